Context: an optimization exercise on an open-source flow, tuned for small area, a short achievable clock period and few clock cycles per item. The choices shown serve that exercise and are no tape-out recipe. At most, simulation tests tie the RTL to the original design; equivalence was not proved. The runs stand in the order in which they began. Some may have run side by side, so a run need not build on the results above it, and the first need not be the original design. The series may have gaps, and a smaller design here may also do less where the tests do not look. For runs 1 to 3, 5 to 10, 12, 13, 18, 22, 25 to 27 and 30 to 32, only the layout was checked, not whether the RTL still works.

**design/flow/design.v**
```verilog
module grn #(parameter SIZE = 69) (
	input logic rst, 
	input logic clk,
	input logic start_in,
	input logic done_in,
	input logic [SIZE-1:0] conf_in,
	output logic [SIZE-1:0] conf_out,
	output logic [31:0] length_out,
	output logic [31:0] transient_out,
	output logic done_out
);
typedef enum{
	STATE_RST,
   STATE_RUN,
   STATE_FINISH,
   STATE_IDLE,
	STATE_INIT
	}
	t_state;
	t_state state_V1, state_V2;
	typedef enum logic [2:0]{
	STATE_RESET,
   STATE_TRANSIENT,
   STATE_LENGTH,
   STATE_DONE,
	STATE_BUBBLE,
	STATE_CONFIG}
	c_state;
c_state state_control;
reg [SIZE-1:0] V1;
reg [SIZE-1:0] V2;
reg [SIZE:0] atractor;
reg [31:0] count;
reg [31:0] transient;
reg [31:0] length_value;
reg stop_1;
reg stop_2;
always @ (posedge clk)
  begin : FSM_1
  if (rst == 1'b1) begin
	 state_V1 <= STATE_RST;
  end
  else begin
    case(state_V1)
      STATE_RST	:	begin
								state_V1 <= STATE_INIT;
							end
		STATE_INIT	: 	begin
								if(start_in == 1'b1) begin
									V1 <= conf_in;
									count <= 32'h00000000;
									state_V1 <= STATE_RUN;
								end
							end
		STATE_RUN 	: 	begin
								if (stop_1 == 1'b0) begin
									V1[0] <= V1[40];
									V1[1] <= V1[40] & ~ V1[32];
									V1[2] <= V1[35] & ~ (V1[36] | V1[6]);
									V1[3] <= ((V1[50] | V1[33]) & V1[36]) & ~ V1[2];
									V1[4] <= ~ (V1[20] & 0);
									V1[5] <= (V1[48] | V1[31]) & ~ (V1[33] | V1[36]);
									V1[6] <= (V1[7] | V1[8]) & ~ V1[21];
									V1[7] <= V1[17] & ~ (V1[10] | V1[32]);
									V1[8] <= V1[13] & ~ (V1[21] | V1[32]);
									V1[9] <= V1[46] & ~ V1[47];
									V1[10] <= V1[31];
									V1[11] <= V1[42] & V1[52];
									V1[12] <= (V1[4] | V1[48] | V1[26]) & ~ V1[20];
									V1[13] <= V1[30];
									V1[14] <= V1[34];
									V1[15] <= V1[28];
									V1[16] <= V1[64];
									V1[17] <= V1[52] | V1[16];
									V1[18] <= V1[15];
									V1[19] <= V1[59];
									V1[20] <= ~ (V1[14] | V1[2]);
									V1[21] <= (V1[31] | V1[48]) & ~ V1[43];
									V1[22] <= ~ V1[23];
									V1[23] <= (V1[2] | (V1[42] & V1[52]));
									V1[24] <= V1[19] & ~ V1[49];
									V1[25] <= V1[1] | V1[29];
									V1[26] <= ((V1[4] | V1[15]) & V1[25]) & ~ V1[20];
									V1[27] <= (V1[33] & V1[2]) & ~ (V1[20] | V1[0]);
									V1[28] <= V1[38] | V1[40];
									V1[29] <= V1[9] | V1[51] | V1[52];
									V1[30] <= (V1[3] | V1[50] | V1[9]) & ~ V1[5];
									V1[31] <= ~ V1[22];
									V1[32] <= (V1[33] | V1[44]) & ~ (V1[20] | V1[6]);
									V1[33] <= (V1[37] | V1[25] | V1[0]) & ~ V1[27];
									V1[34] <= V1[11];
									V1[35] <= (V1[14] | V1[39]) & ~ V1[37];
									V1[36] <= V1[9] & ~ V1[2];
									V1[37] <= V1[33] & ~ (V1[31] | V1[26]);
									V1[38] <= V1[9] | V1[39];
									V1[39] <= V1[14] | V1[19];
									V1[40] <= V1[52] & ~ V1[41];
									V1[41] <= V1[31] | V1[48];
									V1[42] <= V1[47];
									V1[43] <= V1[30];
									V1[44] <= V1[51] & ~ V1[26];
									V1[45] <= V1[44] | V1[31];
									V1[46] <= V1[33] | V1[17];
									V1[47] <= V1[15] | V1[52];
									V1[48] <= V1[24];
									V1[49] <= V1[48];
									V1[50] <= V1[7] & ~ V1[5];
									V1[51] <= V1[57] & ~ V1[45];
									V1[52] <= V1[54];
									V1[53] <= (V1[62] | V1[65]) & ~ V1[59];
									V1[54] <= V1[58];
									V1[55] <= V1[60] & ~ (V1[63] | V1[57]);
									V1[56] <= (V1[61] | V1[63]) & ~ (V1[62] | V1[57] | V1[60]);
									V1[57] <= V1[53];
									V1[58] <= (V1[63] | V1[66]) & ~ V1[62];
									V1[59] <= V1[58] | V1[65] | V1[31];
									V1[60] <= V1[65] | V1[55];
									V1[61] <= V1[65] | V1[58];
									V1[62] <= V1[53] | V1[55];
									V1[63] <= V1[56] | V1[64];
									V1[64] <= V1[63] & ~ V1[57];
									V1[65] <= (V1[66] | V1[54]) & ~ V1[62];
									V1[66] <= V1[31];
									V1[67] <= (V1[18] & V1[12]) & ~ (V1[32] | V1[6]);
									V1[68] <= V1[6];			
									count <= count + 1;
									state_V1 <= STATE_RUN;
								end
								else begin
									state_V1 <= STATE_INIT;
								end
								end
		STATE_IDLE	:	begin
								state_V1 <= STATE_IDLE;
							end
		default : 		begin
								state_V1 <= STATE_IDLE;
							end
    endcase
  end
 end 
always @ (posedge clk)
  begin : FSM2
  if (rst == 1'b1) begin
	 state_V2 <= STATE_RST;
  end
  else begin
    case(state_V2)
		STATE_RST	:	begin
								state_V2 <= STATE_INIT;
							end
      STATE_INIT	:	begin
								if(start_in == 1'b1) begin
									conf_out <= conf_in;
									V2 <= conf_in;
									state_V2 <= STATE_RUN;
								end
							end
		STATE_RUN 	: 	begin
								if (stop_2 == 1'b0) begin
									V2[0] <= (V2[52] & ~ V2[41]);
									V2[1] <= (V2[52] & ~ V2[41]) & ~ ((V2[33] | V2[44]) & ~ (V2[20] | V2[6]));
									V2[2] <= ((V2[14] | V2[39]) & ~ V2[37]) & ~ ((V2[9] & ~ V2[2]) | ((V2[7] | V2[8]) & ~ V2[21]));
									V2[3] <= (((V2[7] & ~ V2[5]) | ((V2[37] | V2[25] | V2[0]) & ~ V2[27])) & (V2[9] & ~ V2[2])) & ~ (V2[35] & ~ (V2[36] | V2[6]));
									V2[4] <= ~ ((~ (V2[14] | V2[2])) & 0);
									V2[5] <= ((V2[24]) | (~ V2[22])) & ~ (((V2[37] | V2[25] | V2[0]) & ~ V2[27]) | (V2[9] & ~ V2[2]));
									V2[6] <= ((V2[17] & ~ (V2[10] | V2[32])) | (V2[13] & ~ (V2[21] | V2[32]))) & ~ ((V2[31] | V2[48]) & ~ V2[43]);
									V2[7] <= (V2[52] | V2[16]) & ~ ((V2[31]) | ((V2[33] | V2[44]) & ~ (V2[20] | V2[6])));
									V2[8] <= (V2[30]) & ~ (((V2[31] | V2[48]) & ~ V2[43]) | ((V2[33] | V2[44]) & ~ (V2[20] | V2[6])));
									V2[9] <= (V2[33] | V2[17]) & ~ (V2[15] | V2[52]);
									V2[10] <= (~ V2[22]);
									V2[11] <= (V2[47]) & (V2[54]);
									V2[12] <= ((~ (V2[20] & 0)) | (V2[24]) | (((V2[4] | V2[15]) & V2[25]) & ~ V2[20])) & ~ (~ (V2[14] | V2[2]));
									V2[13] <= ((V2[3] | V2[50] | V2[9]) & ~ V2[5]);
									V2[14] <= (V2[11]);
									V2[15] <= (V2[38] | V2[40]);
									V2[16] <= (V2[63] & ~ V2[57]);
									V2[17] <= (V2[54]) | (V2[64]);
									V2[18] <= (V2[28]);
									V2[19] <= (V2[58] | V2[65] | V2[31]);
									V2[20] <= ~ ((V2[34]) | (V2[35] & ~ (V2[36] | V2[6])));
									V2[21] <= ((~ V2[22]) | (V2[24])) & ~ (V2[30]);
									V2[22] <= ~ ((V2[2] | (V2[42] & V2[52])));
									V2[23] <= ((V2[35] & ~ (V2[36] | V2[6])) | ((V2[47]) & (V2[54])));
									V2[24] <= (V2[59]) & ~ (V2[48]);
									V2[25] <= (V2[40] & ~ V2[32]) | (V2[9] | V2[51] | V2[52]);
									V2[26] <= (((~ (V2[20] & 0)) | (V2[28])) & (V2[1] | V2[29])) & ~ (~ (V2[14] | V2[2]));
									V2[27] <= (((V2[37] | V2[25] | V2[0]) & ~ V2[27]) & (V2[35] & ~ (V2[36] | V2[6]))) & ~ ((~ (V2[14] | V2[2])) | (V2[40]) );
									V2[28] <= (V2[9] | V2[39]) | (V2[52] & ~ V2[41]);
									V2[29] <= (V2[46] & ~ V2[47]) | (V2[57] & ~ V2[45]) | (V2[54]);
									V2[30] <= ((((V2[50] | V2[33]) & V2[36]) & ~ V2[2]) | (V2[7] & ~ V2[5]) | (V2[46] & ~ V2[47])) & ~ ((V2[48] | V2[31]) & ~ (V2[33] | V2[36]));
									V2[31] <= ~ (~V2[23]);
									V2[32] <= (((V2[37] | V2[25] | V2[0]) & ~ V2[27]) | (V2[51] & ~ V2[26])) & ~ ((~ (V2[14] | V2[2])) | ((V2[7] | V2[8]) & ~ V2[21]));
									V2[33] <= ((V2[33] & ~ (V2[31] | V2[26])) | (V2[1] | V2[29]) | (V2[40]) ) & ~ ((V2[33] & V2[2]) & ~ (V2[20] | V2[0]));
									V2[34] <= (V2[42] & V2[52]);
									V2[35] <= ((V2[34]) | (V2[14] | V2[19])) & ~ (V2[33] & ~ (V2[31] | V2[26]));
									V2[36] <= (V2[46] & ~ V2[47]) & ~ (V2[35] & ~ (V2[36] | V2[6]));
									V2[37] <= ((V2[37] | V2[25] | V2[0]) & ~ V2[27]) & ~ ((~ V2[22]) | (((V2[4] | V2[15]) & V2[25]) & ~ V2[20]));
									V2[38] <= (V2[46] & ~ V2[47]) | (V2[14] | V2[19]);
									V2[39] <= (V2[34]) | (V2[59]);
									V2[40] <= (V2[54]) & ~ (V2[31] | V2[48]);
									V2[41] <= (~ V2[22]) | (V2[24]);
									V2[42] <= (V2[15] | V2[52]);
									V2[43] <= ((V2[3] | V2[50] | V2[9]) & ~ V2[5]);
									V2[44] <= (V2[57] & ~ V2[45]) & ~ (((V2[4] | V2[15]) & V2[25]) & ~ V2[20]);
									V2[45] <= (V2[51] & ~ V2[26]) | (~ V2[22]);
									V2[46] <= ((V2[37] | V2[25] | V2[0]) & ~ V2[27]) | (V2[52] | V2[16]);
									V2[47] <= (V2[28]) | (V2[54]);
									V2[48] <= (V2[19] & ~ V2[49]);
									V2[49] <= (V2[24]);
									V2[50] <= (V2[17] & ~ (V2[10] | V2[32])) & ~ ((V2[48] | V2[31]) & ~ (V2[33] | V2[36]));
									V2[51] <= (V2[53]) & ~ (V2[44] | V2[31]);
									V2[52] <= (V2[58]);
									V2[53] <= ((V2[53] | V2[55]) | ((V2[66] | V2[54]) & ~ V2[62])) & ~ (V2[58] | V2[65] | V2[31]);
									V2[54] <= ((V2[63] | V2[66]) & ~ V2[62]);
									V2[55] <= (V2[65] | V2[55]) & ~ ((V2[56] | V2[64]) | (V2[53]));
									V2[56] <= ((V2[65] | V2[58]) | (V2[56] | V2[64])) & ~ ((V2[53] | V2[55]) | (V2[53]) | (V2[65] | V2[55]));
									V2[57] <= ((V2[62] | V2[65]) & ~ V2[59]);
									V2[58] <= ((V2[56] | V2[64]) | (V2[31])) & ~ (V2[53] | V2[55]);
									V2[59] <= ((V2[63] | V2[66]) & ~ V2[62]) | ((V2[66] | V2[54]) & ~ V2[62]) | (~ V2[22]);
									V2[60] <= ((V2[66] | V2[54]) & ~ V2[62]) | (V2[60] & ~ (V2[63] | V2[57]));
									V2[61] <= ((V2[66] | V2[54]) & ~ V2[62]) | ((V2[63] | V2[66]) & ~ V2[62]);
									V2[62] <= ((V2[62] | V2[65]) & ~ V2[59]) | (V2[60] & ~ (V2[63] | V2[57]));
									V2[63] <= ((V2[61] | V2[63]) & ~ (V2[62] | V2[57] | V2[60])) | (V2[63] & ~ V2[57]);
									V2[64] <= (V2[56] | V2[64]) & ~ (V2[53]);
									V2[65] <= ((V2[31]) | (V2[58])) & ~ (V2[53] | V2[55]);
									V2[66] <= (~ V2[22]);
									V2[67] <= ((V2[15]) & ((V2[4] | V2[48] | V2[26]) & ~ V2[20])) & ~ (((V2[33] | V2[44]) & ~ (V2[20] | V2[6])) | ((V2[7] | V2[8]) & ~ V2[21]));
									V2[68] <= ((V2[7] | V2[8]) & ~ V2[21]);
									state_V2 <= STATE_RUN;
								end
								else begin
									state_V2 <= STATE_INIT;
								end
								end
		STATE_IDLE	:	begin
								state_V2 <= STATE_IDLE;
							end
		default : 		begin
								state_V2 <= STATE_IDLE;
							end
    endcase
  end 
 end
always @ (posedge clk)
  begin : FSM_C
  if (rst == 1'b1) begin
	 done_out <= 1'b0;
	 state_control <= STATE_RESET;
	 stop_1 <= 1'b0;
	 stop_2 <= 1'b0;
  end
  else begin
    case(state_control)
      STATE_RESET 		:	begin
										state_control <= STATE_CONFIG;
									end
		STATE_CONFIG		: 	begin
										if(start_in == 1'b1) begin
											state_control <= STATE_BUBBLE;
										end
									end
		STATE_BUBBLE		: 	begin
										state_control <= STATE_TRANSIENT;
									end
		STATE_TRANSIENT 	: 	begin
										if (V1 == V2) begin
											atractor <= V2;
											transient <= count;
											transient_out<= count;
											state_control <= STATE_LENGTH;
											stop_2<=1;
										end
										else begin
											state_control <= STATE_TRANSIENT;
										end
									end
		STATE_LENGTH		:	begin
										if (V1 == atractor) begin
											done_out <= 1'b1;
											stop_1<=1;
											length_out <= count - transient;
											state_control <= STATE_DONE;
										end
										else begin
											state_control <= STATE_LENGTH;
										end
									end
		STATE_DONE			: 	begin
										stop_1<=0;
										stop_2<=0;
										if (start_in == 1'b1) begin
											done_out <= 1'b0;
											state_control <= STATE_BUBBLE;
										end
										if (done_in == 1'b1) begin
											done_out <= 1'b0;
											state_control <= STATE_DONE;
										end
									end
		default 				: 	begin
										state_control <= STATE_DONE;	
									end
    endcase
	end
  end 
  endmodule 
module grn_farm #(
	parameter BLOCKS_NUMBER = 8,
	parameter VECTOR_SIZE   = 69
) (
	input  logic                   clk,
	input  logic                   rst,
	input  logic                   in_valid,
	input  logic [VECTOR_SIZE-1:0] in_conf,
	output logic                   in_ready,
	output logic                   out_valid,
	output logic [VECTOR_SIZE-1:0] out_conf,
	output logic [31:0]            out_transient,
	output logic [31:0]            out_length
);
typedef enum logic [1:0] {
			STATE_RUN,
			STATE_HANDLE,
			STATE_DONE} t_state;
t_state state;
wire done_in[BLOCKS_NUMBER];
wire [31:0] length_wire[BLOCKS_NUMBER];
wire [31:0] transient_wire[BLOCKS_NUMBER];
wire [VECTOR_SIZE-1:0] conf_out[BLOCKS_NUMBER];
reg [VECTOR_SIZE-1:0] conf_init[BLOCKS_NUMBER];
reg done_out[BLOCKS_NUMBER];
reg start_block[BLOCKS_NUMBER];
reg [BLOCKS_NUMBER-1:0] busy;
reg [31:0] block_ID;
genvar i;
generate
	for (i = 0; i < BLOCKS_NUMBER; i = i + 1) begin : gen_grn
	grn #(.SIZE(VECTOR_SIZE)) block (
		.clk(clk),
		.rst(rst),
		.start_in(start_block[i]),
		.done_in(done_out[i]),
		.conf_in(conf_init[i]),
		.conf_out(conf_out[i]),
		.length_out(length_wire[i]),
		.transient_out(transient_wire[i]),
		.done_out(done_in[i])
	);
	end
endgenerate
logic any_done;
logic [31:0] done_ID;
logic any_free;
logic [31:0] free_ID;
always_comb begin
	any_done = 1'b0;
	done_ID  = 32'd0;
	any_free = 1'b0;
	free_ID  = 32'd0;
	for (int x = 0; x < BLOCKS_NUMBER; x = x + 1) begin
		if (busy[x] && done_in[x]) begin
			any_done = 1'b1;
			done_ID  = x;
		end
		if (!busy[x]) begin
			any_free = 1'b1;
			free_ID  = x;
		end
	end
end
assign in_ready = (state == STATE_RUN) && !any_done && any_free;
always @ (posedge clk)
	begin : FSM
	if (rst == 1'b1) begin
		state     <= STATE_RUN;
		busy      <= '0;
		out_valid <= 1'b0;
		block_ID  <= 32'd0;
		for (int x = 0; x < BLOCKS_NUMBER; x = x + 1) begin
			start_block[x] <= 1'b0;
			done_out[x]    <= 1'b0;
		end
	end
	else begin
		for (int x = 0; x < BLOCKS_NUMBER; x = x + 1) begin
			start_block[x] <= 1'b0;
		end
		case (state)
		STATE_RUN    : begin
						out_valid <= 1'b0;
						if (any_done) begin
							block_ID <= done_ID;
							state    <= STATE_HANDLE;
						end
						else if (in_valid && any_free) begin
							conf_init[free_ID]   <= in_conf;
							start_block[free_ID] <= 1'b1;
							busy[free_ID]        <= 1'b1;
						end
					end
		STATE_HANDLE : begin
						out_conf      <= conf_out[block_ID];
						out_transient <= transient_wire[block_ID];
						out_length    <= length_wire[block_ID];
						out_valid     <= 1'b1;
						done_out[block_ID] <= 1'b1;
						busy[block_ID]     <= 1'b0;
						state <= STATE_DONE;
					end
		STATE_DONE   : begin
						out_valid <= 1'b0;
						done_out[block_ID] <= 1'b0;
						state <= STATE_RUN;
					end
		default      : begin
						state <= STATE_RUN;
					end
		endcase
	end
	end
endmodule
```
**design/flow/run.sh**
```bash
#!/bin/bash
# synth_recipe.tcl (not shown) runs the flow's synth.tcl, then flattens the netlist and writes it again
# the make line also repeats each setting of config.mk as NAME=value (left out here)
make -C /OpenROAD-flow-scripts/flow DESIGN_CONFIG=/design/flow/config.mk WORK_HOME=/design/flow/orfs CLKGATE_MAP_FILE= SYNTH_SCRIPT=/design/flow/synth_recipe.tcl finish
```
**design/flow/config.mk**
```make
export PLATFORM = sky130hd
export DESIGN_NAME = grn_farm
export DESIGN_NICKNAME = grn_farm
export VERILOG_FILES = /design/flow/design.v
export SDC_FILE = /design/flow/constraint.sdc
export NUM_CORES = 4
export LEC_CHECK = 0
export CAP_MARGIN = 20
export CORE_MARGIN = 2
export CORE_UTILIZATION = 45
export PLACE_DENSITY = 0.6
export SLEW_MARGIN = 20
```
**design/flow/constraint.sdc**
```tcl
create_clock -name core_clock -period 5.0 [get_ports {clk}]
set_input_delay 1.0000 -clock core_clock [delete_from_list [all_inputs] [get_ports {clk}]]
set_output_delay 1.0000 -clock core_clock [all_outputs]
set_load 0.01 [all_outputs]
```
==> results.txt, run 1 <==
* Post-synth ARST share at 0%
* Nets at approximately 14000
* Post-detailed-route via-to-cell ratio at a little over 6
* Vias at about 120k
* Dpl hpwl at ~480 mm
* Worst Hold Endpoint: gen_grn[4].block.atractor[68]
* CP required at about 5.7 ns
* CP startpoint kind: flip-flop
* Detailed Route WL at ~650 mm
* DR WL/cell at 34.1 µm
* Global-route usage over all layers at between 30% and 40%
* Fillers at roughly 32000
* Crit path max fanout at 56
* Clock sinks at between 3000 and 4000
* Min-Delay Startpoint: gen_grn[4].block.V2[68]
* Worst-path clk slew at approximately 0.060 ns
* F_max at between 200 and 250 MHz
* Final period utilization at a little over nine tenths
* CTS Root Cell: clkbuf_16
* Worst Setup SP: block_ID[0]
* Chip Width at 618 µm
* First-pass GRT wire length at slightly below 900 mm
* Post-CTS Hold Buffers at 0
* Slew headroom at between 10% and 20%
* Hold Crit Class: reg2reg
* Top-count cell post-synth: edfxtp_1
* Top cells by area, synth: edfxtp_1 (65%), xnor2_1 (4.1%), xor2_1 (3.8%), nand2_1 (3.6%), nor2_1 (2.7%)
* RR Endpoint: out_transient[2]
* Synth Register Bits at 3787
* Unrepaired setup endpoints after global routing: false
* PortBufs at 206
* Skew-Pair Late Insertion Delay at between 1 and 1.5 ns
* Largest net degree at the start of global routing at roughly 110
* Synth Instances at approximately 13000
* Post-CTS Setup Inserts at 0
* Slew Viols, Final at 0
* Clock tree buffer depth at 4
* Final setup fails at 0
* Reg2reg path depth at 8
* Die Area at 382000 µm²
* Initial Utilization at 45.2%
* Synth cell count leaders: edfxtp_1 (3669), nand2_1 (1631), nor2_1 (1231)
* TritonCTS Buffers at 409
* Number of global-route vias before repair at ~110k
* Floorplan core area at 375000 µm²
* Initial DRC Count at between 15000 and 20000
* Cts repair resizes at 0
* Setup Crit Path Kind: reg2reg
* Worst-Margin Slew at ~1.3 ns
* Synth top area share at 65.0%
* Tmin final at 4.69 ns
* Mapped Nets at around 14000
* Die extent in y at 618 µm
* Maxcap violations at 0
* Outcome: complete, no violations
* Post-synth cell types at approximately 90
* Critical Path Sink Type: flip-flop
* Cell row count at between 200 and 250
* H-tree levels at 5
* Critical Path AT at roughly 5.4 ns
* Final Skew at 0.0878 ns
* Setup WS post-layout at just over 0.3 ns
* Boundary Pins at 207
* Syn-to-layout area delta at 13.9%
* TritonRoute pass-1 iters at 13
* Top_reg_cell synth: edfxtp_1
* R2R Setup Slk at 0.31 ns
* Routability cong. at 1.06
* Place WS at 0.328 ns
* Grt ovf at 0
* Hold Vio Cnt, Final at 0
* Finished Core Util at 51.5%
* Synthesized area at 170000 µm²
* Largest area contributor in the netlist: edfxtp_1
* DRC Markers at 0
* Share of layout cells above drive strength 1 at 7.52%
* Initial antenna violation count at 39
* Final ANT Viol Nets at 0
* Post-synthesis sequential area ratio at between 60% and 70%
* Hold Path Depth at 0
* Post-synth EDFFs at around 3700
* Reg2Reg Launch Point: block_ID[0]
* CTS tree: built
* Syn avg cell area at around 13 µm²
* Synth warnings at 2
[state kept, by name (all words and copies together), names as in the netlist, 32 cells and up]
signal                       flops
conf_init                      552
gen_grn.block.V1               552
gen_grn.block.V2               552
gen_grn.block.atractor         552
gen_grn.block.conf_out         552
gen_grn.block.count            256
gen_grn.block.length_out       256
gen_grn.block.transient        224
out_conf                        69
gen_grn.block.transient_out     32
out_length                      32
out_transient                   32
[stage by stage]
stage                     TNS (ns)  hold WS [ns]  std cells  cell area, µm²
after floorplan            -523.09         0.424      13352          170000
after global routing             0         0.457      19117          193000
after global placement           0         0.449      18352          180000
final                            0         0.458      19184          193000
after CTS                        0         0.451      19108          193000
after detailed placement         0         0.456      18363          180000
[critical path, cell delays in order, from the launching register on]
cell and delay [ns]:
dfxtp_1 0.46, inv_1 0.31, ha_4 0.59, buf_4 0.61, buf_4 0.75, a222oi_1 0.41
mux2i_1 0.65, a21oi_1 0.16, a21oi_1 0.42
[layout make-up]
| class | instances | area [µm²] | area share [%] |
|---|---|---|---|
| Timing Repair Buffer | 538 | 5150 | 2.67 |
| Multi-Input combinational cell | 8594 | 54100 | 28.0 |
| Inverter | 454 | 1710 | 0.888 |
| Clock inverter | 243 | 2310 | 1.20 |
| Sequential cell | 3787 | 113000 | 58.3 |
| Tap cell | 4994 | 6250 | 3.24 |
| Clock buffer | 502 | 10900 | 5.62 |
| Antenna cell | 72 | 180 | 0.0933 |
[worst max path at each step]
stage,end,depth (start not counted)
4_1_cts,out_transient[2],8
3_5_place_dp,out_transient[2],8
5_1_grt,out_transient[2],8
6_report,out_transient[2],8
2_1_floorplan,gen_grn[0].block.V2[0],4
3_3_place_gp,out_transient[2],8
[cells by family after synthesis]
family	Yosys count	share of synthesized area (%)
AND/OR/NAND/NOR	4403	11.8
XOR/XNOR	1536	7.93
AO/OA/AOI/OAI	2298	9.23
buffers and inverters	971	2.15
multiplexers	85	0.503
adder cells (fa/ha/maj)	272	2.04
flip-flops	3787	66.4
[placed cells by master, fill, tap and decap left out, types with 102 or more instances in the layout]
cell type | netlist | routed
dfxtp_1 | 118 | 118
a222oi_1 | 218 | 218
xor2_1 | 740 | 740
nor4_1 | 193 | 179
nand3_1 | 183 | 183
o41ai_1 | 102 | 102
clkbuf_16 | 0 | 416
inv_1 | 453 | 452
nor3_1 | 360 | 340
ha_1 | 264 | 260
nor2_1 | 1231 | 1213
a21oi_1 | 535 | 535
xnor2_1 | 796 | 795
clkdlybuf4s50_1 | 0 | 199
a22oi_1 | 103 | 103
o21ai_0 | 484 | 484
buf_4 | 0 | 272
edfxtp_1 | 3669 | 3669
nand4_1 | 235 | 235
a21o_1 | 140 | 140
nand2b_1 | 162 | 162
o31ai_1 | 191 | 190
nand2_1 | 1631 | 1616
[routing by layer]
| metal | share of wire (%) | routed length, µm | global-route usage (%) |
|---|---|---|---|
| met5 | 0.0057 | 37 | 0 |
| met2 | 44 | 285000 | 49.8 |
| met4 | 8.3 | 54200 | 23.4 |
| met3 | 11 | 70500 | 6.35 |
| met1 | 37 | 244000 | 44.4 |
Power of run 1 is not shown: the default activity estimate is doubtful for this run.
==> run 2, diff against run 1 <==
==> design/flow/design.v (replaced) <==
module grn_step (input logic [68:0] v, output logic [68:0] y);
assign y[0] = v[40];
assign y[1] = v[40] & ~ v[32];
assign y[2] = v[35] & ~ (v[36] | v[6]);
assign y[3] = ((v[50] | v[33]) & v[36]) & ~ v[2];
assign y[4] = ~ (v[20] & 0);
assign y[5] = (v[48] | v[31]) & ~ (v[33] | v[36]);
assign y[6] = (v[7] | v[8]) & ~ v[21];
assign y[7] = v[17] & ~ (v[10] | v[32]);
assign y[8] = v[13] & ~ (v[21] | v[32]);
assign y[9] = v[46] & ~ v[47];
assign y[10] = v[31];
assign y[11] = v[42] & v[52];
assign y[12] = (v[4] | v[48] | v[26]) & ~ v[20];
assign y[13] = v[30];
assign y[14] = v[34];
assign y[15] = v[28];
assign y[16] = v[64];
assign y[17] = v[52] | v[16];
assign y[18] = v[15];
assign y[19] = v[59];
assign y[20] = ~ (v[14] | v[2]);
assign y[21] = (v[31] | v[48]) & ~ v[43];
assign y[22] = ~ v[23];
assign y[23] = (v[2] | (v[42] & v[52]));
assign y[24] = v[19] & ~ v[49];
assign y[25] = v[1] | v[29];
assign y[26] = ((v[4] | v[15]) & v[25]) & ~ v[20];
assign y[27] = (v[33] & v[2]) & ~ (v[20] | v[0]);
assign y[28] = v[38] | v[40];
assign y[29] = v[9] | v[51] | v[52];
assign y[30] = (v[3] | v[50] | v[9]) & ~ v[5];
assign y[31] = ~ v[22];
assign y[32] = (v[33] | v[44]) & ~ (v[20] | v[6]);
assign y[33] = (v[37] | v[25] | v[0]) & ~ v[27];
assign y[34] = v[11];
assign y[35] = (v[14] | v[39]) & ~ v[37];
assign y[36] = v[9] & ~ v[2];
assign y[37] = v[33] & ~ (v[31] | v[26]);
assign y[38] = v[9] | v[39];
assign y[39] = v[14] | v[19];
assign y[40] = v[52] & ~ v[41];
assign y[41] = v[31] | v[48];
assign y[42] = v[47];
assign y[43] = v[30];
assign y[44] = v[51] & ~ v[26];
assign y[45] = v[44] | v[31];
assign y[46] = v[33] | v[17];
assign y[47] = v[15] | v[52];
assign y[48] = v[24];
assign y[49] = v[48];
assign y[50] = v[7] & ~ v[5];
assign y[51] = v[57] & ~ v[45];
assign y[52] = v[54];
assign y[53] = (v[62] | v[65]) & ~ v[59];
assign y[54] = v[58];
assign y[55] = v[60] & ~ (v[63] | v[57]);
assign y[56] = (v[61] | v[63]) & ~ (v[62] | v[57] | v[60]);
assign y[57] = v[53];
assign y[58] = (v[63] | v[66]) & ~ v[62];
assign y[59] = v[58] | v[65] | v[31];
assign y[60] = v[65] | v[55];
assign y[61] = v[65] | v[58];
assign y[62] = v[53] | v[55];
assign y[63] = v[56] | v[64];
assign y[64] = v[63] & ~ v[57];
assign y[65] = (v[66] | v[54]) & ~ v[62];
assign y[66] = v[31];
assign y[67] = (v[18] & v[12]) & ~ (v[32] | v[6]);
assign y[68] = v[6];
endmodule
module grn_farm #(
	parameter VECTOR_SIZE = 69,
	parameter LS          = 3           
) (
	input  logic                   clk,
	input  logic                   rst,
	input  logic                   in_valid,
	input  logic [VECTOR_SIZE-1:0] in_conf,
	output logic                   in_ready,
	output logic                   out_valid,
	output logic [VECTOR_SIZE-1:0] out_conf,
	output logic [31:0]            out_transient,
	output logic [31:0]            out_length
);
localparam int S  = 1 << LS;
localparam int CW = 32 - LS;
localparam logic [1:0] P_EMPTY = 2'd0;
localparam logic [1:0] P_ONE   = 2'd1;     
localparam logic [1:0] P_TWO   = 2'd2;     
localparam logic [1:0] P_DONE  = 2'd3;
logic [1:0]             ph [S];
logic [VECTOR_SIZE-1:0] A  [S];
logic [VECTOR_SIZE-1:0] B  [S];
logic [VECTOR_SIZE-1:0] C  [S];
logic [CW-1:0]          c1 [S];
logic [CW-1:0]          c2 [S];
logic [LS-1:0]          s1 [S];
logic [LS-1:0]          dd [S];     
logic                   bw [S];     
logic                   fresh;      
logic [1:0]             ph_n [S];
logic [VECTOR_SIZE-1:0] A_n  [S];
logic [VECTOR_SIZE-1:0] B_h  [S];
logic [VECTOR_SIZE-1:0] B_n  [S];
logic [LS-1:0]          s1_n [S];
logic [LS-1:0]          dd_n [S];
logic                   bw_n [S];
genvar s;
generate
	for (s = 0; s < S; s = s + 1) begin : gen_stage
		logic meet;
		grn_step step_a  (.v(A[s]),   .y(A_n[s]));
		grn_step step_b1 (.v(B[s]),   .y(B_h[s]));
		grn_step step_b2 (.v(B_h[s]), .y(B_n[s]));
		if (s == 0) begin : g_first
			assign meet = (A[s] == B[s]) && !fresh;
		end else begin : g_rest
			assign meet = (A[s] == B[s]);
		end
		always_comb begin
			ph_n[s] = ph[s];
			s1_n[s] = s1[s];
			dd_n[s] = dd[s];
			bw_n[s] = bw[s];
			if (meet && ph[s] == P_ONE) begin
				ph_n[s] = P_TWO;
				s1_n[s] = LS'(s);
			end
			if (meet && ph[s] == P_TWO) begin
				ph_n[s] = P_DONE;
				dd_n[s] = LS'(s) - s1[s];
				bw_n[s] = LS'(s) < s1[s];
			end
		end
		if (s < S - 1) begin : g_pass
			always_ff @(posedge clk) begin
				if (rst) ph[s+1] <= P_EMPTY;
				else     ph[s+1] <= ph_n[s];
				A[s+1]  <= A_n[s];
				B[s+1]  <= B_n[s];
				C[s+1]  <= C[s];
				c1[s+1] <= c1[s];
				c2[s+1] <= c2[s];
				s1[s+1] <= s1_n[s];
				dd[s+1] <= dd_n[s];
				bw[s+1] <= bw_n[s];
			end
		end
	end
endgenerate
logic free;
assign free     = (ph[S-1] == P_EMPTY) || (ph[S-1] == P_DONE);
assign in_ready = free;
always_ff @(posedge clk) begin
	if (rst) begin
		ph[0]     <= P_EMPTY;
		out_valid <= 1'b0;
	end else begin
		ph[0]     <= free ? (in_valid ? P_ONE : P_EMPTY) : ph_n[S-1];
		out_valid <= (ph[S-1] == P_DONE);
	end
	fresh <= free;
	if (free) begin
		A[0]  <= in_conf;
		B[0]  <= in_conf;
		C[0]  <= in_conf;
		c1[0] <= '0;
		c2[0] <= '0;
	end else begin
		A[0]  <= A_n[S-1];
		B[0]  <= B_n[S-1];
		C[0]  <= C[S-1];
		c1[0] <= c1[S-1] + CW'(ph_n[S-1] == P_ONE);
		c2[0] <= c2[S-1] + CW'(ph_n[S-1] == P_TWO);
	end
	s1[0] <= s1_n[S-1];
	dd[0] <= dd_n[S-1];
	bw[0] <= bw_n[S-1];
	out_conf      <= C[S-1];
	out_transient <= {c1[S-1], s1[S-1]};
	out_length    <= {c2[S-1] - CW'(bw[S-1]), dd[S-1]};
end
endmodule
==> results.txt, run 2 <==
* Top cells by area, synth: dfxtp_1 (72%), xnor2_1 (4.2%), xor2_1 (3.5%), nor2_1 (2.8%), or2_2 (1.4%)
* Post-synthesis sequential area ratio at around 72%
* Synth Register Bits at about 2300
* H-tree levels at 4
* PortBufs at approximately 210
* Synth cell count leaders: dfxtp_1 (2284), nor2_1 (480), xnor2_1 (306)
* Tmin final at ~4.3 ns
* Setup Crit Path Kind: reg2reg
* Final period utilization at between 80% and 90%
* Die extent in y at approximately 380 µm
* Synth top area share at just over 70%
* Critical Path AT at approximately 5.0 ns
* Cts repair resizes at 0
* Synthesized area at 63700 µm²
* Largest net degree at the start of global routing at around 110
* Routability cong. at about 0.96
* Cell row count at 138
* CP required at 5.69 ns
* Initial DRC Count at between 3000 and 4000
* Critical Path Sink Type: flip-flop
* CTS Root Cell: clkbuf_16
* Initial Utilization at ~45%
* Global-route usage over all layers at a little under 30%
* CP startpoint kind: flip-flop
* Max reg flops at between 500 and 600
* Register with the most flip-flops: C
* DR WL/cell at 28.0 µm
* Number of global-route vias before repair at between 30000 and 40000
* Largest regs: C: 552 flops, B: 531 flops, A: 530 flops
* Post-detailed-route via-to-cell ratio at a little over 5
* First-pass GRT wire length at ~300 mm
* Hold Vio Cnt, Final at 0
* TritonCTS Buffers at 213
* Setup tns final at 0 ns
* Chip Width at 380 µm
* Outcome: complete, no violations
* Syn avg cell area at about 12 µm²
* CTS tree: built
* Unrepaired setup endpoints after global routing: false
* Final ANT Viol Nets at 0
* DRC Markers at 0
* Crit path max fanout at 5
* Boundary Pins at roughly 210
* Top_reg_cell synth: dfxtp_1
* Post-route insts no fill at just under 8000
* Slew Viols, Final at 0
* Dpl hpwl at approximately 170 mm
* Worst-Margin Slew at ~1.2 ns
* Final Skew at 0.0475 ns
* Post-synth cell types at 69
* TritonRoute pass-1 iters at 6
* Share of layout cells above drive strength 1 at about a tenth
* Worst-path clk slew at roughly 0.060 ns
* Die Area at about 140000 µm²
* Top-count cell post-synth: dfxtp_1
* F_max at between 200 and 250 MHz
* Initial antenna violation count at 20
* Hold_ws at 0.297 ns
* Slew headroom at 18.6%
* Most frequent cells in the layout: dfxtp_1 (2284), nor2_1 (480), xnor2_1 (306)
* Nets at about 5700
* Post-synth ARST share at 0%
* Post-CTS Hold Buffers at 0
* Hold Crit Class: reg2reg
* Clock sinks at around 2300
* Final setup fails at 0
* Synth Instances at 5264
* Post-CTS Setup Inserts at 0
* Placed cells at ~7300
* Mapped Nets at about 5400
* Maxcap violations at 0
* Largest area contributor in the netlist: dfxtp_1
* Syn-to-layout area delta at 19.0%
* Floorplan core area at 141000 µm²
* Skew-Pair Late Insertion Delay at approximately 0.85 ns
* Most common cell after layout, fill and taps aside: dfxtp_1
* Grt ovf at 0
* Clock tree buffer depth at 3
* Vias at roughly 40000
* Synth warnings at 30
* Detailed Route WL at around 220 mm
* Post-synth EDFFs at 0
==> run 2: final cells by class <==
type,instances,area [µm²]
antenna,4,10.0
clock buffer,307,6300
clock inverter,92,1430
fill,12144,65300
inverter,235,882
multi-input combinational,2677,16900
sequential,2284,45700
tap,1890,2360
timing repair buffer,227,2230
==> run 2: per-stage QoR <==
step                utilization (%)  cell area [µm²]  setup WS (ns)
CTS                            53.7            75800          0.702
finish                         53.7            75800          0.672
global route                   53.7            75800          0.237
floorplan                         -            63700           1.62
global placement               48.2            68100          0.691
detailed placement             48.3            68100          0.697
==> run 2: layer usage <==
layer,share of wire (%),wire length [µm],GRT usage [%],up-vias
met3,7.2,15600,5.90,453
met5,0.039,85,0,-
li1,-,-,-,18052
met4,4.4,9600,12.3,12
met2,45,98300,47.0,1731
met1,43,92600,38.9,19330
==> run 2: worst paths after layout <==
path,from,endpoint,slack [ns],cells after the start
worst max register to register,A[7][55],c2[0][28],0.67,15
worst min-delay path,C[6][9],C[7][9],0.30,0
worst max-delay path,A[7][55],c2[0][28],0.67,15
worst min register to register,C[6][9],C[7][9],0.30,0
==> run 2: logic make-up after synthesis <==
kind of cell | count (synthesis) | synth area share, %
muxes | 55 | 0.941
DFF | 2284 | 71.8
AOI/OAI and AO/OA | 395 | 3.81
buffers and inverters | 303 | 1.79
xor gates and xnor gates | 561 | 7.71
and+or+nand+nor | 1651 | 13.7
adders and majority gates | 15 | 0.295
==> run 2: critical path, cell delays in order, from the launching register on <==
cell      delay (ns)
dfxtp_1         0.35
xnor2_1         0.26
o221ai_1        0.18
nor4_1          0.62
nand4_1         0.41
or4_1           0.57
o31ai_1         0.08
ha_1            0.31
ha_1            0.23
and4_1          0.20
nor2b_1         0.24
buf_4           0.18
and3_1          0.23
nand4_1         0.13
xor2_1          0.15
nor2_1          0.05
Power of run 2 is not shown: the default activity estimate is doubtful for this run.
==> run 3, diff against run 2 <==
--- a/design/flow/design.v
+++ b/design/flow/design.v
@@ -73,3 +73,4 @@
 	parameter VECTOR_SIZE = 69,
-	parameter LS          = 3           
+	parameter LS          = 3,          
+	parameter LK          = 0           
 ) (
@@ -86,3 +87,5 @@
 localparam int S  = 1 << LS;
-localparam int CW = 32 - LS;
+localparam int K  = 1 << LK;
+localparam int LU = LS + LK;
+localparam int CW = 32 - LU;
 localparam logic [1:0] P_EMPTY = 2'd0;
@@ -97,4 +100,4 @@
 logic [CW-1:0]          c2 [S];
-logic [LS-1:0]          s1 [S];
-logic [LS-1:0]          dd [S];     
+logic [LU-1:0]          u1 [S];
+logic [LU-1:0]          dd [S];     
 logic                   bw [S];     
@@ -103,33 +106,45 @@
 logic [VECTOR_SIZE-1:0] A_n  [S];
-logic [VECTOR_SIZE-1:0] B_h  [S];
 logic [VECTOR_SIZE-1:0] B_n  [S];
-logic [LS-1:0]          s1_n [S];
-logic [LS-1:0]          dd_n [S];
+logic [LU-1:0]          u1_n [S];
+logic [LU-1:0]          dd_n [S];
 logic                   bw_n [S];
-genvar s;
+genvar s, q;
 generate
 	for (s = 0; s < S; s = s + 1) begin : gen_stage
-		logic meet;
-		grn_step step_a  (.v(A[s]),   .y(A_n[s]));
-		grn_step step_b1 (.v(B[s]),   .y(B_h[s]));
-		grn_step step_b2 (.v(B_h[s]), .y(B_n[s]));
-		if (s == 0) begin : g_first
-			assign meet = (A[s] == B[s]) && !fresh;
-		end else begin : g_rest
-			assign meet = (A[s] == B[s]);
+		logic [VECTOR_SIZE-1:0] a  [K+1];
+		logic [VECTOR_SIZE-1:0] b  [K+1];
+		logic [VECTOR_SIZE-1:0] bh [K];
+		logic [K-1:0]           meet;
+		assign a[0] = A[s];
+		assign b[0] = B[s];
+		for (q = 0; q < K; q = q + 1) begin : gen_sub
+			grn_step step_a  (.v(a[q]),  .y(a[q+1]));
+			grn_step step_b1 (.v(b[q]),  .y(bh[q]));
+			grn_step step_b2 (.v(bh[q]), .y(b[q+1]));
+			if (s == 0 && q == 0) begin : g_first
+				assign meet[q] = (a[q] == b[q]) && !fresh;
+			end else begin : g_rest
+				assign meet[q] = (a[q] == b[q]);
+			end
 		end
+		assign A_n[s] = a[K];
+		assign B_n[s] = b[K];
 		always_comb begin
-			ph_n[s] = ph[s];
-			s1_n[s] = s1[s];
+			logic [1:0] p;
+			p       = ph[s];
+			u1_n[s] = u1[s];
 			dd_n[s] = dd[s];
 			bw_n[s] = bw[s];
-			if (meet && ph[s] == P_ONE) begin
-				ph_n[s] = P_TWO;
-				s1_n[s] = LS'(s);
+			for (int k = 0; k < K; k = k + 1) begin
+				if (meet[k] && p == P_TWO) begin
+					p       = P_DONE;
+					dd_n[s] = LU'(K*s + k) - u1_n[s];
+					bw_n[s] = LU'(K*s + k) < u1_n[s];
+				end
+				if (meet[k] && p == P_ONE) begin
+					p       = P_TWO;
+					u1_n[s] = LU'(K*s + k);
+				end
 			end
-			if (meet && ph[s] == P_TWO) begin
-				ph_n[s] = P_DONE;
-				dd_n[s] = LS'(s) - s1[s];
-				bw_n[s] = LS'(s) < s1[s];
-			end
+			ph_n[s] = p;
 		end
@@ -142,5 +157,10 @@
 				C[s+1]  <= C[s];
-				c1[s+1] <= c1[s];
-				c2[s+1] <= c2[s];
-				s1[s+1] <= s1_n[s];
+				if (s == 0) begin
+					c1[s+1] <= c1[s] + CW'(ph[s] == P_ONE && !fresh);
+					c2[s+1] <= c2[s] + CW'(ph[s] == P_TWO);
+				end else begin
+					c1[s+1] <= c1[s];
+					c2[s+1] <= c2[s];
+				end
+				u1[s+1] <= u1_n[s];
 				dd[s+1] <= dd_n[s];
@@ -173,6 +193,6 @@
 		C[0]  <= C[S-1];
-		c1[0] <= c1[S-1] + CW'(ph_n[S-1] == P_ONE);
-		c2[0] <= c2[S-1] + CW'(ph_n[S-1] == P_TWO);
+		c1[0] <= c1[S-1];
+		c2[0] <= c2[S-1];
 	end
-	s1[0] <= s1_n[S-1];
+	u1[0] <= u1_n[S-1];
 	dd[0] <= dd_n[S-1];
@@ -180,3 +200,3 @@
 	out_conf      <= C[S-1];
-	out_transient <= {c1[S-1], s1[S-1]};
+	out_transient <= {c1[S-1], u1[S-1]};
 	out_length    <= {c2[S-1] - CW'(bw[S-1]), dd[S-1]};
--- a/design/flow/config.mk
+++ b/design/flow/config.mk
@@ -11,2 +11,3 @@
 export PLACE_DENSITY = 0.6
+export SETUP_SLACK_MARGIN = 2.6
 export SLEW_MARGIN = 20
==> results.txt, run 3 <==
* Outcome: complete, no violations
* Crit path max fanout at 2
* Critical Path Sink Type: output pin
* Final Skew at slightly below 0.08 ns
* Place WS at about 2.1 ns
* Dpl hpwl at approximately 170 mm
* Chip Width at between 300 and 400 µm
* Critical path's top delay family: flip-flops
* DR WL/cell at around 28 µm
* Post-synth EDFFs at 0
* TritonCTS Buffers at 212
* Final period utilization at a little over half
* Post-synth ARST share at 0%
* Highest-delay cell along the critical path: dfxtp_2
* Die extent in y at between 300 and 400 µm
* Critical path buffers and inverters at 2
* Synth Register Bits at between 2000 and 2500
* Max reg flops at between 500 and 600
* Synth cell count leaders: dfxtp_1 (2284), nor2_1 (447), xnor2_1 (340)
* Initial antenna violation count at 20
* Mapped Nets at around 5300
* Slew headroom at between 20% and 30%
* Routability cong. at roughly 0.99
* H-tree levels at 4
* Detailed Route WL at roughly 210 mm
* Initial Utilization at between 40 and 50%
* Post-detailed-route via-to-cell ratio at around 5
* Synthesized area at 63600 µm²
* Vias at between 30000 and 40000
* Clock tree buffer depth at 3
* Floorplan core area at 140000 µm²
* CTS tree: built
* CP startpoint kind: flip-flop
* Initial DRC Count at 3591
* Global-route usage over all layers at 28.9%
* Worst-Margin Slew at 1.13 ns
* Hold Crit Class: reg2reg
* Multiplexer area fraction after synthesis at less than 1%
* Grt ovf at 0
* Post-synthesis sequential area ratio at 71.9%
* Synth Instances at approximately 5200
* Final ANT Viol Nets at 0
* Syn avg cell area at 12.2 µm²
* Number of global-route vias before repair at 38987
* Largest net degree at the start of global routing at 79
* F_max at around 370 MHz
* Slew Viols, Final at 0
* Synth Area in Adders at less than 1%
* Synth top area share at a little under three quarters
* Syn-to-layout area delta at 19.0%
* Largest family of logic cells by synthesized area: simple AND/OR/NAND/NOR gates
* CTS Root Cell: clkbuf_16
* Largest regs: C: 552 flops, B: 531 flops, A: 530 flops
* Setup Crit Path Kind: reg2out
* Synth warnings at 71
* Setup tns final at 0 ns
* First-pass GRT wire length at 295 mm
* Top-count cell post-synth: dfxtp_1
* Nets at 5716
* Most frequent cells in the layout: dfxtp_1 (2220), nor2_1 (441), xnor2_1 (332)
* DRC Markers at 0
* Cells along the critical path: inv_2 -> ha_4 -> buf_6
* Boundary Pins at roughly 210
* Unrepaired setup endpoints after global routing: true
* Top_reg_cell synth: dfxtp_1
* Share of layout cells above drive strength 1 at approximately 15%
* Final setup fails at 0
* Tmin final at ~2.7 ns
* Setup WS post-layout at 2.32 ns
* Skew-Pair Late Insertion Delay at approximately 0.86 ns
* PortBufs at between 200 and 250
* Critical Path AT at between 1.5 and 2 ns
* Worst-path clk slew at ~0.070 ns
* Max incr delay on CP at approximately 0.35 ns
* CP required at 4.00 ns
* Post-synthesis compound-gate area fraction at 3.68%
* Top cells by area, synth: dfxtp_1 (72%), xnor2_1 (4.7%), xor2_1 (3.3%), nor2_1 (2.6%), nor2b_1 (1.8%)
* Clock sinks at between 2000 and 2500
* Post-synth cell types at 66
* Xor and xnor area share after synthesis at 8.00%
* Most common cell after layout, fill and taps aside: dfxtp_1
* Hold Vio Cnt, Final at 0
* Cell row count at roughly 140
* Post-CTS Hold Buffers at 0
* Synth Area in Simple Gates at a little over an eighth
* TritonRoute pass-1 iters at 6
* Largest area contributor in the netlist: dfxtp_1
* Register with the most flip-flops: C
* Die Area at about 140000 µm²
* Maxcap violations at 0
## run 3: cell types whose count changed in the layout (fill, tap and decap cells not counted), moves of 19 or more
cell             before   now
clkdlybuf4s50_1     206    71
buf_2                 0   120
dfxtp_1            2284  2220
dfxtp_2               0    61
nor2b_1             138   178
nor2_1              480   441
nand2b_1             83    54
xnor2_1             306   332
clkbuf_8             60    39
mux2_2               15    34
## run 3: kinds of logic after synthesis
family                   after synthesis
flip-flops                          2284
AND/OR/NAND/NOR                     1618
XOR/XNOR                             581
AO/OA/AOI/OAI                        383
buffers and inverters                296
multiplexers                          52
adder cells (fa/ha/maj)               15
## run 3: path summary, 6_finish.rpt
check	startpoint	to	slack (ns)	depth (start not counted)
max	ph[7][0]	in_ready	2.32	3
min	C[5][66]	C[6][66]	0.29	0
max reg2reg	ph[7][0]	A[0][28]	2.54	6
min reg2reg	C[5][66]	C[6][66]	0.29	0
## run 3: routing by layer
layer / vias to the layer above / GRT usage [%] / routed length, µm
met3: 436 / 5.79 / 15600
met1: 19136 / 38.8 / 92500
met5: - / 0 / 31
li1: 17936 / - / -
met4: 6 / 11.3 / 8990
met2: 1629 / 45.9 / 96300
## run 3: cell type report
type | instances | area, µm²
inverters | 238 | 897
multi-input cells | 2649 | 17100
well taps | 1876 | 2350
diodes | 3 | 7.51
clock buffers | 284 | 5970
flip-flops and latches | 2284 | 45800
clock inverters | 108 | 1790
fillers | 12085 | 64100
repair buffers | 244 | 1800
## run 3: through the flow
stage	cells	area [µm²]	hold slack (ns)	util [%]
2_1_floorplan	5229	63600	0.310	-
4_1_cts	7676	75600	0.272	54.0
5_1_grt	7683	75700	0.276	54.2
6_report	7686	75800	0.292	54.2
3_5_place_dp	7264	67900	0.312	48.6
3_3_place_gp	7264	67900	0.310	48.6
## run 3: repair_timing
action / in CTS / in global routing
buffers inserted: 19 / 7
gates cloned: 1 / 0
gates resized for setup: 614 / 61
setup endpoints to repair: 317 / 60
pin swaps: 12 / 7
## run 3: worst register-to-register path, delay by kind of cell (launching register included)
family	cells	cell delay, ns
DFF	1	0.35
and+or+nand+nor	2	1.06
buffers and inverters	3	0.58
adders and majority gates	1	0.28
Power of run 3 is not shown: the default activity estimate is doubtful for this run.
==> run 4, diff against run 3 <==
--- a/design/flow/design.v
+++ b/design/flow/design.v
@@ -73,4 +73,4 @@
 	parameter VECTOR_SIZE = 69,
-	parameter LS          = 3,          
-	parameter LK          = 0           
+	parameter LS          = 2,          
+	parameter LK          = 1           
 ) (
--- a/design/flow/config.mk
+++ b/design/flow/config.mk
@@ -11,3 +11,3 @@
 export PLACE_DENSITY = 0.6
-export SETUP_SLACK_MARGIN = 2.6
+export SETUP_SLACK_MARGIN = 2.0
 export SLEW_MARGIN = 20
==> results.txt, run 4 <==
* Chip Width at around 320 µm
* Synth Area in Adders at less than 1%
* Hold Crit Class: reg2reg
* Largest net degree at the start of global routing at 142
* Worst-path clk slew at roughly 0.06 ns
* Syn-to-layout area delta at 20.9%
* Setup Crit Path Kind: reg2reg
* F_max at 322 MHz
* Synthesized area at about 44000 µm²
* TritonRoute pass-1 iters at 7
* Clock tree buffer depth at 3
* Syn avg cell area at between 9 and 10 µm²
* Nets at ~4800
* Final setup fails at 0
* Largest regs: C: 276 flops, B: 267 flops, A: 266 flops
* Post-synth cell types at between 100 and 150
* Critical Path Sink Type: flip-flop
* Final period utilization at 62.2%
* Critical Path AT at 3.64 ns
* Dpl hpwl at 153 mm
* Initial DRC Count at about 5000
* Outcome: complete, no violations
* First-pass GRT wire length at between 200 and 300 mm
* Initial Utilization at a little under half
* Routability cong. at approximately 1.2
* Cells along the critical path: inv_1 -> ha_4 -> buf_4 -> clkinv_1 -> buf_4 -> nand2_1 -> o31ai_1
* Vias at 36669
* Slew Viols, Final at 0
* Mapped Nets at around 4500
* CP startpoint kind: flip-flop
* Cell row count at approximately 110
* Placed cell area at ~48000 µm²
* Most common cell after layout, fill and taps aside: dfxtp_1
* Xor and xnor area share after synthesis at 10.5%
* TritonCTS Buffers at 118
* Synth Instances at 4436
* Largest family of logic cells by synthesized area: simple AND/OR/NAND/NOR gates
* Boundary Pins at between 200 and 250
* Post-CTS Hold Buffers at 0
* Fillers at ~8600
* Post-synthesis sequential area ratio at 55.2%
* Top cells by area, synth: dfxtp_1 (55%), xor2_1 (5.4%), xnor2_1 (5.2%), nor2_1 (3.5%), nand2_1 (2.4%)
* Synth top area share at between 50% and 60%
* DR WL/cell at 31.9 µm
* Highest-delay cell along the critical path: o31ai_1
* Tmin final at roughly 3.1 ns
* PortBufs at 206
* Top_reg_cell synth: dfxtp_1
* CP dominant cell by count: buf_4
* Detailed Route WL at about 190 mm
* Max reg flops at around 280
* Final Cell Area at 53100 µm²
* Top-count cell post-synth: dfxtp_1
* Most frequent cells in the layout: dfxtp_1 (1108), nor2_1 (394), nand2_1 (285)
* Floorplan core area at between 90000 and 100000 µm²
* Critical path buffers and inverters at 4
* Reg2reg path depth at 7
* Largest area contributor in the netlist: dfxtp_1
* Slew headroom at a little over a fifth
* Register with the most flip-flops: C
* Die Area at between 100000 and 150000 µm²
* CP required at roughly 5.5 ns
* Crit path max fanout at 43
* Final Skew at 0.0491 ns
* Synth warnings at 51
* Die extent in y at approximately 320 µm
* Final ANT Viol Nets at 0
* Synth Register Bits at approximately 1200
* Critical path's top delay family: buffers and inverters
* Share of layout cells above drive strength 1 at roughly 14%
* Synth cell count leaders: dfxtp_1 (1212), nor2_1 (409), nand2_1 (285)
* Setup tns final at 0 ns
* CTS Root Cell: clkbuf_16
* Number of global-route vias before repair at approximately 35000
* Skew-Pair Late Insertion Delay at about 0.74 ns
* Post-synth EDFFs at 0
* Initial antenna violation count at 16
* Global-route usage over all layers at a little under two fifths
* Unrepaired setup endpoints after global routing: true
* Hold Path Depth at 0
* Maxcap violations at 0
* Grt ovf at 0
* H-tree levels at 3
* Post-synthesis compound-gate area fraction at a little under a tenth
* Post-detailed-route via-to-cell ratio at 6.01
* WP depth at 7
* Hold Vio Cnt, Final at 0
* DRC Markers at 0
* Multiplexer area fraction after synthesis at around 1.1%
* Clock sinks at between 1000 and 1500
* Post-synth ARST share at 0%
* Max incr delay on CP at around 0.94 ns
* CTS tree: built
* Synth Area in Simple Gates at around a fifth
* Worst-Margin Slew at about 1.2 ns
## run 4: cell types whose count changed after synthesis, moves of 29 or more
cell / delta
or2_2: -94
nor2b_1: -30
nand2_1: +105
o21bai_1: +34
dfxtp_1: -1072
xnor2_1: -81
a21oi_1: +31
clkbuf_1: +61
nor2_1: -38
inv_1: -72
xor2_1: +29
nand3_1: +70
## run 4: kinds of logic after synthesis
logic type | Yosys count
AOI/OAI and AO/OA | 601
muxes | 45
DFF | 1212
xor gates and xnor gates | 529
and+or+nand+nor | 1741
adders and majority gates | 15
buffers and inverters | 293
## run 4: per-stage QoR
stage               hold WS, ns  worst slack (ns)  std cells  util [%]
CTS                       0.307              1.87       6082      54.1
finish                    0.306              1.89       6102      54.9
floorplan                 0.310              2.12       4436         -
global route              0.315              1.88       6097      54.9
global placement          0.310              1.12       5841      49.2
detailed placement        0.312              1.23       5841      49.2
## run 4: worst paths after layout
check	startpoint	to	slack, ns
min reg2reg	C[1][37]	C[2][37]	0.31
max reg2reg	ph[3][0]	B[0][5]	1.89
max	ph[3][0]	B[0][5]	1.89
min	C[1][37]	C[2][37]	0.31
## run 4: final cells by class
cell class	instances	area [µm²]	area share, %
Clock buffer	151	3290	6.19
Multi-Input combinational cell	2931	19600	36.8
Timing Repair Buffer	290	2740	5.15
Sequential cell	1212	24400	46.0
Tap cell	1276	1600	3.01
Antenna cell	5	12.5	0.0236
Inverter	166	623	1.17
Clock inverter	71	878	1.65
## run 4: what timing repair did
item	4_1_cts	5_1_grt
setup buffers	19	15
cloned	0	0
endpoints found under the setup margin	40	40
pin swaps	17	20
resized for setup	135	176
## run 4: worst register-to-register path, stage by stage (launching register included)
cell,delay [ns]
dfxtp_4,0.40
inv_1,0.09
ha_4,0.26
buf_4,0.24
clkinv_1,0.11
buf_4,0.51
nand2_1,0.39
o31ai_1,0.94
## run 4: routing by layer
| metal | GRT usage [%] | wire, µm |
|---|---|---|
| met4 | 20.1 | 12900 |
| met2 | 58.3 | 83400 |
| met3 | 11.6 | 22000 |
| met1 | 48.0 | 76100 |
| met5 | 0 | 42 |
Testbench counts for the RTL of run 4, summed over its fixed seeds: cycles 6,145, items 1,280.
Power of run 4 is not shown: the default activity estimate is doubtful for this run.
==> run 5, diff against run 4 <==
--- a/design/flow/design.v
+++ b/design/flow/design.v
@@ -172,3 +172,2 @@
 logic free;
-assign free     = (ph[S-1] == P_EMPTY) || (ph[S-1] == P_DONE);
 assign in_ready = free;
@@ -176,2 +175,3 @@
 	if (rst) begin
+		free      <= 1'b1;
 		ph[0]     <= P_EMPTY;
@@ -179,2 +179,3 @@
 	end else begin
+		free      <= (ph_n[S-2] == P_EMPTY) || (ph_n[S-2] == P_DONE);
 		ph[0]     <= free ? (in_valid ? P_ONE : P_EMPTY) : ph_n[S-1];
--- a/design/flow/config.mk
+++ b/design/flow/config.mk
@@ -11,3 +11,3 @@
 export PLACE_DENSITY = 0.6
-export SETUP_SLACK_MARGIN = 2.0
+export SETUP_SLACK_MARGIN = 2.5
 export SLEW_MARGIN = 20
==> results.txt, run 5 <==
* Outcome: complete, no violations
* Max incr delay on CP at around 0.58 ns
* Syn avg cell area at about 10 µm²
* Grt ovf at 0
* CP required at between 5 and 6 ns
* Final ANT Viol Nets at 0
* TritonRoute pass-1 iters at 6
* Most frequent cells in the layout: dfxtp_1 (957), nor2_1 (356), xnor2_1 (257)
* Number of global-route vias before repair at around 34000
* Reg2reg path depth at 9
* Post-synth ARST share at 0%
* Most common cell after layout, fill and taps aside: dfxtp_1
* Initial antenna violation count at 11
* Top_reg_cell synth: dfxtp_1
* Worst-Margin Slew at roughly 1.1 ns
* Routability cong. at 1.08
* Nets at between 4000 and 5000
* Reg2Reg Launch Point: B[3][48]
* First-pass GRT wire length at approximately 260 mm
* Slew Viols, Final at 0
* Synth warnings at 51
* Chip Width at 314 µm
* Clock sinks at ~1200
* Critical path's top delay family: simple AND/OR/NAND/NOR gates
* Max reg flops at roughly 280
* Initial Utilization at a little under half
* H-tree levels at 3
* Place WS at a little over 0.9 ns
* CTS Root Cell: clkbuf_16
* Critical path buffers and inverters at 1
* DRC Markers at 0
* Initial DRC Count at 4504
* Setup Crit Path Kind: reg2reg
* Unrepaired setup endpoints after global routing: true
* R2R Setup Slk at 2.03 ns
* Synth top area share at ~56%
* Tmin final at approximately 3.0 ns
* Setup tns final at 0 ns
* Cell row count at 113
* Synthesized area at 43200 µm²
* Setup WS post-layout at about 2.0 ns
* Top-count cell post-synth: dfxtp_1
* RR Endpoint: dd[0][1]
* Largest regs: C: 276 flops, B: 267 flops, A: 266 flops
* Detailed Route WL at roughly 190 mm
* CP dominant cell by count: nand4_1
* CP startpoint kind: flip-flop
* Global-route usage over all layers at a little under two fifths
* Boundary Pins at roughly 210
* Share of layout cells above drive strength 1 at about 24%
* Post-synthesis sequential area ratio at ~56%
* Syn-to-layout area delta at 28.8%
* Final Skew at ~0.057 ns
* Synth cell count leaders: dfxtp_1 (1213), nor2_1 (396), xnor2_1 (278)
* Critical Path Sink Type: flip-flop
* Clock tree buffer depth at 3
* Top cells by area, synth: dfxtp_1 (56%), xnor2_1 (5.6%), xor2_1 (5.2%), nor2_1 (3.4%), nor2b_1 (2.5%)
* Final period utilization at ~59%
* WP depth at 9
* Highest-delay cell along the critical path: or4_4
* Register with the most flip-flops: C
* PortBufs at 206
* DR WL/cell at 31.1 µm
* Cells along the critical path: nand2b_2 -> xnor2_1 -> nand4_1 -> nor4_2 -> nand4_1 -> buf_4 -> or4_4 -> o21bai_4 -> mux2_2
* Dpl hpwl at between 100 and 150 mm
* Post-synth EDFFs at 0
* Critical Path AT at about 3.6 ns
* Die Area at roughly 100000 µm²
* Worst-path clk slew at approximately 0.060 ns
* Hold Crit Class: reg2reg
* Vias at 35973
* TritonCTS Buffers at about 120
* F_max at about 340 MHz
* CP endpoint: dd[0][1]
* Synth Instances at about 4300
* Hold Vio Cnt, Final at 0
* Worst Setup SP: B[3][48]
* Largest area contributor in the netlist: dfxtp_1
* CTS tree: built
* Post-detailed-route via-to-cell ratio at about 6
* Maxcap violations at 0
* Post-CTS Hold Buffers at 0
* Final setup fails at 0
* Slew headroom at about 29%
* Synth Register Bits at approximately 1200
* Mapped Nets at between 4000 and 5000
* Die extent in y at roughly 310 µm
* Crit path max fanout at 4
* Largest net degree at the start of global routing at roughly 110
* Post-synth cell types at 92
* Skew-Pair Late Insertion Delay at around 0.75 ns
* Floorplan core area at roughly 95000 µm²
[run 5: how the worst min path moves through the flow]
| stage | to | start | cells past startpoint |
|---|---|---|---|
| 6_report | C[1][51] | C[0][51] | 0 |
| 5_1_grt | C[1][55] | C[0][55] | 0 |
| 4_1_cts | C[1][51] | C[0][51] | 0 |
| 3_5_place_dp | C[1][0] | C[0][0] | 0 |
| 3_3_place_gp | c1[3][12] | c1[2][12] | 0 |
| 2_1_floorplan | C[1][0] | C[0][0] | 0 |
[run 5: logic make-up (layout without fill, tap and decap cells)]
group / after synthesis / in the layout / share of synthesized area (%)
multiplexers: 45 / 45 / 1.13
AND/OR/NAND/NOR: 1629 / 1629 / 19.9
AO/OA/AOI/OAI: 588 / 588 / 8.97
XOR/XNOR: 534 / 534 / 10.8
other: 0 / 4 / 0
adder cells (fa/ha/maj): 12 / 12 / 0.347
buffers and inverters: 301 / 834 / 2.65
flip-flops: 1213 / 1213 / 56.1
[run 5: worst register-to-register path, cell delays in order (launching register included)]
cell and delay (ns):
dfxtp_2 0.48, nand2b_2 0.35, xnor2_1 0.17, nand4_1 0.16, nor4_2 0.33, nand4_1 0.12
buf_4 0.17, or4_4 0.58, o21bai_4 0.22, mux2_2 0.28
[run 5: metrics by stage]
step                      hold slack (ns)  util, %  area [µm²]  cells
after global routing                0.317     58.5       55700   6120
after CTS                           0.317     56.5       53800   6034
after detailed placement            0.312     49.6       47200   5724
after floorplan                     0.310        -       43700   4322
final                               0.297     58.5       55700   6124
after global placement              0.310     49.6       47200   5723
[run 5: what timing repair did]
| action | CTS | global route |
|---|---|---|
| pin swaps | 83 | 97 |
| endpoints found under the setup margin | 212 | 60 |
| buffers inserted | 94 | 86 |
| resized for setup | 667 | 338 |
[run 5: layout make-up]
type                    count  area [µm²]
well taps                1265        1580
flip-flops and latches   1213       24800
repair buffers            444        3950
multi-input cells        2808       20500
diodes                      4        10.0
clock inverters            60         916
inverters                 174         661
fillers                  8228       39500
clock buffers             156        3260
[run 5: metal layers]
| layer | vias up | share of wire (%) | global-route usage, % |
|---|---|---|---|
| met3 | 695 | 11 | 9.69 |
| met5 | - | 0.051 | 0 |
| met1 | 17312 | 39 | 48.0 |
| met4 | 10 | 6.9 | 20.9 |
| li1 | 15646 | - | - |
| met2 | 2310 | 43 | 57.9 |
Power of run 5 is not shown: the default activity estimate is doubtful for this run.
==> run 6, diff against run 5 <==
--- a/design/flow/config.mk
+++ b/design/flow/config.mk
@@ -7,2 +7,3 @@
 export LEC_CHECK = 0
+export ABC_CLOCK_PERIOD_IN_PS = 1500
 export CAP_MARGIN = 20
@@ -10,2 +11,4 @@
 export CORE_UTILIZATION = 45
+export CTS_CLUSTER_DIAMETER = 80
+export CTS_CLUSTER_SIZE = 25
 export PLACE_DENSITY = 0.6
==> results.txt, run 6 <==
* Setup tns final at 0 ns
* Post-synth cell types at 92
* Register area at approximately 25000 µm²
* Synth top area share at approximately 56%
* Largest net degree at the start of global routing at 112
* Synth Register Bits at 1213
* CTS Root Cell: clkbuf_16
* Synth cell count leaders: dfxtp_1 (1213), nor2_1 (396), xnor2_1 (278)
* Detailed Route WL at 189 mm
* Routability cong. at between 1 and 1.5
* Number of global-route vias before repair at between 30000 and 40000
* Most common cell after layout, fill and taps aside: dfxtp_1
* CTS tree: built
* Post-CTS Hold Buffers at 0
* Syn-to-layout area delta at 22.4%
* Largest area contributor in the netlist: dfxtp_1
* Largest regs: C: 276 flops, B: 267 flops, A: 266 flops
* Critical Path AT at 3.60 ns
* Reg2reg path depth at 9
* Post-synthesis sequential area ratio at around 56%
* Top_reg_cell synth: dfxtp_1
* Clock sinks at ~1200
* Worst-path clk slew at 0.10 ns
* CP required at between 5 and 6 ns
* Initial Utilization at between 40% and 50%
* Setup Crit Path Kind: reg2reg
* TritonRoute pass-1 iters at 8
* Hold Vio Cnt, Final at 0
* Skew-Pair Late Insertion Delay at 0.74 ns
* Chip Width at approximately 310 µm
* Maxcap violations at 0
* Hold Crit Class: reg2reg
* Top-count cell post-synth: dfxtp_1
* TritonCTS Buffers at a little over 60
* Dpl hpwl at approximately 150 mm
* CP endpoint: dd[0][1]
* Unrepaired setup endpoints after global routing: true
* Final Skew at roughly 0.056 ns
* Synth Instances at between 4000 and 5000
* Final ANT Viol Nets at 0
* Register with the most flip-flops: C
* Share of layout cells above drive strength 1 at between 20% and 30%
* Vias at roughly 36000
* Worst Setup SP: B[3][48]
* Floorplan core area at between 90000 and 100000 µm²
* Syn avg cell area at around 10 µm²
* H-tree levels at 2
* R2R Setup Slk at approximately 2 ns
* Mapped Nets at 4406
* Nets at between 4000 and 5000
* Slew headroom at a little under a quarter
* Initial DRC Count at about 4600
* Die extent in y at ~310 µm
* Fillers at 8486
* Critical Path Sink Type: flip-flop
* F_max at ~330 MHz
* Synth warnings at between 50 and 60
* Final setup fails at 0
* Outcome: complete, no violations
* Die Area at 98600 µm²
* Worst-Margin Slew at 1.13 ns
* Post-synth ARST share at 0%
* Area of the multi-input gates at between 20000 and 25000 µm²
* PortBufs at a little over 200
* Synthesized area at 43200 µm²
* Cell row count at roughly 110
* Top cells by area, synth: dfxtp_1 (56%), xnor2_1 (5.6%), xor2_1 (5.2%), nor2_1 (3.4%), nor2b_1 (2.5%)
* First-pass GRT wire length at 259 mm
* Grt ovf at 0
* RR Endpoint: dd[0][1]
* Max reg flops at between 200 and 300
* Post-detailed-route via-to-cell ratio at 5.95
* Global-route usage over all layers at a little under two fifths
* Reg2Reg Launch Point: B[3][48]
* CP startpoint kind: flip-flop
* Boundary Pins at 207
* Post-synth EDFFs at 0
* DRC Markers at 0
* Tmin final at about 3 ns
* Clock tree buffer depth at 3
* Crit path max fanout at 4
* DR WL/cell at between 30 and 40 µm
* Initial antenna violation count at 13
* Final period utilization at between 60 and 70%
* Slew Viols, Final at 0
* Most frequent cells in the layout: dfxtp_1 (972), nor2_1 (365), xnor2_1 (259)
==> run 6: cell types whose count changed in the layout (fill, tap and decap cells not counted), moves of 8 or more <==
cell and delta:
buf_4 -13, dfxtp_4 +16, clkbuf_8 -20, nor2_2 -8, dfxtp_1 +15, nor2b_2 +8, clkinv_2 -17, nor2_1 +9
clkinv_4 -8, nor4_2 +11, clkbuf_1 -18, clkbuf_16 -53, bufinv_16 -18, dfxtp_2 -31
==> run 6: worst min-delay path by stage <==
stage / start / to / depth (start not counted)
floorplan: C[0][0] / C[1][0] / 0
global placement: c1[2][12] / c1[3][12] / 0
detailed placement: C[0][0] / C[1][0] / 0
CTS: C[1][21] / C[2][21] / 0
global route: C[1][21] / C[2][21] / 0
finish: C[1][21] / C[2][21] / 0
==> run 6: layout make-up <==
cell class / count / area share (%)
Sequential cell: 1213 / 46.9
Multi-Input combinational cell: 2808 / 38.1
Timing Repair Buffer: 428 / 7.22
Clock buffer: 65 / 3.01
Tap cell: 1265 / 2.99
Inverter: 174 / 1.24
Clock inverter: 13 / 0.496
Antenna cell: 6 / 0.0284
==> run 6: metrics by stage <==
step / worst slack, ns / hold WS [ns] / cells / util [%] / instance area [µm²]
floorplan: 2.36 / 0.310 / 4322 / - / 43700
global placement: 0.797 / 0.310 / 5723 / 49.6 / 47200
detailed placement: 0.905 / 0.312 / 5724 / 49.6 / 47200
CTS: 2.07 / 0.317 / 5922 / 54.4 / 51800
global route: 2.02 / 0.312 / 5966 / 55.6 / 52900
finish: 2.00 / 0.318 / 5972 / 55.6 / 52900
==> run 6: repair_timing <==
action                                  CTS  global route
endpoints found under the setup margin  213            56
resized for setup                       720           215
endpoints found under the hold margin     0             0
gates cloned                              0             0
pin swaps                                87            48
setup buffers                           120            44
==> run 6: cells by family after synthesis <==
family          share of synthesized area, %
xor+xnor                                10.8
fa+ha+maj                              0.347
flops                                   56.1
simple gates                            19.9
compound gates                          8.97
mux                                     1.13
buf+inv                                 2.65
==> run 6: per-layer routing <==
metal | vias up | track usage [%] | share of wire, %
li1 | 15419 | - | -
met1 | 17182 | 48.3 | 40
met2 | 2254 | 57.6 | 43
met3 | 643 | 9.08 | 9.9
met4 | 8 | 19.7 | 6.8
met5 | - | 0 | 0.025
==> run 6: worst max-delay path: stages (launching register included) <==
cell	delay, ns
dfxtp_2	0.49
nand2b_2	0.33
xnor2_1	0.17
nand4_1	0.17
nor4_2	0.33
nand4_1	0.13
buf_4	0.18
or4_4	0.59
o21bai_4	0.23
mux2_2	0.28
Power of run 6 is not shown: the default activity estimate is doubtful for this run.
==> run 7, diff against run 6 <==
--- a/design/flow/config.mk
+++ b/design/flow/config.mk
@@ -7,3 +7,3 @@
 export LEC_CHECK = 0
-export ABC_CLOCK_PERIOD_IN_PS = 1500
+export ABC_CLOCK_PERIOD_IN_PS = 2500
 export CAP_MARGIN = 20
@@ -11,4 +11,2 @@
 export CORE_UTILIZATION = 45
-export CTS_CLUSTER_DIAMETER = 80
-export CTS_CLUSTER_SIZE = 25
 export PLACE_DENSITY = 0.6
==> results.txt, run 7 <==
* Largest area contributor in the netlist: dfxtp_1
* Critical Path Sink Type: flip-flop
* Dpl hpwl at about 150 mm
* Syn-to-layout area delta at 28.8%
* Unrepaired setup endpoints after global routing: true
* Chip Width at 314 µm
* Post-synth ARST share at 0%
* Largest regs: C: 276 flops, B: 267 flops, A: 266 flops
* Floorplan core area at approximately 95000 µm²
* Outcome: complete, no violations
* Mapped Nets at approximately 4400
* DRC Markers at 0
* Die Area at 98600 µm²
* Die extent in y at 314 µm
* Initial DRC Count at 4504
* F_max at between 300 and 400 MHz
* Most frequent cells in the layout: dfxtp_1 (957), nor2_1 (356), xnor2_1 (257)
* Setup Crit Path Kind: reg2reg
* CTS Root Cell: clkbuf_16
* Synth top area share at a little under three fifths
* Global-route usage over all layers at a little under two fifths
* CP startpoint kind: flip-flop
* Number of global-route vias before repair at between 30000 and 40000
* Register with the most flip-flops: C
* Clock tree buffer depth at 3
* Synthesized area at 43200 µm²
* Max reg flops at around 280
* PortBufs at 206
* Post-CTS Hold Buffers at 0
* Fillers at approximately 8200
* Routability cong. at between 1 and 1.5
* Post-synth EDFFs at 0
* Initial antenna violation count at 11
* Boundary Pins at between 200 and 250
* Worst-Margin Slew at 1.06 ns
* Final period utilization at between 50% and 60%
* Hold Vio Cnt, Final at 0
* Synth cell count leaders: dfxtp_1 (1213), nor2_1 (396), xnor2_1 (278)
* Largest net degree at the start of global routing at 112
* CTS tree: built
* Cell row count at 113
* Final setup fails at 0
* Synth Instances at 4322
* Skew-Pair Late Insertion Delay at roughly 0.75 ns
* Slew headroom at 28.7%
* TritonCTS Buffers at ~120
* TritonRoute pass-1 iters at 6
* Post-synth cell types at 92
* Crit path max fanout at 4
* Synth warnings at between 50 and 60
* CP required at 5.60 ns
* First-pass GRT wire length at approximately 260 mm
* Post-detailed-route via-to-cell ratio at 5.87
* Initial Utilization at a little under half
* Detailed Route WL at about 190 mm
* H-tree levels at 3
* Worst-path clk slew at around 0.06 ns
* Syn avg cell area at 10.0 µm²
* Slew Viols, Final at 0
* Synth Register Bits at approximately 1200
* Tmin final at between 2 and 3 ns
* Clock sinks at between 1000 and 1500
* Vias at approximately 36000
* Finished Core Util at 58.5%
* DR WL/cell at approximately 31 µm
* Final ANT Viol Nets at 0
* Setup tns final at 0 ns
* Hold_ws at between 0.2 and 0.3 ns
* Share of layout cells above drive strength 1 at roughly a quarter
* Grt ovf at 0
* Top-count cell post-synth: dfxtp_1
* Post-synthesis sequential area ratio at ~56%
* Top_reg_cell synth: dfxtp_1
* Most common cell after layout, fill and taps aside: dfxtp_1
* Critical Path AT at 3.57 ns
* Final Skew at between 0.05 and 0.06 ns
* Maxcap violations at 0
* Hold Crit Class: reg2reg
* Top cells by area, synth: dfxtp_1 (56%), xnor2_1 (5.6%), xor2_1 (5.2%), nor2_1 (3.4%), nor2b_1 (2.5%)
* Nets at 4841
==> run 7: worst max-delay path, cell delays in order, from the launching register on <==
cell      delay, ns
dfxtp_2        0.48
nand2b_2       0.34
xnor2_1        0.17
nand4_1        0.16
nor4_2         0.33
nand4_1        0.12
buf_4          0.17
or4_4          0.58
o21bai_4       0.21
mux2_2         0.28
==> run 7: kinds of logic after synthesis <==
family | share of synthesized area [%]
buf+inv | 2.65
simple gates | 19.9
mux | 1.13
flops | 56.1
xor+xnor | 10.8
fa+ha+maj | 0.347
compound gates | 8.97
==> run 7: what timing repair did <==
item                                   in CTS  in global routing
resized for setup                         667                338
setup buffers                              94                 86
setup endpoints to repair                 212                 60
endpoints found under the hold margin       0                  0
pin swaps                                  83                 97
==> run 7: path summary, 6_finish.rpt <==
check                              start  endpoint  slack [ns]  cells past startpoint
worst max-delay path            B[3][48]  dd[0][1]        2.03                      9
worst min-delay path            C[0][51]  C[1][51]        0.30                      0
worst max register to register  B[3][48]  dd[0][1]        2.03                      9
worst min register to register  C[0][51]  C[1][51]        0.30                      0
==> run 7: metrics by stage <==
stage	cells	area, µm²	worst slack, ns
3_3_place_gp	5723	47200	0.797
5_1_grt	6120	55700	2.02
3_5_place_dp	5724	47200	0.905
6_report	6124	55700	2.03
4_1_cts	6034	53800	1.96
2_1_floorplan	4322	43700	2.36
==> run 7: area by class of cell <==
type | instances | area (µm²) | share of cell area [%]
Sequential cell | 1213 | 24800 | 44.5
Multi-Input combinational cell | 2808 | 20500 | 36.8
Timing Repair Buffer | 444 | 3950 | 7.09
Clock buffer | 156 | 3260 | 5.86
Tap cell | 1265 | 1580 | 2.84
Clock inverter | 60 | 916 | 1.64
Inverter | 174 | 661 | 1.19
Antenna cell | 4 | 10.0 | 0.0180
==> run 7: routing by layer <==
layer	vias to the layer above	GRT usage (%)	part of all wire, %
met3	695	9.69	11
met2	2310	57.9	43
met1	17312	48.0	39
met5	-	0	0.051
met4	10	20.9	6.9
li1	15646	-	-
Power of run 7 is not shown: the default activity estimate is doubtful for this run.
==> run 8, diff against run 7 <==
--- a/design/flow/design.v
+++ b/design/flow/design.v
@@ -98,2 +98,3 @@
 logic [VECTOR_SIZE-1:0] C  [S];
+logic [K-1:0]           E  [S];     
 logic [CW-1:0]          c1 [S];
@@ -107,2 +108,3 @@
 logic [VECTOR_SIZE-1:0] B_n  [S];
+logic [K-1:0]           E_n  [S];
 logic [LU-1:0]          u1_n [S];
@@ -113,2 +115,3 @@
 	for (s = 0; s < S; s = s + 1) begin : gen_stage
+		localparam int SP = (s + S - 1) % S;    
 		logic [VECTOR_SIZE-1:0] a  [K+1];
@@ -116,3 +119,2 @@
 		logic [VECTOR_SIZE-1:0] bh [K];
-		logic [K-1:0]           meet;
 		assign a[0] = A[s];
@@ -124,5 +126,5 @@
 			if (s == 0 && q == 0) begin : g_first
-				assign meet[q] = (a[q] == b[q]) && !fresh;
+				assign E_n[s][q] = (a[q] == b[q]) && !fresh;
 			end else begin : g_rest
-				assign meet[q] = (a[q] == b[q]);
+				assign E_n[s][q] = (a[q] == b[q]);
 			end
@@ -138,10 +140,10 @@
 			for (int k = 0; k < K; k = k + 1) begin
-				if (meet[k] && p == P_TWO) begin
+				if (E[s][k] && p == P_TWO) begin
 					p       = P_DONE;
-					dd_n[s] = LU'(K*s + k) - u1_n[s];
-					bw_n[s] = LU'(K*s + k) < u1_n[s];
+					dd_n[s] = LU'(K*SP + k) - u1_n[s];
+					bw_n[s] = LU'(K*SP + k) < u1_n[s];
 				end
-				if (meet[k] && p == P_ONE) begin
+				if (E[s][k] && p == P_ONE) begin
 					p       = P_TWO;
-					u1_n[s] = LU'(K*s + k);
+					u1_n[s] = LU'(K*SP + k);
 				end
@@ -157,5 +159,6 @@
 				C[s+1]  <= C[s];
+				E[s+1]  <= E_n[s];
 				if (s == 0) begin
-					c1[s+1] <= c1[s] + CW'(ph[s] == P_ONE && !fresh);
-					c2[s+1] <= c2[s] + CW'(ph[s] == P_TWO);
+					c1[s+1] <= c1[s] + CW'(ph_n[s] == P_ONE && !fresh);
+					c2[s+1] <= c2[s] + CW'(ph_n[s] == P_TWO);
 				end else begin
@@ -171,2 +174,13 @@
 endgenerate
+function automatic logic [1:0] next_phase(input logic [1:0] p, input logic [K-1:0] e);
+	logic [1:0] r;
+	r = p;
+	for (int k = 0; k < K; k = k + 1) begin
+		if (e[k] && r == P_TWO)      r = P_DONE;
+		else if (e[k] && r == P_ONE) r = P_TWO;
+	end
+	next_phase = r;
+endfunction
+logic [1:0] ph_ahead;
+assign ph_ahead = next_phase(ph_n[S-2], E_n[S-2]);
 logic free;
@@ -179,5 +193,5 @@
 	end else begin
-		free      <= (ph_n[S-2] == P_EMPTY) || (ph_n[S-2] == P_DONE);
+		free      <= (ph_ahead == P_EMPTY) || (ph_ahead == P_DONE);
 		ph[0]     <= free ? (in_valid ? P_ONE : P_EMPTY) : ph_n[S-1];
-		out_valid <= (ph[S-1] == P_DONE);
+		out_valid <= (ph_n[S-1] == P_DONE);
 	end
@@ -188,2 +202,3 @@
 		C[0]  <= in_conf;
+		E[0]  <= '0;
 		c1[0] <= '0;
@@ -194,2 +209,3 @@
 		C[0]  <= C[S-1];
+		E[0]  <= E_n[S-1];
 		c1[0] <= c1[S-1];
@@ -201,4 +217,4 @@
 	out_conf      <= C[S-1];
-	out_transient <= {c1[S-1], u1[S-1]};
-	out_length    <= {c2[S-1] - CW'(bw[S-1]), dd[S-1]};
+	out_transient <= {c1[S-1], u1_n[S-1]};
+	out_length    <= {c2[S-1] - CW'(bw_n[S-1]), dd_n[S-1]};
 end
--- a/design/flow/config.mk
+++ b/design/flow/config.mk
@@ -7,3 +7,2 @@
 export LEC_CHECK = 0
-export ABC_CLOCK_PERIOD_IN_PS = 2500
 export CAP_MARGIN = 20
@@ -11,2 +10,4 @@
 export CORE_UTILIZATION = 45
+export CTS_CLUSTER_DIAMETER = 80
+export CTS_CLUSTER_SIZE = 25
 export PLACE_DENSITY = 0.6
==> results.txt, run 8 <==
* Largest regs: C: 276 flops, B: 267 flops, A: 266 flops
* Final ANT Viol Nets at 0
* Floorplan core area at 93000 µm²
* Vias at roughly 33000
* Grt ovf at 0
* CP required at between 5 and 6 ns
* Die extent in y at 310 µm
* Post-synthesis sequential area ratio at 57.7%
* Critical path buffers and inverters at 14
* Synth top area share at 57.7%
* Top_reg_cell synth: dfxtp_1
* Post-detailed-route via-to-cell ratio at between 5 and 6
* Die Area at roughly 96000 µm²
* Unrepaired setup endpoints after global routing: true
* CTS Root Cell: clkbuf_16
* Setup Crit Path Kind: reg2reg
* Initial antenna violation count at 7
* Initial DRC Count at roughly 4200
* Synth Register Bits at about 1200
* Post-synth EDFFs at 0
* Final period utilization at a little over half
* Nets at 4583
* Critical path's top delay family: buffers and inverters
* Hold Path Depth at 0
* Post-synth cell types at 91
* Slew headroom at roughly a quarter
* Maxcap violations at 0
* Register with the most flip-flops: C
* DR WL/cell at 31.0 µm
* Reg2reg path depth at 20
* WP depth at 20
* Syn-to-layout area delta at 16.4%
* Number of global-route vias before repair at approximately 32000
* PortBufs at a little over 200
* Top cells by area, synth: dfxtp_1 (58%), xnor2_1 (6.4%), xor2_1 (4.2%), nor2_1 (3.7%), nand2_1 (2.6%)
* RR Endpoint: out_length[2]
* Tmin final at 2.67 ns
* Clock tree buffer depth at 3
* Max incr delay on CP at around 0.37 ns
* DRC Markers at 0
* Boundary Pins at ~210
* Global-route usage over all layers at between 30% and 40%
* Syn avg cell area at ~10 µm²
* Synth Instances at 4238
* Routability cong. at 1.06
* Post-synth ARST share at 0%
* Detailed Route WL at 179 mm
* Largest area contributor in the netlist: dfxtp_1
* CP dominant cell by count: buf_4
* Worst Setup SP: ph[3][0]
* Most frequent cells in the layout: dfxtp_1 (1139), nor2_1 (397), xnor2_1 (304)
* Post-CTS Hold Buffers at 0
* Dpl hpwl at between 100 and 150 mm
* Critical Path Sink Type: flip-flop
* Final setup fails at 0
* Chip Width at 310 µm
* Synth warnings at 55
* Synthesized area at 42200 µm²
* Final Skew at ~0.048 ns
* Top-count cell post-synth: dfxtp_1
* R2R Setup Slk at ~2.3 ns
* Hold Crit Class: reg2reg
* CP startpoint kind: flip-flop
* Outcome: complete, no violations
* Worst-path clk slew at ~0.10 ns
* TritonCTS Buffers at 61
* Fillers at about 8600
* Highest-delay cell along the critical path: dfxtp_4
* H-tree levels at 2
* Clock sinks at 1215
* Share of layout cells above drive strength 1 at 11.8%
* Hold Vio Cnt, Final at 0
* Setup tns final at 0 ns
* CP endpoint: out_length[2]
* CTS tree: built
* Cells along the critical path: nor2b_4 -> nand2_2 -> o21ai_2 -> nand2_2 -> buf_6 -> buf_4 -> buf_4 -> buf_4 -> buf_4 -> buf_4 -> buf_4 -> buf_4 -> buf_4 -> buf_4 -> buf_4 -> buf_4 -> buf_4 -> buf_4 -> nand2_1 -> o21ai_1
* F_max at 374 MHz
* Worst-Margin Slew at 1.13 ns
* TritonRoute pass-1 iters at 6
* Synth cell count leaders: dfxtp_1 (1215), nor2_1 (417), xnor2_1 (310)
* Cell row count at roughly 110
* Reg2Reg Launch Point: ph[3][0]
* First-pass GRT wire length at between 200 and 250 mm
* Slew Viols, Final at 0
* Most common cell after layout, fill and taps aside: dfxtp_1
* Initial Utilization at about 45%
* Critical Path AT at 3.28 ns
* Mapped Nets at between 4000 and 5000
* Crit path max fanout at 5
* Skew-Pair Late Insertion Delay at approximately 0.74 ns
* Largest net degree at the start of global routing at between 100 and 150
* Max reg flops at roughly 280
-- run 8: kinds of logic (layout without fill, tap and decap cells) --
family	count (synthesis)	count (layout)	share of synthesized area, %
XOR/XNOR	513	513	10.7
AO/OA/AOI/OAI	603	603	9.02
buffers and inverters	308	588	2.83
other	0	7	0
adder cells (fa/ha/maj)	13	13	0.380
AND/OR/NAND/NOR	1561	1561	18.8
multiplexers	25	25	0.653
flip-flops	1215	1215	57.7
-- run 8: final cells by class --
class	instances	area, µm²	area share, %
timing repair buffer	313	2790	5.68
clock inverter	19	288	0.586
clock buffer	63	1540	3.14
inverter	193	724	1.48
antenna	7	17.5	0.0357
tap	1254	1570	3.20
sequential	1215	24400	49.8
multi-input combinational	2715	17700	36.1
-- run 8: metrics by stage --
stage	setup slack [ns]	utilization [%]	std cells	instance area, µm²	hold WS (ns)
6_report	2.33	52.8	5779	49100	0.322
5_1_grt	2.19	52.7	5772	49100	0.332
4_1_cts	2.32	51.8	5737	48200	0.326
3_5_place_dp	1.83	49.1	5611	45700	0.312
3_3_place_gp	1.86	49.1	5611	45700	0.310
2_1_floorplan	2.51	-	4238	42200	0.310
-- run 8: worst min path at each step --
| stage | from | endpoint |
|---|---|---|
| 6_report | C[0][31] | C[1][31] |
| 5_1_grt | C[2][32] | C[3][32] |
| 4_1_cts | C[2][28] | C[3][28] |
| 3_5_place_dp | C[0][44] | C[1][44] |
| 3_3_place_gp | C[0][0] | C[1][0] |
| 2_1_floorplan | C[0][0] | C[1][0] |
-- run 8: timing repair --
item | in CTS | in global routing
endpoints found under the setup margin | 187 | 43
hold endpoints to repair | 0 | 0
pin swaps | 30 | 41
setup buffers | 44 | 35
gates resized for setup | 291 | 158
-- run 8: layer usage --
metal / GRT usage (%) / share of wire [%]
met1: 47.4 / 41
met2: 56.3 / 44
met3: 7.55 / 9.0
met4: 21.0 / 6.7
met5: 0 / 0.016
-- run 8: worst reg2reg max path: stages, from the launching register on --
cell	delay, ns
dfxtp_4	0.37
nor2b_4	0.18
nand2_2	0.08
o21ai_2	0.07
nand2_2	0.09
buf_6	0.13
buf_4	0.12
buf_4	0.12
buf_4	0.12
buf_4	0.12
buf_4	0.12
buf_4	0.12
buf_4	0.12
buf_4	0.12
buf_4	0.12
buf_4	0.12
buf_4	0.12
buf_4	0.13
buf_4	0.12
nand2_1	0.04
o21ai_1	0.05
Power of run 8 is not shown: the default activity estimate is doubtful for this run.
==> run 9, diff against run 8 <==
--- a/design/flow/design.v
+++ b/design/flow/design.v
@@ -112,2 +112,6 @@
 logic                   bw_n [S];
+logic [CW-1:0] c1_inc, c2_inc, c2_dec;
+assign c1_inc = c1[0] + 1'b1;
+assign c2_inc = c2[0] + 1'b1;
+assign c2_dec = c2[S-1] - 1'b1;
 genvar s, q;
@@ -161,4 +165,4 @@
 				if (s == 0) begin
-					c1[s+1] <= c1[s] + CW'(ph_n[s] == P_ONE && !fresh);
-					c2[s+1] <= c2[s] + CW'(ph_n[s] == P_TWO);
+					c1[s+1] <= (ph_n[s] == P_ONE && !fresh) ? c1_inc : c1[s];
+					c2[s+1] <= (ph_n[s] == P_TWO) ? c2_inc : c2[s];
 				end else begin
@@ -218,3 +222,3 @@
 	out_transient <= {c1[S-1], u1_n[S-1]};
-	out_length    <= {c2[S-1] - CW'(bw_n[S-1]), dd_n[S-1]};
+	out_length    <= {bw_n[S-1] ? c2_dec : c2[S-1], dd_n[S-1]};
 end
==> results.txt, run 9 <==
* Placed cells at ~5600
* CP startpoint kind: flip-flop
* DR WL/cell at approximately 31 µm
* F_max at 375 MHz
* Register with the most flip-flops: C
* Detailed Route WL at 177 mm
* First-pass GRT wire length at roughly 240 mm
* Critical Path AT at between 3 and 4 ns
* Worst-Margin Slew at 1.25 ns
* Most common cell after layout, fill and taps aside: dfxtp_1
* Syn avg cell area at 9.93 µm²
* Post-route insts no fill at 5752
* Synth Instances at 4262
* Clock tree buffer depth at 3
* Grt ovf at 0
* Synth top area share at a little under three fifths
* Unrepaired setup endpoints after global routing: true
* Synthesized area at between 40000 and 50000 µm²
* Largest regs: C: 276 flops, B: 267 flops, A: 266 flops
* Post-synthesis sequential area ratio at a little under three fifths
* Dpl hpwl at around 140 mm
* TritonCTS Buffers at 60
* Critical path buffers and inverters at 1
* Outcome: complete, no violations
* Syn-to-layout area delta at 14.6%
* Initial antenna violation count at 10
* Top-count cell post-synth: dfxtp_1
* DRC Markers at 0
* Mapped Nets at ~4300
* Worst-path clk slew at 0.11 ns
* Max incr delay on CP at ~0.61 ns
* Vias at around 33000
* Share of layout cells above drive strength 1 at 10.0%
* Critical path's top delay family: simple AND/OR/NAND/NOR gates
* Synth cell count leaders: dfxtp_1 (1215), nor2_1 (424), nand2_1 (296)
* Largest area contributor in the netlist: dfxtp_1
* Initial DRC Count at a little over 4000
* Critical Path Sink Type: flip-flop
* Skew-Pair Late Insertion Delay at ~0.73 ns
* H-tree levels at 2
* Final period utilization at 53.4%
* Area of the multi-input gates at between 15000 and 20000 µm²
* Most frequent cells in the layout: dfxtp_1 (1115), nor2_1 (407), nand2_1 (294)
* Nets at between 4000 and 5000
* Hold Vio Cnt, Final at 0
* Setup Crit Path Kind: reg2reg
* Routability cong. at slightly above 1
* CP required at approximately 5.7 ns
* Chip Width at approximately 310 µm
* Crit path max fanout at 8
* Cells along the critical path: xor2_1 -> nor3_1 -> nand4_1 -> nor3_4 -> buf_6 -> nor4_1 -> o31ai_2 -> a21o_1
* Post-synth cell types at 78
* Synth warnings at 55
* Number of global-route vias before repair at 31636
* Die extent in y at between 300 and 400 µm
* Floorplan core area at ~93000 µm²
* Clock sinks at 1215
* Top cells by area, synth: dfxtp_1 (57%), xnor2_1 (6.1%), xor2_1 (4.9%), nor2_1 (3.8%), nand2_1 (2.6%)
* Boundary Pins at around 210
* Die Area at between 90000 and 100000 µm²
* Maxcap violations at 0
* Post-CTS Hold Buffers at 0
* Cell row count at around 110
* Final setup fails at 0
* Setup tns final at 0 ns
* TritonRoute pass-1 iters at 7
* Post-synth ARST share at 0%
* PortBufs at roughly 200
* Slew Viols, Final at 0
* Post-synth EDFFs at 0
* Hold Crit Class: reg2reg
* Global-route usage over all layers at a little over a third
* Tmin final at 2.67 ns
* CTS tree: built
* Fillers at 8667
* Finished Core Util at a little over half
* Register area at around 25000 µm²
* CTS Root Cell: clkbuf_16
* Largest net degree at the start of global routing at between 100 and 150
* Hold_ws at 0.327 ns
* Highest-delay cell along the critical path: dfxtp_1
* Top_reg_cell synth: dfxtp_1
* Final ANT Viol Nets at 0
* Post-detailed-route via-to-cell ratio at 5.78
* Slew headroom at between 10% and 20%
* Final Skew at 0.0409 ns
* Synth Register Bits at approximately 1200
* Max reg flops at approximately 280
* Initial Utilization at between 40% and 50%
==> run 9: metal layers <==
metal,vias to the layer above,global-route usage (%),share of wire [%]
met2,1868,53.9,43
met1,16116,47.0,41
met5,-,0,0.038
met4,10,18.3,6.3
met3,486,8.56,9.5
li1,14739,-,-
==> run 9: stage by stage <==
stage | worst slack, ns | instance area (µm²)
after floorplan | 2.58 | 42300
after global placement | 1.42 | 45800
after detailed placement | 1.47 | 45800
after CTS | 2.26 | 47800
after global routing | 2.31 | 48500
final | 2.33 | 48500
==> run 9: cells by family after synthesis <==
kind of cell | after synthesis | synth area share (%)
AO/OA/AOI/OAI | 587 | 8.67
XOR/XNOR | 533 | 11.0
adder cells (fa/ha/maj) | 9 | 0.266
buffers and inverters | 314 | 2.84
flip-flops | 1215 | 57.5
multiplexers | 26 | 0.671
AND/OR/NAND/NOR | 1578 | 19.0
==> run 9: repair_timing <==
action,4_1_cts,5_1_grt
setup buffers,11,22
resized for setup,241,162
endpoints found under the setup margin,184,34
pin swaps,10,18
==> run 9: area by class of cell <==
cell class,instances,area share [%]
repair buffers,278,5.10
multi-input cells,2733,36.0
inverters,187,1.45
flip-flops and latches,1215,50.6
clock inverters,14,0.472
diodes,4,0.0206
well taps,1254,3.24
clock buffers,67,3.17
==> run 9: worst paths after layout <==
path | start | end | slack, ns | cells after the start
worst max-delay path | A[2][2] | free | 2.33 | 8
worst min-delay path | C[2][4] | C[3][4] | 0.33 | 0
worst max register to register | A[2][2] | free | 2.33 | 8
worst min register to register | C[2][4] | C[3][4] | 0.33 | 0
Power of run 9 is not shown: the default activity estimate is doubtful for this run.
==> run 10, diff against run 9 <==
--- a/design/flow/config.mk
+++ b/design/flow/config.mk
@@ -9,7 +9,7 @@
 export CORE_MARGIN = 2
-export CORE_UTILIZATION = 45
+export CORE_UTILIZATION = 55
 export CTS_CLUSTER_DIAMETER = 80
 export CTS_CLUSTER_SIZE = 25
-export PLACE_DENSITY = 0.6
-export SETUP_SLACK_MARGIN = 2.5
+export PLACE_DENSITY = 0.65
+export SETUP_SLACK_MARGIN = 3.0
 export SLEW_MARGIN = 20
==> results.txt, run 10 <==
* Floorplan core area at 76100 µm²
* Initial DRC Count at about 5600
* Min-Delay Startpoint: c2[2][9]
* Critical Path AT at ~3.4 ns
* Slew headroom at 23.3%
* Unrepaired setup endpoints after global routing: true
* Global-route usage over all layers at a little under half
* Largest area contributor in the netlist: dfxtp_1
* Worst Setup SP: c2[3][9]
* Register with the most flip-flops: C
* First-pass GRT wire length at between 200 and 300 mm
* Post-detailed-route via-to-cell ratio at roughly 6.5
* Cells along the critical path: or3_4 -> or2_4 -> nor4_4 -> nor4b_4 -> nor3b_4 -> nand2_4 -> nor4_4 -> xor2_1
* CTS Root Cell: clkbuf_16
* Crit path max fanout at 2
* Hold Vio Cnt, Final at 0
* CP required at roughly 5.6 ns
* Syn-to-layout area delta at 21.4%
* Post-synth cell types at between 70 and 80
* Worst-Margin Slew at 1.15 ns
* Dpl hpwl at between 100 and 150 mm
* Final Skew at approximately 0.028 ns
* Tmin final at 2.82 ns
* CP dominant cell by count: nor4_4
* Skew-Pair Late Insertion Delay at 0.73 ns
* Chip Width at roughly 280 µm
* Post-synth ARST share at 0%
* Worst-path clk slew at between 0.1 and 0.15 ns
* CP startpoint kind: flip-flop
* Highest-delay cell along the critical path: or3_4
* Synth warnings at 55
* TritonRoute pass-1 iters at 9
* Share of layout cells above drive strength 1 at between 20% and 30%
* Largest regs: C: 276 flops, B: 267 flops, A: 266 flops
* Synth top area share at roughly 57%
* Max incr delay on CP at roughly 0.38 ns
* Synth cell count leaders: dfxtp_1 (1215), nor2_1 (424), nand2_1 (296)
* Number of global-route vias before repair at ~35000
* Synth Instances at 4262
* Maxcap violations at 0
* Setup tns final at 0 ns
* Cell row count at just over 100
* Die Area at roughly 80000 µm²
* Most common cell after layout, fill and taps aside: dfxtp_1
* Hold Crit Class: reg2reg
* Routability cong. at 1.11
* Synth Register Bits at 1215
* Grt ovf at 0
* Largest net degree at the start of global routing at 110
* Nets at 4666
* PortBufs at between 200 and 250
* Initial antenna violation count at 10
* Reg2Reg Launch Point: c2[3][9]
* Final setup fails at 0
* Clock sinks at 1215
* Finished Core Util at 67.5%
* F_max at roughly 350 MHz
* Max reg flops at around 280
* Top_reg_cell synth: dfxtp_1
* Top cells by area, synth: dfxtp_1 (57%), xnor2_1 (6.1%), xor2_1 (4.9%), nor2_1 (3.8%), nand2_1 (2.6%)
* Initial Utilization at 55.6%
* Syn avg cell area at around 9.9 µm²
* Vias at 36686
* Detailed Route WL at approximately 190 mm
* Post-synth EDFFs at 0
* Outcome: complete, no violations
* Post-synthesis sequential area ratio at a little under three fifths
* TritonCTS Buffers at between 50 and 60
* Boundary Pins at between 200 and 250
* Die extent in y at approximately 280 µm
* Critical Path Sink Type: flip-flop
* Most frequent cells in the layout: dfxtp_1 (979), nor2_1 (369), nand2_1 (280)
* Hold_ws at about 0.32 ns
* Setup Crit Path Kind: reg2reg
* Final period utilization at a little under three fifths
* Synthesized area at 42300 µm²
* Clock tree buffer depth at 3
* DR WL/cell at between 30 and 40 µm
* Mapped Nets at about 4300
* CTS tree: built
* Slew Viols, Final at 0
* H-tree levels at 2
* DRC Markers at 0
* Top-count cell post-synth: dfxtp_1
* Final ANT Viol Nets at 0
run 10: cell counts after synthesis:
Identical to the previous run, type by type.
run 10: layout make-up:
type	count	area [µm²]
sequential	1215	24800
fill	5588	24700
multi-input combinational	2733	19200
timing repair buffer	389	3590
clock buffer	62	1510
tap	1030	1290
inverter	187	714
clock inverter	15	240
antenna	5	12.5
run 10: path summary, 6_finish.rpt:
path,endpoint,slack [ns],cells past startpoint
min reg2reg,c2[3][9],0.32,0
max,out_length[26],2.18,8
max reg2reg,out_length[26],2.18,8
min,c2[3][9],0.32,0
run 10: logic make-up after synthesis:
| logic type | Yosys count | share of synthesized area, % |
|---|---|---|
| and+or+nand+nor | 1578 | 19.0 |
| adders and majority gates | 9 | 0.266 |
| xor gates and xnor gates | 533 | 11.0 |
| AOI/OAI and AO/OA | 587 | 8.67 |
| DFF | 1215 | 57.5 |
| muxes | 26 | 0.671 |
| buffers and inverters | 314 | 2.84 |
run 10: critical path, delay by kind of cell (launching register included):
kind | cells | cell delay, ns
and+or+nand+nor | 7 | 1.92
xor gates and xnor gates | 1 | 0.38
DFF | 1 | 0.37
run 10: repair_timing:
action / CTS / global route
pin swaps: 74 / 82
endpoints found under the setup margin: 452 / 251
gates cloned: 2 / 1
gates resized for setup: 1130 / 337
hold buffers: 0 / 0
setup buffers: 102 / 50
run 10: metal layers:
metal / share of wire [%] / routed length, µm / global-route usage [%]
met4: 8.8 / 16900 / 28.9
met2: 42 / 80900 / 68.4
met1: 36 / 69300 / 55.7
met3: 13 / 24300 / 13.9
met5: 0.058 / 112 / 0
run 10: through the flow:
step	std cells	instance area [µm²]	setup WS, ns
3_3_place_gp	5399	45500	1.55
5_1_grt	5631	51300	2.19
6_report	5636	51300	2.18
3_5_place_dp	5399	45600	1.63
4_1_cts	5580	49600	2.46
2_1_floorplan	4262	42500	2.78
Power of run 10 is not shown: the default activity estimate is doubtful for this run.
==> run 11, diff against run 10 <==
--- a/design/flow/design.v
+++ b/design/flow/design.v
@@ -74,3 +74,4 @@
 	parameter LS          = 2,          
-	parameter LK          = 1           
+	parameter LK          = 1,          
+	parameter G           = 6           
 ) (
@@ -90,2 +91,3 @@
 localparam int CW = 32 - LU;
+localparam int EW = 1 + (K - 1) * G;    
 localparam logic [1:0] P_EMPTY = 2'd0;
@@ -98,3 +100,3 @@
 logic [VECTOR_SIZE-1:0] C  [S];
-logic [K-1:0]           E  [S];     
+logic [EW-1:0]          E  [S];     
 logic [CW-1:0]          c1 [S];
@@ -108,3 +110,3 @@
 logic [VECTOR_SIZE-1:0] B_n  [S];
-logic [K-1:0]           E_n  [S];
+logic [EW-1:0]          E_n  [S];
 logic [LU-1:0]          u1_n [S];
@@ -129,6 +131,15 @@
 			grn_step step_b2 (.v(bh[q]), .y(b[q+1]));
-			if (s == 0 && q == 0) begin : g_first
-				assign E_n[s][q] = (a[q] == b[q]) && !fresh;
-			end else begin : g_rest
-				assign E_n[s][q] = (a[q] == b[q]);
+			if (q == 0) begin : g_first
+				if (s == 0) begin : g_s0
+					assign E_n[s][0] = (a[0] == b[0]) && !fresh;
+				end else begin : g_sn
+					assign E_n[s][0] = (a[0] == b[0]);
+				end
+			end else begin : g_late
+				genvar g;
+				for (g = 0; g < G; g = g + 1) begin : gen_grp
+					localparam int LO = g * VECTOR_SIZE / G;
+					localparam int HI = (g + 1) * VECTOR_SIZE / G - 1;
+					assign E_n[s][1 + (q - 1) * G + g] = (a[q][HI:LO] == b[q][HI:LO]);
+				end
 			end
@@ -137,2 +148,7 @@
 		assign B_n[s] = b[K];
+		logic [K-1:0] meet;
+		assign meet[0] = E[s][0];
+		for (q = 1; q < K; q = q + 1) begin : gen_meet
+			assign meet[q] = &E[s][1 + (q - 1) * G +: G];
+		end
 		always_comb begin
@@ -144,3 +160,3 @@
 			for (int k = 0; k < K; k = k + 1) begin
-				if (E[s][k] && p == P_TWO) begin
+				if (meet[k] && p == P_TWO) begin
 					p       = P_DONE;
@@ -149,3 +165,3 @@
 				end
-				if (E[s][k] && p == P_ONE) begin
+				if (meet[k] && p == P_ONE) begin
 					p       = P_TWO;
@@ -178,13 +194,8 @@
 endgenerate
-function automatic logic [1:0] next_phase(input logic [1:0] p, input logic [K-1:0] e);
-	logic [1:0] r;
-	r = p;
-	for (int k = 0; k < K; k = k + 1) begin
-		if (e[k] && r == P_TWO)      r = P_DONE;
-		else if (e[k] && r == P_ONE) r = P_TWO;
-	end
-	next_phase = r;
-endfunction
 logic [1:0] ph_ahead;
-assign ph_ahead = next_phase(ph_n[S-2], E_n[S-2]);
+always_comb begin
+	ph_ahead = ph_n[S-2];
+	if (E_n[S-2][0] && ph_ahead == P_TWO)      ph_ahead = P_DONE;
+	else if (E_n[S-2][0] && ph_ahead == P_ONE) ph_ahead = P_TWO;
+end
 logic free;
@@ -199,3 +210,3 @@
 		ph[0]     <= free ? (in_valid ? P_ONE : P_EMPTY) : ph_n[S-1];
-		out_valid <= (ph_n[S-1] == P_DONE);
+		out_valid <= free && (ph_n[S-1] == P_DONE);
 	end
--- a/design/flow/config.mk
+++ b/design/flow/config.mk
@@ -9,7 +9,7 @@
 export CORE_MARGIN = 2
-export CORE_UTILIZATION = 55
+export CORE_UTILIZATION = 35
 export CTS_CLUSTER_DIAMETER = 80
 export CTS_CLUSTER_SIZE = 25
-export PLACE_DENSITY = 0.65
-export SETUP_SLACK_MARGIN = 3.0
+export PLACE_DENSITY = 0.55
+export SETUP_SLACK_MARGIN = 2.6
 export SLEW_MARGIN = 20
==> results.txt, run 11 <==
* Synth Register Bits at roughly 1200
* Final period utilization at 51.1%
* DRC Markers at 0
* Largest area contributor in the netlist: dfxtp_1
* Area of the multi-input gates at around 18000 µm²
* Hold Crit Class: reg2reg
* Synth top area share at between 50% and 60%
* Clock tree buffer depth at 3
* Setup WS post-layout at approximately 2.4 ns
* Register area at around 25000 µm²
* Final Skew at approximately 0.034 ns
* Register with the most flip-flops: C
* Setup tns final at 0 ns
* Synth cell count leaders: dfxtp_1 (1235), nor2_1 (372), xnor2_1 (295)
* Crit path max fanout at 54
* Largest regs: C: 276 flops, B: 267 flops, A: 266 flops
* Dpl hpwl at between 100 and 150 mm
* Most common cell after layout, fill and taps aside: dfxtp_1
* Die extent in y at about 360 µm
* CP required at 5.49 ns
* Cell row count at between 100 and 150
* Unrepaired setup endpoints after global routing: true
* Worst-Margin Slew at between 1 and 1.5 ns
* CTS tree: built
* Top_reg_cell synth: dfxtp_1
* Maxcap violations at 0
* Grt ovf at 0
* First-pass GRT wire length at 252 mm
* Reg2reg path depth at 6
* Initial antenna violation count at 8
* Min-Delay Startpoint: c1[2][22]
* Mapped Nets at roughly 4400
* Largest net degree at the start of global routing at roughly 180
* Top-count cell post-synth: dfxtp_1
* Skew-Pair Late Insertion Delay at slightly below 0.7 ns
* Outcome: complete, no violations
* PortBufs at slightly above 200
* Synthesized area at approximately 43000 µm²
* Synth warnings at between 50 and 60
* Initial DRC Count at around 3600
* DR WL/cell at 29.9 µm
* Met1 WL at 79.2 mm
* Tmin final at between 2 and 3 ns
* Vias at 33288
* Critical Path AT at 3.05 ns
* Post-synth cell types at 89
* Reg2Reg Launch Point: free
* Routability cong. at 0.998
* Post-synth EDFFs at 0
* Fillers at between 10000 and 15000
* Nets at approximately 4600
* Met2 Routed Length at roughly 82 mm
* Max reg flops at 276
* Top Metal Used: met5
* Floorplan core area at roughly 120000 µm²
* CTS Root Cell: clkbuf_16
* Syn-to-layout area delta at 14.2%
* Chip Width at approximately 360 µm
* TritonRoute pass-1 iters at 6
* Syn avg cell area at 10.1 µm²
* Worst Hold Endpoint: c1[3][22]
* R2R Setup Slk at about 2.4 ns
* Post-CTS Hold Buffers at 0
* Die Area at between 100000 and 150000 µm²
* Hold Vio Cnt, Final at 0
* Initial Utilization at a little over a third
* RR Endpoint: B[0][37]
* Post-synthesis sequential area ratio at 57.0%
* Place WS at about 2.3 ns
* Most frequent cells in the layout: dfxtp_1 (1221), nor2_1 (369), xnor2_1 (295)
* Worst-path clk slew at roughly 0.090 ns
* F_max at about 390 MHz
* CP startpoint kind: flip-flop
* Final setup fails at 0
* Synth Instances at about 4300
* Detailed Route WL at about 180 mm
* Slew headroom at 19.6%
* Final ANT Viol Nets at 0
* H-tree levels at 3
* Number of global-route vias before repair at 32129
* Boundary Pins at between 200 and 250
* Critical Path Sink Type: flip-flop
* Worst Setup SP: free
* Hold Path Depth at 0
* Setup Crit Path Kind: reg2reg
* Global-route usage over all layers at 28.3%
* Top cells by area, synth: dfxtp_1 (57%), xnor2_1 (6.0%), xor2_1 (5.4%), nor2_1 (3.2%), nor2b_1 (2.4%)
* Post-detailed-route via-to-cell ratio at 5.41
* TritonCTS Buffers at roughly 70
* Post-synth ARST share at 0%
* Share of layout cells above drive strength 1 at 6.63%
* Clock sinks at between 1000 and 1500
* DR WL met3 at 13.7 mm
* Slew Viols, Final at 0
## run 11: through the flow
step | util [%] | cells | hold slack [ns] | area, µm²
finish | 40.2 | 6150 | 0.320 | 49600
global route | 40.2 | 6149 | 0.316 | 49600
CTS | 40.1 | 6145 | 0.316 | 49400
detailed placement | 38.3 | 6037 | 0.312 | 47200
global placement | 38.2 | 6036 | 0.310 | 47200
floorplan | - | 4317 | 0.310 | 43400
## run 11: cells by family (layout without fill, tap and decap cells)
group	after synthesis	count (layout)	synth area share [%]
xor gates and xnor gates	564	564	11.4
DFF	1235	1235	57.0
and+or+nand+nor	1568	1568	18.8
muxes	30	30	0.761
adders and majority gates	9	9	0.259
other	0	2	0
buffers and inverters	305	499	2.69
AOI/OAI and AO/OA	606	606	9.20
## run 11: cell type report
type                       count  share of cell area, %
sequential                  1235                   49.9
multi-input combinational   2777                   35.9
timing repair buffer         243                   4.47
tap                         1637                   4.13
clock buffer                  74                   3.62
inverter                     156                   1.18
clock inverter                26                  0.765
antenna                        2                 0.0101
## run 11: repair_timing
item / 4_1_cts / 5_1_grt
setup endpoints to repair: 164 / 56
setup buffers: 8 / 3
pin swaps: 3 / 3
cloned: 0 / 0
resized for setup: 170 / 44
## run 11: worst max path at each step
| stage | slack (ns) | endpoint |
|---|---|---|
| floorplan | 2.86 | E[2][3] |
| global placement | 1.88 | B[0][26] |
| detailed placement | 2.28 | B[0][26] |
| CTS | 2.51 | B[3][2] |
| global route | 2.45 | B[0][37] |
| finish | 2.45 | B[0][37] |
## run 11: worst max-delay path, cell delays in order (launching register included)
cell     delay [ns]
dfxtp_4        0.39
buf_4          0.24
buf_4          0.33
nor3_1         0.30
buf_4          0.23
o21ai_0        0.12
o21ai_0        0.71
## run 11: per-layer routing
| layer | vias up | GRT usage, % |
|---|---|---|
| met5 | - | 0 |
| met4 | 8 | 11.9 |
| met3 | 414 | 5.74 |
| met2 | 1620 | 44.7 |
| met1 | 16322 | 37.5 |
| li1 | 14924 | - |
Testbench counts for the RTL of run 11, summed over its fixed seeds: cycles 6,150, items 1,280.
Power of run 11 is not shown: the default activity estimate is doubtful for this run.
==> run 12, diff against run 11 <==
--- a/design/flow/design.v
+++ b/design/flow/design.v
@@ -117,3 +117,3 @@
 assign c2_inc = c2[0] + 1'b1;
-assign c2_dec = c2[S-1] - 1'b1;
+assign c2_dec = c2[S-2] - 1'b1;
 genvar s, q;
@@ -125,2 +125,3 @@
 		logic [VECTOR_SIZE-1:0] bh [K];
+		logic                   eq0;
 		assign a[0] = A[s];
@@ -133,6 +134,7 @@
 				if (s == 0) begin : g_s0
-					assign E_n[s][0] = (a[0] == b[0]) && !fresh;
+					assign eq0 = (a[0] == b[0]) && !fresh;
 				end else begin : g_sn
-					assign E_n[s][0] = (a[0] == b[0]);
-				end
+					assign eq0 = (a[0] == b[0]);
+				end
+				assign E_n[s][0] = (s == S - 2) ? 1'b0 : eq0;
 			end else begin : g_late
@@ -170,2 +172,13 @@
 			end
+			if (s == S - 2) begin
+				if (eq0 && p == P_TWO) begin
+					p       = P_DONE;
+					dd_n[s] = LU'(K*s) - u1_n[s];
+					bw_n[s] = LU'(K*s) < u1_n[s];
+				end
+				if (eq0 && p == P_ONE) begin
+					p       = P_TWO;
+					u1_n[s] = LU'(K*s);
+				end
+			end
 			ph_n[s] = p;
@@ -183,2 +196,5 @@
 					c2[s+1] <= (ph_n[s] == P_TWO) ? c2_inc : c2[s];
+				end else if (s == S - 2) begin
+					c1[s+1] <= c1[s];
+					c2[s+1] <= (ph_n[s] == P_DONE && bw_n[s]) ? c2_dec : c2[s];
 				end else begin
@@ -194,10 +210,7 @@
 endgenerate
-logic [1:0] ph_ahead;
-always_comb begin
-	ph_ahead = ph_n[S-2];
-	if (E_n[S-2][0] && ph_ahead == P_TWO)      ph_ahead = P_DONE;
-	else if (E_n[S-2][0] && ph_ahead == P_ONE) ph_ahead = P_TWO;
-end
 logic free;
-assign in_ready = free;
+assign in_ready      = free;
+assign out_conf      = C[S-1];
+assign out_transient = {c1[S-1], u1[S-1]};
+assign out_length    = {c2[S-1], dd[S-1]};
 always_ff @(posedge clk) begin
@@ -208,5 +221,5 @@
 	end else begin
-		free      <= (ph_ahead == P_EMPTY) || (ph_ahead == P_DONE);
+		free      <= (ph_n[S-2] == P_EMPTY) || (ph_n[S-2] == P_DONE);
 		ph[0]     <= free ? (in_valid ? P_ONE : P_EMPTY) : ph_n[S-1];
-		out_valid <= free && (ph_n[S-1] == P_DONE);
+		out_valid <= (ph_n[S-2] == P_DONE);
 	end
@@ -231,5 +244,2 @@
 	bw[0] <= bw_n[S-1];
-	out_conf      <= C[S-1];
-	out_transient <= {c1[S-1], u1_n[S-1]};
-	out_length    <= {bw_n[S-1] ? c2_dec : c2[S-1], dd_n[S-1]};
 end
--- a/design/flow/config.mk
+++ b/design/flow/config.mk
@@ -9,6 +9,6 @@
 export CORE_MARGIN = 2
-export CORE_UTILIZATION = 35
+export CORE_UTILIZATION = 45
 export CTS_CLUSTER_DIAMETER = 80
 export CTS_CLUSTER_SIZE = 25
-export PLACE_DENSITY = 0.55
+export PLACE_DENSITY = 0.6
 export SETUP_SLACK_MARGIN = 2.6
==> results.txt, run 12 <==
* Grt ovf at 0
* Nets at around 4500
* DR WL/cell at around 33 µm
* Post-synth EDFFs at 0
* Largest area contributor in the netlist: dfxtp_1
* PortBufs at between 200 and 250
* Reg2reg path depth at 15
* Slew headroom at 15.4%
* Outcome: complete, no violations
* Cell row count at 110
* Share of layout cells above drive strength 1 at a little over a tenth
* Max reg flops at 276
* Clock tree buffer depth at 3
* Most frequent cells in the layout: dfxtp_1 (1034), nor2_1 (402), xnor2_1 (286)
* Synth warnings at 55
* CTS tree: built
* Slew Viols, Final at 0
* Top-count cell post-synth: dfxtp_1
* Final setup fails at 0
* Largest regs: C: 276 flops, B: 267 flops, A: 266 flops
* Largest net degree at the start of global routing at ~150
* TritonRoute pass-1 iters at 7
* Unrepaired setup endpoints after global routing: true
* Initial Utilization at a little under half
* Top_reg_cell synth: dfxtp_1
* Final Skew at 0.0446 ns
* Final period utilization at ~60%
* Crit path max fanout at 7
* Die extent in y at around 300 µm
* Post-detailed-route via-to-cell ratio at 5.97
* Setup tns final at 0 ns
* Top cells by area, synth: dfxtp_1 (55%), xnor2_1 (6.5%), xor2_1 (5.4%), nor2_1 (3.8%), nand2_1 (2.5%)
* Global-route usage over all layers at 38.4%
* CP startpoint kind: flip-flop
* Die Area at between 90000 and 100000 µm²
* Synth Instances at between 4000 and 5000
* Synthesized area at 40500 µm²
* Setup Crit Path Kind: reg2reg
* CP required at 5.57 ns
* Floorplan core area at approximately 90000 µm²
* Tmin final at a little over 3 ns
* Final ANT Viol Nets at 0
* Finished Core Util at ~52%
* Routability cong. at roughly 1.1
* Hold Vio Cnt, Final at 0
* Register with the most flip-flops: C
* Worst-Margin Slew at roughly 1.3 ns
* Syn avg cell area at a little under 10 µm²
* Most common cell after layout, fill and taps aside: dfxtp_1
* Critical Path AT at ~3.6 ns
* Reg2Reg Launch Point: A[2][54]
* Detailed Route WL at between 150 and 200 mm
* Synth top area share at around 55%
* Vias at between 30000 and 40000
* Synth cell count leaders: dfxtp_1 (1107), nor2_1 (415), xnor2_1 (299)
* Post-synthesis sequential area ratio at ~55%
* Dpl hpwl at between 100 and 150 mm
* Chip Width at ~300 µm
* Synth Register Bits at between 1000 and 1500
* Initial antenna violation count at 18
* Hold Path Depth at 0
* Post-CTS Hold Buffers at 0
* F_max at 331 MHz
* TritonCTS Buffers at 57
* Post-synth cell types at 86
* Maxcap violations at 0
* Critical Path Sink Type: flip-flop
* Number of global-route vias before repair at approximately 32000
* DRC Markers at 0
* Initial DRC Count at around 4700
* Boundary Pins at a little over 200
* Skew-Pair Late Insertion Delay at a little under 0.7 ns
* R2R Setup Slk at a little under 2 ns
* Hold Crit Class: reg2reg
* RR Endpoint: c2[3][6]
* CP endpoint: c2[3][6]
* Worst Setup SP: A[2][54]
* Fillers at between 8000 and 9000
* Syn-to-layout area delta at 15.8%
* First-pass GRT wire length at 250 mm
* Post-synth ARST share at 0%
* Clock sinks at 1107
* H-tree levels at 2
* Worst-path clk slew at approximately 0.10 ns
* Mapped Nets at ~4200
* CTS Root Cell: clkbuf_16
-- run 12: cell types whose count changed in the layout (fill, tap and decap cells not counted), sizes merged, moves of 12 or more --
cell	delta
dfxtp	-128
buf	+43
nor2	+43
inv	+25
nand3	-19
xor2	-19
o21bai	-18
a2111oi	+15
or2	+14
clkbuf	-12
nor2b	-12
o21ba	-12
-- run 12: kinds of logic after synthesis --
logic type      count (synthesis)  synth area share [%]
compound gates                576                  9.38
xor+xnor                      549                  11.9
mux                            39                  1.04
simple gates                 1565                  19.7
buf+inv                       311                  2.98
fa+ha+maj                      10                 0.309
flops                        1107                  54.7
-- run 12: stage by stage --
| step | area (µm²) | cells | setup slack [ns] | hold slack (ns) |
|---|---|---|---|---|
| after floorplan | 40800 | 4157 | 2.52 | 0.310 |
| after global placement | 44200 | 5461 | 1.44 | 0.310 |
| after detailed placement | 44200 | 5461 | 1.41 | 0.312 |
| after CTS | 46500 | 5566 | 2.08 | 0.326 |
| after global routing | 46900 | 5578 | 1.94 | 0.332 |
| final | 46900 | 5586 | 1.98 | 0.325 |
-- run 12: how the worst min path moves through the flow --
| stage | start | endpoint | slack [ns] |
|---|---|---|---|
| 2_1_floorplan | C[0][0] | C[1][0] | 0.31 |
| 3_3_place_gp | C[1][62] | C[2][62] | 0.31 |
| 3_5_place_dp | C[0][15] | C[1][15] | 0.31 |
| 4_1_cts | c2[1][3] | c2[2][3] | 0.33 |
| 5_1_grt | C[2][2] | C[3][2] | 0.33 |
| 6_report | c2[1][3] | c2[2][3] | 0.33 |
-- run 12: cell type report --
cell class | instances | area, µm² | share of cell area, %
antenna | 8 | 20.0 | 0.0427
timing repair buffer | 284 | 2670 | 5.69
tap | 1176 | 1470 | 3.14
clock buffer | 61 | 1450 | 3.09
sequential | 1107 | 22300 | 47.5
inverter | 188 | 706 | 1.50
multi-input combinational | 2743 | 18100 | 38.5
clock inverter | 19 | 268 | 0.571
-- run 12: metal layers --
layer / routed length (µm) / vias to the layer above / global-route usage, %
met5: 57 / - / 0
met4: 11500 / 8 / 21.0
met3: 19700 / 522 / 9.51
met2: 77000 / 2213 / 57.3
met1: 74600 / 16122 / 51.1
li1: - / 14511 / -
-- run 12: what timing repair did --
action                     CTS  global route
resized for setup          283            91
setup buffers               20            12
setup endpoints to repair  254            84
pin swaps                   45            24
gates cloned                 5             0
-- run 12: critical path, cell delays in order, from the launching register on --
cell and delay [ns]:
dfxtp_2 0.33, buf_6 0.12, xnor2_4 0.16, nand4_1 0.26, nor4_4 0.33, nand3_2 0.22, nor2_4 0.24, mux2i_4 0.27
nor3_2 0.05, ha_2 0.20, buf_12 0.14, buf_6 0.11, nand2b_4 0.14, buf_4 0.14, a211oi_2 0.03, xor2_1 0.15
Power of run 12 is not shown: the default activity estimate is doubtful for this run.
==> run 13, diff against run 12 <==
--- a/design/flow/design.v
+++ b/design/flow/design.v
@@ -117,3 +117,3 @@
 assign c2_inc = c2[0] + 1'b1;
-assign c2_dec = c2[S-2] - 1'b1;
+always_ff @(posedge clk) c2_dec <= c2[S-3] - 1'b1;
 genvar s, q;
==> results.txt, run 13 <==
* Outcome: complete, no violations
* Synth Register Bits at ~1100
* Reg2Reg Launch Point: A[2][6]
* Top-count cell post-synth: dfxtp_1
* Largest net degree at the start of global routing at 164
* Hold Crit Class: reg2reg
* Tmin final at approximately 3.2 ns
* PortBufs at between 200 and 250
* Crit path max fanout at 7
* H-tree levels at 2
* Register with the most flip-flops: C
* Critical Path AT at about 3.7 ns
* Hold Path Depth at 0
* Max reg flops at between 200 and 300
* DR WL/cell at 31.3 µm
* Post-CTS Hold Buffers at 0
* Syn avg cell area at slightly below 10 µm²
* Dpl hpwl at around 140 mm
* Post-detailed-route via-to-cell ratio at around 5.8
* Final Skew at around 0.057 ns
* Vias at 32600
* Share of layout cells above drive strength 1 at between 9 and 10%
* CTS Root Cell: clkbuf_16
* Initial DRC Count at between 4000 and 5000
* Clock sinks at about 1100
* Reg2reg path depth at 13
* Cells along the critical path: xor2_1 -> nor4_1 -> nand4_1 -> nor2_2 -> and3_4 -> a21oi_2 -> nor3_2 -> ha_2 -> nand4_1 -> mux2i_4 -> buf_12 -> clkbuf_16 -> mux2_2
* Top_reg_cell synth: dfxtp_1
* Slew Viols, Final at 0
* TritonRoute pass-1 iters at 6
* Synth warnings at 55
* TritonCTS Buffers at 58
* Worst-Margin Slew at about 1.3 ns
* CTS tree: built
* Chip Width at 305 µm
* Grt ovf at 0
* Max incr delay on CP at roughly 0.5 ns
* Worst Hold Endpoint: c1[2][17]
* Clock tree buffer depth at 3
* Largest area contributor in the netlist: dfxtp_1
* Hold Vio Cnt, Final at 0
* Critical Path Sink Type: flip-flop
* F_max at between 300 and 400 MHz
* Setup Crit Path Kind: reg2reg
* Detailed Route WL at between 150 and 200 mm
* Initial Utilization at a little under half
* Top cells by area, synth: dfxtp_1 (56%), xnor2_1 (6.3%), xor2_1 (5.4%), nor2_1 (3.9%), nor2b_1 (2.5%)
* Final period utilization at between 60% and 70%
* Most frequent cells in the layout: dfxtp_1 (1079), nor2_1 (413), xnor2_1 (294)
* Mapped Nets at about 4200
* Number of global-route vias before repair at 31305
* R2R Setup Slk at about 1.8 ns
* First-pass GRT wire length at around 240 mm
* Global-route usage over all layers at 36.4%
* Cell row count at 110
* Largest regs: C: 276 flops, B: 267 flops, A: 266 flops
* CP dominant cell by count: nand4_1
* Syn-to-layout area delta at 14.8%
* Setup tns final at 0 ns
* Placed cells at 5477
* Die Area at roughly 93000 µm²
* Highest-delay cell along the critical path: dfxtp_1
* Synth top area share at 55.7%
* Synth cell count leaders: dfxtp_1 (1136), nor2_1 (425), xnor2_1 (295)
* Final setup fails at 0
* Initial antenna violation count at 17
* Final ANT Viol Nets at 0
* Post-synthesis sequential area ratio at 55.7%
* Min-Delay Startpoint: c1[1][17]
* RR Endpoint: c2[3][4]
* Die extent in y at 305 µm
* Boundary Pins at just over 200
* Skew-Pair Late Insertion Delay at 0.70 ns
* Nets at approximately 4500
* Worst-path clk slew at 0.09 ns
* Synth Instances at around 4200
* Post-synth cell types at 74
* CP required at about 5.6 ns
* Most common cell after layout, fill and taps aside: dfxtp_1
* Maxcap violations at 0
* Post-route insts no fill at approximately 5600
* DRC Markers at 0
* Floorplan core area at roughly 90000 µm²
* Slew headroom at about a tenth
* Synthesized area at ~40000 µm²
* Post-synth ARST share at 0%
* Post-synth EDFFs at 0
* CP startpoint kind: flip-flop
* Unrepaired setup endpoints after global routing: true
* Routability cong. at approximately 1.1
run 13: cell types whose count changed after synthesis, sizes merged, moves of 7 or more:
cell,previous run,this run
a22o,2,9
nor3,173,184
dfxtp,1107,1136
a211oi,27,16
or3,29,20
a2111oi,26,11
nor2,415,425
clkbuf,109,97
a22oi,12,4
inv,188,169
a21oi,114,125
mux2,26,54
nor4,104,112
run 13: per-stage QoR:
| step | setup slack (ns) | util [%] | instance area, µm² | hold slack (ns) |
|---|---|---|---|---|
| floorplan | 2.21 | - | 40900 | 0.310 |
| global placement | 1.31 | 49.3 | 44300 | 0.310 |
| detailed placement | 1.26 | 49.3 | 44400 | 0.312 |
| CTS | 1.78 | 51.7 | 46500 | 0.326 |
| global route | 1.70 | 52.1 | 46900 | 0.333 |
| finish | 1.82 | 52.1 | 46900 | 0.310 |
run 13: how the worst max path moves through the flow:
stage / end / depth (start not counted) / startpoint / slack (ns)
detailed placement: c2[3][1] / 11 / A[2][58] / 1.26
CTS: c2[3][22] / 13 / B[2][34] / 1.78
finish: c2[3][4] / 13 / A[2][6] / 1.82
floorplan: c2[3][18] / 14 / B[2][15] / 2.21
global route: c2[3][20] / 13 / A[2][36] / 1.70
global placement: c2[3][16] / 12 / B[2][40] / 1.31
run 13: repair_timing:
| item | 4_1_cts | 5_1_grt |
|---|---|---|
| pin swaps | 13 | 12 |
| gates resized for setup | 246 | 84 |
| endpoints found under the hold margin | 0 | 0 |
| endpoints found under the setup margin | 239 | 85 |
| setup buffers | 10 | 3 |
| gates cloned | 2 | 1 |
run 13: worst max-delay path: cells and delay by family (launching register included):
kind	cells	cell delay (ns)
and+or+nand+nor	6	1.28
muxes	2	0.51
DFF	1	0.50
buffers and inverters	2	0.35
adders and majority gates	1	0.20
xor gates and xnor gates	1	0.12
AOI/OAI and AO/OA	1	0.05
run 13: final cells by class:
type                    instances  area (µm²)
fillers                      8515       43100
flip-flops and latches       1136       22800
multi-input cells            2748       17700
repair buffers                264        2440
clock buffers                  59        1480
well taps                    1176        1470
inverters                     169         634
clock inverters                20         322
diodes                          6        15.0
run 13: logic make-up (layout without fill, tap and decap cells):
logic type	Yosys count	count (layout)	share of synthesized area (%)
simple gates	1577	1577	19.5
flops	1136	1136	55.7
compound gates	549	549	8.40
xor+xnor	547	547	11.7
buf+inv	279	512	2.59
mux	65	65	1.76
fa+ha+maj	10	10	0.306
other cells	0	6	0
run 13: metal layers:
metal | global-route usage, % | routed length [µm] | up-vias
li1 | - | - | 14464
met1 | 47.5 | 70400 | 15607
met2 | 57.1 | 76400 | 2004
met3 | 7.91 | 17300 | 515
met4 | 18.2 | 10200 | 10
met5 | 0 | 101 | -
Power of run 13 is not shown: the default activity estimate is doubtful for this run.
==> run 14, diff against run 13 <==
--- a/design/flow/design.v
+++ b/design/flow/design.v
@@ -117,3 +117,3 @@
 assign c2_inc = c2[0] + 1'b1;
-always_ff @(posedge clk) c2_dec <= c2[S-3] - 1'b1;
+assign c2_dec = c2[S-1] - 1'b1;
 genvar s, q;
@@ -125,3 +125,2 @@
 		logic [VECTOR_SIZE-1:0] bh [K];
-		logic                   eq0;
 		assign a[0] = A[s];
@@ -134,7 +133,6 @@
 				if (s == 0) begin : g_s0
-					assign eq0 = (a[0] == b[0]) && !fresh;
+					assign E_n[s][0] = (a[0] == b[0]) && !fresh;
 				end else begin : g_sn
-					assign eq0 = (a[0] == b[0]);
-				end
-				assign E_n[s][0] = (s == S - 2) ? 1'b0 : eq0;
+					assign E_n[s][0] = (a[0] == b[0]);
+				end
 			end else begin : g_late
@@ -172,13 +170,2 @@
 			end
-			if (s == S - 2) begin
-				if (eq0 && p == P_TWO) begin
-					p       = P_DONE;
-					dd_n[s] = LU'(K*s) - u1_n[s];
-					bw_n[s] = LU'(K*s) < u1_n[s];
-				end
-				if (eq0 && p == P_ONE) begin
-					p       = P_TWO;
-					u1_n[s] = LU'(K*s);
-				end
-			end
 			ph_n[s] = p;
@@ -196,5 +183,2 @@
 					c2[s+1] <= (ph_n[s] == P_TWO) ? c2_inc : c2[s];
-				end else if (s == S - 2) begin
-					c1[s+1] <= c1[s];
-					c2[s+1] <= (ph_n[s] == P_DONE && bw_n[s]) ? c2_dec : c2[s];
 				end else begin
@@ -210,7 +194,10 @@
 endgenerate
+logic [1:0] ph_ahead;
+always_comb begin
+	ph_ahead = ph_n[S-2];
+	if (E_n[S-2][0] && ph_ahead == P_TWO)      ph_ahead = P_DONE;
+	else if (E_n[S-2][0] && ph_ahead == P_ONE) ph_ahead = P_TWO;
+end
 logic free;
-assign in_ready      = free;
-assign out_conf      = C[S-1];
-assign out_transient = {c1[S-1], u1[S-1]};
-assign out_length    = {c2[S-1], dd[S-1]};
+assign in_ready = free;
 always_ff @(posedge clk) begin
@@ -221,5 +208,5 @@
 	end else begin
-		free      <= (ph_n[S-2] == P_EMPTY) || (ph_n[S-2] == P_DONE);
+		free      <= (ph_ahead == P_EMPTY) || (ph_ahead == P_DONE);
 		ph[0]     <= free ? (in_valid ? P_ONE : P_EMPTY) : ph_n[S-1];
-		out_valid <= (ph_n[S-2] == P_DONE);
+		out_valid <= free && (ph_n[S-1] == P_DONE);
 	end
@@ -244,2 +231,5 @@
 	bw[0] <= bw_n[S-1];
+	out_conf      <= C[S-1];
+	out_transient <= {c1[S-1], u1_n[S-1]};
+	out_length    <= {bw_n[S-1] ? c2_dec : c2[S-1], dd_n[S-1]};
 end
==> results.txt, run 14 <==
* Max reg flops at between 200 and 300
* Synth top area share at a little under three fifths
* Synth Instances at 4317
* Final ANT Viol Nets at 0
* Largest area contributor in the netlist: dfxtp_1
* Floorplan core area at approximately 95000 µm²
* Detailed Route WL at ~180 mm
* Hold Crit Class: reg2reg
* Critical Path AT at between 2 and 3 ns
* Synth cell count leaders: dfxtp_1 (1235), nor2_1 (372), xnor2_1 (295)
* Most frequent cells in the layout: dfxtp_1 (1223), nor2_1 (371), xnor2_1 (295)
* CP required at 5.52 ns
* Initial antenna violation count at 11
* Largest family of logic cells by synthesized area: simple AND/OR/NAND/NOR gates
* Vias at between 30000 and 40000
* TritonRoute pass-1 iters at 6
* Post-synth EDFFs at 0
* Post-synth cell types at just under 90
* Largest net degree at the start of global routing at 161
* Number of global-route vias before repair at about 32000
* Critical Path Sink Type: flip-flop
* Synth Area in Adders at less than 1%
* Hold_ws at 0.321 ns
* DR WL/cell at 30.9 µm
* TritonCTS Buffers at 66
* Top_reg_cell synth: dfxtp_1
* Synth warnings at 55
* PortBufs at 206
* Setup tns final at 0 ns
* Final Skew at roughly 0.03 ns
* Mapped Nets at approximately 4400
* Top-count cell post-synth: dfxtp_1
* Global-route usage over all layers at 35.5%
* Synthesized area at 43400 µm²
* Worst-Margin Slew at about 1.3 ns
* Dpl hpwl at between 100 and 150 mm
* Post-synthesis sequential area ratio at 57.0%
* Synth Area in Simple Gates at between 10% and 20%
* Tmin final at 2.46 ns
* CP endpoint: B[3][2]
* Die Area at just under 100000 µm²
* Skew-Pair Late Insertion Delay at just under 0.7 ns
* Cell row count at roughly 110
* First-pass GRT wire length at 247 mm
* Synth Register Bits at ~1200
* Worst Setup SP: B[2][33]
* Post-detailed-route via-to-cell ratio at slightly below 6
* Routability cong. at 1.03
* CTS Root Cell: clkbuf_16
* Top cells by area, synth: dfxtp_1 (57%), xnor2_1 (6.0%), xor2_1 (5.4%), nor2_1 (3.2%), nor2b_1 (2.4%)
* Unrepaired setup endpoints after global routing: true
* Most common cell after layout, fill and taps aside: dfxtp_1
* Clock sinks at between 1000 and 1500
* Final period utilization at between 40% and 50%
* Multiplexer area fraction after synthesis at less than 1%
* H-tree levels at 3
* Die extent in y at 315 µm
* Crit path max fanout at 8
* Initial DRC Count at approximately 4500
* Worst-path clk slew at approximately 0.10 ns
* Nets at around 4600
* DRC Markers at 0
* Initial Utilization at approximately 46%
* Syn-to-layout area delta at 12.7%
* CP startpoint kind: flip-flop
* RR Endpoint: B[3][2]
* Maxcap violations at 0
* F_max at between 400 and 500 MHz
* Grt ovf at 0
* Share of layout cells above drive strength 1 at ~6.2%
* Reg2Reg Launch Point: B[2][33]
* Final setup fails at 0
* Chip Width at 315 µm
* Boundary Pins at 207
* Reg2reg path depth at 5
* Slew headroom at roughly 14%
* Clock tree buffer depth at 3
* R2R Setup Slk at around 2.5 ns
* Outcome: complete, no violations
* Xor and xnor area share after synthesis at between 10% and 20%
* Slew Viols, Final at 0
* Syn avg cell area at about 10 µm²
* CTS tree: built
* Register with the most flip-flops: C
* Post-synthesis compound-gate area fraction at 9.20%
* Hold Vio Cnt, Final at 0
* Largest regs: C: 276 flops, B: 267 flops, A: 266 flops
* Setup Crit Path Kind: reg2reg
* Post-synth ARST share at 0%
[run 14: cell count changes in the layout (fill, tap and decap cells not counted), moves of 16 or more]
| cell | before | now |
|---|---|---|
| a211oi_1 | 15 | 33 |
| nor2_1 | 413 | 371 |
| dfxtp_2 | 53 | 11 |
| o21bai_1 | 21 | 44 |
| nand3_1 | 67 | 86 |
| xor2_1 | 251 | 269 |
| mux2_4 | 16 | 0 |
| dfxtp_1 | 1079 | 1223 |
| or2_2 | 54 | 38 |
| nor4_1 | 84 | 102 |
[run 14: what timing repair did]
action	in CTS	in global routing
pin swaps	1	3
buffers inserted	6	5
hold endpoints to repair	0	0
gates resized for setup	151	37
setup endpoints to repair	163	50
hold buffers	0	0
[run 14: per-stage QoR]
| stage | setup WS, ns | area [µm²] | utilization, % | std cells |
|---|---|---|---|---|
| global route | 2.58 | 48900 | 51.3 | 5772 |
| detailed placement | 2.42 | 46800 | 49.1 | 5671 |
| finish | 2.54 | 48900 | 51.3 | 5775 |
| CTS | 2.35 | 48700 | 51.1 | 5767 |
| floorplan | 2.86 | 43400 | - | 4317 |
| global placement | 2.26 | 46700 | 49.1 | 5671 |
[run 14: area by class of cell]
| cell class | count | area [µm²] |
|---|---|---|
| antenna | 3 | 7.51 |
| clock buffer | 72 | 1780 |
| clock inverter | 18 | 248 |
| fill | 8985 | 46400 |
| inverter | 156 | 586 |
| multi-input combinational | 2777 | 17700 |
| sequential | 1235 | 24700 |
| tap | 1265 | 1580 |
| timing repair buffer | 249 | 2250 |
[run 14: kinds of logic after synthesis]
| kind of cell | Yosys count |
|---|---|
| simple gates | 1568 |
| flops | 1235 |
| compound gates | 606 |
| xor+xnor | 564 |
| buf+inv | 305 |
| mux | 30 |
| fa+ha+maj | 9 |
[run 14: worst min-delay path by stage]
stage / slack [ns] / endpoint / cells past startpoint / start
4_1_cts: 0.32 / C[2][19] / 0 / C[1][19]
5_1_grt: 0.34 / C[3][10] / 0 / C[2][10]
6_report: 0.32 / C[2][30] / 0 / C[1][30]
3_5_place_dp: 0.31 / C[2][20] / 0 / C[1][20]
2_1_floorplan: 0.31 / C[1][0] / 0 / C[0][0]
3_3_place_gp: 0.31 / C[2][63] / 0 / C[1][63]
[run 14: layer usage]
layer	track usage [%]	vias to the layer above	part of all wire, %
met2	55.1	1987	44
li1	-	14935	-
met4	18.6	2	6.2
met3	6.40	483	8.5
met1	47.2	16267	41
met5	0	-	0.0062
[run 14: critical path: stages, from the launching register on]
cell and delay (ns):
dfxtp_1 0.58, o21bai_1 0.27, o221ai_1 0.47, nor2_1 0.09
o2bb2a_1 0.41, nor4_1 0.49
Testbench counts for the RTL of run 14, summed over its fixed seeds: cycles 6,150, items 1,280.
Power of run 14 is not shown: the default activity estimate is doubtful for this run.
==> run 15, diff against run 14 <==
--- a/design/flow/config.mk
+++ b/design/flow/config.mk
@@ -9,6 +9,6 @@
 export CORE_MARGIN = 2
-export CORE_UTILIZATION = 45
+export CORE_UTILIZATION = 60
 export CTS_CLUSTER_DIAMETER = 80
 export CTS_CLUSTER_SIZE = 25
-export PLACE_DENSITY = 0.6
+export PLACE_DENSITY = 0.7
 export SETUP_SLACK_MARGIN = 2.6
==> results.txt, run 15 <==
* Outcome: complete, no violations
* Largest area contributor in the netlist: dfxtp_1
* Unrepaired setup endpoints after global routing: true
* Post-synth cell types at 89
* Post-route insts no fill at approximately 5400
* Synth warnings at 55
* Post-synth ARST share at 0%
* Vias at 34835
* Final period utilization at about half
* TritonRoute pass-1 iters at 6
* CTS Root Cell: clkbuf_16
* Initial Utilization at between 60% and 70%
* Boundary Pins at ~210
* Most common cell after layout, fill and taps aside: dfxtp_1
* First-pass GRT wire length at roughly 230 mm
* Post-synthesis sequential area ratio at between 50% and 60%
* Chip Width at between 200 and 300 µm
* Nets at between 4000 and 5000
* CTS tree: built
* Setup Crit Path Kind: reg2reg
* Max reg flops at roughly 280
* Post-CTS Hold Buffers at 0
* Largest net degree at the start of global routing at approximately 170
* CP startpoint kind: flip-flop
* Cells along the critical path: xnor2_1 -> nand4_1 -> nor4_1 -> nand3_1 -> o311ai_0
* Max incr delay on CP at 0.91 ns
* Largest regs: C: 276 flops, B: 267 flops, A: 266 flops
* Die extent in y at 273 µm
* Post-detailed-route via-to-cell ratio at approximately 6.4
* Synthesized area at between 40000 and 50000 µm²
* Final setup fails at 0
* Global-route usage over all layers at a little over two fifths
* H-tree levels at 2
* Syn avg cell area at approximately 10 µm²
* Worst-path clk slew at 0.10 ns
* Area of the multi-input gates at between 15000 and 20000 µm²
* Synth Register Bits at around 1200
* Setup tns final at 0 ns
* Final Skew at between 0.03 and 0.04 ns
* Number of global-route vias before repair at about 34000
* Mapped Nets at about 4400
* Grt ovf at 0
* Clock tree buffer depth at 3
* DR WL/cell at between 30 and 40 µm
* Top cells by area, synth: dfxtp_1 (57%), xnor2_1 (6.0%), xor2_1 (5.4%), nor2_1 (3.2%), nor2b_1 (2.4%)
* Critical Path Sink Type: flip-flop
* Register area at around 25000 µm²
* Synth top area share at 57.0%
* F_max at about 410 MHz
* DRC Markers at 0
* Synth cell count leaders: dfxtp_1 (1235), nor2_1 (372), xnor2_1 (295)
* Top_reg_cell synth: dfxtp_1
* Tmin final at 2.42 ns
* Fillers at about 5500
* Share of layout cells above drive strength 1 at about 5.3%
* Synth Instances at 4317
* Hold_ws at 0.320 ns
* Slew headroom at approximately 16%
* Initial DRC Count at between 5000 and 6000
* Cell row count at between 90 and 100
* Final ANT Viol Nets at 0
* Critical Path AT at between 2 and 3 ns
* Syn-to-layout area delta at 10.7%
* Dpl hpwl at 128 mm
* Crit path max fanout at 10
* PortBufs at 206
* Top-count cell post-synth: dfxtp_1
* Worst Setup SP: B[2][23]
* Floorplan core area at 71600 µm²
* Placed cells at around 5300
* Maxcap violations at 0
* Die Area at between 70000 and 80000 µm²
* CP required at about 5.6 ns
* Most frequent cells in the layout: dfxtp_1 (1227), nor2_1 (372), xnor2_1 (295)
* Worst-Margin Slew at roughly 1.3 ns
* Register with the most flip-flops: C
* Skew-Pair Late Insertion Delay at between 0.6 and 0.7 ns
* Slew Viols, Final at 0
* Reg2Reg Launch Point: B[2][23]
* Clock sinks at 1235
* Hold Vio Cnt, Final at 0
* Routability cong. at 1.11
* Highest-delay cell along the critical path: dfxtp_1
* Post-synth EDFFs at 0
* Initial antenna violation count at 8
* Hold Crit Class: reg2reg
* Min-Delay Startpoint: c1[2][24]
* TritonCTS Buffers at 59
* Detailed Route WL at about 170 mm
==> run 15: cell counts after synthesis <==
Identical to the previous run, type by type.
==> run 15: final timing paths <==
path               end  slack (ns)  cells after the start
max               free        2.58                      5
min          c1[3][24]        0.32                      0
max reg2reg       free        2.58                      5
min reg2reg  c1[3][24]        0.32                      0
==> run 15: what timing repair did <==
item / 4_1_cts / 5_1_grt
pin swaps: 2 / 2
gates resized for setup: 149 / 25
setup buffers: 6 / 2
endpoints found under the setup margin: 160 / 50
==> run 15: metrics by stage <==
step                setup slack [ns]  instance area [µm²]  utilization (%)
floorplan                       2.86                43400                -
global placement                2.40                46300             64.6
detailed placement              2.39                46300             64.6
CTS                             2.39                47900             66.9
global route                    2.50                48100             67.1
finish                          2.58                48100             67.1
==> run 15: kinds of logic after synthesis <==
kind of cell	count (synthesis)	share of synthesized area, %
XOR/XNOR	564	11.4
multiplexers	30	0.761
adder cells (fa/ha/maj)	9	0.259
AO/OA/AOI/OAI	606	9.20
buffers and inverters	305	2.69
AND/OR/NAND/NOR	1568	18.8
flip-flops	1235	57.0
==> run 15: layout make-up <==
cell class	instances	area share, %
sequential	1235	51.5
multi-input combinational	2777	36.8
timing repair buffer	237	4.54
clock buffer	63	3.19
tap	950	2.47
inverter	156	1.22
clock inverter	10	0.281
antenna	6	0.0312
==> run 15: worst max-delay path: cells and delay by family, from the launching register on <==
kind | cells | cell delay, ns
AO/OA/AOI/OAI | 1 | 0.42
flip-flops | 1 | 0.91
XOR/XNOR | 1 | 0.22
AND/OR/NAND/NOR | 3 | 0.73
==> run 15: metal layers <==
layer  share of wire [%]  vias to the layer above  GRT usage (%)  routed length (µm)
met5               0.014                        -              0                  23
met4                 7.6                        4           27.1               12700
met3                  12                      673           12.9               20700
met2                  43                     2655           66.6               72000
met1                  37                    16618           54.2               61500
li1                    -                    14885              -                   -
Power of run 15 is not shown: the default activity estimate is doubtful for this run.
==> run 16, diff against run 15 <==
--- a/design/flow/config.mk
+++ b/design/flow/config.mk
@@ -7,8 +7,9 @@
 export LEC_CHECK = 0
+export ABC_AREA = 1
 export CAP_MARGIN = 20
 export CORE_MARGIN = 2
-export CORE_UTILIZATION = 60
+export CORE_UTILIZATION = 45
 export CTS_CLUSTER_DIAMETER = 80
 export CTS_CLUSTER_SIZE = 25
-export PLACE_DENSITY = 0.7
+export PLACE_DENSITY = 0.6
 export SETUP_SLACK_MARGIN = 2.6
==> results.txt, run 16 <==
* DR WL met3 at slightly below 20 mm
* TritonRoute pass-1 iters at 8
* Synth top area share at between 50% and 60%
* Setup Crit Path Kind: reg2reg
* Reg2reg path depth at 6
* Final ANT Viol Nets at 0
* Number of global-route vias before repair at around 37000
* # diodes at 0
* Unrepaired setup endpoints after global routing: false
* Crit path max fanout at 4
* Post-synth cell types at 55
* CP startpoint kind: flip-flop
* H-tree levels at 2
* Cell row count at approximately 120
* Initial Utilization at between 40% and 50%
* Global-route usage over all layers at 37.2%
* Post-CTS Hold Buffers at 0
* CP required at about 5.6 ns
* Slew Viols, Final at 0
* Detailed Route WL at ~190 mm
* TritonCTS Buffers at 61
* Worst-Margin Slew at between 1 and 1.5 ns
* Post-synthesis sequential area ratio at between 50% and 60%
* Met1 WL at 81.1 mm
* Min-Delay Startpoint: C[1][45]
* Hold Crit Class: reg2reg
* Max reg flops at ~280
* Routability cong. at about 1.1
* Post-synth ARST share at 0%
* Top cells by area, synth: dfxtp_1 (56%), nand2_1 (10%), inv_1 (6.6%), nor2_1 (5.7%), xor2_1 (3.9%)
* Synth warnings at 55
* Synthesized area at roughly 45000 µm²
* Synth Register Bits at approximately 1200
* Synth Instances at between 5000 and 6000
* Post-synth EDFFs at 0
* Final Skew at between 0.07 and 0.08 ns
* Finished Core Util at 50.8%
* Clock sinks at about 1200
* Slew headroom at 12.3%
* Post-detailed-route via-to-cell ratio at between 5 and 6
* Top-count cell post-synth: dfxtp_1
* Register with the most flip-flops: C
* Setup tns final at 0 ns
* Die extent in y at 319 µm
* Vias at a little under 40000
* Grt ovf at 0
* PortBufs at 206
* Syn avg cell area at 8.17 µm²
* Dpl hpwl at roughly 160 mm
* Most frequent cells in the layout: dfxtp_1 (1231), nand2_1 (1196), inv_1 (778)
* Syn-to-layout area delta at 12.1%
* Critical Path AT at between 2 and 3 ns
* Maxcap violations at 0
* Top_reg_cell synth: dfxtp_1
* Initial DRC Count at 5241
* Outcome: complete, no violations
* Tmin final at between 2 and 2.5 ns
* First-pass GRT wire length at between 200 and 300 mm
* Largest net degree at the start of global routing at 128
* Synth cell count leaders: dfxtp_1 (1235), nand2_1 (1196), inv_1 (779)
* Final setup fails at 0
* Clock tree buffer depth at 3
* Largest regs: C: 276 flops, B: 267 flops, A: 266 flops
* Chip Width at 319 µm
* CTS tree: built
* Top Metal Used: met5
* Die Area at 101000 µm²
* Largest area contributor in the netlist: dfxtp_1
* DRC Markers at 0
* Reg2Reg Launch Point: B[0][7]
* DR WL/cell at between 20 and 30 µm
* Final period utilization at a little under half
* Initial antenna violation count at 9
* Hold Vio Cnt, Final at 0
* Fillers at just under 10000
* Floorplan core area at approximately 100000 µm²
* Worst-path clk slew at 0.11 ns
* F_max at about 420 MHz
* Worst Setup SP: B[0][7]
* Critical Path Sink Type: flip-flop
* CTS Root Cell: clkbuf_16
* Nets at around 5800
* Met2 Routed Length at about 80 mm
* Mapped Nets at 5534
* Skew-Pair Late Insertion Delay at 0.75 ns
* Hold Path Depth at 0
* Most common cell after layout, fill and taps aside: dfxtp_1
* Boundary Pins at 207
* Share of layout cells above drive strength 1 at 3.08%
## run 16: critical path: stages, from the launching register on
cell and delay [ns]:
dfxtp_1 0.41, o21ai_0 0.70, nand3_1 0.44, inv_1 0.22, nand4_1 0.11, o21ai_0 0.21
inv_1 0.10
## run 16: metrics by stage
| stage | instance area (µm²) | hold slack [ns] | worst slack (ns) | std cells |
|---|---|---|---|---|
| 6_report | 49900 | 0.288 | 2.61 | 6993 |
| 5_1_grt | 49900 | 0.298 | 2.60 | 6993 |
| 3_5_place_dp | 48100 | 0.312 | 2.46 | 6910 |
| 2_1_floorplan | 44500 | 0.310 | 3.35 | 5453 |
| 3_3_place_gp | 48100 | 0.310 | 2.27 | 6909 |
| 4_1_cts | 49900 | 0.311 | 2.35 | 6993 |
## run 16: final cells by class
cell class	instances	area, µm²	share of cell area (%)
inverter	783	2950	5.90
clock inverter	17	309	0.619
timing repair buffer	227	2130	4.27
tap	1287	1610	3.23
multi-input combinational	3381	16600	33.3
sequential	1235	24700	49.6
clock buffer	63	1540	3.09
## run 16: logic make-up after synthesis
group | synth area share, %
AOI/OAI and AO/OA | 7.68
xor gates and xnor gates | 6.12
adders and majority gates | 0.253
buffers and inverters | 7.17
DFF | 55.5
and+or+nand+nor | 23.3
## run 16: per-layer routing
layer | global-route usage [%] | vias to the layer above
met1 | 50.1 | 18265
li1 | - | 17641
met3 | 8.08 | 577
met2 | 54.6 | 2410
met4 | 22.3 | 10
met5 | 0 | -
## run 16: worst paths after layout
check	to	slack [ns]
setup reg to reg	B[1][33]	2.61
setup / recovery	B[1][33]	2.61
hold reg to reg	C[2][45]	0.29
hold / removal	C[2][45]	0.29
## run 16: repair_timing
item | in CTS | in global routing
pin swaps | 0 | 0
endpoints found under the setup margin | 143 | 30
resized for setup | 153 | 12
setup buffers | 3 | 0
gates cloned | 0 | 0
Power of run 16 is not shown: the default activity estimate is doubtful for this run.
==> run 17, diff against run 16 <==
--- a/design/flow/config.mk
+++ b/design/flow/config.mk
@@ -7,3 +7,2 @@
 export LEC_CHECK = 0
-export ABC_AREA = 1
 export CAP_MARGIN = 20
@@ -14,3 +13,3 @@
 export PLACE_DENSITY = 0.6
-export SETUP_SLACK_MARGIN = 2.6
+export SETUP_SLACK_MARGIN = 3.2
 export SLEW_MARGIN = 20
==> results.txt, run 17 <==
* Final Skew at approximately 0.037 ns
* Final setup fails at 0
* Crit path max fanout at 2
* Place WS at ~2.4 ns
* Initial DRC Count at between 4000 and 5000
* Post-synthesis sequential area ratio at 57.0%
* Cells along the critical path: buf_6
* Setup WS post-layout at about 2.8 ns
* Post-synth ARST share at 0%
* Fillers at 8452
* Worst-Margin Slew at around 1.1 ns
* Tmin final at between 2 and 2.5 ns
* Nets at 4731
* Critical path buffers and inverters at 1
* Dpl hpwl at between 100 and 150 mm
* CTS tree: built
* Vias at about 35000
* Chip Width at roughly 310 µm
* Reg2reg path depth at 6
* Critical path's top delay family: flip-flops
* Initial Utilization at between 40% and 50%
* Highest-delay cell along the critical path: dfxtp_4
* Grt ovf at 0
* CTS Root Cell: clkbuf_16
* Critical Path AT at ~1.2 ns
* Maxcap violations at 0
* Largest regs: C: 276 flops, B: 267 flops, A: 266 flops
* WP depth at 1
* DR WL/cell at ~31 µm
* Max incr delay on CP at roughly 0.41 ns
* Top cells by area, synth: dfxtp_1 (57%), xnor2_1 (6.0%), xor2_1 (5.4%), nor2_1 (3.2%), nor2b_1 (2.4%)
* Synth top area share at a little under three fifths
* CP required at around 4.0 ns
* Syn avg cell area at ~10 µm²
* Final ANT Viol Nets at 0
* Cell row count at between 100 and 150
* Routability cong. at 1.05
* Largest net degree at the start of global routing at 75
* Clock sinks at around 1200
* PortBufs at a little over 200
* Largest area contributor in the netlist: dfxtp_1
* Max reg flops at ~280
* Clock tree buffer depth at 3
* Hold Crit Class: reg2reg
* TritonRoute pass-1 iters at 8
* Critical Path Sink Type: output pin
* Share of layout cells above drive strength 1 at ~27%
* Die extent in y at between 300 and 400 µm
* Most common cell after layout, fill and taps aside: dfxtp_1
* DRC Markers at 0
* H-tree levels at 3
* Synthesized area at 43400 µm²
* Outcome: complete, no violations
* Syn-to-layout area delta at 24.1%
* Post-detailed-route via-to-cell ratio at between 5 and 6
* Post-synth cell types at between 80 and 90
* F_max at 457 MHz
* Detailed Route WL at 186 mm
* CP startpoint kind: flip-flop
* Hold Path Depth at 0
* Mapped Nets at 4398
* Synth warnings at 55
* Setup Crit Path Kind: reg2out
* Top_reg_cell synth: dfxtp_1
* Number of global-route vias before repair at approximately 33000
* Floorplan core area at roughly 95000 µm²
* Synth Instances at about 4300
* Synth Register Bits at roughly 1200
* Global-route usage over all layers at 36.5%
* Setup tns final at 0 ns
* Boundary Pins at a little over 200
* Slew headroom at approximately 25%
* R2R Setup Slk at around 2.9 ns
* Skew-Pair Late Insertion Delay at approximately 0.7 ns
* Slew Viols, Final at 0
* Unrepaired setup endpoints after global routing: true
* Post-synth EDFFs at 0
* Initial antenna violation count at 3
* Synth cell count leaders: dfxtp_1 (1235), nor2_1 (372), xnor2_1 (295)
* Die Area at ~99000 µm²
* Final period utilization at a little over two fifths
* Hold Vio Cnt, Final at 0
* Worst-path clk slew at 0.10 ns
* Most frequent cells in the layout: dfxtp_1 (909), nor2_1 (334), xnor2_1 (278)
* Top-count cell post-synth: dfxtp_1
* TritonCTS Buffers at 66
* First-pass GRT wire length at 255 mm
* Register with the most flip-flops: C
run 17: cell type report:
type	count	area (µm²)	share of cell area, %
flip-flops and latches	1235	25300	47.0
multi-input cells	2782	20500	38.0
repair buffers	409	3830	7.11
clock buffers	78	1850	3.43
well taps	1265	1580	2.94
inverters	156	592	1.10
clock inverters	14	219	0.406
diodes	2	5.00	0.00929
run 17: cell families after synthesis:
| kind of cell | Yosys count | synth area share [%] |
|---|---|---|
| flip-flops | 1235 | 57.0 |
| buffers and inverters | 305 | 2.69 |
| XOR/XNOR | 564 | 11.4 |
| AO/OA/AOI/OAI | 606 | 9.20 |
| AND/OR/NAND/NOR | 1568 | 18.8 |
| adder cells (fa/ha/maj) | 9 | 0.259 |
| multiplexers | 30 | 0.761 |
run 17: what timing repair did:
item	4_1_cts	5_1_grt
setup buffers	96	80
resized for setup	1306	339
hold buffers	0	0
hold endpoints to repair	0	0
endpoints found under the setup margin	590	379
gates cloned	9	1
pin swaps	92	122
run 17: worst paths after layout:
path / end / startpoint
worst max register to register: out_length[28] / c2[3][15]
worst max-delay path: in_ready / free
worst min register to register: C[3][42] / C[2][42]
worst min-delay path: C[3][42] / C[2][42]
run 17: metal layers:
metal  vias to the layer above  track usage [%]  part of all wire [%]
met4                         2             21.4                   7.4
met1                     16930             47.1                    39
met3                       638             8.53                   9.9
met5                         -                0                0.0070
li1                      15265                -                     -
met2                      2264             55.9                    43
run 17: through the flow:
step | utilization, % | cells | hold slack, ns | instance area, µm²
finish | 56.5 | 5941 | 0.317 | 53900
global route | 56.5 | 5939 | 0.317 | 53900
CTS | 54.5 | 5858 | 0.319 | 52000
detailed placement | 49.2 | 5661 | 0.312 | 46900
global placement | 49.2 | 5661 | 0.310 | 46900
floorplan | - | 4317 | 0.310 | 43700
Power of run 17 is not shown: the default activity estimate is doubtful for this run.
==> run 18, diff against run 17 <==
--- a/design/flow/design.v
+++ b/design/flow/design.v
@@ -71,2 +71,73 @@
 endmodule
+module grn_step2 (input logic [68:0] v, output logic [68:0] y);
+assign y[0] = (v[52] & ~ v[41]);
+assign y[1] = (v[52] & ~ v[41]) & ~ ((v[33] | v[44]) & ~ (v[20] | v[6]));
+assign y[2] = ((v[14] | v[39]) & ~ v[37]) & ~ ((v[9] & ~ v[2]) | ((v[7] | v[8]) & ~ v[21]));
+assign y[3] = (((v[7] & ~ v[5]) | ((v[37] | v[25] | v[0]) & ~ v[27])) & (v[9] & ~ v[2])) & ~ (v[35] & ~ (v[36] | v[6]));
+assign y[4] = ~ ((~ (v[14] | v[2])) & 0);
+assign y[5] = ((v[24]) | (~ v[22])) & ~ (((v[37] | v[25] | v[0]) & ~ v[27]) | (v[9] & ~ v[2]));
+assign y[6] = ((v[17] & ~ (v[10] | v[32])) | (v[13] & ~ (v[21] | v[32]))) & ~ ((v[31] | v[48]) & ~ v[43]);
+assign y[7] = (v[52] | v[16]) & ~ ((v[31]) | ((v[33] | v[44]) & ~ (v[20] | v[6])));
+assign y[8] = (v[30]) & ~ (((v[31] | v[48]) & ~ v[43]) | ((v[33] | v[44]) & ~ (v[20] | v[6])));
+assign y[9] = (v[33] | v[17]) & ~ (v[15] | v[52]);
+assign y[10] = (~ v[22]);
+assign y[11] = (v[47]) & (v[54]);
+assign y[12] = ((~ (v[20] & 0)) | (v[24]) | (((v[4] | v[15]) & v[25]) & ~ v[20])) & ~ (~ (v[14] | v[2]));
+assign y[13] = ((v[3] | v[50] | v[9]) & ~ v[5]);
+assign y[14] = (v[11]);
+assign y[15] = (v[38] | v[40]);
+assign y[16] = (v[63] & ~ v[57]);
+assign y[17] = (v[54]) | (v[64]);
+assign y[18] = (v[28]);
+assign y[19] = (v[58] | v[65] | v[31]);
+assign y[20] = ~ ((v[34]) | (v[35] & ~ (v[36] | v[6])));
+assign y[21] = ((~ v[22]) | (v[24])) & ~ (v[30]);
+assign y[22] = ~ ((v[2] | (v[42] & v[52])));
+assign y[23] = ((v[35] & ~ (v[36] | v[6])) | ((v[47]) & (v[54])));
+assign y[24] = (v[59]) & ~ (v[48]);
+assign y[25] = (v[40] & ~ v[32]) | (v[9] | v[51] | v[52]);
+assign y[26] = (((~ (v[20] & 0)) | (v[28])) & (v[1] | v[29])) & ~ (~ (v[14] | v[2]));
+assign y[27] = (((v[37] | v[25] | v[0]) & ~ v[27]) & (v[35] & ~ (v[36] | v[6]))) & ~ ((~ (v[14] | v[2])) | (v[40]) );
+assign y[28] = (v[9] | v[39]) | (v[52] & ~ v[41]);
+assign y[29] = (v[46] & ~ v[47]) | (v[57] & ~ v[45]) | (v[54]);
+assign y[30] = ((((v[50] | v[33]) & v[36]) & ~ v[2]) | (v[7] & ~ v[5]) | (v[46] & ~ v[47])) & ~ ((v[48] | v[31]) & ~ (v[33] | v[36]));
+assign y[31] = ~ (~v[23]);
+assign y[32] = (((v[37] | v[25] | v[0]) & ~ v[27]) | (v[51] & ~ v[26])) & ~ ((~ (v[14] | v[2])) | ((v[7] | v[8]) & ~ v[21]));
+assign y[33] = ((v[33] & ~ (v[31] | v[26])) | (v[1] | v[29]) | (v[40]) ) & ~ ((v[33] & v[2]) & ~ (v[20] | v[0]));
+assign y[34] = (v[42] & v[52]);
+assign y[35] = ((v[34]) | (v[14] | v[19])) & ~ (v[33] & ~ (v[31] | v[26]));
+assign y[36] = (v[46] & ~ v[47]) & ~ (v[35] & ~ (v[36] | v[6]));
+assign y[37] = ((v[37] | v[25] | v[0]) & ~ v[27]) & ~ ((~ v[22]) | (((v[4] | v[15]) & v[25]) & ~ v[20]));
+assign y[38] = (v[46] & ~ v[47]) | (v[14] | v[19]);
+assign y[39] = (v[34]) | (v[59]);
+assign y[40] = (v[54]) & ~ (v[31] | v[48]);
+assign y[41] = (~ v[22]) | (v[24]);
+assign y[42] = (v[15] | v[52]);
+assign y[43] = ((v[3] | v[50] | v[9]) & ~ v[5]);
+assign y[44] = (v[57] & ~ v[45]) & ~ (((v[4] | v[15]) & v[25]) & ~ v[20]);
+assign y[45] = (v[51] & ~ v[26]) | (~ v[22]);
+assign y[46] = ((v[37] | v[25] | v[0]) & ~ v[27]) | (v[52] | v[16]);
+assign y[47] = (v[28]) | (v[54]);
+assign y[48] = (v[19] & ~ v[49]);
+assign y[49] = (v[24]);
+assign y[50] = (v[17] & ~ (v[10] | v[32])) & ~ ((v[48] | v[31]) & ~ (v[33] | v[36]));
+assign y[51] = (v[53]) & ~ (v[44] | v[31]);
+assign y[52] = (v[58]);
+assign y[53] = ((v[53] | v[55]) | ((v[66] | v[54]) & ~ v[62])) & ~ (v[58] | v[65] | v[31]);
+assign y[54] = ((v[63] | v[66]) & ~ v[62]);
+assign y[55] = (v[65] | v[55]) & ~ ((v[56] | v[64]) | (v[53]));
+assign y[56] = ((v[65] | v[58]) | (v[56] | v[64])) & ~ ((v[53] | v[55]) | (v[53]) | (v[65] | v[55]));
+assign y[57] = ((v[62] | v[65]) & ~ v[59]);
+assign y[58] = ((v[56] | v[64]) | (v[31])) & ~ (v[53] | v[55]);
+assign y[59] = ((v[63] | v[66]) & ~ v[62]) | ((v[66] | v[54]) & ~ v[62]) | (~ v[22]);
+assign y[60] = ((v[66] | v[54]) & ~ v[62]) | (v[60] & ~ (v[63] | v[57]));
+assign y[61] = ((v[66] | v[54]) & ~ v[62]) | ((v[63] | v[66]) & ~ v[62]);
+assign y[62] = ((v[62] | v[65]) & ~ v[59]) | (v[60] & ~ (v[63] | v[57]));
+assign y[63] = ((v[61] | v[63]) & ~ (v[62] | v[57] | v[60])) | (v[63] & ~ v[57]);
+assign y[64] = (v[56] | v[64]) & ~ (v[53]);
+assign y[65] = ((v[31]) | (v[58])) & ~ (v[53] | v[55]);
+assign y[66] = (~ v[22]);
+assign y[67] = ((v[15]) & ((v[4] | v[48] | v[26]) & ~ v[20])) & ~ (((v[33] | v[44]) & ~ (v[20] | v[6])) | ((v[7] | v[8]) & ~ v[21]));
+assign y[68] = ((v[7] | v[8]) & ~ v[21]);
+endmodule
 module grn_farm #(
@@ -124,3 +195,2 @@
 		logic [VECTOR_SIZE-1:0] b  [K+1];
-		logic [VECTOR_SIZE-1:0] bh [K];
 		assign a[0] = A[s];
@@ -128,5 +198,4 @@
 		for (q = 0; q < K; q = q + 1) begin : gen_sub
-			grn_step step_a  (.v(a[q]),  .y(a[q+1]));
-			grn_step step_b1 (.v(b[q]),  .y(bh[q]));
-			grn_step step_b2 (.v(bh[q]), .y(b[q+1]));
+			grn_step  step_a (.v(a[q]), .y(a[q+1]));
+			grn_step2 step_b (.v(b[q]), .y(b[q+1]));
 			if (q == 0) begin : g_first
--- a/design/flow/config.mk
+++ b/design/flow/config.mk
@@ -13,3 +13,3 @@
 export PLACE_DENSITY = 0.6
-export SETUP_SLACK_MARGIN = 3.2
+export SETUP_SLACK_MARGIN = 2.9
 export SLEW_MARGIN = 20
==> results.txt, run 18 <==
* Synth cell count leaders: dfxtp_1 (1235), nor2_1 (411), xnor2_1 (305)
* Global-route met1 utilization at 46.4%
* Hold Vio Cnt, Final at 0
* Slew Viols, Final at 0
* Final setup fails at 0
* Top-count cell post-synth: dfxtp_1
* Cell row count at 113
* GR Util met2 at between 50% and 60%
* Setup tns final at 0 ns
* PortBufs at between 200 and 250
* R2R Setup Slk at 2.78 ns
* Final Skew at around 0.027 ns
* Synth top area share at 57.6%
* Nets at about 4600
* Hold_ws at about 0.32 ns
* Register with the most flip-flops: C
* Skew-Pair Late Insertion Delay at between 0.7 and 0.8 ns
* Post-synth cell types at 78
* Initial Utilization at a little under half
* Post-synthesis sequential area ratio at about 58%
* Share of layout cells above drive strength 1 at roughly 16%
* Post-CTS Hold Buffers at 0
* Post-detailed-route via-to-cell ratio at 5.81
* Initial antenna violation count at 5
* CTS Root Cell: clkbuf_16
* Clock sinks at between 1000 and 1500
* CP endpoint: B[1][33]
* Die Area at slightly below 100000 µm²
* Floorplan core area at between 90000 and 100000 µm²
* Reg2reg path depth at 6
* Dpl hpwl at roughly 140 mm
* Detailed Route WL at roughly 180 mm
* Die extent in y at roughly 310 µm
* Fillers at 8781
* Max reg flops at ~280
* Top_reg_cell synth: dfxtp_1
* Top Usage Layer GRT: met2
* Number of global-route vias before repair at between 30000 and 40000
* Largest area contributor in the netlist: dfxtp_1
* Maxcap violations at 0
* Most frequent cells in the layout: dfxtp_1 (1046), nor2_1 (391), xnor2_1 (302)
* Synth Instances at 4306
* Most common cell after layout, fill and taps aside: dfxtp_1
* Setup Crit Path Kind: reg2reg
* Worst Setup SP: B[0][33]
* Met3 Use GR at between 6 and 7%
* Placed cells at around 5700
* DRC Markers at 0
* Post-route insts no fill at between 5000 and 6000
* Largest net degree at the start of global routing at ~210
* Top cells by area, synth: dfxtp_1 (58%), xnor2_1 (6.2%), xor2_1 (4.5%), nor2_1 (3.6%), nand2_1 (2.4%)
* Routability cong. at about 1.1
* Synthesized area at 42900 µm²
* Reg2Reg Launch Point: B[0][33]
* Post-synth ARST share at 0%
* Syn-to-layout area delta at 15.5%
* First-pass GRT wire length at around 250 mm
* Hold Crit Class: reg2reg
* Grt ovf at 0
* Vias at 33724
* Crit path max fanout at 8
* Worst-path clk slew at 0.10 ns
* Final period utilization at about 44%
* Clock tree buffer depth at 3
* Slew headroom at a little over a quarter
* Post-synth EDFFs at 0
* TritonRoute pass-1 iters at 6
* F_max at around 450 MHz
* Critical Path AT at around 2.8 ns
* TritonCTS Buffers at 61
* Chip Width at between 300 and 400 µm
* Syn avg cell area at about 10 µm²
* Critical Path Sink Type: flip-flop
* H-tree levels at 2
* Outcome: complete, no violations
* Boundary Pins at just over 200
* Tmin final at approximately 2.2 ns
* Global-route usage over all layers at 35.8%
* Final ANT Viol Nets at 0
* DR WL/cell at 31.1 µm
* CTS tree: built
* Largest regs: C: 276 flops, B: 267 flops, A: 266 flops
* Synth Register Bits at 1235
* CP required at roughly 5.6 ns
* RR Endpoint: B[1][33]
* Synth warnings at between 50 and 60
* Worst-Margin Slew at around 1.1 ns
* CP startpoint kind: flip-flop
* Unrepaired setup endpoints after global routing: true
* Mapped Nets at 4387
* Initial DRC Count at approximately 4200
## run 18: changes by cell type after synthesis, sizes merged, moves of 15 or more
cell / change
clkbuf: -15
inv: +34
nor2: +40
o21bai: -22
xor2: -48
## run 18: repair_timing
| item | CTS | global route |
|---|---|---|
| resized for setup | 890 | 174 |
| pin swaps | 12 | 29 |
| gates cloned | 2 | 1 |
| endpoints found under the setup margin | 390 | 247 |
| buffers inserted | 24 | 14 |
## run 18: routing by layer
layer  wire length [µm]  share of wire, %  vias up
met2              79100                44     1867
li1                   -                 -    14948
met3              14600               8.1      553
met1              73900                41    16354
met5                 13            0.0072        -
met4              13100               7.2        2
## run 18: cell type report
type,count,area (µm²),share of cell area [%]
Tap cell,1265,1580,3.19
Clock buffer,62,1530,3.09
Inverter,190,718,1.45
Sequential cell,1235,25000,50.5
Antenna cell,3,7.51,0.0151
Clock inverter,17,284,0.573
Timing Repair Buffer,272,2560,5.16
Multi-Input combinational cell,2757,17900,36.1
## run 18: stage by stage
| step | worst slack (ns) | utilization, % | cell area (µm²) |
|---|---|---|---|
| CTS | 2.74 | 51.6 | 48900 |
| detailed placement | 2.30 | 49.0 | 46400 |
| finish | 2.78 | 52.4 | 49600 |
| global route | 2.75 | 52.3 | 49600 |
| floorplan | 2.88 | - | 43000 |
| global placement | 2.35 | 48.9 | 46400 |
## run 18: worst min-delay path by stage
stage,endpoint,start,cells past startpoint
floorplan,C[1][0],C[0][0],0
global placement,c2[2][27],c2[1][27],0
detailed placement,C[3][27],C[2][27],0
CTS,C[1][23],C[0][23],0
global route,c1[3][5],c1[2][5],0
finish,C[1][23],C[0][23],0
## run 18: worst max-delay path, stage by stage (launching register included)
cell	delay (ns)
dfxtp_2	0.54
nor3b_2	0.41
o41ai_4	0.16
buf_4	0.20
nor3b_2	0.34
nor2_1	0.11
a21oi_2	0.30
## run 18: cells by family after synthesis
logic type	after synthesis	synth area share, %
xor gates and xnor gates	526	10.7
AOI/OAI and AO/OA	599	8.96
buffers and inverters	315	2.78
DFF	1235	57.6
adders and majority gates	9	0.262
muxes	38	0.958
and+or+nand+nor	1584	18.7
Power of run 18 is not shown: the default activity estimate is doubtful for this run.
==> run 19, diff against run 18 <==
==> design/flow/design.v: back to that of run 11 <==
--- a/design/flow/config.mk
+++ b/design/flow/config.mk
@@ -9,6 +9,6 @@
 export CORE_MARGIN = 2
-export CORE_UTILIZATION = 45
+export CORE_UTILIZATION = 60
 export CTS_CLUSTER_DIAMETER = 80
 export CTS_CLUSTER_SIZE = 25
-export PLACE_DENSITY = 0.6
+export PLACE_DENSITY = 0.7
 export SETUP_SLACK_MARGIN = 2.9
==> results.txt, run 19 <==
* Cells along the critical path: ha_2 -> nand2_1 -> or4b_4 -> a211oi_1 -> xor2_1
* Slew headroom at about a tenth
* Nets at 4585
* Synth Register Bits at 1235
* PortBufs at 206
* Max reg flops at approximately 280
* Die extent in y at roughly 270 µm
* Min-Delay Startpoint: C[2][57]
* Synth Instances at around 4300
* Initial antenna violation count at 16
* Dpl hpwl at between 100 and 150 mm
* Share of layout cells above drive strength 1 at between 10% and 20%
* Finished Core Util at 69.0%
* Detailed Route WL at approximately 180 mm
* Largest regs: C: 276 flops, B: 267 flops, A: 266 flops
* CTS tree: built
* Critical path's top delay family: simple AND/OR/NAND/NOR gates
* Placed cell area at 46300 µm²
* Largest area contributor in the netlist: dfxtp_1
* Setup tns final at 0 ns
* Place WS at approximately 2.4 ns
* DR WL/cell at between 30 and 40 µm
* TritonCTS Buffers at 57
* Routability cong. at roughly 1.1
* Slew Viols, Final at 0
* Top cells by area, synth: dfxtp_1 (57%), xnor2_1 (6.0%), xor2_1 (5.4%), nor2_1 (3.2%), nor2b_1 (2.4%)
* WP depth at 5
* Tmin final at about 2.4 ns
* F_max at around 420 MHz
* Die Area at ~75000 µm²
* Hold Crit Class: reg2reg
* Chip Width at approximately 270 µm
* Critical Path Sink Type: flip-flop
* CP required at about 5.6 ns
* Most frequent cells in the layout: dfxtp_1 (1089), nor2_1 (359), xnor2_1 (293)
* Global-route usage over all layers at a little under half
* First-pass GRT wire length at 254 mm
* Boundary Pins at roughly 210
* Synth top area share at 57.0%
* Syn-to-layout area delta at 13.8%
* Synth warnings at 55
* Final period utilization at between 40% and 50%
* Post-synth EDFFs at 0
* Worst Setup SP: c2[0][1]
* Max incr delay on CP at just over 0.6 ns
* Grt ovf at 0
* Maxcap violations at 0
* Post-detailed-route via-to-cell ratio at between 6 and 7
* Final Cell Area at slightly below 50000 µm²
* Synth cell count leaders: dfxtp_1 (1235), nor2_1 (372), xnor2_1 (295)
* Vias at between 30000 and 40000
* Critical Path AT at about 3.0 ns
* Final setup fails at 0
* Highest-delay cell along the critical path: or4b_4
* Cell row count at 98
* Largest net degree at the start of global routing at 86
* Synthesized area at roughly 43000 µm²
* Setup Crit Path Kind: reg2reg
* Final ANT Viol Nets at 0
* Worst-path clk slew at about 0.11 ns
* Initial DRC Count at 6179
* Unrepaired setup endpoints after global routing: true
* TritonRoute pass-1 iters at 8
* Number of global-route vias before repair at 35244
* Hold Path Depth at 0
* Skew-Pair Late Insertion Delay at 0.69 ns
* Syn avg cell area at just over 10 µm²
* CP startpoint kind: flip-flop
* Worst-Margin Slew at 1.33 ns
* Reg2reg path depth at 5
* Clock sinks at between 1000 and 1500
* Reg2Reg Launch Point: c2[0][1]
* Post-synth cell types at 89
* Outcome: complete, no violations
* Top_reg_cell synth: dfxtp_1
* Mapped Nets at around 4400
* Initial Utilization at between 60% and 70%
* CTS Root Cell: clkbuf_16
* H-tree levels at 2
* Crit path max fanout at 12
* Top-count cell post-synth: dfxtp_1
* Floorplan core area at approximately 72000 µm²
* Most common cell after layout, fill and taps aside: dfxtp_1
* Setup WS post-layout at 2.63 ns
* Final Skew at 0.0337 ns
* Clock tree buffer depth at 3
* Register with the most flip-flops: C
* Critical path buffers and inverters at 0
* Hold Vio Cnt, Final at 0
* Post-synth ARST share at 0%
* Post-synthesis sequential area ratio at a little under three fifths
* DRC Markers at 0
[run 19: repair_timing]
item	CTS	global route
setup endpoints to repair	468	280
gates resized for setup	815	205
buffers inserted	30	13
pin swaps	14	17
hold buffers	0	0
cloned	2	0
[run 19: metrics by stage]
step	cells	hold slack, ns
global route	5469	0.326
CTS	5455	0.320
global placement	5350	0.310
finish	5476	0.314
floorplan	4317	0.310
detailed placement	5350	0.312
[run 19: worst reg2reg max path, cell delays in order (launching register included)]
cell and delay (ns):
dfxtp_1 0.51, ha_2 0.33, nand2_1 0.08, or4b_4 0.62, a211oi_1 0.40, xor2_1 0.33
[run 19: worst paths after layout]
path	slack, ns	endpoint
hold / removal	0.31	C[3][57]
setup / recovery	2.63	c2[1][26]
setup reg to reg	2.63	c2[1][26]
hold reg to reg	0.31	C[3][57]
[run 19: cell type report]
class                   count  area, µm²
flip-flops and latches   1235      24900
fillers                  5210      22200
multi-input cells        2779      18500
repair buffers            275       2510
clock buffers              63       1480
well taps                 950       1190
inverters                 156        589
clock inverters            10        160
diodes                      8       20.0
[run 19: logic make-up after synthesis]
family          share of synthesized area, %
simple gates                            18.8
flops                                   57.0
compound gates                          9.20
xor+xnor                                11.4
buf+inv                                 2.69
mux                                    0.761
fa+ha+maj                              0.259
[run 19: layer usage]
metal | vias up | routed length, µm | part of all wire, % | global-route usage (%)
li1 | 14965 | - | - | -
met2 | 3303 | 79700 | 43 | 73.9
met1 | 17402 | 65800 | 36 | 57.8
met5 | - | 140 | 0.076 | 0
met4 | 10 | 14900 | 8.0 | 28.2
met3 | 941 | 24300 | 13 | 15.2
Testbench counts for the RTL of run 19, summed over its fixed seeds: cycles 6,150, items 1,280.
Power of run 19 is not shown: the default activity estimate is doubtful for this run.
==> run 20, diff against run 19 <==
--- a/design/flow/config.mk
+++ b/design/flow/config.mk
@@ -9,6 +9,6 @@
 export CORE_MARGIN = 2
-export CORE_UTILIZATION = 60
+export CORE_UTILIZATION = 45
 export CTS_CLUSTER_DIAMETER = 80
 export CTS_CLUSTER_SIZE = 25
-export PLACE_DENSITY = 0.7
+export PLACE_DENSITY = 0.6
 export SETUP_SLACK_MARGIN = 2.9
==> results.txt, run 20 <==
* Outcome: complete, no violations
* Clock sinks at between 1000 and 1500
* Crit path max fanout at 2
* Top-count cell post-synth: dfxtp_1
* Critical Path Sink Type: output pin
* Setup tns final at 0 ns
* Most frequent cells in the layout: dfxtp_1 (1080), nor2_1 (364), xnor2_1 (293)
* DR WL/cell at between 30 and 40 µm
* Synth Register Bits at 1235
* Mapped Nets at ~4400
* Skew-Pair Late Insertion Delay at roughly 0.73 ns
* Max incr delay on CP at 0.40 ns
* Final Skew at between 0.05 and 0.06 ns
* Synthesized area at about 43000 µm²
* PortBufs at 206
* Die Area at ~100000 µm²
* Largest net degree at the start of global routing at slightly above 70
* Number of global-route vias before repair at around 33000
* Largest regs: C: 276 flops, B: 267 flops, A: 266 flops
* Hold_ws at about 0.31 ns
* CTS Root Cell: clkbuf_16
* Critical path buffers and inverters at 1
* Initial DRC Count at roughly 4400
* Top Usage Layer GRT: met2
* Hold Vio Cnt, Final at 0
* GR Util met2 at between 50% and 60%
* Highest-delay cell along the critical path: dfxtp_4
* Worst-Margin Slew at 1.13 ns
* F_max at 451 MHz
* Synth top area share at 57.0%
* First-pass GRT wire length at between 200 and 250 mm
* Area of the multi-input gates at about 18000 µm²
* Final setup fails at 0
* H-tree levels at 2
* Post-CTS Hold Buffers at 0
* CP startpoint kind: flip-flop
* Routability cong. at just over 1
* Cells along the critical path: buf_6
* Register with the most flip-flops: C
* Most common cell after layout, fill and taps aside: dfxtp_1
* Finished Core Util at a little over half
* Global-route usage over all layers at a little over a third
* Synth warnings at between 50 and 60
* Final ANT Viol Nets at 0
* Post-synthesis sequential area ratio at between 50 and 60%
* Slew Viols, Final at 0
* Global-route met1 utilization at ~47%
* Register area at 25000 µm²
* Grt ovf at 0
* Post-detailed-route via-to-cell ratio at about 5.8
* Tmin final at roughly 2.2 ns
* Critical path's top delay family: flip-flops
* Fillers at roughly 8800
* Slew headroom at between 20% and 30%
* Critical Path AT at ~1.2 ns
* TritonRoute pass-1 iters at 6
* Hold Crit Class: reg2reg
* Synth Instances at roughly 4300
* Detailed Route WL at between 150 and 200 mm
* Worst-path clk slew at 0.10 ns
* Final period utilization at 44.4%
* Post-synth ARST share at 0%
* Nets at ~4600
* Maxcap violations at 0
* Die extent in y at between 300 and 400 µm
* Boundary Pins at 207
* Clock tree buffer depth at 3
* CP required at 4.00 ns
* Top cells by area, synth: dfxtp_1 (57%), xnor2_1 (6.0%), xor2_1 (5.4%), nor2_1 (3.2%), nor2b_1 (2.4%)
* CTS tree: built
* DRC Markers at 0
* Setup Crit Path Kind: reg2out
* TritonCTS Buffers at 61
* Floorplan core area at 95300 µm²
* Syn-to-layout area delta at 15.2%
* Cell row count at between 100 and 150
* Initial antenna violation count at 13
* Top_reg_cell synth: dfxtp_1
* Dpl hpwl at 140 mm
* Chip Width at ~310 µm
* Share of layout cells above drive strength 1 at about 15%
* Place WS at between 2 and 2.5 ns
* Post-synth cell types at slightly below 90
* Initial Utilization at a little under half
* Unrepaired setup endpoints after global routing: true
* Setup WS post-layout at ~2.8 ns
* Largest area contributor in the netlist: dfxtp_1
* Post-synth EDFFs at 0
* Syn avg cell area at about 10 µm²
* Met3 Use GR at between 6 and 7%
* Max reg flops at 276
* Synth cell count leaders: dfxtp_1 (1235), nor2_1 (372), xnor2_1 (295)
* Vias at about 34000
==> run 20: stage by stage <==
stage / area [µm²] / cells
finish: 50000 / 5790
global placement: 46700 / 5666
detailed placement: 46700 / 5668
CTS: 49300 / 5770
floorplan: 43400 / 4317
global route: 50000 / 5787
==> run 20: path summary, 6_finish.rpt <==
check,from,to,slack (ns),depth (start not counted)
hold / removal,C[2][15],C[3][15],0.31,0
setup reg to reg,B[3][53],E[0][5],2.82,4
hold reg to reg,C[2][15],C[3][15],0.31,0
setup / recovery,free,in_ready,2.78,1
==> run 20: logic make-up (layout without fill, tap and decap cells) <==
| logic type | after synthesis | in the layout | share of synthesized area, % |
|---|---|---|---|
| compound gates | 606 | 607 | 9.20 |
| xor+xnor | 564 | 564 | 11.4 |
| fa+ha+maj | 9 | 9 | 0.259 |
| buf+inv | 305 | 507 | 2.69 |
| flops | 1235 | 1235 | 57.0 |
| mux | 30 | 30 | 0.761 |
| other cells | 0 | 5 | 0 |
| simple gates | 1568 | 1568 | 18.8 |
==> run 20: final cells by class <==
cell class | count | share of cell area (%)
diodes | 5 | 0.0250
clock buffers | 67 | 3.22
multi-input cells | 2778 | 37.0
clock inverters | 16 | 0.455
well taps | 1265 | 3.16
inverters | 156 | 1.18
flip-flops and latches | 1235 | 49.9
repair buffers | 268 | 5.07
==> run 20: timing repair <==
item	CTS	global route
buffers inserted	17	14
pin swaps	9	23
gates cloned	2	1
endpoints found under the setup margin	350	223
resized for setup	883	158
==> run 20: metal layers <==
layer	routed length, µm	part of all wire, %
met5	52	0.029
met4	11400	6.4
met3	14800	8.3
met2	77500	43
met1	74500	42
Power of run 20 is not shown: the default activity estimate is doubtful for this run.
==> run 21, diff against run 20 <==
--- a/design/flow/config.mk
+++ b/design/flow/config.mk
@@ -13,3 +13,3 @@
 export PLACE_DENSITY = 0.6
-export SETUP_SLACK_MARGIN = 2.9
+export SETUP_SLACK_MARGIN = 3.0
 export SLEW_MARGIN = 20
==> results.txt, run 21 <==
* CTS tree: built
* First-pass GRT wire length at 247 mm
* Post-synthesis sequential area ratio at 57.0%
* Synth Instances at 4317
* Hold Path Depth at 0
* Initial Utilization at between 40% and 50%
* Top-count cell post-synth: dfxtp_1
* Synthesized area at 43400 µm²
* Final period utilization at between 40 and 50%
* Clock tree buffer depth at 3
* DRC Markers at 0
* Largest area contributor in the netlist: dfxtp_1
* Hold Vio Cnt, Final at 0
* Cells along the critical path: buf_6
* Final setup fails at 0
* Skew-Pair Late Insertion Delay at ~0.73 ns
* Die Area at between 90000 and 100000 µm²
* Max reg flops at between 200 and 300
* Initial DRC Count at around 4000
* Critical Path AT at ~1.2 ns
* Most common cell after layout, fill and taps aside: dfxtp_1
* Setup tns final at 0 ns
* Share of layout cells above drive strength 1 at between 10% and 20%
* Critical path buffers and inverters at 1
* Synth top area share at about 57%
* Synth cell count leaders: dfxtp_1 (1235), nor2_1 (372), xnor2_1 (295)
* Number of global-route vias before repair at approximately 33000
* Post-CTS Hold Buffers at 0
* Maxcap violations at 0
* Reg2reg path depth at 4
* Hold Crit Class: reg2reg
* Vias at about 34000
* Final Skew at 0.0408 ns
* Largest net degree at the start of global routing at between 90 and 100
* Tmin final at 2.20 ns
* DR WL met3 at 15.2 mm
* Worst Hold Endpoint: C[3][23]
* Highest-delay cell along the critical path: dfxtp_4
* Critical path's top delay family: flip-flops
* Boundary Pins at a little over 200
* Largest regs: C: 276 flops, B: 267 flops, A: 266 flops
* Floorplan core area at ~95000 µm²
* Slew headroom at between 30% and 40%
* CTS Root Cell: clkbuf_16
* Top_reg_cell synth: dfxtp_1
* Setup Crit Path Kind: reg2out
* Met2 Routed Length at roughly 80 mm
* Top cells by area, synth: dfxtp_1 (57%), xnor2_1 (6.0%), xor2_1 (5.4%), nor2_1 (3.2%), nor2b_1 (2.4%)
* Post-synth cell types at between 80 and 90
* Global-route usage over all layers at 35.3%
* Post-synth EDFFs at 0
* TritonCTS Buffers at a little over 60
* CP startpoint kind: flip-flop
* R2R Setup Slk at about 2.9 ns
* Slew Viols, Final at 0
* PortBufs at approximately 200
* Post-synth ARST share at 0%
* Routability cong. at ~1.0
* Top Metal Used: met5
* Critical Path Sink Type: output pin
* TritonRoute pass-1 iters at 6
* Chip Width at 315 µm
* Detailed Route WL at approximately 180 mm
* Most frequent cells in the layout: dfxtp_1 (1044), nor2_1 (359), xnor2_1 (289)
* Outcome: complete, no violations
* F_max at 454 MHz
* Crit path max fanout at 2
* Synth Register Bits at between 1000 and 1500
* Finished Core Util at a little over half
* DR WL/cell at 30.9 µm
* Syn-to-layout area delta at 17.2%
* Final Cell Area at 50900 µm²
* Final ANT Viol Nets at 0
* Clock sinks at ~1200
* Syn avg cell area at 10.1 µm²
* Initial antenna violation count at 7
* Worst-Margin Slew at approximately 1.0 ns
* Post-detailed-route via-to-cell ratio at 5.82
* Mapped Nets at 4398
* Max incr delay on CP at roughly 0.38 ns
* Unrepaired setup endpoints after global routing: true
* Placed cell area at about 47000 µm²
* Worst-path clk slew at ~0.090 ns
* Grt ovf at 0
* Dpl hpwl at 138 mm
* Fillers at a little under 9000
* Nets at ~4600
* Synth warnings at 55
* CP required at around 4 ns
* H-tree levels at 2
* Reg2Reg Launch Point: A[1][30]
* Die extent in y at between 300 and 400 µm
* Register with the most flip-flops: C
* Min-Delay Startpoint: C[2][23]
* Met1 WL at roughly 74 mm
* RR Endpoint: E[2][0]
* Cell row count at ~110
[run 21: metrics by stage]
stage	setup slack, ns	hold WS, ns	instances
after floorplan	3.01	0.310	4317
after global placement	2.39	0.310	5660
after detailed placement	2.37	0.312	5660
after CTS	2.75	0.320	5783
after global routing	2.75	0.321	5820
final	2.80	0.321	5823
[run 21: cells by family (layout without fill, tap and decap cells)]
kind of cell               count (synthesis)  in the layout  synth area share (%)
and+or+nand+nor                         1568           1570                  18.8
DFF                                     1235           1235                  57.0
AOI/OAI and AO/OA                        606            609                  9.20
xor gates and xnor gates                 564            564                  11.4
buffers and inverters                    305            537                  2.69
muxes                                     30             30                 0.761
adders and majority gates                  9              9                 0.259
other                                      0              4                     0
[run 21: worst max path at each step]
stage | start | endpoint | depth (start not counted)
3_5_place_dp | free | in_ready | 1
5_1_grt | free | in_ready | 1
6_report | free | in_ready | 1
3_3_place_gp | free | B[0][37] | 4
2_1_floorplan | B[1][20] | E[2][3] | 6
4_1_cts | free | in_ready | 1
[run 21: worst register-to-register path: stages (launching register included)]
cell	delay (ns)
dfxtp_1	0.73
xor2_1	0.14
nor4_1	0.44
nand3_1	0.25
nor3_4	0.40
[run 21: what timing repair did]
action	4_1_cts	5_1_grt
cloned	3	4
pin swaps	27	26
setup endpoints to repair	497	274
gates resized for setup	960	214
buffers inserted	38	32
[run 21: layout make-up]
cell class	count	area [µm²]	area share, %
diodes	4	10.0	0.0197
clock buffers	66	1600	3.14
clock inverters	16	230	0.453
inverters	156	589	1.16
multi-input cells	2782	19000	37.3
flip-flops and latches	1235	25000	49.2
well taps	1265	1580	3.11
repair buffers	299	2840	5.58
[run 21: per-layer routing]
| metal | GRT usage [%] | vias up |
|---|---|---|
| li1 | - | 15026 |
| met1 | 46.0 | 16481 |
| met2 | 55.5 | 1851 |
| met3 | 7.64 | 495 |
| met4 | 17.1 | 10 |
| met5 | 0 | - |
Power of run 21 is not shown: the default activity estimate is doubtful for this run.
==> run 22, diff against run 21 <==
--- a/design/flow/design.v
+++ b/design/flow/design.v
@@ -75,3 +75,4 @@
 	parameter LK          = 1,          
-	parameter G           = 6           
+	parameter G           = 6,          
+	parameter CL          = 4           
 ) (
@@ -90,4 +91,5 @@
 localparam int LU = LS + LK;
-localparam int CW = 32 - LU;
-localparam int EW = 1 + (K - 1) * G;    
+localparam int CW = 32 - LU;             
+localparam int CH = CW - CL;             
+localparam int EW = 1 + (K - 1) * G;     
 localparam logic [1:0] P_EMPTY = 2'd0;
@@ -101,4 +103,6 @@
 logic [EW-1:0]          E  [S];     
-logic [CW-1:0]          c1 [S];
-logic [CW-1:0]          c2 [S];
+logic [CL-1:0]          c1 [S];
+logic [CL-1:0]          c2 [S];
+logic                   own[S];     
+logic                   rs [S];     
 logic [LU-1:0]          u1 [S];
@@ -107,2 +111,4 @@
 logic                   fresh;      
+logic                   busy;
+logic [CH-1:0]          h1, h2;
 logic [1:0]             ph_n [S];
@@ -114,6 +120,9 @@
 logic                   bw_n [S];
-logic [CW-1:0] c1_inc, c2_inc, c2_dec;
-assign c1_inc = c1[0] + 1'b1;
-assign c2_inc = c2[0] + 1'b1;
-assign c2_dec = c2[S-1] - 1'b1;
+logic inc1, inc2, ov1, ov2, take, again;
+assign inc1  = (ph_n[0] == P_ONE) && !fresh;
+assign inc2  = (ph_n[0] == P_TWO);
+assign ov1   = inc1 && (&c1[0]);
+assign ov2   = inc2 && (&c2[0]);
+assign take  = (ov1 || ov2) && !own[0] && !busy;
+assign again = (ov1 || ov2) && !own[0] && busy;
 genvar s, q;
@@ -181,7 +190,11 @@
 				if (s == 0) begin
-					c1[s+1] <= (ph_n[s] == P_ONE && !fresh) ? c1_inc : c1[s];
-					c2[s+1] <= (ph_n[s] == P_TWO) ? c2_inc : c2[s];
+					c1[s+1]  <= c1[s] + CL'(inc1);
+					c2[s+1]  <= c2[s] + CL'(inc2);
+					own[s+1] <= own[s] || take;
+					rs[s+1]  <= rs[s] || again;
 				end else begin
-					c1[s+1] <= c1[s];
-					c2[s+1] <= c2[s];
+					c1[s+1]  <= c1[s];
+					c2[s+1]  <= c2[s];
+					own[s+1] <= own[s];
+					rs[s+1]  <= rs[s];
 				end
@@ -200,4 +213,10 @@
 end
-logic free;
+logic free, restart, load;
+logic [VECTOR_SIZE-1:0] new_conf;
 assign in_ready = free;
+assign load     = free || restart;
+assign new_conf = restart ? C[S-1] : in_conf;
+logic [CW-1:0] len_hi, len_dec;
+assign len_hi  = {own[S-1] ? h2 : {CH{1'b0}}, c2[S-1]};
+assign len_dec = len_hi - 1'b1;
 always_ff @(posedge clk) begin
@@ -205,2 +224,4 @@
 		free      <= 1'b1;
+		restart   <= 1'b0;
+		busy      <= 1'b0;
 		ph[0]     <= P_EMPTY;
@@ -208,21 +229,34 @@
 	end else begin
-		free      <= (ph_ahead == P_EMPTY) || (ph_ahead == P_DONE);
-		ph[0]     <= free ? (in_valid ? P_ONE : P_EMPTY) : ph_n[S-1];
+		free      <= (ph_ahead == P_EMPTY) || (ph_ahead == P_DONE && !rs[S-2]);
+		restart   <= (ph_ahead != P_EMPTY) && rs[S-2];
+		busy      <= take || (busy && !(free && own[S-1] && ph_n[S-1] == P_DONE));
+		ph[0]     <= load ? ((restart || in_valid) ? P_ONE : P_EMPTY) : ph_n[S-1];
 		out_valid <= free && (ph_n[S-1] == P_DONE);
 	end
-	fresh <= free;
-	if (free) begin
-		A[0]  <= in_conf;
-		B[0]  <= in_conf;
-		C[0]  <= in_conf;
-		E[0]  <= '0;
-		c1[0] <= '0;
-		c2[0] <= '0;
+	if (take) begin
+		h1 <= CH'(ov1);
+		h2 <= CH'(ov2);
+	end else if (own[0]) begin
+		h1 <= h1 + CH'(ov1);
+		h2 <= h2 + CH'(ov2);
+	end
+	fresh <= load;
+	if (load) begin
+		A[0]   <= new_conf;
+		B[0]   <= new_conf;
+		C[0]   <= new_conf;
+		E[0]   <= '0;
+		c1[0]  <= '0;
+		c2[0]  <= '0;
+		own[0] <= 1'b0;
+		rs[0]  <= 1'b0;
 	end else begin
-		A[0]  <= A_n[S-1];
-		B[0]  <= B_n[S-1];
-		C[0]  <= C[S-1];
-		E[0]  <= E_n[S-1];
-		c1[0] <= c1[S-1];
-		c2[0] <= c2[S-1];
+		A[0]   <= A_n[S-1];
+		B[0]   <= B_n[S-1];
+		C[0]   <= C[S-1];
+		E[0]   <= E_n[S-1];
+		c1[0]  <= c1[S-1];
+		c2[0]  <= c2[S-1];
+		own[0] <= own[S-1];
+		rs[0]  <= rs[S-1];
 	end
@@ -232,4 +266,4 @@
 	out_conf      <= C[S-1];
-	out_transient <= {c1[S-1], u1_n[S-1]};
-	out_length    <= {bw_n[S-1] ? c2_dec : c2[S-1], dd_n[S-1]};
+	out_transient <= {own[S-1] ? h1 : {CH{1'b0}}, c1[S-1], u1_n[S-1]};
+	out_length    <= {bw_n[S-1] ? len_dec : len_hi, dd_n[S-1]};
 end
--- a/design/flow/config.mk
+++ b/design/flow/config.mk
@@ -13,3 +13,3 @@
 export PLACE_DENSITY = 0.6
-export SETUP_SLACK_MARGIN = 3.0
+export SETUP_SLACK_MARGIN = 2.9
 export SLEW_MARGIN = 20
==> results.txt, run 22 <==
* Critical Path AT at about 3 ns
* Syn avg cell area at 9.36 µm²
* Highest-delay cell along the critical path: a2111oi_4
* TritonRoute pass-1 iters at 7
* Final setup fails at 0
* Vias at between 30000 and 40000
* Crit path max fanout at 4
* Largest net degree at the start of global routing at 68
* Fillers at ~8500
* H-tree levels at 2
* RR Endpoint: h1[13]
* Synth cell count leaders: dfxtp_1 (1093), nor2_1 (443), nand2_1 (408)
* Worst Setup SP: c1[0][0]
* Setup Crit Path Kind: reg2reg
* Final ANT Viol Nets at 0
* Cells along the critical path: nand4_1 -> a2111oi_4 -> buf_6 -> ha_4 -> nand4_1 -> buf_4 -> nor4_4 -> xnor2_1 -> nor2_1
* Post-route insts no fill at 5976
* Setup WS post-layout at around 2.6 ns
* Global-route usage over all layers at between 40% and 50%
* Outcome: complete, no violations
* Detailed Route WL at about 200 mm
* Synth Register Bits at approximately 1100
* PortBufs at ~200
* Share of layout cells above drive strength 1 at 18.7%
* Setup tns final at 0 ns
* CP dominant cell by count: nand4_1
* Reg2reg path depth at 9
* Placed cell area at ~45000 µm²
* CP endpoint: h1[13]
* Post-synth ARST share at 0%
* Skew-Pair Late Insertion Delay at 0.72 ns
* Slew Viols, Final at 0
* Maxcap violations at 0
* Reg2Reg Launch Point: c1[0][0]
* Top-count cell post-synth: dfxtp_1
* Place WS at 1.91 ns
* Most common cell after layout, fill and taps aside: dfxtp_1
* Max reg flops at about 280
* Number of global-route vias before repair at roughly 35000
* Hold Crit Class: reg2reg
* Final Cell Area at approximately 50000 µm²
* Synth warnings at between 50 and 60
* Syn-to-layout area delta at 19.2%
* Nets at between 4000 and 5000
* Slew headroom at 16.2%
* Floorplan core area at about 92000 µm²
* Cell row count at about 110
* Clock tree buffer depth at 3
* Hold Vio Cnt, Final at 0
* Largest regs: C: 276 flops, B: 267 flops, A: 266 flops
* Grt ovf at 0
* Synth Instances at ~4500
* CP startpoint kind: flip-flop
* Die extent in y at about 310 µm
* Boundary Pins at around 210
* DR WL/cell at between 30 and 40 µm
* Initial antenna violation count at 19
* CTS tree: built
* Placed cells at about 5800
* Post-synth EDFFs at 2
* Chip Width at a little over 300 µm
* Routability cong. at between 1 and 1.5
* DRC Markers at 0
* Initial DRC Count at between 4000 and 5000
* Largest area contributor in the netlist: dfxtp_1
* Critical Path Sink Type: flip-flop
* Clock sinks at about 1100
* Unrepaired setup endpoints after global routing: true
* Post-synth cell types at 87
* CP required at approximately 5.6 ns
* F_max at slightly above 400 MHz
* Worst-Margin Slew at ~1.2 ns
* Worst-path clk slew at roughly 0.10 ns
* Final Skew at between 0.03 and 0.04 ns
* Final period utilization at between 40% and 50%
* Top_reg_cell synth: dfxtp_1
* Tmin final at between 2 and 2.5 ns
* Max incr delay on CP at approximately 0.44 ns
* CTS Root Cell: clkbuf_16
* Dpl hpwl at 151 mm
* Post-CTS Hold Buffers at 0
* First-pass GRT wire length at between 200 and 300 mm
* R2R Setup Slk at around 2.6 ns
* Mapped Nets at 4556
* Post-synthesis sequential area ratio at a little over half
* Synthesized area at 41800 µm²
* Most frequent cells in the layout: dfxtp_1 (909), nor2_1 (399), nand2_1 (395)
* Die Area at around 95000 µm²
* Register with the most flip-flops: C
* Synth top area share at a little over half
* Top cells by area, synth: dfxtp_1 (52%), xnor2_1 (6.1%), xor2_1 (4.2%), nor2_1 (4.0%), nand2_1 (3.7%)
* Post-detailed-route via-to-cell ratio at a little over 6
* Initial Utilization at a little under half
* TritonCTS Buffers at 57
-- run 22: cell types whose count changed after synthesis, moves of 21 or more --
cell / before / now
and2_1: 31 / 60
nor2_1: 372 / 443
a22oi_1: 4 / 25
xor2_1: 269 / 202
dfxtp_1: 1235 / 1093
nor2b_1: 169 / 116
nand2_1: 279 / 408
o21ai_0: 173 / 148
a21oi_1: 118 / 174
-- run 22: area by class of cell --
| class | count | area (µm²) | area share, % |
|---|---|---|---|
| Sequential cell | 1095 | 22200 | 44.6 |
| Multi-Input combinational cell | 3054 | 20400 | 40.8 |
| Timing Repair Buffer | 352 | 3440 | 6.90 |
| Tap cell | 1243 | 1560 | 3.12 |
| Clock buffer | 65 | 1490 | 2.98 |
| Inverter | 148 | 567 | 1.14 |
| Clock inverter | 15 | 239 | 0.479 |
| Timing Repair inverter | 1 | 7.51 | 0.0150 |
| Antenna cell | 3 | 7.51 | 0.0150 |
-- run 22: worst min path at each step --
stage	end	start	slack (ns)	cells past startpoint
CTS	own[3]	own[2]	0.32	0
finish	C[2][43]	C[1][43]	0.32	0
global placement	C[1][60]	C[0][60]	0.31	0
floorplan	C[1][0]	C[0][0]	0.31	0
detailed placement	C[1][24]	C[0][24]	0.31	0
global route	C[3][27]	C[2][27]	0.32	0
-- run 22: worst max-delay path, delay by kind of cell (launching register included) --
kind | cells | cell delay, ns
and+or+nand+nor | 4 | 0.79
buffers and inverters | 2 | 0.45
AOI/OAI and AO/OA | 1 | 0.44
DFF | 1 | 0.34
adders and majority gates | 1 | 0.17
xor gates and xnor gates | 1 | 0.15
-- run 22: logic make-up after synthesis --
family                   synth area share [%]
flip-flops                               52.4
buffers and inverters                    3.01
AND/OR/NAND/NOR                          21.1
XOR/XNOR                                 10.3
AO/OA/AOI/OAI                            12.4
multiplexers                            0.299
adder cells (fa/ha/maj)                 0.448
-- run 22: metal layers --
layer	part of all wire [%]	vias up	GRT usage (%)
li1	-	15806	-
met1	40	17672	52.4
met2	41	2419	58.2
met3	10	655	10.1
met4	8.2	18	27.5
met5	0.065	-	0
-- run 22: what timing repair did --
action                                  4_1_cts  5_1_grt
pin swaps                                    44       59
endpoints found under the setup margin      441      303
gates resized for setup                     946      289
buffers inserted                             64       31
gates cloned                                 12        2
-- run 22: stage by stage --
step                      hold WS, ns  utilization [%]
after floorplan                 0.310                -
after global placement          0.310             49.2
after detailed placement        0.312             49.2
after CTS                       0.325             52.8
after global routing            0.320             54.3
final                           0.323             54.3
Power of run 22 is not shown: the default activity estimate is doubtful for this run.
==> run 23, diff against run 22 <==
--- a/design/flow/design.v
+++ b/design/flow/design.v
@@ -113,2 +113,3 @@
 logic [CH-1:0]          h1, h2;
+logic                   tk_r, o1_r, o2_r;
 logic [1:0]             ph_n [S];
@@ -235,8 +236,17 @@
 	end
-	if (take) begin
-		h1 <= CH'(ov1);
-		h2 <= CH'(ov2);
-	end else if (own[0]) begin
-		h1 <= h1 + CH'(ov1);
-		h2 <= h2 + CH'(ov2);
+	if (rst) begin
+		tk_r <= 1'b0;
+		o1_r <= 1'b0;
+		o2_r <= 1'b0;
+	end else begin
+		tk_r <= take;
+		o1_r <= ov1 && (take || own[0]);
+		o2_r <= ov2 && (take || own[0]);
+	end
+	if (tk_r) begin
+		h1 <= CH'(o1_r);
+		h2 <= CH'(o2_r);
+	end else begin
+		h1 <= h1 + CH'(o1_r);
+		h2 <= h2 + CH'(o2_r);
 	end
--- a/design/flow/config.mk
+++ b/design/flow/config.mk
@@ -13,3 +13,3 @@
 export PLACE_DENSITY = 0.6
-export SETUP_SLACK_MARGIN = 2.9
+export SETUP_SLACK_MARGIN = 3.0
 export SLEW_MARGIN = 20
==> results.txt, run 23 <==
* Dpl hpwl at between 100 and 150 mm
* Post-synth EDFFs at 0
* Post-detailed-route via-to-cell ratio at 6.18
* Chip Width at 308 µm
* TritonRoute pass-1 iters at 6
* Share of layout cells above drive strength 1 at a little under a fifth
* Worst-Margin Slew at just over 1 ns
* Slew Viols, Final at 0
* Critical Path AT at between 1 and 1.5 ns
* DR WL/cell at 32.6 µm
* Top cells by area, synth: dfxtp_1 (53%), xnor2_1 (6.5%), xor2_1 (4.3%), nor2_1 (4.0%), nand2_1 (3.4%)
* Die extent in y at 308 µm
* Setup tns final at 0 ns
* PortBufs at around 200
* Post-synth cell types at between 80 and 90
* Die Area at 94700 µm²
* Syn-to-layout area delta at 18.7%
* CTS tree: built
* Mapped Nets at between 4000 and 5000
* Maxcap violations at 0
* Hold Vio Cnt, Final at 0
* Unrepaired setup endpoints after global routing: true
* Hold Crit Class: reg2reg
* Clock sinks at between 1000 and 1500
* Setup Crit Path Kind: reg2out
* Most frequent cells in the layout: dfxtp_1 (934), nor2_1 (421), nand2_1 (370)
* Skew-Pair Late Insertion Delay at around 0.75 ns
* Initial Utilization at around 45%
* Detailed Route WL at between 150 and 200 mm
* Synth Register Bits at between 1000 and 1500
* Synth Area in Simple Gates at 21.0%
* Vias at between 30000 and 40000
* Post-CTS Hold Buffers at 0
* Final period utilization at between 40 and 50%
* Synth Instances at between 4000 and 5000
* Global-route usage over all layers at 39.0%
* Setup WS post-layout at about 2.6 ns
* Post-synthesis sequential area ratio at ~53%
* Grt ovf at 0
* Post-synthesis compound-gate area fraction at between 10% and 20%
* Outcome: complete, no violations
* Crit path max fanout at 3
* Routability cong. at 1.07
* F_max at 408 MHz
* Slew headroom at 32.0%
* TritonCTS Buffers at 56
* Place WS at 1.99 ns
* CTS Root Cell: clkbuf_16
* CP required at ~4.0 ns
* Largest net degree at the start of global routing at between 60 and 70
* Initial DRC Count at ~5300
* Largest area contributor in the netlist: dfxtp_1
* Largest family of logic cells by synthesized area: simple AND/OR/NAND/NOR gates
* Critical Path Sink Type: output pin
* Clock tree buffer depth at 3
* Top_reg_cell synth: dfxtp_1
* Top-count cell post-synth: dfxtp_1
* Worst-path clk slew at approximately 0.1 ns
* Boundary Pins at roughly 210
* Register with the most flip-flops: C
* Synth Area in Adders at 0.452%
* Tmin final at ~2.4 ns
* Final setup fails at 0
* Post-synth ARST share at 0%
* Synthesized area at 41500 µm²
* Most common cell after layout, fill and taps aside: dfxtp_1
* H-tree levels at 2
* CP startpoint kind: flip-flop
* Floorplan core area at 91500 µm²
* DRC Markers at 0
* Synth warnings at between 50 and 60
* Multiplexer area fraction after synthesis at 0.380%
* Largest regs: C: 276 flops, B: 267 flops, A: 266 flops
* Syn avg cell area at between 9 and 10 µm²
* Synth cell count leaders: dfxtp_1 (1098), nor2_1 (439), nand2_1 (377)
* Number of global-route vias before repair at around 34000
* Final ANT Viol Nets at 0
* Nets at between 4000 and 5000
* First-pass GRT wire length at between 200 and 300 mm
* Cell row count at about 110
* Synth top area share at between 50% and 60%
* Max reg flops at 276
* Initial antenna violation count at 12
* Xor and xnor area share after synthesis at 10.7%
* Final Skew at slightly above 0.05 ns
-- run 23: changes by cell type after synthesis, sizes merged, moves of 10 or more --
cell     delta
clkbuf     +11
nand4      +11
nand2      -31
nand2b     -12
nor3       -23
or3        +13
nor3b      +15
a2111oi    -11
buf        -10
nor2b      -20
xnor2      +14
inv        -17
-- run 23: stage by stage --
step | instance area, µm² | std cells | utilization [%] | hold WS, ns
2_1_floorplan | 41500 | 4395 | - | 0.310
3_3_place_gp | 44600 | 5642 | 48.8 | 0.310
3_5_place_dp | 44700 | 5642 | 48.8 | 0.312
4_1_cts | 48000 | 5790 | 52.5 | 0.316
5_1_grt | 49200 | 5829 | 53.8 | 0.317
6_report | 49300 | 5834 | 53.8 | 0.318
-- run 23: kinds of logic after synthesis --
kind of cell / after synthesis
compound gates: 730
xor+xnor: 508
fa+ha+maj: 15
buf+inv: 307
flops: 1098
mux: 15
simple gates: 1722
-- run 23: layout make-up --
class                   count  area [µm²]
clock inverters            21         363
flip-flops and latches   1098       22300
fillers                  8387       42300
clock buffers              58        1410
repair buffers            341        3150
diodes                      6        15.0
inverters                 131         492
well taps                1186        1480
multi-input cells        2993       20100
-- run 23: path summary, 6_finish.rpt --
path	cells past startpoint	to	slack [ns]	from
hold reg to reg	0	C[3][60]	0.32	C[2][60]
hold / removal	0	C[3][60]	0.32	C[2][60]
setup / recovery	2	in_ready	2.55	free
setup reg to reg	6	free	2.75	B[2][37]
-- run 23: critical path: stages (launching register included) --
cell,delay (ns)
dfxtp_4,0.44
buf_12,0.15
buf_6,0.10
-- run 23: routing by layer --
metal | vias up | wire, µm | global-route usage [%]
met5 | - | 48 | 0
met4 | 8 | 12800 | 21.6
met3 | 616 | 21400 | 10.9
met2 | 2459 | 80700 | 58.6
met1 | 17387 | 75300 | 50.5
li1 | 15563 | - | -
-- run 23: timing repair --
| action | CTS | global route |
|---|---|---|
| hold endpoints to repair | 0 | 0 |
| gates resized for setup | 977 | 203 |
| setup buffers | 65 | 38 |
| setup endpoints to repair | 424 | 336 |
| pin swaps | 43 | 42 |
| cloned | 4 | 0 |
Testbench counts for the RTL of run 23, summed over its fixed seeds: cycles 6,150, items 1,280.
Power of run 23 is not shown: the default activity estimate is doubtful for this run.
==> run 24, diff against run 23 <==
--- a/design/flow/config.mk
+++ b/design/flow/config.mk
@@ -13,3 +13,3 @@
 export PLACE_DENSITY = 0.6
-export SETUP_SLACK_MARGIN = 3.0
+export SETUP_SLACK_MARGIN = 2.9
 export SLEW_MARGIN = 20
==> results.txt, run 24 <==
* Routability cong. at 1.06
* TritonCTS Buffers at 57
* Critical path's top delay family: flip-flops
* Post-synth cell types at 85
* DRC Markers at 0
* Share of layout cells above drive strength 1 at between 10% and 20%
* Vias at around 36000
* Post-synth ARST share at 0%
* Synthesized area at about 41000 µm²
* Post-detailed-route via-to-cell ratio at between 6 and 7
* Register with the most flip-flops: C
* F_max at between 400 and 500 MHz
* DR WL/cell at roughly 32 µm
* Top_reg_cell synth: dfxtp_1
* Clock tree buffer depth at 3
* Initial Utilization at a little under half
* Post-synthesis sequential area ratio at around 53%
* CP startpoint kind: flip-flop
* Setup tns final at 0 ns
* Post-synth EDFFs at 0
* Largest regs: C: 276 flops, B: 267 flops, A: 266 flops
* Die Area at about 95000 µm²
* Initial DRC Count at between 4000 and 5000
* CTS Root Cell: clkbuf_16
* Max reg flops at 276
* CP required at roughly 4 ns
* Synth Register Bits at roughly 1100
* Slew Viols, Final at 0
* Most common cell after layout, fill and taps aside: dfxtp_1
* Nets at 4665
* Mapped Nets at between 4000 and 5000
* Tmin final at ~2.2 ns
* Setup Crit Path Kind: reg2out
* Place WS at 2.03 ns
* Cells along the critical path: clkbuf_2
* Floorplan core area at 91500 µm²
* Most frequent cells in the layout: dfxtp_1 (931), nor2_1 (422), nand2_1 (369)
* TritonRoute pass-1 iters at 16
* Setup WS post-layout at around 2.8 ns
* Unrepaired setup endpoints after global routing: true
* Worst-Margin Slew at 1.14 ns
* Outcome: complete, no violations
* Hold Crit Class: reg2reg
* Largest net degree at the start of global routing at slightly above 60
* Crit path max fanout at 2
* Die extent in y at roughly 310 µm
* Max incr delay on CP at around 0.38 ns
* Grt ovf at 0
* PortBufs at 206
* Synth Area in Adders at less than 1%
* CTS tree: built
* Highest-delay cell along the critical path: dfxtp_4
* Top-count cell post-synth: dfxtp_1
* Cell row count at about 110
* Final ANT Viol Nets at 0
* H-tree levels at 2
* Critical Path Sink Type: output pin
* Syn-to-layout area delta at 16.0%
* Synth warnings at about 60
* Synth Instances at roughly 4400
* Slew headroom at roughly a quarter
* Number of global-route vias before repair at approximately 34000
* Chip Width at between 300 and 400 µm
* Syn avg cell area at 9.44 µm²
* Synth Area in Simple Gates at a little over a fifth
* Xor and xnor area share after synthesis at 10.7%
* First-pass GRT wire length at approximately 260 mm
* Synth cell count leaders: dfxtp_1 (1098), nor2_1 (439), nand2_1 (377)
* Dpl hpwl at roughly 140 mm
* Multiplexer area fraction after synthesis at less than 1%
* Final period utilization at between 40% and 50%
* Detailed Route WL at 188 mm
* Final Skew at between 0.05 and 0.06 ns
* Worst-path clk slew at approximately 0.090 ns
* Post-synthesis compound-gate area fraction at 11.7%
* Largest family of logic cells by synthesized area: simple AND/OR/NAND/NOR gates
* Maxcap violations at 0
* Skew-Pair Late Insertion Delay at approximately 0.73 ns
* Top cells by area, synth: dfxtp_1 (53%), xnor2_1 (6.5%), xor2_1 (4.3%), nor2_1 (4.0%), nand2_1 (3.4%)
* Hold Vio Cnt, Final at 0
* Clock sinks at about 1100
* Critical Path AT at approximately 1.2 ns
* Largest area contributor in the netlist: dfxtp_1
* Critical path buffers and inverters at 1
* Synth top area share at a little over half
* Final setup fails at 0
* Global-route usage over all layers at 38.5%
* Boundary Pins at ~210
* Initial antenna violation count at 14
-- run 24: cell counts after synthesis --
No cell type changed its count.
-- run 24: path summary, 6_finish.rpt --
kind,startpoint,cells past startpoint,slack (ns),end
hold reg to reg,C[1][26],0,0.32,C[2][26]
hold / removal,C[1][26],0,0.32,C[2][26]
setup / recovery,free,1,2.77,in_ready
setup reg to reg,A[0][47],5,2.81,E[1][0]
-- run 24: layout make-up --
| type | count | area, µm² |
|---|---|---|
| well taps | 1186 | 1480 |
| repair buffers | 296 | 2680 |
| repair inverters | 1 | 7.51 |
| flip-flops and latches | 1098 | 22200 |
| clock inverters | 17 | 310 |
| diodes | 2 | 5.00 |
| inverters | 131 | 499 |
| fillers | 8481 | 43400 |
| clock buffers | 59 | 1440 |
| multi-input cells | 2993 | 19500 |
-- run 24: what timing repair did --
item	in CTS	in global routing
hold buffers	0	0
endpoints found under the setup margin	392	255
gates resized for setup	861	193
cloned	4	2
buffers inserted	45	9
pin swaps	29	14
endpoints found under the hold margin	0	0
-- run 24: logic make-up after synthesis --
group,count (synthesis)
xor+xnor,508
mux,15
flops,1098
compound gates,730
buf+inv,307
simple gates,1722
fa+ha+maj,15
-- run 24: per-layer routing --
layer / vias up / GRT usage [%] / wire length (µm)
met2: 2241 / 59.2 / 81700
met3: 572 / 11.3 / 20500
li1: 15450 / - / -
met4: 18 / 20.5 / 11600
met5: - / 0 / 149
met1: 17248 / 48.8 / 74000
-- run 24: metrics by stage --
| step | instance area, µm² | instances | hold slack (ns) | util, % |
|---|---|---|---|---|
| 6_report | 48100 | 5783 | 0.318 | 52.6 |
| 5_1_grt | 48100 | 5781 | 0.330 | 52.6 |
| 4_1_cts | 47300 | 5770 | 0.319 | 51.7 |
| 3_5_place_dp | 44700 | 5645 | 0.312 | 48.8 |
| 3_3_place_gp | 44700 | 5645 | 0.310 | 48.8 |
| 2_1_floorplan | 41500 | 4395 | 0.310 | - |
Power of run 24 is not shown: the default activity estimate is doubtful for this run.
==> run 25, diff against run 24 <==
--- a/design/flow/design.v
+++ b/design/flow/design.v
@@ -94,2 +94,4 @@
 localparam int EW = 1 + (K - 1) * G;     
+localparam logic [VECTOR_SIZE-1:0] CMP =
+	~((VECTOR_SIZE'(1) << 4) | (VECTOR_SIZE'(1) << 43) | (VECTOR_SIZE'(1) << 66));
 localparam logic [1:0] P_EMPTY = 2'd0;
@@ -143,5 +145,5 @@
 				if (s == 0) begin : g_s0
-					assign E_n[s][0] = (a[0] == b[0]) && !fresh;
+					assign E_n[s][0] = !((a[0] ^ b[0]) & CMP) && !fresh;
 				end else begin : g_sn
-					assign E_n[s][0] = (a[0] == b[0]);
+					assign E_n[s][0] = !((a[0] ^ b[0]) & CMP);
 				end
@@ -152,3 +154,3 @@
 					localparam int HI = (g + 1) * VECTOR_SIZE / G - 1;
-					assign E_n[s][1 + (q - 1) * G + g] = (a[q][HI:LO] == b[q][HI:LO]);
+					assign E_n[s][1 + (q - 1) * G + g] = !((a[q][HI:LO] ^ b[q][HI:LO]) & CMP[HI:LO]);
 				end
==> results.txt, run 25 <==
* Reg2Reg Launch Point: A[0][52]
* Cell row count at 111
* DR WL met3 at approximately 20 mm
* Post-synth ARST share at 0%
* Synthesized area at ~42000 µm²
* Critical Path AT at approximately 1.2 ns
* Most frequent cells in the layout: dfxtp_1 (943), nor2_1 (430), nand2_1 (396)
* Setup Crit Path Kind: reg2out
* Tmin final at about 2.2 ns
* Grt ovf at 0
* CTS Root Cell: clkbuf_16
* Post-CTS Hold Buffers at 0
* Slew Viols, Final at 0
* Min-Delay Startpoint: C[0][38]
* Worst-Margin Slew at around 1.2 ns
* Global-route usage over all layers at between 30% and 40%
* Routability cong. at about 1.1
* Syn-to-layout area delta at 15.5%
* Worst Setup SP: out_conf[46]
* Initial antenna violation count at 13
* Max incr delay on CP at between 0.3 and 0.4 ns
* Post-synth cell types at a little under 90
* Critical Path Sink Type: output pin
* Number of global-route vias before repair at 33376
* Synth cell count leaders: dfxtp_1 (1098), nor2_1 (443), nand2_1 (399)
* Detailed Route WL at ~190 mm
* Vias at approximately 36000
* Die extent in y at 308 µm
* Largest net degree at the start of global routing at 76
* Placed cell area at approximately 45000 µm²
* Slew headroom at roughly a fifth
* Die Area at approximately 95000 µm²
* Initial Utilization at around 45%
* Highest-delay cell along the critical path: dfxtp_2
* Floorplan core area at a little over 90000 µm²
* Cells along the critical path: buf_6
* CP required at 4.00 ns
* Hold Crit Class: reg2reg
* F_max at ~450 MHz
* Met2 Routed Length at between 80 and 90 mm
* TritonRoute pass-1 iters at 6
* Critical path's top delay family: flip-flops
* Top Metal Used: met5
* Met1 WL at around 80 mm
* Outcome: complete, no violations
* CTS tree: built
* Boundary Pins at ~210
* TritonCTS Buffers at between 50 and 60
* Final Cell Area at slightly below 50000 µm²
* Post-detailed-route via-to-cell ratio at between 6 and 7
* Synth top area share at approximately 53%
* Final period utilization at between 40% and 50%
* Largest area contributor in the netlist: dfxtp_1
* DRC Markers at 0
* Hold Vio Cnt, Final at 0
* CP startpoint kind: flip-flop
* Top-count cell post-synth: dfxtp_1
* Register with the most flip-flops: C
* Maxcap violations at 0
* Top_reg_cell synth: dfxtp_1
* Final ANT Viol Nets at 0
* Synth warnings at 59
* Syn avg cell area at approximately 9.4 µm²
* Area of the multi-input gates at 19400 µm²
* Top cells by area, synth: dfxtp_1 (53%), xnor2_1 (6.4%), xor2_1 (4.5%), nor2_1 (4.0%), nand2_1 (3.6%)
* Worst-path clk slew at roughly 0.11 ns
* Dpl hpwl at roughly 150 mm
* Post-synthesis sequential area ratio at between 50% and 60%
* Mapped Nets at about 4500
* Crit path max fanout at 1
* Synth Register Bits at approximately 1100
* Initial DRC Count at 5144
* Most common cell after layout, fill and taps aside: dfxtp_1
* Synth Instances at 4445
* Fillers at roughly 8600
* Hold_ws at 0.320 ns
* H-tree levels at 2
* PortBufs at 206
* Nets at roughly 4700
* Final Skew at approximately 0.053 ns
* Largest regs: C: 276 flops, A: 267 flops, B: 266 flops
* Post-synth EDFFs at 0
* Clock sinks at between 1000 and 1500
* Register area at around 22000 µm²
* Max reg flops at about 280
* Clock tree buffer depth at 3
* Setup tns final at 0 ns
* DR WL/cell at roughly 32 µm
* Share of layout cells above drive strength 1 at between 15 and 20%
* Final setup fails at 0
* Skew-Pair Late Insertion Delay at approximately 0.73 ns
* Chip Width at roughly 310 µm
* First-pass GRT wire length at roughly 260 mm
* Critical path buffers and inverters at 1
* Unrepaired setup endpoints after global routing: true
==> run 25: changes by cell type after synthesis, sizes merged, moves of 10 or more <==
cell,delta
a32o,-10
xor2,+14
nor4,+10
inv,-20
nand2,+22
nor3,+23
o21ai,+21
==> run 25: layer usage <==
layer | vias to the layer above | GRT usage (%)
met5 | - | 0.775
met4 | 8 | 19.9
met3 | 494 | 8.54
met2 | 2251 | 57.4
met1 | 17371 | 54.0
li1 | 15587 | -
==> run 25: per-stage QoR <==
| step | worst slack, ns | instances | util [%] |
|---|---|---|---|
| finish | 2.80 | 5901 | 52.5 |
| global route | 2.76 | 5896 | 52.5 |
| CTS | 2.73 | 5867 | 51.6 |
| detailed placement | 2.34 | 5748 | 49.0 |
| global placement | 2.32 | 5747 | 49.0 |
| floorplan | 2.89 | 4445 | - |
==> run 25: cell families after synthesis <==
group | count (synthesis) | share of synthesized area (%)
AOI/OAI and AO/OA | 728 | 11.5
xor gates and xnor gates | 522 | 11.0
adders and majority gates | 15 | 0.450
buffers and inverters | 293 | 2.76
DFF | 1098 | 52.7
muxes | 17 | 0.438
and+or+nand+nor | 1772 | 21.2
==> run 25: final timing paths <==
| kind | to | slack, ns | depth (start not counted) |
|---|---|---|---|
| worst max register to register | E[1][0] | 2.81 | 5 |
| worst max-delay path | out_conf[46] | 2.80 | 1 |
| worst min-delay path | C[1][38] | 0.32 | 0 |
| worst min register to register | C[1][38] | 0.32 | 0 |
==> run 25: timing repair <==
action                     4_1_cts  5_1_grt
cloned                           2        1
setup endpoints to repair      356      243
setup buffers                   38       28
pin swaps                       18       21
resized for setup              824      170
==> run 25: layout make-up <==
| cell class | instances | area share, % |
|---|---|---|
| well taps | 1243 | 3.23 |
| repair buffers | 309 | 5.70 |
| clock inverters | 18 | 0.667 |
| diodes | 5 | 0.0260 |
| inverters | 111 | 0.872 |
| multi-input cells | 3056 | 40.3 |
| flip-flops and latches | 1098 | 46.1 |
| clock buffers | 61 | 3.05 |
Power of run 25 is not shown: the default activity estimate is doubtful for this run.
==> run 26, diff against run 25 <==
--- a/design/flow/config.mk
+++ b/design/flow/config.mk
@@ -9,6 +9,6 @@
 export CORE_MARGIN = 2
-export CORE_UTILIZATION = 45
+export CORE_UTILIZATION = 50
 export CTS_CLUSTER_DIAMETER = 80
 export CTS_CLUSTER_SIZE = 25
-export PLACE_DENSITY = 0.6
+export PLACE_DENSITY = 0.65
 export SETUP_SLACK_MARGIN = 2.9
==> results.txt, run 26 <==
* Vias at 36170
* Slew headroom at 25.8%
* Worst-Margin Slew at approximately 1.1 ns
* Syn-to-layout area delta at 15.2%
* Final period utilization at 44.6%
* Clock sinks at approximately 1100
* Die extent in y at 293 µm
* Largest net degree at the start of global routing at 67
* Post-route insts no fill at 5726
* Largest regs: C: 276 flops, A: 267 flops, B: 266 flops
* Global-route usage over all layers at approximately two fifths
* Skew-Pair Late Insertion Delay at ~0.7 ns
* Routability cong. at roughly 1.1
* Detailed Route WL at approximately 180 mm
* Post-synth ARST share at 0%
* Top cells by area, synth: dfxtp_1 (53%), xnor2_1 (6.4%), xor2_1 (4.5%), nor2_1 (4.0%), nand2_1 (3.6%)
* R2R Setup Slk at 2.77 ns
* Area of the multi-input gates at 19600 µm²
* PortBufs at slightly above 200
* Number of global-route vias before repair at around 34000
* Maxcap violations at 0
* Synthesized area at roughly 42000 µm²
* CTS Root Cell: clkbuf_16
* Share of layout cells above drive strength 1 at between 10% and 20%
* Chip Width at ~290 µm
* Worst Hold Endpoint: C[3][43]
* Final Skew at about 0.035 ns
* Cell row count at 105
* DRC Markers at 0
* Post-synth EDFFs at 0
* Crit path max fanout at 7
* Most frequent cells in the layout: dfxtp_1 (946), nor2_1 (426), nand2_1 (396)
* Initial antenna violation count at 3
* Placed cell area at around 45000 µm²
* Post-detailed-route via-to-cell ratio at between 6 and 7
* F_max at roughly 450 MHz
* Synth top area share at a little over half
* Reg2reg path depth at 5
* Mapped Nets at 4532
* Synth Register Bits at 1098
* Initial Utilization at 50.6%
* Finished Core Util at roughly three fifths
* Final ANT Viol Nets at 0
* Critical Path Sink Type: flip-flop
* # diodes at 0
* TritonRoute pass-1 iters at 10
* Placed cells at roughly 5600
* Final setup fails at 0
* Top_reg_cell synth: dfxtp_1
* Worst-path clk slew at 0.09 ns
* Most common cell after layout, fill and taps aside: dfxtp_1
* DR WL/cell at between 30 and 40 µm
* Register with the most flip-flops: C
* Fillers at slightly above 7000
* Die Area at around 86000 µm²
* Critical Path AT at between 2 and 3 ns
* Synth Instances at 4445
* Dpl hpwl at 143 mm
* Post-synth cell types at between 80 and 90
* Synth warnings at 59
* Slew Viols, Final at 0
* Post-synthesis sequential area ratio at a little over half
* Setup Crit Path Kind: reg2reg
* Tmin final at 2.23 ns
* Initial DRC Count at between 5000 and 6000
* Top-count cell post-synth: dfxtp_1
* H-tree levels at 2
* Grt ovf at 0
* Hold Path Depth at 0
* Outcome: complete, no violations
* Min-Delay Startpoint: C[2][43]
* Reg2Reg Launch Point: B[2][7]
* CP required at around 5.6 ns
* Clock tree buffer depth at 3
* Nets at 4727
* Syn avg cell area at around 9.4 µm²
* Boundary Pins at 207
* Max reg flops at 276
* Hold Vio Cnt, Final at 0
* CP startpoint kind: flip-flop
* Unrepaired setup endpoints after global routing: true
* First-pass GRT wire length at 254 mm
* Post-CTS Hold Buffers at 0
* RR Endpoint: E[3][1]
* Hold Crit Class: reg2reg
* Final Cell Area at around 48000 µm²
* Largest area contributor in the netlist: dfxtp_1
* CTS tree: built
* TritonCTS Buffers at between 50 and 60
* Synth cell count leaders: dfxtp_1 (1098), nor2_1 (443), nand2_1 (399)
* Register area at 22200 µm²
* Setup tns final at 0 ns
* Floorplan core area at between 80000 and 90000 µm²
## run 26: cell count changes in the layout (fill, tap and decap cells not counted), moves of 5 or more
cell and delta:
diode_2 -5, nor3_2 +5, a22oi_2 +5, buf_6 +9
a22oi_1 -5
## run 26: worst max path at each step
stage               cells after the start    start  slack, ns        endpoint
floorplan                               7   h2[15]       2.89  out_length[29]
global placement                        4     free       2.26        B[0][35]
detailed placement                      4     free       2.23        B[0][35]
CTS                                     1     free       2.72        in_ready
global route                            5   h2[11]       2.64  out_length[27]
finish                                  5  B[2][7]       2.77         E[3][1]
## run 26: per-layer routing
metal	vias up	GRT usage [%]	wire length, µm
li1	15569	-	-
met1	17559	56.3	74500
met2	2495	61.2	76900
met3	547	10.9	21300
met4	0	20.9	11600
met5	-	0	0
## run 26: logic make-up after synthesis
group	after synthesis	synth area share, %
adder cells (fa/ha/maj)	15	0.450
buffers and inverters	293	2.76
multiplexers	17	0.438
XOR/XNOR	522	11.0
AO/OA/AOI/OAI	728	11.5
AND/OR/NAND/NOR	1772	21.2
flip-flops	1098	52.7
## run 26: timing repair
item | CTS | global route
pin swaps | 14 | 20
buffers inserted | 47 | 27
endpoints found under the setup margin | 366 | 260
cloned | 3 | 0
gates resized for setup | 809 | 212
## run 26: final cells by class
type | count | area share (%)
clock buffer | 59 | 2.96
sequential | 1098 | 46.2
timing repair buffer | 316 | 5.80
inverter | 111 | 0.883
clock inverter | 15 | 0.570
multi-input combinational | 3057 | 40.8
tap | 1070 | 2.79
## run 26: metrics by stage
step / worst slack (ns) / hold WS (ns)
after floorplan: 2.89 / 0.310
after global placement: 2.26 / 0.310
after detailed placement: 2.23 / 0.312
after CTS: 2.72 / 0.316
after global routing: 2.64 / 0.317
final: 2.77 / 0.315
## run 26: critical path: stages, from the launching register on
cell,delay [ns]
dfxtp_1,0.37
o21bai_1,0.47
o2111a_2,0.47
xor2_1,0.09
or4_1,0.46
nor4_1,0.25
Power of run 26 is not shown: the default activity estimate is doubtful for this run.
==> run 27, diff against run 26 <==
--- a/design/flow/config.mk
+++ b/design/flow/config.mk
@@ -9,7 +9,7 @@
 export CORE_MARGIN = 2
-export CORE_UTILIZATION = 50
+export CORE_UTILIZATION = 45
 export CTS_CLUSTER_DIAMETER = 80
 export CTS_CLUSTER_SIZE = 25
-export PLACE_DENSITY = 0.65
-export SETUP_SLACK_MARGIN = 2.9
+export PLACE_DENSITY = 0.6
+export SETUP_SLACK_MARGIN = 2.8
 export SLEW_MARGIN = 20
==> results.txt, run 27 <==
* Outcome: complete, no violations
* Boundary Pins at between 200 and 250
* Floorplan core area at 91800 µm²
* Final period utilization at between 40% and 50%
* Initial antenna violation count at 8
* Post-route insts no fill at 5882
* Synth Register Bits at 1098
* Top Metal Used: met5
* Unrepaired setup endpoints after global routing: true
* Most common cell after layout, fill and taps aside: dfxtp_1
* TritonRoute pass-1 iters at 8
* Worst-Margin Slew at roughly 1.2 ns
* Dpl hpwl at between 100 and 150 mm
* WP depth at 6
* Synth top area share at between 50% and 60%
* Mapped Nets at about 4500
* Post-CTS Hold Buffers at 0
* First-pass GRT wire length at between 200 and 300 mm
* Post-synth EDFFs at 0
* Hold_ws at 0.318 ns
* Setup Crit Path Kind: reg2reg
* Placed cells at roughly 5700
* Number of global-route vias before repair at roughly 33000
* Grt ovf at 0
* Setup tns final at 0 ns
* TritonCTS Buffers at 56
* Largest net degree at the start of global routing at 68
* Final ANT Viol Nets at 0
* Met2 Routed Length at 78.3 mm
* Vias at approximately 36000
* Initial Utilization at between 40% and 50%
* Post-synthesis sequential area ratio at approximately 53%
* Hold Vio Cnt, Final at 0
* Slew Viols, Final at 0
* Global-route usage over all layers at between 30% and 40%
* Detailed Route WL at 188 mm
* Nets at between 4000 and 5000
* Hold Path Depth at 0
* Maxcap violations at 0
* DR WL/cell at ~32 µm
* Largest area contributor in the netlist: dfxtp_1
* Synth warnings at between 50 and 60
* PortBufs at 206
* Post-synth cell types at slightly below 90
* Top-count cell post-synth: dfxtp_1
* DR WL met3 at about 19 mm
* Routability cong. at 1.06
* Worst-path clk slew at roughly 0.10 ns
* Critical Path AT at just over 3 ns
* Top_reg_cell synth: dfxtp_1
* CP required at around 5.7 ns
* Synth cell count leaders: dfxtp_1 (1098), nor2_1 (443), nand2_1 (399)
* Largest regs: C: 276 flops, A: 267 flops, B: 266 flops
* H-tree levels at 2
* Cells along the critical path: nand2b_1 -> o2111ai_1 -> a2111oi_0 -> nand4_1 -> nor4_2 -> buf_4
* Synthesized area at roughly 42000 µm²
* Critical path's top delay family: simple AND/OR/NAND/NOR gates
* Clock tree buffer depth at 3
* Syn avg cell area at roughly 9.4 µm²
* Met1 WL at about 79 mm
* Initial DRC Count at a little under 5000
* CP startpoint kind: flip-flop
* Die Area at 95100 µm²
* Crit path max fanout at 7
* Skew-Pair Late Insertion Delay at about 0.73 ns
* Max reg flops at between 200 and 300
* Syn-to-layout area delta at 14.4%
* Final setup fails at 0
* Tmin final at roughly 2.4 ns
* Highest-delay cell along the critical path: dfxtp_1
* Critical Path Sink Type: flip-flop
* Die extent in y at about 310 µm
* Post-synth ARST share at 0%
* Slew headroom at around 18%
* Cell row count at ~110
* Chip Width at between 300 and 400 µm
* F_max at ~420 MHz
* Max incr delay on CP at approximately 0.60 ns
* Most frequent cells in the layout: dfxtp_1 (979), nor2_1 (429), nand2_1 (398)
* CTS Root Cell: clkbuf_16
* Final Skew at 0.0339 ns
* Synth Instances at ~4400
* Share of layout cells above drive strength 1 at between 10% and 20%
* Clock sinks at 1098
* Register with the most flip-flops: C
* Hold Crit Class: reg2reg
* DRC Markers at 0
* Post-detailed-route via-to-cell ratio at approximately 6.1
* Critical path buffers and inverters at 1
* Reg2reg path depth at 6
* CTS tree: built
* Top cells by area, synth: dfxtp_1 (53%), xnor2_1 (6.4%), xor2_1 (4.5%), nor2_1 (4.0%), nand2_1 (3.6%)
run 27: cell counts after synthesis:
No cell type changed its count.
run 27: logic make-up (layout without fill, tap and decap cells):
kind of cell    count (synthesis)  count (layout)  share of synthesized area, %
mux                            17              17                         0.438
other cells                     0               4                             0
compound gates                728             730                          11.5
buf+inv                       293             478                          2.76
xor+xnor                      522             522                          11.0
flops                        1098            1098                          52.7
simple gates                 1772            1775                          21.2
fa+ha+maj                      15              15                         0.450
run 27: worst paths after layout:
| path | from | to | slack [ns] |
|---|---|---|---|
| worst max-delay path | A[0][58] | E[1][0] | 2.64 |
| worst min-delay path | C[2][49] | C[3][49] | 0.32 |
| worst max register to register | A[0][58] | E[1][0] | 2.64 |
| worst min register to register | C[2][49] | C[3][49] | 0.32 |
run 27: cell type report:
cell class	instances	area [µm²]
repair buffers	288	2490
flip-flops and latches	1098	22200
clock inverters	18	338
multi-input cells	3059	19300
diodes	4	10.0
inverters	111	420
fillers	8641	44100
clock buffers	61	1460
well taps	1243	1560
run 27: metrics by stage:
| stage | utilization (%) | instance area (µm²) | setup WS [ns] |
|---|---|---|---|
| after detailed placement | 48.9 | 44900 | 2.14 |
| after global placement | 48.9 | 44900 | 2.14 |
| after floorplan | - | 41700 | 2.80 |
| after global routing | 52.0 | 47700 | 2.69 |
| final | 52.0 | 47700 | 2.64 |
| after CTS | 51.2 | 47000 | 2.64 |
run 27: repair_timing:
action                     CTS  global route
gates cloned                 4             1
setup endpoints to repair  359           178
gates resized for setup    759           154
setup buffers               27            24
pin swaps                   11            17
run 27: metal layers:
layer / vias up / GRT usage (%)
met5: - / 0
met4: 8 / 18.8
met1: 17473 / 53.2
li1: 15566 / -
met3: 467 / 9.00
met2: 2249 / 56.5
Power of run 27 is not shown: the default activity estimate is doubtful for this run.
==> run 28, diff against run 27 <==
--- a/design/flow/design.v
+++ b/design/flow/design.v
@@ -94,4 +94,2 @@
 localparam int EW = 1 + (K - 1) * G;     
-localparam logic [VECTOR_SIZE-1:0] CMP =
-	~((VECTOR_SIZE'(1) << 4) | (VECTOR_SIZE'(1) << 43) | (VECTOR_SIZE'(1) << 66));
 localparam logic [1:0] P_EMPTY = 2'd0;
@@ -145,5 +143,5 @@
 				if (s == 0) begin : g_s0
-					assign E_n[s][0] = !((a[0] ^ b[0]) & CMP) && !fresh;
+					assign E_n[s][0] = (a[0] == b[0]) && !fresh;
 				end else begin : g_sn
-					assign E_n[s][0] = !((a[0] ^ b[0]) & CMP);
+					assign E_n[s][0] = (a[0] == b[0]);
 				end
@@ -154,3 +152,3 @@
 					localparam int HI = (g + 1) * VECTOR_SIZE / G - 1;
-					assign E_n[s][1 + (q - 1) * G + g] = !((a[q][HI:LO] ^ b[q][HI:LO]) & CMP[HI:LO]);
+					assign E_n[s][1 + (q - 1) * G + g] = (a[q][HI:LO] == b[q][HI:LO]);
 				end
--- a/design/flow/config.mk
+++ b/design/flow/config.mk
@@ -10,6 +10,6 @@
 export CORE_UTILIZATION = 45
-export CTS_CLUSTER_DIAMETER = 80
-export CTS_CLUSTER_SIZE = 25
+export CTS_CLUSTER_DIAMETER = 60
+export CTS_CLUSTER_SIZE = 20
 export PLACE_DENSITY = 0.6
-export SETUP_SLACK_MARGIN = 2.8
+export SETUP_SLACK_MARGIN = 2.9
 export SLEW_MARGIN = 20
==> results.txt, run 28 <==
* Boundary Pins at 207
* PortBufs at around 200
* DRC Markers at 0
* Post-synthesis sequential area ratio at 53.0%
* Critical Path AT at around 2.8 ns
* Synthesized area at ~41000 µm²
* Die Area at around 95000 µm²
* Final setup fails at 0
* Worst Setup SP: A[2][33]
* Post-synthesis compound-gate area fraction at between 10% and 20%
* DR WL/cell at 32.1 µm
* Initial DRC Count at about 4800
* CTS tree: built
* Final ANT Viol Nets at 0
* Largest area contributor in the netlist: dfxtp_1
* Crit path max fanout at 7
* Syn-to-layout area delta at 18.8%
* TritonRoute pass-1 iters at 7
* Maxcap violations at 0
* Final Skew at between 0.02 and 0.03 ns
* CTS Root Cell: clkbuf_16
* Synth warnings at about 60
* Synth Area in Adders at less than 1%
* Xor and xnor area share after synthesis at ~11%
* Critical path buffers and inverters at 0
* Chip Width at 308 µm
* Max incr delay on CP at 0.98 ns
* Setup Crit Path Kind: reg2reg
* Synth top area share at between 50 and 60%
* First-pass GRT wire length at approximately 260 mm
* Unrepaired setup endpoints after global routing: true
* Multiplexer area fraction after synthesis at less than 1%
* Critical path's top delay family: simple AND/OR/NAND/NOR gates
* Top_reg_cell synth: dfxtp_1
* Detailed Route WL at 188 mm
* Global-route usage over all layers at approximately two fifths
* Cell row count at 111
* Worst-path clk slew at 0.08 ns
* Post-synth cell types at 85
* Slew headroom at 22.6%
* Initial antenna violation count at 10
* Mapped Nets at between 4000 and 5000
* Min-Delay Startpoint: C[2][62]
* Synth Instances at approximately 4400
* Number of global-route vias before repair at approximately 34000
* Largest regs: C: 276 flops, B: 267 flops, A: 266 flops
* Synth cell count leaders: dfxtp_1 (1098), nor2_1 (439), nand2_1 (377)
* Hold Vio Cnt, Final at 0
* Outcome: complete, no violations
* Largest net degree at the start of global routing at 61
* Syn avg cell area at 9.44 µm²
* Slew Viols, Final at 0
* Clock tree buffer depth at 3
* Synth Register Bits at 1098
* CP startpoint kind: flip-flop
* Cells along the critical path: nor3b_1 -> nor4_1 -> nor2_1
* Skew-Pair Late Insertion Delay at roughly 0.69 ns
* Worst Hold Endpoint: C[3][62]
* Hold Path Depth at 0
* Largest family of logic cells by synthesized area: simple AND/OR/NAND/NOR gates
* Setup tns final at 0 ns
* Final period utilization at 44.0%
* Initial Utilization at ~45%
* Share of layout cells above drive strength 1 at 17.6%
* Dpl hpwl at ~140 mm
* Die extent in y at a little over 300 µm
* Reg2Reg Launch Point: A[2][33]
* Grt ovf at 0
* F_max at around 450 MHz
* Clock sinks at about 1100
* CP required at about 5.6 ns
* Top-count cell post-synth: dfxtp_1
* Routability cong. at roughly 1.1
* Vias at 35726
* Synth Area in Simple Gates at about a fifth
* Hold Crit Class: reg2reg
* Post-synth EDFFs at 0
* RR Endpoint: A[3][33]
* Register with the most flip-flops: C
* Tmin final at about 2.2 ns
* Nets at between 4000 and 5000
* Max reg flops at approximately 280
* Worst-Margin Slew at 1.16 ns
* Fillers at roughly 8400
* Post-synth ARST share at 0%
* Highest-delay cell along the critical path: nor3b_1
* Reg2reg path depth at 3
* Post-detailed-route via-to-cell ratio at between 6 and 7
* Critical Path Sink Type: flip-flop
* Floorplan core area at ~92000 µm²
* R2R Setup Slk at 2.80 ns
* Most frequent cells in the layout: dfxtp_1 (923), nor2_1 (426), nand2_1 (370)
* H-tree levels at 3
* Top cells by area, synth: dfxtp_1 (53%), xnor2_1 (6.5%), xor2_1 (4.3%), nor2_1 (4.0%), nand2_1 (3.4%)
* TritonCTS Buffers at 84
* Most common cell after layout, fill and taps aside: dfxtp_1
run 28: worst register-to-register path, stage by stage, from the launching register on:
cell	delay, ns
dfxtp_1	0.61
nor3b_1	0.99
nor4_1	0.09
nor2_1	0.38
run 28: worst max path at each step:
stage	endpoint	slack (ns)	cells past startpoint
finish	A[3][33]	2.80	3
global route	out_transient[1]	2.78	1
CTS	E[0][0]	2.66	6
detailed placement	B[0][46]	2.03	6
global placement	B[0][46]	1.92	6
floorplan	out_length[31]	2.89	6
run 28: per-stage QoR:
stage	setup slack, ns	hold slack [ns]	utilization (%)	instances	area, µm²
4_1_cts	2.66	0.327	52.7	5827	48300
2_1_floorplan	2.89	0.310	-	4395	41500
6_report	2.80	0.324	53.9	5849	49300
3_5_place_dp	2.03	0.312	48.8	5645	44700
5_1_grt	2.78	0.329	53.9	5848	49300
3_3_place_gp	1.92	0.310	48.8	5645	44700
run 28: layer usage:
metal  vias to the layer above  share of wire [%]  track usage [%]
li1                      15550                  -                -
met1                     17309                 39             49.0
met2                      2267                 43             59.1
met3                       594                 11             11.4
met4                         6                6.4             20.1
met5                         -              0.022                0
run 28: repair_timing:
action | CTS | global route
endpoints found under the hold margin | 0 | 0
gates resized for setup | 841 | 234
setup buffers | 42 | 19
setup endpoints to repair | 390 | 272
pin swaps | 30 | 18
hold buffers | 0 | 0
gates cloned | 2 | 2
run 28: logic make-up (layout without fill, tap and decap cells):
family / count (synthesis) / in the layout
adders and majority gates: 15 / 15
other: 0 / 1
DFF: 1098 / 1098
buffers and inverters: 307 / 572
and+or+nand+nor: 1722 / 1723
AOI/OAI and AO/OA: 730 / 730
xor gates and xnor gates: 508 / 508
muxes: 15 / 16
run 28: final cells by class:
cell class	instances	area, µm²	area share [%]
diodes	1	2.50	0.00507
inverters	131	495	1.00
clock inverters	45	603	1.22
repair buffers	302	2710	5.50
repair inverters	1	7.51	0.0152
well taps	1186	1480	3.01
clock buffers	93	2200	4.46
flip-flops and latches	1098	22300	45.1
multi-input cells	2992	19600	39.7
Testbench counts for the RTL of run 28, summed over its fixed seeds: cycles 6,150, items 1,280.
Power of run 28 is not shown: the default activity estimate is doubtful for this run.
==> run 29, diff against run 28 <==
--- a/design/flow/config.mk
+++ b/design/flow/config.mk
@@ -10,5 +10,5 @@
 export CORE_UTILIZATION = 45
-export CTS_CLUSTER_DIAMETER = 60
-export CTS_CLUSTER_SIZE = 20
-export PLACE_DENSITY = 0.6
+export CTS_CLUSTER_DIAMETER = 80
+export CTS_CLUSTER_SIZE = 25
+export PLACE_DENSITY = 0.7
 export SETUP_SLACK_MARGIN = 2.9
==> results.txt, run 29 <==
* Vias at about 36000
* Register with the most flip-flops: C
* Synth cell count leaders: dfxtp_1 (1098), nor2_1 (439), nand2_1 (377)
* Slew headroom at between 10% and 20%
* Tmin final at roughly 2.3 ns
* Worst-path clk slew at roughly 0.10 ns
* CP required at ~4 ns
* Final Cell Area at 47800 µm²
* Highest-delay cell along the critical path: dfxtp_4
* Synth warnings at 59
* Setup WS post-layout at roughly 2.7 ns
* TritonRoute pass-1 iters at 8
* Final Skew at 0.0335 ns
* Post-synthesis sequential area ratio at between 50% and 60%
* DR WL/cell at roughly 32 µm
* Crit path max fanout at 6
* Finished Core Util at 52.2%
* Top Usage Layer GRT: met2
* Global-route met1 utilization at slightly below 50%
* Top_reg_cell synth: dfxtp_1
* Dpl hpwl at 144 mm
* Worst Setup SP: free
* Most common cell after layout, fill and taps aside: dfxtp_1
* Mapped Nets at between 4000 and 5000
* Met3 Use GR at 9.87%
* Synth Register Bits at about 1100
* Hold Vio Cnt, Final at 0
* CTS Root Cell: clkbuf_16
* Largest net degree at the start of global routing at approximately 70
* Floorplan core area at 91500 µm²
* Grt ovf at 0
* Setup tns final at 0 ns
* Unrepaired setup endpoints after global routing: true
* Place WS at 1.95 ns
* Largest regs: C: 276 flops, B: 267 flops, A: 266 flops
* H-tree levels at 2
* Synthesized area at 41500 µm²
* Worst-Margin Slew at around 1.2 ns
* Die Area at 94700 µm²
* Post-CTS Hold Buffers at 0
* DRC Markers at 0
* F_max at 440 MHz
* Post-synth ARST share at 0%
* Die extent in y at roughly 310 µm
* Syn avg cell area at ~9.4 µm²
* Final period utilization at approximately 45%
* Routability cong. at about 1.1
* Skew-Pair Late Insertion Delay at a little under 0.7 ns
* Cells along the critical path: buf_6
* Final ANT Viol Nets at 0
* Boundary Pins at 207
* Critical Path AT at approximately 1.3 ns
* Initial DRC Count at 4674
* Global-route usage over all layers at between 30% and 40%
* Hold Crit Class: reg2reg
* Critical path's top delay family: flip-flops
* Share of layout cells above drive strength 1 at between 10% and 20%
* CP startpoint kind: flip-flop
* Slew Viols, Final at 0
* Synth top area share at a little over half
* Outcome: complete, no violations
* PortBufs at between 200 and 250
* Nets at around 4700
* TritonCTS Buffers at between 50 and 60
* Reg2Reg Launch Point: A[0][32]
* Top cells by area, synth: dfxtp_1 (53%), xnor2_1 (6.5%), xor2_1 (4.3%), nor2_1 (4.0%), nand2_1 (3.4%)
* Post-detailed-route via-to-cell ratio at ~6.2
* Synth Instances at roughly 4400
* Detailed Route WL at around 180 mm
* Most frequent cells in the layout: dfxtp_1 (955), nor2_1 (428), nand2_1 (376)
* Clock tree buffer depth at 3
* CTS tree: built
* Max reg flops at 276
* First-pass GRT wire length at approximately 250 mm
* Syn-to-layout area delta at 15.1%
* Clock sinks at 1098
* Largest area contributor in the netlist: dfxtp_1
* Critical Path Sink Type: output pin
* Initial Utilization at a little under half
* Number of global-route vias before repair at 34042
* Setup Crit Path Kind: reg2out
* Min-Delay Startpoint: C[0][8]
* Initial antenna violation count at 14
* Maxcap violations at 0
* Placed cell area at 44700 µm²
* Post-synth EDFFs at 0
* Max incr delay on CP at roughly 0.45 ns
* GR Util met2 at between 50% and 60%
* Chip Width at a little over 300 µm
* Critical path buffers and inverters at 1
* Top-count cell post-synth: dfxtp_1
* Cell row count at 111
* Post-synth cell types at 85
* Final setup fails at 0
## run 29: cell families after synthesis
group | synth area share (%)
adders and majority gates | 0.452
AOI/OAI and AO/OA | 11.7
DFF | 53.0
and+or+nand+nor | 21.0
xor gates and xnor gates | 10.7
muxes | 0.380
buffers and inverters | 2.83
## run 29: cell type report
class                      count  area [µm²]
fill                        8428       43800
sequential                  1098       22200
multi-input combinational   2992       19300
timing repair buffer         284        2520
tap                         1186        1480
clock buffer                  59        1440
inverter                     131         495
clock inverter                20         278
antenna                        4        10.0
## run 29: what timing repair did
action,CTS,global route
setup buffers,31,11
gates cloned,2,1
gates resized for setup,824,174
pin swaps,14,14
setup endpoints to repair,381,280
## run 29: path summary, 6_finish.rpt
kind                   end  slack [ns]  depth (start not counted)
setup reg to reg   E[1][6]        2.78                          4
setup / recovery  in_ready        2.73                          1
hold / removal     C[1][8]        0.33                          0
hold reg to reg    C[1][8]        0.33                          0
## run 29: routing by layer
| layer | wire [µm] | vias to the layer above |
|---|---|---|
| met1 | 72600 | 17271 |
| met3 | 19600 | 689 |
| met4 | 13800 | 14 |
| met5 | 86 | - |
| li1 | - | 15435 |
| met2 | 78800 | 2312 |
## run 29: through the flow
step,std cells,hold WS [ns]
2_1_floorplan,4395,0.310
3_3_place_gp,5645,0.310
3_5_place_dp,5645,0.312
4_1_cts,5757,0.326
5_1_grt,5770,0.334
6_report,5774,0.326
Power of run 29 is not shown: the default activity estimate is doubtful for this run.
==> run 30, diff against run 29 <==
--- a/design/flow/design.v
+++ b/design/flow/design.v
@@ -188,3 +188,4 @@
 				B[s+1]  <= B_n[s];
-				C[s+1]  <= C[s];
+				if (s == 0) C[s+1] <= fresh ? A[s] : C[s];
+				else        C[s+1] <= C[s];
 				E[s+1]  <= E_n[s];
@@ -217,2 +218,3 @@
 assign in_ready = free;
+assign out_conf = C[0];
 assign load     = free || restart;
@@ -256,3 +258,2 @@
 		B[0]   <= new_conf;
-		C[0]   <= new_conf;
 		E[0]   <= '0;
@@ -265,3 +266,2 @@
 		B[0]   <= B_n[S-1];
-		C[0]   <= C[S-1];
 		E[0]   <= E_n[S-1];
@@ -272,2 +272,3 @@
 	end
+	C[0]  <= C[S-1];
 	u1[0] <= u1_n[S-1];
@@ -275,3 +276,2 @@
 	bw[0] <= bw_n[S-1];
-	out_conf      <= C[S-1];
 	out_transient <= {own[S-1] ? h1 : {CH{1'b0}}, c1[S-1], u1_n[S-1]};
--- a/design/flow/config.mk
+++ b/design/flow/config.mk
@@ -12,3 +12,3 @@
 export CTS_CLUSTER_SIZE = 25
-export PLACE_DENSITY = 0.7
+export PLACE_DENSITY = 0.6
 export SETUP_SLACK_MARGIN = 2.9
==> results.txt, run 30 <==
* Largest area contributor in the netlist: dfxtp_1
* Tmin final at ~2.2 ns
* Slew Viols, Final at 0
* Post-CTS Hold Buffers at 0
* Critical Path AT at 2.81 ns
* Synth top area share at roughly 51%
* Area of the multi-input gates at around 20000 µm²
* Worst-Margin Slew at 1.17 ns
* Max reg flops at 276
* First-pass GRT wire length at 263 mm
* CTS tree: built
* Register with the most flip-flops: C
* Dpl hpwl at 149 mm
* Min-Delay Startpoint: C[2][44]
* Final ANT Viol Nets at 0
* Most frequent cells in the layout: dfxtp_1 (841), nor2_1 (424), xnor2_1 (303)
* Global-route usage over all layers at 40.3%
* Grt ovf at 0
* DR WL/cell at 33.9 µm
* Synth warnings at just under 60
* Detailed Route WL at 192 mm
* Initial Utilization at a little under half
* Synth cell count leaders: dfxtp_1 (1029), nor2_1 (437), xnor2_1 (304)
* Initial antenna violation count at 21
* Cells along the critical path: buf_4 -> nand2b_2 -> a21oi_1 -> nor3b_1 -> nand4_1 -> a2111oi_2
* Synthesized area at between 40000 and 50000 µm²
* Max incr delay on CP at ~0.44 ns
* Most common cell after layout, fill and taps aside: dfxtp_1
* CTS Root Cell: clkbuf_16
* Share of layout cells above drive strength 1 at 19.1%
* Placed cell area at approximately 44000 µm²
* Top cells by area, synth: dfxtp_1 (51%), xnor2_1 (6.6%), xor2_1 (4.1%), nor2_1 (4.0%), a21oi_1 (2.2%)
* Maxcap violations at 0
* Slew headroom at between 20% and 30%
* Floorplan core area at about 90000 µm²
* Hold Vio Cnt, Final at 0
* Top_reg_cell synth: dfxtp_1
* Syn-to-layout area delta at 17.2%
* Critical Path Sink Type: flip-flop
* Routability cong. at about 1.1
* Post-synth EDFFs at 0
* Chip Width at slightly above 300 µm
* Die extent in y at slightly above 300 µm
* Post-synth cell types at between 90 and 100
* Post-synth ARST share at 0%
* Vias at roughly 35000
* Final setup fails at 0
* Outcome: complete, no violations
* Setup tns final at 0 ns
* Synth Register Bits at slightly above 1000
* CP required at roughly 5.6 ns
* Final Skew at roughly 0.042 ns
* Setup Crit Path Kind: reg2reg
* Initial DRC Count at roughly 4600
* Skew-Pair Late Insertion Delay at between 0.6 and 0.7 ns
* Top-count cell post-synth: dfxtp_1
* TritonRoute pass-1 iters at 9
* Post-synthesis sequential area ratio at between 50% and 60%
* Largest net degree at the start of global routing at 61
* Clock tree buffer depth at 3
* Clock sinks at 1029
* Hold Crit Class: reg2reg
* Nets at roughly 4600
* Highest-delay cell along the critical path: a2111oi_2
* TritonCTS Buffers at 53
* Number of global-route vias before repair at approximately 34000
* F_max at about 450 MHz
* Synth Instances at roughly 4300
* Die Area at 92400 µm²
* Register area at between 20000 and 25000 µm²
* Final Cell Area at between 40000 and 50000 µm²
* Fillers at about 8300
* Cell row count at 110
* Final period utilization at around 45%
* PortBufs at a little over 200
* Boundary Pins at between 200 and 250
* DRC Markers at 0
* H-tree levels at 2
* Post-detailed-route via-to-cell ratio at 6.25
* CP startpoint kind: flip-flop
* Unrepaired setup endpoints after global routing: true
* Mapped Nets at 4353
* Syn avg cell area at ~9.5 µm²
* Reg2Reg Launch Point: A[0][47]
* Largest regs: C: 276 flops, B: 267 flops, A: 266 flops
* Crit path max fanout at 6
* Worst-path clk slew at around 0.1 ns
* Worst Setup SP: A[0][47]
==> run 30: changes by cell type after synthesis, moves of 7 or more <==
cell / before / now
nand2_1: 377 / 238
mux2_2: 6 / 76
dfxtp_1: 1098 / 1029
xor2_1: 202 / 191
nor4_1: 107 / 97
nand2b_1: 75 / 84
nor3_1: 162 / 155
o41ai_1: 17 / 10
==> run 30: cell families after synthesis <==
kind of cell	count (synthesis)	synth area share [%]
AO/OA/AOI/OAI	744	12.4
XOR/XNOR	495	10.7
buffers and inverters	307	2.93
AND/OR/NAND/NOR	1592	20.3
adder cells (fa/ha/maj)	15	0.463
flip-flops	1029	50.9
multiplexers	84	2.31
==> run 30: per-stage QoR <==
stage	utilization [%]	setup slack (ns)	hold slack, ns	std cells
floorplan	-	2.87	0.310	4266
global placement	48.7	1.94	0.310	5505
detailed placement	48.7	1.98	0.312	5506
CTS	52.1	2.74	0.327	5648
global route	53.0	2.74	0.329	5672
finish	53.0	2.77	0.325	5678
==> run 30: final cells by class <==
| type | count | share of cell area, % |
|---|---|---|
| Inverter | 129 | 1.04 |
| Clock buffer | 56 | 2.88 |
| Clock inverter | 19 | 0.509 |
| Multi-Input combinational cell | 2933 | 41.7 |
| Tap cell | 1176 | 3.10 |
| Timing Repair Buffer | 330 | 6.71 |
| Sequential cell | 1029 | 44.0 |
| Antenna cell | 6 | 0.0316 |
==> run 30: layer usage <==
metal | track usage [%] | up-vias | share of wire [%]
met5 | 0 | - | 0.046
met4 | 20.9 | 10 | 6.4
met3 | 11.4 | 633 | 11
met2 | 62.8 | 2420 | 44
met1 | 50.8 | 17199 | 39
li1 | - | 15222 | -
==> run 30: final timing paths <==
path | end | slack [ns] | cells past startpoint
max | E[1][1] | 2.77 | 6
min | C[3][44] | 0.32 | 0
max reg2reg | E[1][1] | 2.77 | 6
min reg2reg | C[3][44] | 0.32 | 0
==> run 30: worst max-delay path, delay by kind of cell (launching register included) <==
family                 cells  cell delay, ns
and+or+nand+nor            3            0.93
AOI/OAI and AO/OA          2            0.51
buffers and inverters      1            0.26
DFF                        1            0.43
==> run 30: repair_timing <==
item | in CTS | in global routing
setup endpoints to repair | 338 | 248
setup buffers | 60 | 24
gates cloned | 7 | 0
gates resized for setup | 982 | 157
pin swaps | 18 | 33
Power of run 30 is not shown: the default activity estimate is doubtful for this run.
==> run 31, diff against run 30 <==
--- a/design/flow/config.mk
+++ b/design/flow/config.mk
@@ -13,3 +13,3 @@
 export PLACE_DENSITY = 0.6
-export SETUP_SLACK_MARGIN = 2.9
+export SETUP_SLACK_MARGIN = 3.0
 export SLEW_MARGIN = 20
==> results.txt, run 31 <==
* Register area at between 20000 and 25000 µm²
* Outcome: complete, no violations
* Detailed Route WL at 192 mm
* Fillers at ~8300
* Slew headroom at between 20% and 30%
* Hold Crit Class: reg2reg
* Post-synth cell types at 91
* First-pass GRT wire length at 263 mm
* Register with the most flip-flops: C
* Hold Vio Cnt, Final at 0
* Skew-Pair Late Insertion Delay at slightly above 0.7 ns
* Largest regs: C: 276 flops, B: 267 flops, A: 266 flops
* Area of the multi-input gates at 20400 µm²
* Floorplan core area at around 90000 µm²
* Synth Register Bits at ~1000
* Unrepaired setup endpoints after global routing: true
* Most frequent cells in the layout: dfxtp_1 (743), nor2_1 (420), xnor2_1 (298)
* F_max at 452 MHz
* Routability cong. at approximately 1.1
* PortBufs at a little over 200
* Worst-Margin Slew at 1.11 ns
* Max incr delay on CP at about 0.40 ns
* Critical path buffers and inverters at 1
* Tmin final at approximately 2.2 ns
* Post-detailed-route via-to-cell ratio at between 6 and 7
* Cells along the critical path: buf_6
* Crit path max fanout at 3
* Top Usage Layer GRT: met2
* Top cells by area, synth: dfxtp_1 (51%), xnor2_1 (6.6%), xor2_1 (4.1%), nor2_1 (4.0%), a21oi_1 (2.2%)
* Final period utilization at between 40% and 50%
* CP required at roughly 4.0 ns
* Post-CTS Hold Buffers at 0
* Boundary Pins at between 200 and 250
* Synth Instances at around 4300
* Worst-path clk slew at about 0.1 ns
* GR Util met2 at 62.3%
* CP startpoint kind: flip-flop
* Most common cell after layout, fill and taps aside: dfxtp_1
* DRC Markers at 0
* Global-route met1 utilization at between 50% and 60%
* Cell row count at 110
* Mapped Nets at 4353
* H-tree levels at 2
* Top-count cell post-synth: dfxtp_1
* Die extent in y at 304 µm
* Initial Utilization at 45.2%
* Clock sinks at about 1000
* Synth top area share at between 50% and 60%
* Vias at 35734
* Post-synthesis sequential area ratio at about half
* Share of layout cells above drive strength 1 at approximately a quarter
* Initial antenna violation count at 11
* Syn avg cell area at 9.49 µm²
* Final Skew at a little over 0.04 ns
* Setup tns final at 0 ns
* Syn-to-layout area delta at 20.3%
* Largest area contributor in the netlist: dfxtp_1
* Die Area at ~90000 µm²
* Post-synth ARST share at 0%
* Global-route usage over all layers at around two fifths
* Max reg flops at between 200 and 300
* DR WL/cell at around 34 µm
* Final setup fails at 0
* Critical Path AT at about 1.2 ns
* Post-synth EDFFs at 0
* Highest-delay cell along the critical path: dfxtp_4
* Number of global-route vias before repair at between 30000 and 40000
* Synthesized area at between 40000 and 50000 µm²
* Grt ovf at 0
* Chip Width at roughly 300 µm
* CTS Root Cell: clkbuf_16
* Setup Crit Path Kind: reg2out
* Clock tree buffer depth at 3
* TritonRoute pass-1 iters at 6
* Met3 Use GR at under 10%
* Critical Path Sink Type: output pin
* Maxcap violations at 0
* Final ANT Viol Nets at 0
* Nets at 4596
* Synth cell count leaders: dfxtp_1 (1029), nor2_1 (437), xnor2_1 (304)
* Top_reg_cell synth: dfxtp_1
* Critical path's top delay family: flip-flops
* Initial DRC Count at about 5000
* TritonCTS Buffers at 55
* Slew Viols, Final at 0
* CTS tree: built
* Synth warnings at 59
* Dpl hpwl at 149 mm
* Largest net degree at the start of global routing at a little over 80
==> run 31: cell counts after synthesis <==
No cell type changed its count.
==> run 31: final cells by class <==
cell class	instances	share of cell area [%]
flip-flops and latches	1029	43.3
multi-input cells	2934	41.9
repair buffers	360	7.24
well taps	1176	3.02
clock buffers	59	2.92
inverters	129	1.01
clock inverters	20	0.565
diodes	3	0.0154
==> run 31: kinds of logic (layout without fill, tap and decap cells) <==
group                      after synthesis  in the layout  synth area share (%)
muxes                                   84             84                  2.31
and+or+nand+nor                       1592           1594                  20.3
other                                    0              3                     0
AOI/OAI and AO/OA                      744            746                  12.4
adders and majority gates               15             15                 0.463
xor gates and xnor gates               495            495                  10.7
buffers and inverters                  307            568                  2.93
DFF                                   1029           1029                  50.9
==> run 31: worst paths after layout <==
kind	start	to	slack, ns	depth (start not counted)
min reg2reg	C[2][14]	C[3][14]	0.33	0
min	C[2][14]	C[3][14]	0.33	0
max reg2reg	ph[3][1]	out_length[25]	2.82	10
max	free	in_ready	2.79	1
==> run 31: what timing repair did <==
item	4_1_cts	5_1_grt
endpoints found under the setup margin	343	253
cloned	5	2
resized for setup	1132	260
pin swaps	49	60
setup buffers	77	46
==> run 31: per-layer routing <==
| layer | vias to the layer above | routed length, µm |
|---|---|---|
| li1 | 15281 | - |
| met1 | 17348 | 74300 |
| met2 | 2488 | 83800 |
| met3 | 611 | 20700 |
| met4 | 6 | 13000 |
| met5 | - | 30 |
==> run 31: stage by stage <==
stage / setup slack (ns) / util, % / cells / hold WS, ns / instance area (µm²)
after global placement: 2.21 / 48.7 / 5497 / 0.310 / 43600
final: 2.79 / 54.4 / 5710 / 0.325 / 48700
after floorplan: 2.87 / - / 4266 / 0.310 / 40600
after detailed placement: 2.16 / 48.7 / 5498 / 0.312 / 43600
after CTS: 2.74 / 52.8 / 5659 / 0.330 / 47300
after global routing: 2.77 / 54.4 / 5707 / 0.331 / 48700
Power of run 31 is not shown: the default activity estimate is doubtful for this run.
==> run 32, diff against run 31 <==
--- a/design/flow/config.mk
+++ b/design/flow/config.mk
@@ -12,4 +12,4 @@
 export CTS_CLUSTER_SIZE = 25
-export PLACE_DENSITY = 0.6
-export SETUP_SLACK_MARGIN = 3.0
+export PLACE_DENSITY = 0.7
+export SETUP_SLACK_MARGIN = 2.9
 export SLEW_MARGIN = 20
==> results.txt, run 32 <==
* Initial Utilization at between 40% and 50%
* Chip Width at a little over 300 µm
* Max incr delay on CP at just under 0.6 ns
* Top_reg_cell synth: dfxtp_1
* Syn-to-layout area delta at 17.3%
* Most common cell after layout, fill and taps aside: dfxtp_1
* Initial antenna violation count at 10
* Post-detailed-route via-to-cell ratio at 6.25
* Routability cong. at 1.08
* First-pass GRT wire length at approximately 270 mm
* Post-synth EDFFs at 0
* Slew headroom at 20.2%
* Share of layout cells above drive strength 1 at between 10% and 20%
* Post-synthesis sequential area ratio at approximately half
* Finished Core Util at between 50% and 60%
* F_max at approximately 430 MHz
* Highest-delay cell along the critical path: or4b_1
* Post-synth cell types at just over 90
* Boundary Pins at between 200 and 250
* Final period utilization at between 40 and 50%
* Dpl hpwl at around 150 mm
* CTS Root Cell: clkbuf_16
* Top-count cell post-synth: dfxtp_1
* CTS tree: built
* Post-synth ARST share at 0%
* Critical path buffers and inverters at 0
* Most frequent cells in the layout: dfxtp_1 (836), nor2_1 (423), xnor2_1 (300)
* Vias at 35347
* Hold Vio Cnt, Final at 0
* Register with the most flip-flops: C
* Skew-Pair Late Insertion Delay at slightly below 0.7 ns
* Floorplan core area at 89600 µm²
* Register area at between 20000 and 25000 µm²
* Detailed Route WL at slightly below 200 mm
* Cell row count at 110
* Die extent in y at around 300 µm
* Number of global-route vias before repair at 33955
* DRC Markers at 0
* Largest area contributor in the netlist: dfxtp_1
* DR WL/cell at 34.3 µm
* Area of the multi-input gates at about 20000 µm²
* Syn avg cell area at ~9.5 µm²
* Nets at roughly 4500
* Final Skew at 0.0394 ns
* Final ANT Viol Nets at 0
* TritonRoute pass-1 iters at 6
* Clock sinks at roughly 1000
* Critical path's top delay family: simple AND/OR/NAND/NOR gates
* Hold Crit Class: reg2reg
* Largest net degree at the start of global routing at between 60 and 70
* Largest regs: C: 276 flops, B: 267 flops, A: 266 flops
* Initial DRC Count at 4692
* Global-route usage over all layers at about two fifths
* Fillers at ~8000
* PortBufs at 206
* CP required at ~5.5 ns
* Die Area at 92400 µm²
* Mapped Nets at ~4400
* Post-CTS Hold Buffers at 0
* Grt ovf at 0
* Crit path max fanout at 9
* Slew Viols, Final at 0
* Synth cell count leaders: dfxtp_1 (1029), nor2_1 (437), xnor2_1 (304)
* Critical Path AT at between 2 and 3 ns
* Synth warnings at about 60
* Synth top area share at 50.9%
* Top cells by area, synth: dfxtp_1 (51%), xnor2_1 (6.6%), xor2_1 (4.1%), nor2_1 (4.0%), a21oi_1 (2.2%)
* Critical Path Sink Type: flip-flop
* H-tree levels at 2
* Synth Instances at 4266
* Unrepaired setup endpoints after global routing: true
* Cells along the critical path: or3b_4 -> a32o_1 -> or4b_1 -> o211ai_1 -> a21oi_1
* Outcome: complete, no violations
* Setup Crit Path Kind: reg2reg
* Tmin final at about 2.3 ns
* Synthesized area at 40500 µm²
* Final setup fails at 0
* Synth Register Bits at 1029
* Max reg flops at between 200 and 300
* Setup tns final at 0 ns
* Maxcap violations at 0
* Worst-Margin Slew at about 1.2 ns
* Worst-path clk slew at 0.11 ns
* Clock tree buffer depth at 3
* CP startpoint kind: flip-flop
* TritonCTS Buffers at 54
## run 32: cell counts after synthesis
Identical to the previous run, type by type.
## run 32: area by class of cell
class	count	area share, %
repair buffers	310	6.40
inverters	129	1.03
well taps	1176	3.10
clock inverters	17	0.637
flip-flops and latches	1029	43.9
multi-input cells	2932	41.9
clock buffers	59	2.95
diodes	5	0.0263
## run 32: repair_timing
action | CTS | global route
pin swaps | 25 | 26
setup endpoints to repair | 335 | 239
setup buffers | 53 | 20
gates resized for setup | 994 | 163
gates cloned | 4 | 1
## run 32: per-layer routing
metal / wire [µm] / part of all wire, % / vias to the layer above / global-route usage [%]
li1: - / - / 15197 / -
met1: 77100 / 40 / 17198 / 52.5
met2: 83400 / 43 / 2352 / 61.7
met3: 20700 / 11 / 598 / 9.93
met4: 13000 / 6.7 / 2 / 22.5
met5: 12 / 0.0062 / - / 0
## run 32: cell families (layout without fill, tap and decap cells)
family / after synthesis / count (layout) / share of synthesized area (%)
buffers and inverters: 307 / 515 / 2.93
AOI/OAI and AO/OA: 744 / 745 / 12.4
muxes: 84 / 84 / 2.31
other: 0 / 5 / 0
xor gates and xnor gates: 495 / 495 / 10.7
adders and majority gates: 15 / 15 / 0.463
and+or+nand+nor: 1592 / 1593 / 20.3
DFF: 1029 / 1029 / 50.9
## run 32: stage by stage
stage	setup WS, ns	area [µm²]	hold WS (ns)	std cells
finish	2.68	47500	0.323	5657
floorplan	2.87	40500	0.310	4266
detailed placement	2.02	43600	0.312	5498
global route	2.70	47500	0.330	5652
CTS	2.63	46700	0.325	5631
global placement	1.98	43600	0.310	5498
## run 32: worst paths after layout
path	start	to	slack, ns	cells after the start
setup / recovery	B[3][33]	B[0][33]	2.68	5
hold / removal	C[2][46]	C[3][46]	0.32	0
setup reg to reg	B[3][33]	B[0][33]	2.68	5
hold reg to reg	C[2][46]	C[3][46]	0.32	0
Power of run 32 is not shown: the default activity estimate is doubtful for this run.

[separate check: timing with driven ports]
The flow's constraints put no driver on any port. The routed layouts listed below were extracted and timed again, unchanged, in two steps. Step 1, drivers: a clkbuf_16 drives clk and a buf_2 each remaining input, both assumed. Step 2 also shifts input and output timing later by t, the mid clock arrival at the registers, as if the neighbouring blocks saw the same clock. Three values: no drivers, after step 1, after step 2; two values: the first two.
run	t (ns)	setup slack, ns	hold WS [ns]	worst register clock-pin slew, ns	pins driven straight from the clock port
run 1	1.091	0.310 / 0.310 / 0.310	0.458 / 0.448 / 0.458	0.07 / 0.07	1
run 2	0.899	0.672 / 0.672 / 0.672	0.297 / 0.297 / 0.297	0.07 / 0.07	1
run 3	0.901	2.321 / 2.247 / 2.391	0.292 / 0.292 / 0.292	0.07 / 0.07	1
run 4	0.779	1.892 / 1.892 / 1.892	0.306 / 0.306 / 0.306	0.08 / 0.08	1
run 5	0.798	2.030 / 2.030 / 2.030	0.297 / 0.297 / 0.297	0.08 / 0.08	1
run 6	0.778	1.995 / 1.995 / 1.995	0.318 / 0.318 / 0.318	0.11 / 0.11	1
run 7	0.798	2.030 / 2.030 / 2.030	0.297 / 0.297 / 0.297	0.08 / 0.08	1
run 8	0.789	2.328 / 2.328 / 2.328	0.322 / 0.322 / 0.322	0.10 / 0.10	1
run 9	0.777	2.331 / 2.331 / 2.331	0.327 / 0.327 / 0.327	0.11 / 0.11	1
run 10	0.781	2.181 / 2.181 / 2.181	0.320 / 0.320 / 0.320	0.12 / 0.12	1
run 11	0.750	2.447 / 2.447 / 2.447	0.320 / 0.320 / 0.320	0.11 / 0.11	1
run 12	0.750	1.980 / 1.980 / 1.980	0.325 / 0.325 / 0.325	0.11 / 0.11	1
run 13	0.746	1.815 / 1.815 / 1.815	0.310 / 0.310 / 0.310	0.11 / 0.11	1
run 14	0.740	2.537 / 2.537 / 2.537	0.321 / 0.321 / 0.321	0.11 / 0.11	1
run 15	0.737	2.584 / 2.584 / 2.584	0.320 / 0.320 / 0.320	0.11 / 0.11	1
run 16	0.790	2.608 / 2.567 / 2.608	0.288 / 0.288 / 0.288	0.11 / 0.11	1
run 17	0.742	2.813 / 2.745 / 2.729	0.317 / 0.317 / 0.317	0.11 / 0.11	1
run 18	0.798	2.784 / 2.722 / 2.686	0.322 / 0.322 / 0.322	0.11 / 0.11	1
run 19	0.747	2.631 / 2.631 / 2.631	0.314 / 0.314 / 0.314	0.11 / 0.11	1
run 20	0.766	2.782 / 2.716 / 2.595	0.310 / 0.310 / 0.310	0.10 / 0.10	1
run 21	0.773	2.795 / 2.727 / 2.731	0.321 / 0.321 / 0.321	0.11 / 0.11	1
run 22	0.778	2.561 / 2.558 / 2.343	0.323 / 0.323 / 0.323	0.10 / 0.10	1
run 23	0.800	2.551 / 2.477 / 2.362	0.318 / 0.318 / 0.318	0.11 / 0.11	1
run 24	0.782	2.773 / 2.698 / 2.588	0.318 / 0.318 / 0.318	0.11 / 0.11	1
run 25	0.786	2.798 / 2.716 / 2.430	0.320 / 0.320 / 0.320	0.11 / 0.11	1
run 26	0.771	2.772 / 2.706 / 2.304	0.315 / 0.315 / 0.315	0.11 / 0.11	1
run 27	0.790	2.642 / 2.642 / 2.515	0.318 / 0.318 / 0.318	0.11 / 0.11	1
run 28	0.760	2.798 / 2.737 / 2.572	0.324 / 0.324 / 0.324	0.08 / 0.08	1
run 29	0.746	2.725 / 2.651 / 2.395	0.326 / 0.326 / 0.326	0.11 / 0.11	1
run 30	0.748	2.768 / 2.715 / 2.476	0.325 / 0.325 / 0.325	0.10 / 0.10	1
run 31	0.776	2.790 / 2.714 / 2.482	0.325 / 0.325 / 0.325	0.11 / 0.11	1
run 32	0.741	2.682 / 2.682 / 2.369	0.323 / 0.323 / 0.323	0.11 / 0.11	1
After both steps setup and hold are still met in every run listed. The setup slack of run 26, which loses most, moves by -0.066 ns with the drivers and by -0.468 ns with both steps.
